Context: an optimization exercise on an open-source flow, tuned for a short achievable clock period and few clock cycles. The choices shown serve that exercise and are no tape-out recipe. RTL that was checked went through simulation tests only; none was proved equivalent to the original. Runs are listed by start time; runs that overlapped did not see each other's results, and the first one shown may already differ from the original design. Some runs may be left out. An edit can pass the tests and still lose a function that they never use. Function not checked in runs 3 and 5 to 8: the RTL went through the layout flow alone. No activity file was given, so power comes from the tool's default toggle rates.

--- design.v ---
module ALU (
    VAL1,
    VAL2,
    EXE_cmd,
    c_in,
    ALU_res,
    status_bits
);
    input[31:0] VAL1;
    input[31:0] VAL2;
    input[3:0] EXE_cmd;
    input c_in;
    output[31:0] ALU_res;
    output[3:0] status_bits;
    wire N, Z, C, V;
    assign status_bits = {N, Z, C, V};
    assign {C, ALU_res}=(EXE_cmd == 4'b0001) ? VAL2:
                        (EXE_cmd == 4'b1001) ? ~VAL2:
                        (EXE_cmd == 4'b0010) ? VAL1 + VAL2:
                        (EXE_cmd == 4'b0011) ? VAL1 + VAL2 + c_in:
                        (EXE_cmd == 4'b0100) ? VAL1 - VAL2:
                        (EXE_cmd == 4'b0101) ? VAL1 - VAL2 - {31'b0, ~c_in}:
                        (EXE_cmd == 4'b0110) ? VAL1 & VAL2:
                        (EXE_cmd == 4'b0111) ? VAL1 | VAL2:
                        (EXE_cmd == 4'b1000) ? VAL1 ^ VAL2:
                        33'b0;
    assign Z = ~(|ALU_res);
    assign N = ALU_res[31];
    assign V =  (EXE_cmd == 4'b0010 || EXE_cmd == 4'b0011) ? 
                ((ALU_res[31] & ~VAL1[31] & ~VAL2[31]) || (~ALU_res[31] & VAL1[31] & VAL2[31])):
                (EXE_cmd == 4'b0100 || EXE_cmd == 4'b0101) ?
                ((ALU_res[31] & ~VAL1[31] & VAL2[31]) || (~ALU_res[31] & VAL1[31] & ~VAL2[31])):
                1'b0;                      
endmodule
module Condition_Check (
    cond, Status_Reg, 
    cond_check
);
    input [3:0] cond, Status_Reg;
    output reg cond_check;
    wire Z_SR, C, N, V;
    assign N = Status_Reg[3];
    assign Z_SR = Status_Reg[2];
    assign C = Status_Reg[1];
    assign V = Status_Reg[0];
    always @(cond, Status_Reg) begin
        cond_check = 0;
        case (cond)
            4'd0:
                cond_check = Z_SR;
            4'd1:
                cond_check = ~Z_SR;
            4'd2:
                cond_check = C;
            4'd3:
                cond_check = ~C;
            4'd4:
                cond_check = N;
            4'd5:
                cond_check = ~N;
            4'd6:
                cond_check = V;
            4'd7:
                cond_check = ~V;
            4'd8:
                cond_check = C & ~Z_SR;
            4'd9:
                cond_check = ~C & Z_SR;
            4'd10:
                cond_check = N == V;
            4'd11:
                cond_check = N != V;
            4'd12:
                cond_check = Z_SR == 0 & N == V;
            4'd13:
                cond_check = Z_SR == 1 | N != V;
            4'd14:
                cond_check = 1;
            default:
                cond_check = 1;
        endcase
    end
endmodule
module ControlUnit(
    mode,
    opcode, 
    S,
	Instruction,
    mem_read,
    mem_write,
    B,
    EXE_CMD, 
	WB_enable, 
    up_status
);
    input [1:0] mode;
    input [3:0] opcode;
    input S;
	input [31:0] Instruction;
    output reg mem_write, mem_read;
    output reg WB_enable, B;
    output reg [3:0] EXE_CMD;
    output reg up_status;
    always @(*) begin
        {up_status, B, EXE_CMD, mem_write, mem_read, WB_enable} = 0;
        if (mode == 2'b00) begin
            up_status = S;
            case (opcode)
                4'b1101: begin
                    WB_enable = 1'b1;
                    EXE_CMD = 4'b0001;
                end
                4'b1111: begin
                    WB_enable = 1'b1;
                    EXE_CMD = 4'b1001;
                end
                4'b0100: begin
                    WB_enable = 1'b1;
                    EXE_CMD = 4'b0010;
                end
                4'b0101: begin
                    WB_enable = 1'b1;
                    EXE_CMD = 4'b0011;
                end
                4'b0010: begin
                    WB_enable = 1'b1;
                    EXE_CMD = 4'b0100;
                end
                4'b0110: begin
                    WB_enable = 1'b1;
                    EXE_CMD = 4'b0101;
                end
                4'b0000: begin
                    WB_enable = (Instruction == {4'b1110, 28'b0}) ? 1'b0 : 1'b1;
                    EXE_CMD = 4'b0110;
                end
                4'b1100: begin
                    WB_enable = 1'b1;
                    EXE_CMD = 4'b0111;
                end
                4'b0001: begin
                    WB_enable = 1'b1;
                    EXE_CMD = 4'b1000;
                end
                4'b1010: begin  
                    WB_enable = 1'b0;
                    EXE_CMD = 4'b0100;
                end
                4'b1000: begin  
                    WB_enable = 1'b0;
                    EXE_CMD = 4'b0110;
                end
            endcase
        end
        else if (mode == 2'b01) begin
            if (opcode == 4'b0100) begin
                if (S == 1'b1) begin
                    mem_read = 1'b1;
                    EXE_CMD = 4'b0010;
                    WB_enable = 1'b1;
                end
                else begin
                    mem_write = 1'b1;
                    EXE_CMD = 4'b0010;
                end
            end
        end
        else if (mode == 2'b10) begin
            if(Instruction[24] == 0)begin
                B = 1'b1;
            end
        end
        else begin
            {B, EXE_CMD, mem_write, mem_read, WB_enable} = 0;
        end
    end
endmodule
module DecodeReg (
    clk,
    rst,
    flush,
    PC_in,
    B_in,
    EXE_CMD_in,
    S_in,
    MEM_R_EN_in,
    MEM_W_EN_in,
    Status_Reg_in,
    WB_EN_in,
    Signed_imm_24_in,
    Dest_in,
    Val_Rn_in,
    Val_Rm_in,
    imm_in,
    Shift_operand_in,
    PC,
    B,
    EXE_CMD,
    S,
    MEM_R_EN,
    MEM_W_EN,
    WB_EN,
    Signed_imm_24,
    Dest,
    Val_Rn,
    Val_Rm,
    imm,
    Shift_operand,
    Status_Reg,
    src1_in,
    src2_in,
    src1,
    src2,
    freeze
);
    input wire clk;
    input wire rst;
    input wire flush;
    input wire [31:0] PC_in, Val_Rn_in, Val_Rm_in;
    input B_in, S_in, MEM_R_EN_in, MEM_W_EN_in, WB_EN_in, imm_in;
    input [23:0] Signed_imm_24_in;
    input [3:0] Dest_in, EXE_CMD_in, Status_Reg_in;
    input [11:0] Shift_operand_in;
    input [3:0] src1_in, src2_in;
    input freeze;
    output reg [31:0] PC;
    output reg [23:0] Signed_imm_24;
    output reg [3:0] Dest;
    output reg B, S, MEM_W_EN, MEM_R_EN, WB_EN, imm;
    output reg [3:0] EXE_CMD, Status_Reg;
    output reg [31:0] Val_Rm, Val_Rn;
    output reg [11:0] Shift_operand;
    output reg [3:0] src1, src2;
    always @(posedge clk, posedge rst) begin
        if(rst)begin
            {PC, Signed_imm_24, Dest, B, S, MEM_W_EN, MEM_R_EN, WB_EN, EXE_CMD, Val_Rm, Val_Rn, imm, Shift_operand, Status_Reg, src1, src2} <= 0;
        end
        else if(flush)begin
            {PC, Signed_imm_24, Dest, B, S, MEM_W_EN, MEM_R_EN, WB_EN, EXE_CMD, Val_Rm, Val_Rn, imm, Shift_operand, Status_Reg, src1, src2} <= 0;
        end
        else if (~freeze) begin
            {PC, Signed_imm_24, Dest, B, S, MEM_W_EN, MEM_R_EN, WB_EN, EXE_CMD, Val_Rm, Val_Rn, imm, Shift_operand, Status_Reg, src1, src2} <=
            {PC_in, Signed_imm_24_in, Dest_in, B_in, S_in, MEM_W_EN_in, MEM_R_EN_in, WB_EN_in, EXE_CMD_in, Val_Rm_in, Val_Rn_in, imm_in, Shift_operand_in, Status_Reg_in, src1_in, src2_in};
        end
    end
endmodule
module DecodeStage (
    clk,
    rst,
    WB_WB_EN,
    Instruction,
    Status_Reg,
    hazard,
    Dest_wb,
    Result_Wb,
    Signed_imm_24,
    Dest,
    S,
    B,
    MEM_W_EN,
    MEM_R_EN,
    WB_EN,
    EXE_CMD,
    Val_Rn,
    Val_Rm,
    imm,
    Shift_operand,
    src1,
    src2,
    Two_src
);
    input clk;
    input rst;
    input [31:0] Instruction, Result_Wb;
    input [3:0] Status_Reg;
    input [3:0] Dest_wb;
    input hazard, WB_WB_EN;
    output [23:0] Signed_imm_24;
    output [3:0] Dest;
    output wire B, S, MEM_W_EN, MEM_R_EN, WB_EN;
    output wire [3:0] EXE_CMD;
    output wire [31:0] Val_Rn, Val_Rm;
	output imm;
	output[11:0] Shift_operand;
    output [3:0] src1, src2;
    output Two_src;
    assign imm = Instruction[25];
    assign Shift_operand = Instruction[11:0];
    wire [3:0] Rm, Rn, Rd;
    assign Rm = Instruction[3:0];
    assign Rd = Instruction[15:12];
    assign Rn = Instruction[19:16];
    wire [3:0] opcode;
    assign opcode = Instruction[24:21];
    wire S_in;
    assign S_in = Instruction[20];
    wire [1:0] mode;
    assign mode = Instruction[27:26];
    wire [3:0] cond;
    assign cond = Instruction[31:28];
    assign Dest = Rd;
    wire [3:0] in1_Addr, in2_Addr;
    wire cond_check;
    wire CU_B, CU_MEM_W_EN, CU_MEM_R_EN, CU_WB_EN, CU_up_status;
    wire [3:0] CU_EXE_CMD;
    assign in1_Addr = Rn;
    assign in2_Addr = CU_MEM_W_EN ? Rd : Rm;
    RegisterFile RF (
        .clk(clk),
        .rst(rst),
        .src1(in1_Addr), 
        .src2(in2_Addr), 
        .Dest_wb(Dest_wb),
        .Result_wb(Result_Wb),
        .writeBackEn(WB_WB_EN),
        .reg1(Val_Rn), 
		.reg2(Val_Rm)
    );
    ControlUnit CU (
        .mode(mode), 
        .opcode(opcode),
        .S(S_in),
		.Instruction(Instruction),
        .mem_read(CU_MEM_R_EN), 
        .mem_write(CU_MEM_W_EN),
        .B(CU_B),
        .EXE_CMD(CU_EXE_CMD),
		.WB_enable(CU_WB_EN), 
        .up_status(CU_up_status)
    );
    Condition_Check CC (
        .cond(cond), 
		.Status_Reg(Status_Reg),
        .cond_check(cond_check)
    );
    assign Signed_imm_24 = {{16{Instruction[7]}}, Instruction[7:0]};
    assign {S, B, MEM_W_EN, MEM_R_EN, WB_EN, EXE_CMD} = (~cond_check | hazard) ? 0 :
           {S_in, CU_B, CU_MEM_W_EN, CU_MEM_R_EN, CU_WB_EN, CU_EXE_CMD};
    assign Two_src = ~imm | CU_MEM_W_EN;
    assign src1 = in1_Addr;
    assign src2 = in2_Addr;
endmodule
module ExecuteReg (
    clk,
    rst,
    WB_en_in,
    MEM_R_EN_in,
    MEM_W_EN_in,
    ALU_result_in,
    ST_val_in,
    Dest_in,
    WB_en,
    MEM_R_EN,
    MEM_W_EN,
    ALU_result,
    ST_val,
    Dest,
    freeze
);
    input clk;
    input rst;
    input WB_en_in;
    input MEM_R_EN_in;
    input MEM_W_EN_in;
    input [31:0] ALU_result_in;
    input [31:0] ST_val_in;
    input [3:0] Dest_in;
    input freeze;
    output reg WB_en;
    output reg MEM_R_EN;
    output reg MEM_W_EN;
    output reg [31:0] ALU_result;
    output reg [31:0] ST_val;
    output reg [3:0] Dest;
	always @(posedge clk, posedge rst) begin
		if (rst == 1) begin
			WB_en	        <= 0;
			MEM_W_EN 	    <= 0;
			MEM_R_EN	    <= 0;
			ALU_result	    <= 32'b0;
			ST_val		    <= 32'b0;
			Dest			<= 4'b0;
		end
		else if(freeze != 1'b1) begin
			WB_en           <= WB_en_in;
			MEM_W_EN        <= MEM_W_EN_in;
			MEM_R_EN        <= MEM_R_EN_in;
			ALU_result      <= ALU_result_in;
		    ST_val          <= ST_val_in;
		    Dest            <= Dest_in;
		end		
	end
endmodule
module ExecuteStage(
    clk,
    EXE_CMD,
    MEM_R_EN,
    MEM_W_EN,
    PC,
    Val_Rn,
    Val_Rm,
    imm,
    Shift_operand,
    Signed_imm_24,
    Status_Reg_in,
    ALU_result,
    Br_addr,
    Status_Reg,
    sel_src1,
    sel_src2,
    ALU_result_ER,
    WB_Value,
    MEM_ADDR
);
    input clk;
    input MEM_R_EN;
    input MEM_W_EN;
    input imm;
    input [31:0] PC;
    input [31:0] Val_Rn;
    input [31:0] Val_Rm;
    input [3:0] EXE_CMD;
    input [3:0] Status_Reg_in;
    input [11:0] Shift_operand;
    input [23:0] Signed_imm_24;
    input [1:0] sel_src1, sel_src2;
    input [31:0] ALU_result_ER, WB_Value;
    output [31:0] ALU_result;
    output [31:0] Br_addr;
    output [3:0] Status_Reg;
    output [31:0] MEM_ADDR;
    wire [31:0] VAL2GEN;
    wire [31:0] Val1, Val2;
    assign Val1 =   (sel_src1 == 2'b00) ? Val_Rn : 
                    (sel_src1 == 2'b01) ? ALU_result_ER :
                    (sel_src1 == 2'b10) ? WB_Value : 32'b0;
    assign Val2 =   (sel_src2 == 2'b00) ? Val_Rm : 
                    (sel_src2 == 2'b01) ? ALU_result_ER :
                    (sel_src2 == 2'b10) ? WB_Value : 32'b0;
    assign MEM_ADDR = Val2;
    ALU ALU1(
        .VAL1(Val1),
        .VAL2(VAL2GEN),
        .EXE_cmd(EXE_CMD),
        .c_in(Status_Reg_in[1]),
        .ALU_res(ALU_result),
        .status_bits(Status_Reg)
    );
    adder_addr ADDEER_ADDR(
        .PC(PC),
        .sign_24_imm(Signed_imm_24),
        .br_addr(Br_addr)
    );
    Val2_Gen VAL2GENERATOR(
        .imm(imm),
        .MEM_RW_EN(MEM_W_EN | MEM_R_EN),
        .shift_operand(Shift_operand),
        .Val_Rm(Val2),
        .Val2(VAL2GEN)
    );
endmodule
module FetchReg (
    clk,
    rst,
    freeze,
    flush,
    PC_in,
    Instruction_in,
    PC,
    Instruction
);
    input wire clk;
    input wire rst;
    input wire freeze;
    input wire flush;
    input [31:0] PC_in;
    input [31:0] Instruction_in;
    output reg [31:0] PC;
    output reg [31:0] Instruction;
    always @(posedge clk, posedge rst) begin
        if(rst)begin
            Instruction <= 0;
            PC <= 0;
        end
        else if (flush)begin
            Instruction <= {4'b1110, 28'b0};
            PC <= 0;
        end        
        else if(~freeze)begin
            PC <= PC_in;
            Instruction <= Instruction_in;
        end
    end
endmodule
module FetchStage (
    clk,
    rst,
    freeze,
    Branch_taken,
    BranchAddr,
    Inst_addr,
    Inst_data,
    PC,
    Instruction
);
    input wire clk;
    input wire rst;
    input wire freeze;
    input wire Branch_taken;
    input [31:0] BranchAddr;
    input [31:0] Inst_data;
    output [31:0] Inst_addr;
    output [31:0] PC;
    output [31:0] Instruction;
    reg [31:0] PC_Reg;
    wire [31:0] PC_In;
    assign Inst_addr = PC_Reg;
    assign Instruction = Inst_data;
    always @(posedge clk, posedge rst) begin
        if(rst)
            PC_Reg <= 0;
        else if(~freeze)
            PC_Reg <= PC_In;
    end
    assign PC_In = Branch_taken ? BranchAddr : PC;
    assign PC = PC_Reg + 4;
endmodule
module ForwardingUnit (
    src1, 
    src2,
    Dest_ER,
    Dest_MR, 
    WB_EN_MR,
    WB_EN_ER,
    sel_src1,
    sel_src2
);
    input [3:0] src1; 
    input [3:0] src2;
    input [3:0] Dest_ER, Dest_MR;
    input WB_EN_ER, WB_EN_MR;
    output [1:0] sel_src1;
    output [1:0] sel_src2;
    assign sel_src1 =   ((src1 == Dest_ER) && (WB_EN_ER == 1'b1)) ? 2'b01 :
                        ((src1 == Dest_MR) && (WB_EN_MR == 1'b1)) ? 2'b10 : 2'b00;
    assign sel_src2 =   ((src2 == Dest_ER) && (WB_EN_ER == 1'b1)) ? 2'b01 :
                        ((src2 == Dest_MR) && (WB_EN_MR == 1'b1)) ? 2'b10 : 2'b00;
endmodule
module HazardDetectionUnit (
    EXE_MEM_R_EN,
    F_or_nH,
    opcode,
    src1,
    src2,
    two_src,
    Exe_Dest,
    Exe_WB_EN,
    Mem_Dest,
    Mem_WB_EN,
    hazard_detect
);
    input[3:0] src1, src2, Mem_Dest, Exe_Dest, opcode;
    input Exe_WB_EN, Mem_WB_EN, two_src;
    input EXE_MEM_R_EN, F_or_nH;
    output hazard_detect;
    assign hazard_detect =  (EXE_MEM_R_EN == 1'b1 && F_or_nH && (Exe_Dest == src1 || (Exe_Dest == src2 && two_src == 1'b1))) ? 1'b1 :
                            F_or_nH ? 1'b0 : ~(opcode == 4'b1101 || opcode == 4'b1111) ?
                            ((src1 == Exe_Dest)&&(Exe_WB_EN == 1'b1)) ? 1'b1 :
                            ((src1 == Mem_Dest)&&(Mem_WB_EN == 1'b1)) ? 1'b1 :
                            ((src2 == Exe_Dest)&&(Exe_WB_EN == 1'b1)&&(two_src == 1'b1)) ? 1'b1 :
                            ((src2 == Mem_Dest)&&(Mem_WB_EN == 1'b1)&&(two_src == 1'b1)) : 1'b0;
    endmodule
module MemAccessReg(
    clk,
    rst,
    WB_EN_in,
    MEM_R_EN_in,
	Dest_in,
	ALU_Res,
	Data_mem_res_in,
	ALU_Result,
	WB_EN,MEM_R_EN,
	Dest,
	Data_mem_res,
	freeze
);
	input clk, rst, WB_EN_in, MEM_R_EN_in;
	input [3:0] Dest_in;
	input [31:0] ALU_Res;
	input [31:0] Data_mem_res_in;
    input freeze;
	output reg [31:0] ALU_Result;
	output reg WB_EN, MEM_R_EN;
	output reg [3:0] Dest;
	output reg [31:0] Data_mem_res;
	always @(posedge clk, posedge rst) begin
		if (rst == 1) begin
			ALU_Result      <= 32'b0;
			WB_EN           <= 0;
			MEM_R_EN        <= 0;
			Dest            <= 4'b0;
			Data_mem_res    <= 32'b0;
		end
		else if (~freeze) begin
			ALU_Result      <= ALU_Res;
			WB_EN           <= WB_EN_in;
			MEM_R_EN        <= MEM_R_EN_in;
			Dest            <= Dest_in;
			Data_mem_res    <= Data_mem_res_in;
		end
	end
endmodule
module RegisterFile (
    clk,
    rst,
    src1,
    src2, 
    Dest_wb,
    Result_wb,
    writeBackEn,
    reg1,
    reg2
);
    input wire clk, rst;
    input wire [3:0] src1, src2, Dest_wb;
    input wire [31:0] Result_wb; 
    input wire writeBackEn;
    output wire [31:0] reg1, reg2;
    reg [31:0] Reg_File [14:0];
    integer i;
    always @(negedge clk, posedge rst) begin
        if (rst) begin
            for (i = 0; i < 15; i = i + 1) begin
                Reg_File[i] <= i;
            end
        end
        else if(writeBackEn) begin
            Reg_File[Dest_wb] <= Result_wb;
        end
    end
    assign reg1 = Reg_File[src1];
    assign reg2 = Reg_File[src2];
endmodule
module SRAM_Controller (
    input clk,
    input rst,
    input MEM_W_EN,
    input MEM_R_EN,
    input [31:0] Data_address,  
    input [31:0] Data_in,  
    output [31:0] Data_out,  
    output freeze_signal,
    input [15:0] SRAM_DQ_in,  
    output [15:0] SRAM_DQ_out,  
    output [17:0] SRAM_ADDR,  
    output SRAM_WE_N  
);
    reg [3:0] counter;
    always@(posedge clk, posedge rst)begin
        if(rst == 1'b1)begin
            counter <= 3'b0;
        end
        else if((MEM_W_EN == 1'b1) || (MEM_R_EN == 1'b1)) begin
            if(counter != 3'b101)
                counter <= counter + 3'b001;
            else
                counter <= 3'b0;
        end
        else 
            counter <= 3'b0;
    end
    assign SRAM_WE_N = ((MEM_W_EN == 1'b1) && (counter < 3'b010)) ? 1'b0 : 1'b1;
    assign freeze_signal = (MEM_W_EN || MEM_R_EN) & (counter != 3'b101);
    wire [31:0] Decoded_Address;
    assign Decoded_Address = (Data_address - 32'd1024);
    wire [31:0] Memory_address;
    assign Memory_address = {1'b0 , Decoded_Address[31:1]};
    assign SRAM_ADDR =  ((MEM_W_EN == 1'b1) && counter == 3'b000) ? (Memory_address [17:0]) :  
                        ((MEM_W_EN == 1'b1) && counter == 3'b001) ? (Memory_address [17:0] + 1'b1) :
                        ((MEM_R_EN == 1'b1) && counter == 3'b000) ? (Memory_address [17:0]) :
                        ((MEM_R_EN == 1'b1) && counter == 3'b001) ? (Memory_address [17:0] + 1'b1) : 18'b0;
    assign SRAM_DQ_out = ((MEM_W_EN == 1'b1) && counter == 3'b000) ? Data_in [15:0] :
                         ((MEM_W_EN == 1'b1) && counter == 3'b001) ? Data_in [31:16] : 16'b0;
    reg [31:0] Data_out_reg;
    always @(posedge clk, posedge rst) begin
        if (rst) begin
            Data_out_reg <= 0;
        end
        else if ((MEM_R_EN == 1'b1) && counter == 3'b000) begin
            Data_out_reg[15:0] <= SRAM_DQ_in;
        end
        else if ((MEM_R_EN == 1'b1) && counter == 3'b001) begin
            Data_out_reg[31:16] <= SRAM_DQ_in;
        end
    end
    assign Data_out = Data_out_reg;
endmodule
module Val2_Gen (
	imm,
	MEM_RW_EN,
	shift_operand,
	Val_Rm,
	Val2
);
	input imm;
	input MEM_RW_EN;
	input[11:0] shift_operand;
	input[31:0] Val_Rm;
	output reg[31:0] Val2;
	always @(imm, MEM_RW_EN, shift_operand, Val_Rm) 
	begin
		Val2 = Val_Rm;
		if (MEM_RW_EN == 1)
		begin
			Val2 = {{20{shift_operand[11]}}, shift_operand[11:0]};
		end
		else if (imm == 1) begin
			Val2 = {shift_operand[7:0], 24'b0, shift_operand[7:0]} >> {shift_operand[11:8], 1'b0};
		end
		else if(shift_operand[4] == 1'b0)
		begin
			case(shift_operand[6:5])
				2'b00:  Val2 = Val_Rm 		   << 	shift_operand[11:7];
		        2'b01:	Val2 = Val_Rm 		   >> 	shift_operand[11:7];
		        2'b10:	Val2 = Val_Rm 		   >>> 	shift_operand[11:7];
		        2'b11:	Val2 = {Val_Rm,Val_Rm} >>   shift_operand[11:7];
			endcase
		end
	end
endmodule
module WriteBackStage(
    ALU_result,
    MEM_result,
    MEM_R_en,
    out
);
	input  [31:0]ALU_result;
	input  [31:0]MEM_result;
	input  MEM_R_en;
	output [31:0]out;
	reg	   [31:0]out;
	always @(MEM_R_en, ALU_result, MEM_result) 
		case (MEM_R_en)
			1'b0  : out = ALU_result;
			1'b1  : out = MEM_result;			
		endcase
endmodule
module adder_addr(
    PC,
    sign_24_imm,
    br_addr
);
    input[31:0] PC;
    input[23:0] sign_24_imm;
    output[31:0] br_addr;
    wire[31:0] branch;
    assign branch = ({{8{sign_24_imm[23]}}, sign_24_imm}) << 2'b10;
    assign br_addr = PC + branch;
endmodule
module status_reg(
	clk,
	rst,
	S,
	status_bit,
	SR
);
	input clk, rst, S;
	input[3:0] status_bit;
	output reg [3:0] SR;
	always@(negedge clk, posedge rst)
	begin
		if(rst)
			SR <= 4'b0;
		else if(S)
			SR <= status_bit;
	end
endmodule
module ARM
	(
		CLK,							 
		RST,							 
		INST_ADDR,						 
		INST_DATA,						 
		SRAM_ADDR,						 
		SRAM_WE_N,						 
		SRAM_DQ_OUT,					 
		SRAM_DQ_IN						 
	);
input			CLK;
input			RST;
output	[31:0]	INST_ADDR;
input	[31:0]	INST_DATA;
output	[17:0]	SRAM_ADDR;
output			SRAM_WE_N;
output	[15:0]	SRAM_DQ_OUT;
input	[15:0]	SRAM_DQ_IN;
	wire [31:0] PC, PC_FR, PC_DR;
	wire [31:0] Instruction, Instruction_FR;
	wire flush, rst;
	wire hazard, freeze;
	wire F_or_nH;
	assign rst = RST;
	assign F_or_nH = 1'b1;  
	wire B_DR;
	wire [31:0] BranchAddr;
	wire CLOCK_25;
	assign CLOCK_25 = CLK;
	FetchStage FS (
		.clk(CLOCK_25),
		.rst(rst),
		.freeze(hazard | freeze),
		.Branch_taken(B_DR),
		.BranchAddr(BranchAddr),
		.Inst_addr(INST_ADDR),
		.Inst_data(INST_DATA),
		.PC(PC),
		.Instruction(Instruction)
	);
	FetchReg FR (
		.clk(CLOCK_25),
		.rst(rst),
		.freeze(hazard | freeze),
		.flush(flush),
		.PC_in(PC),
		.Instruction_in(Instruction),
		.PC(PC_FR),
		.Instruction(Instruction_FR)
	);
	wire [23:0] Signed_imm_24, Signed_imm_24_DR;
	wire S, B, MEM_R_EN, MEM_W_EN, WB_EN;
	wire S_DR, MEM_R_EN_DR, MEM_W_EN_DR, WB_EN_DR;
	wire MEM_R_EN_ER, MEM_W_EN_ER, WB_EN_ER, WB_EN_MR, MEM_R_EN_MR;
	wire [3:0] Dest, Dest_DR, Dest_ER, Dest_MR;
	wire [3:0] EXE_CMD, EXE_CMD_DR;
	wire [31:0] Val_Rn, Val_Rm, Val_Rn_DR, Val_Rm_DR, Val_Rm_ER;
	wire [31:0] WB_Value;
	wire imm, imm_DR;
	wire [11:0] Shift_operand, Shift_operand_DR;
	wire [3:0] Status_Reg, Status_Reg_DR, Status_Reg_ER;
	wire [3:0] Rn, src2, src1_DR, src2_DR;
	wire Two_src;
	wire [1:0] sel_src1, sel_src2, sel_src1_FU, sel_src2_FU;
	DecodeStage DS (
		.clk(CLOCK_25), 
		.rst(rst),
		.WB_WB_EN(WB_EN_MR),
		.Instruction(Instruction_FR),
		.Status_Reg(Status_Reg_ER),
		.hazard(hazard),
		.Dest_wb(Dest_MR),
		.Result_Wb(WB_Value),
		.Signed_imm_24(Signed_imm_24),
		.Dest(Dest),
		.S(S),
		.B(B),
		.MEM_W_EN(MEM_W_EN),
		.MEM_R_EN(MEM_R_EN),
		.WB_EN(WB_EN),
		.EXE_CMD(EXE_CMD),
    	.Val_Rn(Val_Rn),
    	.Val_Rm(Val_Rm),
		.imm(imm),
		.Shift_operand(Shift_operand),
		.src1(Rn),
		.src2(src2),
		.Two_src(Two_src)
	);
	assign flush = B_DR & ~freeze;
	DecodeReg DR (
		.clk(CLOCK_25),
		.rst(rst),
		.flush(flush),
		.imm_in(imm),
		.Shift_operand_in(Shift_operand),
		.PC_in(PC_FR),
		.PC(PC_DR),
		.B_in(B),
		.EXE_CMD_in(EXE_CMD),
		.S_in(S), 
		.MEM_R_EN_in(MEM_R_EN),
		.MEM_W_EN_in(MEM_W_EN),
    	.Status_Reg_in(Status_Reg_ER),
		.WB_EN_in(WB_EN),
		.Signed_imm_24_in(Signed_imm_24),
		.Dest_in(Dest),
		.B(B_DR),
		.EXE_CMD(EXE_CMD_DR),
		.S(S_DR),
		.MEM_R_EN(MEM_R_EN_DR),
		.MEM_W_EN(MEM_W_EN_DR),
		.WB_EN(WB_EN_DR),
		.Signed_imm_24(Signed_imm_24_DR),
		.Dest(Dest_DR),
		.Val_Rn_in(Val_Rn),
		.Val_Rm_in(Val_Rm),
		.Val_Rn(Val_Rn_DR),
		.Val_Rm(Val_Rm_DR),
		.imm(imm_DR),
		.Shift_operand(Shift_operand_DR),
		.Status_Reg(Status_Reg_DR),
    	.src1_in(Rn),
    	.src2_in(src2),
    	.src1(src1_DR),
    	.src2(src2_DR),
		.freeze(freeze)
	);
	status_reg sr(
		.clk(CLOCK_25),
		.rst(rst),
		.S(S_DR),
		.status_bit(Status_Reg),
		.SR(Status_Reg_ER)
	);
	wire [31:0] ALU_result, ALU_result_ER, ALU_result_MR, MEM_ADDR;
	ExecuteStage ES(
		.clk(CLOCK_25),
		.EXE_CMD(EXE_CMD_DR),
		.MEM_R_EN(MEM_R_EN_DR),
		.MEM_W_EN(MEM_W_EN_DR),
		.PC(PC_DR),
		.Val_Rn(Val_Rn_DR),
		.Val_Rm(Val_Rm_DR),
		.imm(imm_DR),
		.Shift_operand(Shift_operand_DR),
		.Signed_imm_24(Signed_imm_24_DR),
		.Status_Reg_in(Status_Reg_DR),
		.ALU_result(ALU_result),
		.Br_addr(BranchAddr),
		.Status_Reg(Status_Reg),
		.sel_src1(sel_src1),
		.sel_src2(sel_src2),
		.ALU_result_ER(ALU_result_ER),
		.WB_Value(WB_Value),
		.MEM_ADDR(MEM_ADDR)
	);
	ExecuteReg ER (
		.clk(CLOCK_25),
		.rst(rst),
		.WB_en_in(WB_EN_DR),
		.MEM_R_EN_in(MEM_R_EN_DR),
		.MEM_W_EN_in(MEM_W_EN_DR),
		.ALU_result_in(ALU_result),
		.ST_val_in(MEM_ADDR),
		.Dest_in(Dest_DR),
		.WB_en(WB_EN_ER),
		.MEM_R_EN(MEM_R_EN_ER),
		.MEM_W_EN(MEM_W_EN_ER),
		.ALU_result(ALU_result_ER),
		.ST_val(Val_Rm_ER),
		.Dest(Dest_ER),
		.freeze(freeze)
	);
	wire [31:0] Data_mem_res, Data_mem_res_MR;
	MemAccessReg MAR(
		.clk(CLOCK_25),
		.rst(rst),
		.WB_EN_in(WB_EN_ER),
		.MEM_R_EN_in(MEM_R_EN_ER),
		.Dest_in(Dest_ER),
		.ALU_Res(ALU_result_ER),
		.Data_mem_res_in(Data_mem_res),
		.ALU_Result(ALU_result_MR),
		.WB_EN(WB_EN_MR),
		.MEM_R_EN(MEM_R_EN_MR),
		.Dest(Dest_MR),
		.Data_mem_res(Data_mem_res_MR),
		.freeze(freeze)
	);
	WriteBackStage WBS(
		.ALU_result(ALU_result_MR),
		.MEM_result(Data_mem_res_MR),
		.MEM_R_en(MEM_R_EN_MR),
		.out(WB_Value)
	);
	HazardDetectionUnit HDU(
		.EXE_MEM_R_EN(MEM_R_EN_DR),
		.F_or_nH(F_or_nH),
		.opcode(Instruction_FR[24:21]),
		.src1(Rn),
		.src2(src2),
		.two_src(Two_src),
		.Exe_Dest(Dest_DR),
		.Exe_WB_EN(WB_EN_DR),
		.Mem_Dest(Dest_ER),
		.Mem_WB_EN(WB_EN_ER),
		.hazard_detect(hazard)
	);
	ForwardingUnit FU(
    	.src1(src1_DR),
		.src2(src2_DR),
		.Dest_ER(Dest_ER),
		.Dest_MR(Dest_MR),
		.WB_EN_MR(WB_EN_MR),
		.WB_EN_ER(WB_EN_ER),
		.sel_src1(sel_src1_FU),
		.sel_src2(sel_src2_FU)
	);
	assign sel_src1 = F_or_nH ? sel_src1_FU : 2'b0;
	assign sel_src2 = F_or_nH ? sel_src2_FU : 2'b0;
	SRAM_Controller SC(
		.clk(CLOCK_25),
		.rst(rst),
		.MEM_W_EN(MEM_W_EN_ER),
		.MEM_R_EN(MEM_R_EN_ER),
		.Data_address(ALU_result_ER),
		.Data_in(Val_Rm_ER),
		.freeze_signal(freeze),
		.Data_out(Data_mem_res),
		.SRAM_DQ_in(SRAM_DQ_IN),
		.SRAM_DQ_out(SRAM_DQ_OUT),
		.SRAM_ADDR(SRAM_ADDR),
		.SRAM_WE_N(SRAM_WE_N)
	);
endmodule
--- run.sh ---
#!/bin/bash
# synth_recipe.tcl (not shown) runs the flow's synth.tcl, then flattens the netlist and writes it again
# the make line also repeats each setting of config.mk as NAME=value (left out here)
make -C /OpenROAD-flow-scripts/flow DESIGN_CONFIG=/design/flow/config.mk WORK_HOME=/design/flow/orfs CLKGATE_MAP_FILE= SYNTH_SCRIPT=/design/flow/synth_recipe.tcl finish
--- constraint.sdc ---
create_clock -name core_clock -period 20.0 [get_ports {CLK}]
set_input_delay 4.0000 -clock core_clock [delete_from_list [all_inputs] [get_ports {CLK}]]
set_output_delay 4.0000 -clock core_clock [all_outputs]
set_load 0.01 [all_outputs]
--- config.mk ---
export PLATFORM = sky130hd
export DESIGN_NAME = ARM
export DESIGN_NICKNAME = ARM
export VERILOG_FILES = /design/flow/design.v
export SDC_FILE = /design/flow/constraint.sdc
export NUM_CORES = 4
export LEC_CHECK = 0
export ABC_CLOCK_PERIOD_IN_PS = 10000
export CAP_MARGIN = 20
export CORE_MARGIN = 2
export CORE_UTILIZATION = 40
export SETUP_SLACK_MARGIN = 3
export SLEW_MARGIN = 20
==> metrics.yaml, run 1 <==
outcome:
  status: "complete, no violations"
synthesis:
  yosys_warnings: 13
  synth_area_per_cell_um2: 8.29
  yosysSeqAreaShare: 0.379
  netlist_instances: 7086
  syn-cell-area_um2: 58700
  ys.flop_type: "dfrtn_1"
  ys_ff_latch: 888
  async_flop_share: 1.00
  synth_edf_count: 0
  synth_cell_types: 111
setup_path:
  required_ns: 10.47
  critPathMostFrequentCell: "buf_4"
  reg2reg_depth: 32
  cp_slowest_cell: "mux4_2"
  cp.depth: 32
  worstSetupEndpointType: "flip-flop"
  critPathMaxFanout: 29
  critPathMaxStageDelay_ns: 0.59
  path_class: "reg2reg"
  cp_top_family: "compound AO/OA/AOI/OAI gates"
  arrival_ns: 8.52
  crit_path_start_kind: "flip-flop"
  path_buf_inv: 9
finish:
  final_common_cell: "nand2_1"
  mostFrequentLayoutCells: "nand2_1, nor2_1, a21oi_1"
  largest_register_ffs: 480
  nNetsFinal: 7453
  top_register: "DS.RF.Reg_File"
  area_growth_pct: 19.6
  drive_above_1_share: 0.173
global_routing:
  grt_pass1_wl_mm: 419
  grt.total_usage: 0.377
  grt_max_degree: 210
  first_global_vias: 58000
  grt_overflow_total: 0
  antenna_found_initial: 13
floorplan:
  dieArea_um2: 150000
  core_area_um2: 146000
  ios: 117
  die_h_um: 387
  start_util: 0.403
  die_width_um: 387
  rows: 140
cts:
  numCtsBuffers: 91
  insertion_delay_ns: 0.71
  cts.sinks: 888
  clk_pin_slew_ns: 0.06
  htreeDepth: 3
  cts_buffer_depth: 3
  holdBufCountCts: 0
  cts_root_buf: "clkbuf_16"
  cts_tree: "done"
sta:
  skew_ns: 0.0771
  report.final.setup_viol: 0
  slew_headroom: 0.205
  setup_ws_ns: 1.96
  setup_tns_ns: 0
  finalHoldViolCount: 0
  finalMaxSlewViolations: 0
  worstMarginPinSlew_ns: 1.19
  grt_setup_unrepaired: "yes"
route:
  drtPass1Iterations: 9
  drtIter0Drc: 8179
  wl_per_cell_um: 31.6
  drc: 0
  vias: 61400
  finalWirelength_mm: 293
  avgViaCountPerCell: 6.62
  final_antenna_net_count: 0
power_and_ir_drop:
  switching_share: 0.533
  internal-power_mw: 7.36
  clkPwrFrac: 0.112
  share_comb_of_total_power: 0.678
  p_seq_frac: 0.209
  p_leak_nw: 29.1
  p_sw_mw: 8.41
  p_per_area_nw_per_um2: 225
  ir_drop_mv: 0.0989
place:
  gp_congestion: 1.07
  hpwl_mm: 199
  dp_slack_ns: 0.482
  portBuffers: 116
min_path:
  holdPathStages: 2
  min_path_type: "reg2reg"
flow_run:
  maxCapViolCount: 0
## through the flow
step / util / power (mW) / cells / cell area (um^2) / hold WS (ns)
final: 0.482 / 15.8 / 9268 / 70300 / 0.447
after global placement: 0.436 / 12.6 / 8908 / 63600 / 0.442
after detailed placement: 0.436 / 12.6 / 8909 / 63600 / 0.451
after floorplan: - / 8.73 / 7086 / 59000 / 0.427
after global routing: 0.482 / 16.4 / 9263 / 70300 / 0.473
after CTS: 0.476 / 15.1 / 9220 / 69400 / 0.451
## Yosys cell counts (68+ instances only)
cell      count  area, um^2
nand2_1     903        3390
nor2_1      817        3070
a21oi_1     675        3380
o21ai_0     547        2740
clkbuf_1    486        1820
dfrtn_1     456       11400
dfrtp_1     404       10100
a22oi_1     334        2510
nand3_1     154         771
inv_1       150         563
ha_1        133        1660
nand4_1     133         832
nor3_1      117         586
mux2i_1     112        1120
xnor2_1     108         946
o31ai_1      88         661
a22o_1       68         596
## worst paths after layout
| check | startpoint | to | slack (ns) |
|---|---|---|---|
| max in group asynchronous | RST | DS.RF.Reg_File[0][7] | 4.64 |
| max | DR.src2[0] | sr.SR[2] | 1.96 |
| min in group asynchronous | RST | DR.PC[31] | 4.35 |
| min | DS.RF.Reg_File[0][23] | DS.RF.Reg_File[0][23] | 0.45 |
| max reg2reg | DR.src2[0] | sr.SR[2] | 1.96 |
| min reg2reg | DS.RF.Reg_File[0][23] | DS.RF.Reg_File[0][23] | 0.45 |
## power groups by stage
stage | Sequential, mW | Clock [mW] | Combinational [mW]
final | 3.30 | 1.77 | 10.7
after floorplan | 2.97 | 0.00886 | 5.76
after global placement | 3.28 | 0.00886 | 9.30
after CTS | 3.28 | 1.79 | 10.0
after global routing | 3.38 | 1.87 | 11.2
after detailed placement | 3.29 | 0.00886 | 9.26
## routing by layer
layer	wire, um	part of all wire	global-route usage
met1	114000	0.39	0.491
met2	123000	0.42	0.547
met3	32600	0.11	0.0985
met4	23200	0.079	0.258
met5	37	0.00013	0
## tightest hold or removal path, stage by stage, from the launching register on
cell and delay [ns]:
dfrtn_1 0.42, nand2_1 0.05, o21ai_0 0.06
## layout make-up
type	count	area, um^2
timing repair buffer	634	5600
fill	14100	75500
inverter	157	598
antenna	8	20.0
sequential	888	22300
tap	1917	2400
clock buffer	132	2630
clock inverter	65	473
multi-input combinational	5467	36300
## repair_timing
item,in CTS,in global routing
endpoints found under the setup margin,4,4
setup buffers,106,38
cloned,9,2
resized for setup,310,94
pin swaps,83,67
## kinds of logic after synthesis
group | Yosys count | share of synthesized area
compound gates | 2481 | 0.279
buf+inv | 735 | 0.0495
fa+ha+maj | 136 | 0.0293
flops | 888 | 0.379
simple gates | 2437 | 0.184
xor+xnor | 176 | 0.0264
mux | 233 | 0.0537
Testbench counts, summed over its fixed seeds: cycles 84,912.
==> run 2, diff against run 1 <==
==> design.v (replaced) <==
module ARM
	(
		CLK,
		RST,
		INST_ADDR,
		INST_DATA,
		SRAM_ADDR,
		SRAM_WE_N,
		SRAM_DQ_OUT,
		SRAM_DQ_IN
	);
input			CLK;
input			RST;
output	[31:0]	INST_ADDR;
input	[31:0]	INST_DATA;
output	[17:0]	SRAM_ADDR;
output			SRAM_WE_N;
output	[15:0]	SRAM_DQ_OUT;
input	[15:0]	SRAM_DQ_IN;
	function cond_ok;
		input [3:0] c;
		input [3:0] f;	 
		begin
			case (c)
				4'd0:  cond_ok = f[2];
				4'd1:  cond_ok = ~f[2];
				4'd2:  cond_ok = f[1];
				4'd3:  cond_ok = ~f[1];
				4'd4:  cond_ok = f[3];
				4'd5:  cond_ok = ~f[3];
				4'd6:  cond_ok = f[0];
				4'd7:  cond_ok = ~f[0];
				4'd8:  cond_ok = f[1] & ~f[2];
				4'd9:  cond_ok = ~f[1] & f[2];
				4'd10: cond_ok = f[3] == f[0];
				4'd11: cond_ok = f[3] != f[0];
				4'd12: cond_ok = ~f[2] & (f[3] == f[0]);
				4'd13: cond_ok = f[2] | (f[3] != f[0]);
				default: cond_ok = 1'b1;
			endcase
		end
	endfunction
	reg [31:0] pc;
	reg        id_valid;
	reg [31:0] id_ir, id_pc;
	reg [31:0] rf [0:14];
	reg [3:0]  flags;			 
	reg [14:0] pending;			 
	reg        ex_valid;
	reg [3:0]  ex_cond;
	reg        ex_wb, ex_setf, ex_ld, ex_st, ex_br, ex_pred;
	reg [3:0]  ex_dest;
	reg        ex_add, ex_sub, ex_usec, ex_and, ex_orr, ex_eor, ex_mov, ex_mvn;
	reg        ex_breg;
	reg [4:0]  ex_samt;
	reg [1:0]  ex_styp;
	reg [31:0] ex_imm;
	reg [18:0] ex_imm_adj;
	reg [31:0] ex_a, ex_m;
	reg        ex_fa_alu, ex_fa_ld, ex_fm_alu, ex_fm_ld;
	reg [31:0] ex_alt_pc;
	reg [31:0] alu_q;			 
	reg [31:0] ld_q;			 
	reg        act_v, act_ph, act_ld;
	reg [3:0]  act_dest;
	reg [15:0] act_hi, act_lo;
	reg [17:0] sram_addr_q;
	reg [15:0] sram_dq_q;
	reg        sram_we_n_q;
	reg [1:0]  q_cnt;
	reg        q0_ld, q1_ld;
	reg [17:0] q0_h, q1_h;
	reg [31:0] q0_d, q1_d;
	reg [3:0]  q0_dest, q1_dest;
	assign INST_ADDR   = pc;
	assign SRAM_ADDR   = sram_addr_q;
	assign SRAM_DQ_OUT = sram_dq_q;
	assign SRAM_WE_N   = sram_we_n_q;
	wire ex_pass = cond_ok(ex_cond, flags);
	wire [31:0] opa = ex_fa_alu ? alu_q : ex_fa_ld ? ld_q : ex_a;
	wire [31:0] opm = ex_fm_alu ? alu_q : ex_fm_ld ? ld_q : ex_m;
	reg [31:0] shifted;
	always @(*) begin
		case (ex_styp)
			2'b00: shifted = opm << ex_samt;
			2'b11: shifted = ({opm, opm} >> ex_samt);
			default: shifted = opm >> ex_samt;
		endcase
	end
	wire [31:0] opb = ex_breg ? shifted : ex_imm;
	wire [31:0] bx  = ex_sub ? ~opb : opb;
	wire        cin = ex_usec ? flags[1] : ex_sub;
	wire [32:0] sum = {1'b0, opa} + {1'b0, bx} + {32'b0, cin};
	wire        arith = ex_add | ex_sub;
	wire [31:0] logic_r = ({32{ex_and}} & (opa & opb)) |
	                      ({32{ex_orr}} & (opa | opb)) |
	                      ({32{ex_eor}} & (opa ^ opb)) |
	                      ({32{ex_mov}} & opb) |
	                      ({32{ex_mvn}} & ~opb);
	wire [31:0] result = arith ? sum[31:0] : logic_r;
	wire f_n = result[31];
	wire f_z = ~|result;
	wire f_c = arith ? (sum[32] ^ ex_sub) : ex_mvn;
	wire f_v = arith & ((result[31] ^ opa[31]) & ~(opa[31] ^ bx[31]));
	wire ex_do    = ex_valid & ex_pass;
	wire ex_wr    = ex_do & ex_wb & ~ex_ld;
	wire ex_redir = ex_valid & ex_br & (ex_pass != ex_pred);
	wire [18:0] maddr = opa[18:0] + ex_imm_adj;
	wire        iss_v  = ex_do & (ex_ld | ex_st);
	wire ld_done  = act_v & act_ph & act_ld;
	wire sram_free = ~act_v | act_ph;
	wire q_pop   = sram_free & (q_cnt != 2'd0);
	wire direct  = sram_free & (q_cnt == 2'd0) & iss_v;
	wire q_push  = iss_v & ~direct;
	wire [31:0] ld_word = {SRAM_DQ_IN, act_lo};
	wire [3:0] opc = id_ir[24:21];
	wire m00 = id_ir[27:26] == 2'b00;
	wire m01 = id_ir[27:26] == 2'b01;
	wire m10 = id_ir[27:26] == 2'b10;
	wire is_mem = m01 & (opc == 4'b0100);
	wire is_ld  = is_mem & id_ir[20];
	wire is_st  = is_mem & ~id_ir[20];
	wire is_br  = m10 & ~id_ir[24];
	wire o_mov = m00 & (opc == 4'b1101);
	wire o_mvn = m00 & (opc == 4'b1111);
	wire o_add = m00 & (opc == 4'b0100);
	wire o_adc = m00 & (opc == 4'b0101);
	wire o_sub = m00 & (opc == 4'b0010);
	wire o_sbc = m00 & (opc == 4'b0110);
	wire o_and = m00 & (opc == 4'b0000);
	wire o_orr = m00 & (opc == 4'b1100);
	wire o_eor = m00 & (opc == 4'b0001);
	wire o_cmp = m00 & (opc == 4'b1010);
	wire o_tst = m00 & (opc == 4'b1000);
	wire d_wb = o_mov | o_mvn | o_add | o_adc | o_sub | o_sbc | o_orr | o_eor |
	            (o_and & (id_ir != 32'hE000_0000)) | is_ld;
	wire [3:0] rn = id_ir[19:16];
	wire [3:0] rd = id_ir[15:12];
	wire [3:0] rm = id_ir[3:0];
	wire [3:0] r2 = is_st ? rd : rm;
	wire use_a = (m00 & ~o_mov & ~o_mvn) | is_mem;
	wire use_m = (m00 & ~id_ir[25]) | is_st;
	wire use_d = d_wb;
	wire [31:0] rd_a = (rn == 4'd15) ? 32'b0 : rf[rn];
	wire [31:0] rd_m = (r2 == 4'd15) ? 32'b0 : rf[r2];
	wire ex_ld_go = ex_do & ex_ld;
	function busy;
		input [3:0] r;
		input [14:0] pend;
		input ldd; input [3:0] ldr;
		input exl; input [3:0] exr;
		begin
			busy = (r != 4'd15 && pend[r] && !(ldd && ldr == r)) || (exl && exr == r);
		end
	endfunction
	wire haz = (use_a & busy(rn, pending, ld_done, act_dest, ex_ld_go, ex_dest)) |
	           (use_m & busy(r2, pending, ld_done, act_dest, ex_ld_go, ex_dest)) |
	           (use_d & busy(rd, pending, ld_done, act_dest, ex_ld_go, ex_dest));
	wire memfull = is_mem & ((q_cnt + {1'b0, ex_valid & (ex_ld | ex_st)}) >= 2'd2);
	wire id_stall = id_valid & (haz | memfull);
	wire flags_stable = ~(ex_valid & ex_setf & ex_pass);
	wire id_pass = cond_ok(id_ir[31:28], flags);
	wire pred = flags_stable ? id_pass : ((id_ir[31:28] >= 4'd14) | id_ir[7]);
	wire [31:0] id_pc4 = id_pc + 32'd4;
	wire [31:0] br_tgt = id_pc4 + {{22{id_ir[7]}}, id_ir[7:0], 2'b00};
	wire id_take = id_valid & is_br & pred;
	wire [63:0] rot_src = {24'b0, id_ir[7:0], 24'b0, id_ir[7:0]};
	wire [63:0] rot_sh = rot_src >> {id_ir[11:8], 1'b0};
	wire [31:0] imm12 = {{20{id_ir[11]}}, id_ir[11:0]};
	wire [31:0] imm_adj = imm12 - 32'd1024;
	wire ld_fin = act_v & act_ph & act_ld;
	integer i;
	always @(posedge CLK or posedge RST) begin
		if (RST) begin
			pc <= 32'b0;
			id_valid <= 1'b0;
			id_ir <= 32'b0;
			id_pc <= 32'b0;
			for (i = 0; i < 15; i = i + 1) rf[i] <= i;
			flags <= 4'b0;
			pending <= 15'b0;
			ex_valid <= 1'b0;
			ex_cond <= 4'b0; ex_wb <= 1'b0; ex_setf <= 1'b0; ex_ld <= 1'b0; ex_st <= 1'b0;
			ex_br <= 1'b0; ex_pred <= 1'b0; ex_dest <= 4'b0;
			ex_add <= 1'b0; ex_sub <= 1'b0; ex_usec <= 1'b0; ex_and <= 1'b0; ex_orr <= 1'b0;
			ex_eor <= 1'b0; ex_mov <= 1'b0; ex_mvn <= 1'b0;
			ex_breg <= 1'b0; ex_samt <= 5'b0; ex_styp <= 2'b0; ex_imm <= 32'b0; ex_imm_adj <= 19'b0;
			ex_a <= 32'b0; ex_m <= 32'b0;
			ex_fa_alu <= 1'b0; ex_fa_ld <= 1'b0; ex_fm_alu <= 1'b0; ex_fm_ld <= 1'b0;
			ex_alt_pc <= 32'b0;
			alu_q <= 32'b0; ld_q <= 32'b0;
			act_v <= 1'b0; act_ph <= 1'b0; act_ld <= 1'b0; act_dest <= 4'b0;
			act_hi <= 16'b0; act_lo <= 16'b0;
			sram_addr_q <= 18'b0; sram_dq_q <= 16'b0; sram_we_n_q <= 1'b1;
			q_cnt <= 2'b0;
			q0_ld <= 1'b0; q1_ld <= 1'b0; q0_h <= 18'b0; q1_h <= 18'b0;
			q0_d <= 32'b0; q1_d <= 32'b0; q0_dest <= 4'b0; q1_dest <= 4'b0;
		end else begin
			if (ex_redir) begin
				pc <= ex_alt_pc;
				id_valid <= 1'b0;
			end else if (!id_stall) begin
				if (id_take) begin
					pc <= br_tgt;
					id_valid <= 1'b0;
				end else begin
					pc <= pc + 32'd4;
					id_valid <= 1'b1;
					id_ir <= INST_DATA;
					id_pc <= pc;
				end
			end
			ex_valid <= id_valid & ~id_stall & ~ex_redir;
			ex_cond <= id_ir[31:28];
			ex_wb <= d_wb;
			ex_setf <= id_ir[20];
			ex_ld <= is_ld;
			ex_st <= is_st;
			ex_br <= is_br;
			ex_pred <= pred;
			ex_dest <= rd;
			ex_add <= o_add | o_adc | is_mem;
			ex_sub <= o_sub | o_sbc | o_cmp;
			ex_usec <= o_adc | o_sbc;
			ex_and <= o_and | o_tst;
			ex_orr <= o_orr;
			ex_eor <= o_eor;
			ex_mov <= o_mov;
			ex_mvn <= o_mvn;
			ex_breg <= m00 & ~id_ir[25];
			ex_samt <= id_ir[4] ? 5'd0 : id_ir[11:7];
			ex_styp <= id_ir[6:5];
			ex_imm <= is_mem ? imm12 : rot_sh[31:0];
			ex_imm_adj <= imm_adj[18:0];
			ex_a <= rd_a;
			ex_m <= rd_m;
			ex_fa_alu <= ex_wr & (ex_dest == rn);
			ex_fm_alu <= ex_wr & (ex_dest == r2);
			ex_fa_ld <= ld_fin & (act_dest == rn);
			ex_fm_ld <= ld_fin & (act_dest == r2);
			ex_alt_pc <= pred ? id_pc4 : br_tgt;
			alu_q <= result;
			if (ex_do & ex_setf)
				flags <= {f_n, f_z, f_c, f_v};
			if (ex_wr && ex_dest != 4'd15)
				rf[ex_dest] <= result;
			if (ld_done) begin
				ld_q <= ld_word;
				if (act_dest != 4'd15 && !(ex_wr && ex_dest == act_dest))
					rf[act_dest] <= ld_word;
			end
			for (i = 0; i < 15; i = i + 1) begin
				if (ex_ld_go && ex_dest == i)
					pending[i] <= 1'b1;
				else if (ld_done && act_dest == i)
					pending[i] <= 1'b0;
			end
			if (sram_free) begin
				if (q_cnt != 2'd0) begin
					act_v <= 1'b1; act_ph <= 1'b0; act_ld <= q0_ld; act_dest <= q0_dest;
					sram_addr_q <= q0_h; sram_dq_q <= q0_d[15:0]; act_hi <= q0_d[31:16];
					sram_we_n_q <= q0_ld;
				end else if (iss_v) begin
					act_v <= 1'b1; act_ph <= 1'b0; act_ld <= ex_ld; act_dest <= ex_dest;
					sram_addr_q <= maddr[18:1]; sram_dq_q <= opm[15:0]; act_hi <= opm[31:16];
					sram_we_n_q <= ex_ld;
				end else begin
					act_v <= 1'b0; act_ph <= 1'b0;
					sram_we_n_q <= 1'b1;
				end
			end else begin
				act_ph <= 1'b1;
				sram_addr_q <= sram_addr_q + 18'd1;
				sram_dq_q <= act_hi;
				act_lo <= SRAM_DQ_IN;
			end
			if (q_pop) begin
				q0_ld <= q1_ld; q0_h <= q1_h; q0_d <= q1_d; q0_dest <= q1_dest;
			end
			if (q_push) begin
				if ((q_cnt - {1'b0, q_pop}) == 2'd0) begin
					q0_ld <= ex_ld; q0_h <= maddr[18:1]; q0_d <= opm; q0_dest <= ex_dest;
				end else begin
					q1_ld <= ex_ld; q1_h <= maddr[18:1]; q1_d <= opm; q1_dest <= ex_dest;
				end
			end
			q_cnt <= q_cnt - {1'b0, q_pop} + {1'b0, q_push};
		end
	end
endmodule
--- a/config.mk
+++ b/config.mk
@@ -6,8 +6,8 @@
 export NUM_CORES = 4
 export LEC_CHECK = 0
-export ABC_CLOCK_PERIOD_IN_PS = 10000
+export ABC_CLOCK_PERIOD_IN_PS = 4000
 export CAP_MARGIN = 20
 export CORE_MARGIN = 2
 export CORE_UTILIZATION = 40
-export SETUP_SLACK_MARGIN = 3
+export SETUP_SLACK_MARGIN = 5
 export SLEW_MARGIN = 20
==> metrics.yaml, run 2 <==
outcome:
  status: "complete, no violations"
sta:
  slew_headroom: 0.176
  finalCritPeriodShare: 0.445
  report.final.setup_viol: 0
  grt_setup_unrepaired: "no"
  fin_hold_ws_ns: 0.397
  skew_ns: 0.0748
  worstMarginPinSlew_ns: 1.24
  max_freq_mhz: 112
  finalHoldViolCount: 0
  finalMaxSlewViolations: 0
  min_period_ns: 8.91
  setup_tns_ns: 0
cts:
  holdBufCountCts: 0
  insertion_delay_ns: 0.81
  cts_root_buf: "clkbuf_16"
  htreeDepth: 3
  postCtsSetupBuffers: 0
  cts_tree: "done"
  cts.sinks: 1020
  clk_pin_slew_ns: 0.08
  cts_buffer_depth: 3
  ctsResizeCount: 0
  numCtsBuffers: 112
min_path:
  holdPathStages: 0
  min_path_type: "reg2reg"
synthesis:
  synth_edf_count: 0
  synth_cell_types: 95
  synth_top_area_cell: "dfrtp_1"
  ys.flop_type: "dfrtp_1"
  synth_common_cells: "dfrtp_1, nand2_1, nor2_1, clkbuf_1, o21ai_0"
  syn-cell-area_um2: 63800
  async_flop_share: 1.00
  ys_ff_latch: 1020
  yosysSeqAreaShare: 0.401
  synth.most_common_cell: "dfrtp_1"
  yosys_warnings: 2
  synth_top_area_frac: 0.389
  netlist_instances: 7154
  ys_top_cells_by_area: "dfrtp_1, mux2i_1, nand2_1, o21ai_0, nor2_1"
  synth_area_per_cell_um2: 8.92
finish:
  largest_register_ffs: 480
  drive_above_1_share: 0.119
  final_common_cell: "dfrtp_1"
  mostFrequentLayoutCells: "dfrtp_1, nand2_1, nor2_1"
  area_growth_pct: 11.3
  utilization: 0.448
  multi_input_area_um2: 35800
  seqCellArea_um2: 25600
  top_register: "rf"
  fillers: 15100
  nNetsFinal: 7140
floorplan:
  start_util: 0.403
  rows: 146
  ios: 117
  core_area_um2: 158000
  die_h_um: 403
  die_width_um: 403
  dieArea_um2: 163000
setup_path:
  cp_cell_sequence: "inv_2, buf_4, mux4_2, a2111oi_0, a21o_1, nor2_1, o311ai_0, nand2_1, a21oi_1, xnor2_1, ha_1, o2111ai_1, a31o_2, o211ai_1, a2111oi_0, buf_4, o311a_1, xnor2_1, o22ai_1, inv_1, or4_1, a211oi_1, nand4b_1, o41ai_2"
  critPathMaxStageDelay_ns: 0.91
  cp_slowest_cell: "o311ai_0"
  worstSetupEndpointType: "flip-flop"
  reg2reg_depth: 24
  required_ns: 20.69
  cp_top_family: "compound AO/OA/AOI/OAI gates"
  cp.depth: 24
  path_class: "reg2reg"
  crit_path_start_kind: "flip-flop"
  arrival_ns: 9.59
  path_buf_inv: 4
  critPathMaxFanout: 26
route:
  route.layer.met1.wl_mm: 109
  wl_per_cell_um: 31.0
  finalWirelength_mm: 283
  final_antenna_net_count: 0
  drc: 0
  drtIter0Drc: 9098
  top_layer: "met5"
  avgViaCountPerCell: 6.63
  drtPass1Iterations: 11
  wl_met2_mm: 122
  met3WireLength_mm: 32.4
  vias: 60400
place:
  portBuffers: 116
  hpwl_mm: 178
  gp_congestion: 1.02
power_and_ir_drop:
  p_leak_nw: 30.2
  ir_drop_mv: 0.131
  p_per_area_nw_per_um2: 202
global_routing:
  grt.total_usage: 0.339
  first_global_vias: 56900
  grt_overflow_total: 0
  grt_max_degree: 87
  antenna_found_initial: 18
  grt_pass1_wl_mm: 408
flow_run:
  maxCapViolCount: 0
==> run 2: cell count changes in the layout (fill, tap and decap cells not counted), sizes merged, moves of 120 or more <==
cell,before,now
a21oi,677,474
a31oi,51,194
buf,512,169
dfrtn,456,0
dfrtp,404,991
mux2,62,182
mux2i,112,391
nor2,818,669
==> run 2: path summary, 6_finish.rpt <==
kind                       slack, ns        from      endpoint
setup / recovery               11.09  ex_samt[0]      flags[2]
hold / removal                  0.40    id_pc[1]  ex_alt_pc[1]
setup reg to reg               11.09  ex_samt[0]      flags[2]
hold reg to reg                 0.40    id_pc[1]  ex_alt_pc[1]
max in group asynchronous      12.87         RST     rf[1][26]
min in group asynchronous       3.54         RST       ex_a[0]
==> run 2: cell families after synthesis <==
family / count (synthesis) / share of synthesized area
mux: 662 / 0.126
fa+ha+maj: 154 / 0.0307
buf+inv: 780 / 0.0467
simple gates: 2194 / 0.149
flops: 1020 / 0.401
compound gates: 2148 / 0.220
xor+xnor: 196 / 0.0269
==> run 2: report_power, final <==
| part | internal (mW) | switching, mW |
|---|---|---|
| Clock | 1.33 | 0.951 |
| Sequential | 2.99 | 1.11 |
| Combinational | 2.83 | 5.11 |
==> run 2: final cells by class <==
type                    count  area share
diodes                      5    0.000176
repair buffers            285      0.0346
inverters                 163     0.00867
flip-flops and latches   1020       0.360
clock inverters            51      0.0107
clock buffers             160      0.0457
well taps                2072      0.0365
multi-input cells        5354       0.504
==> run 2: per-stage QoR <==
step                cell area, um^2  power (mW)  setup slack [ns]  instances
floorplan                     63800        8.70              1.97       7154
global placement              66900        11.6             10.70       8893
detailed placement            67000        11.7             11.31       8894
CTS                           71000        14.0             11.24       9105
global route                  71000        14.9             10.64       9106
finish                        71000        14.3             11.09       9110
==> run 2: worst register-to-register path, stage by stage, from the launching register on <==
cell	delay, ns
dfrtp_2	0.53
inv_2	0.32
buf_4	0.51
mux4_2	0.64
a2111oi_0	0.78
a21o_1	0.34
nor2_1	0.09
o311ai_0	0.91
nand2_1	0.11
a21oi_1	0.39
xnor2_1	0.12
ha_1	0.37
o2111ai_1	0.17
a31o_2	0.31
o211ai_1	0.31
a2111oi_0	0.18
buf_4	0.18
o311a_1	0.38
xnor2_1	0.15
o22ai_1	0.41
inv_1	0.38
or4_1	0.60
a211oi_1	0.23
nand4b_1	0.18
o41ai_2	0.22
==> run 2: metal layers <==
layer	GRT usage	up-vias
met5	0	-
met4	0.192	8
met3	0.0935	1077
met2	0.511	4078
met1	0.439	29600
li1	-	25600
Testbench counts for the RTL of run 2, summed over its fixed seeds: cycles 45,838.
==> run 3, diff against run 2 <==
==> design.v (replaced) <==
module ARM
	(
		CLK,
		RST,
		INST_ADDR,
		INST_DATA,
		SRAM_ADDR,
		SRAM_WE_N,
		SRAM_DQ_OUT,
		SRAM_DQ_IN
	);
input			CLK;
input			RST;
output	[31:0]	INST_ADDR;
input	[31:0]	INST_DATA;
output	[17:0]	SRAM_ADDR;
output			SRAM_WE_N;
output	[15:0]	SRAM_DQ_OUT;
input	[15:0]	SRAM_DQ_IN;
	function cond_ok;
		input [3:0] c;
		input [3:0] f;	 
		begin
			case (c)
				4'd0:  cond_ok = f[2];
				4'd1:  cond_ok = ~f[2];
				4'd2:  cond_ok = f[1];
				4'd3:  cond_ok = ~f[1];
				4'd4:  cond_ok = f[3];
				4'd5:  cond_ok = ~f[3];
				4'd6:  cond_ok = f[0];
				4'd7:  cond_ok = ~f[0];
				4'd8:  cond_ok = f[1] & ~f[2];
				4'd9:  cond_ok = ~f[1] & f[2];
				4'd10: cond_ok = f[3] == f[0];
				4'd11: cond_ok = f[3] != f[0];
				4'd12: cond_ok = ~f[2] & (f[3] == f[0]);
				4'd13: cond_ok = f[2] | (f[3] != f[0]);
				default: cond_ok = 1'b1;
			endcase
		end
	endfunction
	function [32:0] ks_add;
		input [31:0] a;
		input [31:0] b;
		input        ci;
		reg [31:0] g, p, gg, pp, gn, pn;
		integer i, l;
		begin
			g = a & b;
			p = a ^ b;
			gg = g;
			pp = p;
			gg[0] = g[0] | (p[0] & ci);
			for (l = 0; l < 5; l = l + 1) begin
				for (i = 0; i < 32; i = i + 1) begin
					if (i >= (1 << l)) begin
						gn[i] = gg[i] | (pp[i] & gg[i - (1 << l)]);
						pn[i] = pp[i] & pp[i - (1 << l)];
					end else begin
						gn[i] = gg[i];
						pn[i] = pp[i];
					end
				end
				gg = gn;
				pp = pn;
			end
			ks_add[0] = p[0] ^ ci;
			for (i = 1; i < 32; i = i + 1)
				ks_add[i] = p[i] ^ gg[i - 1];
			ks_add[32] = gg[31];
		end
	endfunction
	function [8:0] ks_add8;
		input [7:0] a;
		input [7:0] b;
		reg [7:0] g, p, gg, pp, gn, pn;
		integer i, l;
		begin
			g = a & b;
			p = a ^ b;
			gg = g | p;
			gg[7:1] = g[7:1];
			pp = p;
			for (l = 0; l < 3; l = l + 1) begin
				for (i = 0; i < 8; i = i + 1) begin
					if (i >= (1 << l)) begin
						gn[i] = gg[i] | (pp[i] & gg[i - (1 << l)]);
						pn[i] = pp[i] & pp[i - (1 << l)];
					end else begin
						gn[i] = gg[i];
						pn[i] = pp[i];
					end
				end
				gg = gn;
				pp = pn;
			end
			ks_add8[0] = ~p[0];
			for (i = 1; i < 8; i = i + 1)
				ks_add8[i] = p[i] ^ gg[i - 1];
			ks_add8[8] = gg[7];
		end
	endfunction
	reg [31:0] pc;
	reg        id_valid;
	reg        ex_valid;
	reg [31:0] rf [0:14];
	reg [3:0]  flags;			 
	reg [14:0] pending;			 
	reg        wb_alu_v, wb_ld_v;	 
	reg        act_v;
	reg        sram_we_n_q;
	localparam QD = 4;
	localparam QW = 3;
	reg [QW-1:0] q_cnt;
	reg [31:0] id_ir, id_pc, id_pc4;
	reg        id_pred;
	reg [3:0]  ex_cond;
	reg        ex_wb, ex_setf, ex_ld, ex_st, ex_br, ex_pred;
	reg [3:0]  ex_dest;
	reg        ex_add, ex_sub, ex_usec, ex_and, ex_orr, ex_eor, ex_mov, ex_mvn;
	reg [31:0] ex_b;
	reg [18:0] ex_imm_adj;
	reg [31:0] ex_a, ex_m;
	reg        ex_fa_alu, ex_fa_ld, ex_fm_alu, ex_fm_ld, ex_fb_alu, ex_fb_ld;
	reg [31:0] ex_alt_pc;
	reg [31:0] alu_q;			 
	reg [31:0] ld_q;			 
	reg [3:0]  wb_alu_d, wb_ld_d;
	reg        act_ph, act_ld;
	reg [3:0]  act_dest;
	reg [15:0] act_hi, act_lo;
	reg [17:0] sram_addr_q;
	reg [15:0] sram_dq_q;
	reg        q_ld [0:QD-1];
	reg [17:0] q_h [0:QD-1];
	reg [31:0] q_d [0:QD-1];
	reg [3:0]  q_dest [0:QD-1];
	wire [31:0] id_tgt = id_pc4 + {{22{id_ir[7]}}, id_ir[7:0], 2'b00};
	assign INST_ADDR   = pc;
	assign SRAM_ADDR   = sram_addr_q;
	assign SRAM_DQ_OUT = sram_dq_q;
	assign SRAM_WE_N   = sram_we_n_q;
	wire ex_pass = cond_ok(ex_cond, flags);
	wire [31:0] opa = ex_fa_alu ? alu_q : ex_fa_ld ? ld_q : ex_a;
	wire [31:0] opm = ex_fm_alu ? alu_q : ex_fm_ld ? ld_q : ex_m;
	wire [31:0] opb = ex_fb_alu ? alu_q : ex_fb_ld ? ld_q : ex_b;
	wire [31:0] bx  = ex_sub ? ~opb : opb;
	wire        cin = ex_usec ? flags[1] : ex_sub;
	wire [32:0] sum = ks_add(opa, bx, cin);
	wire        arith = ex_add | ex_sub;
	wire [31:0] logic_r = ({32{ex_and}} & (opa & opb)) |
	                      ({32{ex_orr}} & (opa | opb)) |
	                      ({32{ex_eor}} & (opa ^ opb)) |
	                      ({32{ex_mov}} & opb) |
	                      ({32{ex_mvn}} & ~opb);
	wire [31:0] result = arith ? sum[31:0] : logic_r;
	wire [31:0] zt = {opa[30:0] | bx[30:0], cin};
	wire z_arith = &(~(opa ^ bx ^ zt));
	wire z_logic = ~|logic_r;
	wire f_n = result[31];
	wire f_z = arith ? z_arith : z_logic;
	wire f_c = arith ? (sum[32] ^ ex_sub) : ex_mvn;
	wire f_v = arith & ((result[31] ^ opa[31]) & ~(opa[31] ^ bx[31]));
	wire ex_do    = ex_valid & ex_pass;
	wire ex_wr    = ex_do & ex_wb & ~ex_ld;
	wire ex_redir = ex_valid & ex_br & (ex_pass != ex_pred);
	wire [18:0] maddr = opa[18:0] + ex_imm_adj;
	wire        iss_v = ex_do & (ex_ld | ex_st);
	wire ld_done   = act_v & act_ph & act_ld;
	wire sram_free = ~act_v | act_ph;
	wire q_pop     = sram_free & (q_cnt != 0);
	wire direct    = sram_free & (q_cnt == 0) & iss_v;
	wire q_push    = iss_v & ~direct;
	wire [QW-1:0] q_cnt_p = q_cnt - q_pop;
	wire [31:0] ld_word = {SRAM_DQ_IN, act_lo};
	wire [3:0] opc = id_ir[24:21];
	wire m00 = id_ir[27:26] == 2'b00;
	wire m01 = id_ir[27:26] == 2'b01;
	wire m10 = id_ir[27:26] == 2'b10;
	wire is_mem = m01 & (opc == 4'b0100);
	wire is_ld  = is_mem & id_ir[20];
	wire is_st  = is_mem & ~id_ir[20];
	wire is_br  = m10 & ~id_ir[24];
	wire o_mov = m00 & (opc == 4'b1101);
	wire o_mvn = m00 & (opc == 4'b1111);
	wire o_add = m00 & (opc == 4'b0100);
	wire o_adc = m00 & (opc == 4'b0101);
	wire o_sub = m00 & (opc == 4'b0010);
	wire o_sbc = m00 & (opc == 4'b0110);
	wire o_and = m00 & (opc == 4'b0000);
	wire o_orr = m00 & (opc == 4'b1100);
	wire o_eor = m00 & (opc == 4'b0001);
	wire o_cmp = m00 & (opc == 4'b1010);
	wire o_tst = m00 & (opc == 4'b1000);
	wire d_wb = o_mov | o_mvn | o_add | o_adc | o_sub | o_sbc | o_orr | o_eor |
	            (o_and & (id_ir != 32'hE000_0000)) | is_ld;
	wire [3:0] rn = id_ir[19:16];
	wire [3:0] rd = id_ir[15:12];
	wire [3:0] rm = id_ir[3:0];
	wire [3:0] r2 = is_st ? rd : rm;
	wire use_a = (m00 & ~o_mov & ~o_mvn) | is_mem;
	wire use_m = (m00 & ~id_ir[25]) | is_st;
	wire use_d = d_wb;
	wire breg = m00 & ~id_ir[25];					 
	wire [4:0] samt = id_ir[4] ? 5'd0 : id_ir[11:7];
	wire bshift = breg & (samt != 5'd0);			 
	wire [31:0] rd_a = (wb_alu_v && wb_alu_d == rn) ? alu_q :
	                   (wb_ld_v && wb_ld_d == rn) ? ld_q :
	                   (rn == 4'd15) ? 32'b0 : rf[rn];
	wire [31:0] rd_m = (wb_alu_v && wb_alu_d == r2) ? alu_q :
	                   (wb_ld_v && wb_ld_d == r2) ? ld_q :
	                   (r2 == 4'd15) ? 32'b0 : rf[r2];
	wire ex_ld_go = ex_do & ex_ld;
	function busy;
		input [3:0] r;
		input [14:0] pend;
		input ldd; input [3:0] ldr;
		input exl; input [3:0] exr;
		begin
			busy = (r != 4'd15 && pend[r] && !(ldd && ldr == r)) || (exl && exr == r);
		end
	endfunction
	wire haz = (use_a & busy(rn, pending, ld_done, act_dest, ex_ld_go, ex_dest)) |
	           (use_m & busy(r2, pending, ld_done, act_dest, ex_ld_go, ex_dest)) |
	           (use_d & busy(rd, pending, ld_done, act_dest, ex_ld_go, ex_dest));
	wire memfull = is_mem & ((q_cnt + (ex_valid & (ex_ld | ex_st))) >= QD);
	wire shdep = bshift & ((ex_wr & (ex_dest == rm)) | (ld_done & (act_dest == rm)));
	wire id_stall = id_valid & (haz | memfull | shdep);
	reg [31:0] shifted;
	always @(*) begin
		case (id_ir[6:5])
			2'b00: shifted = rd_m << samt;
			2'b11: shifted = ({rd_m, rd_m} >> samt);
			default: shifted = rd_m >> samt;
		endcase
	end
	wire [63:0] rot_src = {24'b0, id_ir[7:0], 24'b0, id_ir[7:0]};
	wire [63:0] rot_sh = rot_src >> {id_ir[11:8], 1'b0};
	wire [31:0] imm12 = {{20{id_ir[11]}}, id_ir[11:0]};
	wire [31:0] imm_adj = imm12 - 32'd1024;
	wire [31:0] pc4 = pc + 32'd4;
	wire [8:0]  f_lo = ks_add8(pc[9:2], INST_DATA[7:0]);
	wire        f_near = (f_lo[8] == INST_DATA[7]) & ~(&pc[9:2]);
	wire f_isbr = (INST_DATA[27:26] == 2'b10) & ~INST_DATA[24];
	wire f_stable = ~(id_valid & id_ir[20]) & ~(ex_valid & ex_setf & ex_pass);
	wire f_pred = f_stable ? cond_ok(INST_DATA[31:28], flags) :
	              ((INST_DATA[31:28] >= 4'd14) | INST_DATA[7]);
	wire f_take = f_isbr & f_pred & f_near;
	integer i;
	always @(posedge CLK or posedge RST) begin
		if (RST) begin
			pc <= 32'b0;
			id_valid <= 1'b0;
			ex_valid <= 1'b0;
			for (i = 0; i < 15; i = i + 1) rf[i] <= i;
			flags <= 4'b0;
			pending <= 15'b0;
			wb_alu_v <= 1'b0;
			wb_ld_v <= 1'b0;
			act_v <= 1'b0;
			sram_we_n_q <= 1'b1;
			q_cnt <= 0;
		end else begin
			if (ex_redir) begin
				pc <= ex_alt_pc;
				id_valid <= 1'b0;
			end else if (!id_stall) begin
				pc <= {pc4[31:10], f_take ? f_lo[7:0] : pc4[9:2], pc4[1:0]};
				id_valid <= 1'b1;
			end
			ex_valid <= id_valid & ~id_stall & ~ex_redir;
			if (ex_do & ex_setf)
				flags <= {f_n, f_z, f_c, f_v};
			wb_alu_v <= ex_wr;
			wb_ld_v <= ld_done;
			if (wb_alu_v && wb_alu_d != 4'd15)
				rf[wb_alu_d] <= alu_q;
			if (wb_ld_v && wb_ld_d != 4'd15 && !(wb_alu_v && wb_alu_d == wb_ld_d))
				rf[wb_ld_d] <= ld_q;
			for (i = 0; i < 15; i = i + 1) begin
				if (ex_ld_go && ex_dest == i)
					pending[i] <= 1'b1;
				else if (ld_done && act_dest == i)
					pending[i] <= 1'b0;
			end
			if (sram_free) begin
				if (q_cnt != 0) begin
					act_v <= 1'b1;
					sram_we_n_q <= q_ld[0];
				end else if (iss_v) begin
					act_v <= 1'b1;
					sram_we_n_q <= ex_ld;
				end else begin
					act_v <= 1'b0;
					sram_we_n_q <= 1'b1;
				end
			end
			q_cnt <= q_cnt_p + q_push;
		end
	end
	always @(posedge CLK) begin
		if (!ex_redir && !id_stall) begin
			id_ir <= INST_DATA;
			id_pc <= pc;
			id_pred <= f_take;
			id_pc4 <= pc4;
		end
		ex_cond <= id_ir[31:28];
		ex_wb <= d_wb;
		ex_setf <= id_ir[20];
		ex_ld <= is_ld;
		ex_st <= is_st;
		ex_br <= is_br;
		ex_pred <= id_pred;
		ex_dest <= rd;
		ex_add <= o_add | o_adc | is_mem;
		ex_sub <= o_sub | o_sbc | o_cmp;
		ex_usec <= o_adc | o_sbc;
		ex_and <= o_and | o_tst;
		ex_orr <= o_orr;
		ex_eor <= o_eor;
		ex_mov <= o_mov;
		ex_mvn <= o_mvn;
		ex_b <= breg ? shifted : is_mem ? imm12 : rot_sh[31:0];
		ex_imm_adj <= imm_adj[18:0];
		ex_a <= rd_a;
		ex_m <= rd_m;
		ex_fa_alu <= ex_wr & (ex_dest == rn);
		ex_fm_alu <= ex_wr & (ex_dest == r2);
		ex_fa_ld <= ld_done & (act_dest == rn);
		ex_fm_ld <= ld_done & (act_dest == r2);
		ex_fb_alu <= breg & ~bshift & ex_wr & (ex_dest == rm);
		ex_fb_ld <= breg & ~bshift & ld_done & (act_dest == rm);
		ex_alt_pc <= id_pred ? id_pc4 : id_tgt;
		alu_q <= result;
		wb_alu_d <= ex_dest;
		wb_ld_d <= act_dest;
		if (ld_done)
			ld_q <= ld_word;
		if (sram_free) begin
			act_ph <= 1'b0;
			if (q_cnt != 0) begin
				act_ld <= q_ld[0]; act_dest <= q_dest[0];
				sram_addr_q <= q_h[0]; sram_dq_q <= q_d[0][15:0]; act_hi <= q_d[0][31:16];
			end else begin
				act_ld <= ex_ld; act_dest <= ex_dest;
				sram_addr_q <= maddr[18:1]; sram_dq_q <= opm[15:0]; act_hi <= opm[31:16];
			end
		end else begin
			act_ph <= 1'b1;
			sram_addr_q <= sram_addr_q + 18'd1;
			sram_dq_q <= act_hi;
			act_lo <= SRAM_DQ_IN;
		end
		for (i = 0; i < QD; i = i + 1) begin
			if (q_push && q_cnt_p == i) begin
				q_ld[i] <= ex_ld; q_h[i] <= maddr[18:1]; q_d[i] <= opm; q_dest[i] <= ex_dest;
			end else if (q_pop && i < QD - 1) begin
				q_ld[i] <= q_ld[i+1]; q_h[i] <= q_h[i+1]; q_d[i] <= q_d[i+1]; q_dest[i] <= q_dest[i+1];
			end
		end
	end
endmodule
==> flow/run.sh (new file) <==
#!/bin/bash
# Layout flow: the standard synthesis unchanged, then the standard ORFS
# layout steps with timing repair aimed well below the clock constraint
# (a larger setup margin and full TNS repair), so the achieved period is
# pushed down. Each step's full output goes to a log file here; ORFS also
# keeps its per-stage logs under orfs/logs.
set -euo pipefail
MARGIN=${FLOW_SETUP_MARGIN:-14.5}
bash standard.sh synth > flow_synth.log 2>&1
bash standard.sh SETUP_SLACK_MARGIN=$MARGIN TNS_END_PERCENT=100 finish > flow_layout.log 2>&1
==> standard.sh (new file) <==
#!/bin/bash
# synth_recipe.tcl (not shown) runs the flow's synth.tcl, then flattens the netlist and writes it again
# the make line also repeats each setting of config.mk as NAME=value (left out here)
make -C /OpenROAD-flow-scripts/flow DESIGN_CONFIG=/design/flow/config.mk WORK_HOME=/design/flow/orfs CLKGATE_MAP_FILE= SYNTH_SCRIPT=/design/flow/synth_recipe.tcl "${@:-finish}"
--- a/config.mk
+++ b/config.mk
@@ -6,8 +6,8 @@
 export NUM_CORES = 4
 export LEC_CHECK = 0
-export ABC_CLOCK_PERIOD_IN_PS = 4000
+export ABC_CLOCK_PERIOD_IN_PS = 10000
 export CAP_MARGIN = 20
 export CORE_MARGIN = 2
 export CORE_UTILIZATION = 40
-export SETUP_SLACK_MARGIN = 5
+export SETUP_SLACK_MARGIN = 3
 export SLEW_MARGIN = 20
removed: run.sh
==> metrics.yaml, run 3 <==
synthesis:
  synth_area_per_cell_um2: 8.94
  ys_top_cells_by_area: "dfrtp_1, edfxtp_1, mux2i_1, dfxtp_1, o21ai_0"
  synth_top_area_frac: 0.175
  async_flop_share: 0.475
  synth_top_area_cell: "dfrtp_1"
  synth_edf_count: 354
  syn-cell-area_um2: 73100
  synth.most_common_cell: "nand2_1"
  yosys_warnings: 6
  synth_common_cells: "nand2_1, o21ai_0, mux2i_1, clkbuf_1, nor2_1"
  yosysSeqAreaShare: 0.397
  ys_ff_latch: 1138
  ys.flop_type: "dfrtp_1"
  netlist_instances: 8178
  synth_cell_types: 120
power_and_ir_drop:
  internal-power_mw: 7.40
  total_power_mw: 14.6
  clkPwrFrac: 0.182
  p_seq_frac: 0.309
  p_sw_mw: 7.20
  p_leak_nw: 33.4
  switching_share: 0.493
  ir_drop_mv: 0.0833
  p_per_area_nw_per_um2: 175
  share_comb_of_total_power: 0.510
route:
  drtIter0Drc: 12000
  drc: 0
  avgViaCountPerCell: 6.82
  finalWirelength_mm: 381
  drtPass1Iterations: 14
  vias: 71700
  wl_per_cell_um: 36.3
  final_antenna_net_count: 0
setup_path:
  arrival_ns: 6.54
  cp_top_family: "compound AO/OA/AOI/OAI gates"
  crit_path_start_kind: "primary input"
  path_buf_inv: 3
  path_class: "in2reg"
  reg2reg_depth: 15
  required_ns: 20.79
  critPathMaxFanout: 6
  worstSetupEndpointType: "flip-flop"
  critPathMostFrequentCell: "a21oi_2"
  cp_cell_sequence: "buf_12, inv_12, ha_4, inv_2, fa_2, a21o_1, a21oi_2, o21bai_1, a21oi_2, o21bai_1, a21oi_2, xnor2_2, or3_4, o31a_1, a211oi_2, a21o_1"
  critPathMaxStageDelay_ns: 0.41
  cp.depth: 16
  cp_slowest_cell: "or3_4"
finish:
  stdcell_count: 10500
  stdcell_area_um2: 83200
  nNetsFinal: 8256
  mostFrequentLayoutCells: "nand2_1, o21ai_0, mux2i_1"
  final_common_cell: "nand2_1"
  drive_above_1_share: 0.135
  utilization: 0.459
  top_register: "rf"
  largest_register_ffs: 480
  largestRegisters: "rf (480), q_d (128), q_h (72)"
  area_growth_pct: 13.7
global_routing:
  grt_overflow_total: 0
  antenna_found_initial: 23
  grt_pass1_wl_mm: 529
  grt_max_degree: 93
  grt.total_usage: 0.398
  first_global_vias: 66500
floorplan:
  rows: 156
  start_util: 0.404
  die_h_um: 432
  dieArea_um2: 186000
  core_area_um2: 181000
  ios: 117
  die_width_um: 432
cts:
  cts_root_buf: "clkbuf_16"
  cts_tree: "done"
  holdBufCountCts: 0
  cts.sinks: 1138
  numCtsBuffers: 137
  clk_pin_slew_ns: 0.06
  htreeDepth: 4
  insertion_delay_ns: 0.86
  cts_buffer_depth: 3
sta:
  min_period_ns: 5.75
  slew_headroom: 0.192
  setup_tns_ns: 0
  max_freq_mhz: 174
  finalHoldViolCount: 0
  finalMaxSlewViolations: 0
  finalCritPeriodShare: 0.288
  report.final.setup_viol: 0
  grt_setup_unrepaired: "yes"
  worstMarginPinSlew_ns: 1.20
  skew_ns: 0.0526
flow_run:
  maxCapViolCount: 0
place:
  gp_congestion: 1.09
  portBuffers: 116
  dpl.cell_count: 10200
  hpwl_mm: 255
  post_dp_cell_area_um2: 77000
min_path:
  min_path_type: "reg2reg"
  holdPathStages: 0
outcome:
  status: "complete, no violations"
## run 3: cell types whose count changed in the layout (fill, tap and decap cells not counted), sizes merged, moves of 54 or more
cell,previous run,this run
edfxtp,0,354
a31oi,194,87
clkdlybuf4s50,116,44
dfxtp,0,244
nand2,954,1008
buf,169,356
nand3,110,184
inv,168,248
dfrtp,991,511
mux2,182,91
mux2i,391,709
o21ai,508,854
mux4,89,24
nor2,669,536
## run 3: worst reg2reg max path: cells and delay by family (launching register included)
family | cells | cell delay [ns]
muxes | 1 | 0.56
AOI/OAI and AO/OA | 6 | 1.75
and+or+nand+nor | 5 | 1.99
buffers and inverters | 3 | 0.82
DFF | 1 | 0.47
## run 3: per-layer routing
layer  vias up  track usage  wire, um
li1      29800            -         -
met1     35000        0.515    148000
met2      5416        0.543    149000
met3      1502        0.167     53100
met4        16        0.248     30700
met5         -       0.0104       292
## run 3: cells by family after synthesis
| logic type | count (synthesis) | share of synthesized area |
|---|---|---|
| AO/OA/AOI/OAI | 2471 | 0.221 |
| buffers and inverters | 995 | 0.0544 |
| XOR/XNOR | 259 | 0.0310 |
| multiplexers | 824 | 0.119 |
| adder cells (fa/ha/maj) | 193 | 0.0335 |
| flip-flops | 1138 | 0.397 |
| AND/OR/NAND/NOR | 2298 | 0.144 |
## run 3: stage by stage
step	setup slack (ns)	hold WS, ns
2_1_floorplan	8.68	0.323
3_3_place_gp	12.16	0.329
3_5_place_dp	12.14	0.332
4_1_cts	14.18	0.348
5_1_grt	14.10	0.351
6_report	14.25	0.344
## run 3: final timing paths
path / from / slack [ns] / end
max: INST_DATA[0] / 14.25 / pc[5]
min in group asynchronous: RST / 3.71 / rf[2][18]
max reg2reg: id_ir[20] / 14.33 / ex_b[24]
min reg2reg: id_pc4[1] / 0.34 / ex_alt_pc[1]
max in group asynchronous: RST / 14.69 / sram_we_n_q
min: id_pc4[1] / 0.34 / ex_alt_pc[1]
## run 3: what timing repair did
item | in CTS | in global routing
gates resized for setup | 364 | 93
setup buffers | 45 | 7
pin swaps | 18 | 15
setup endpoints to repair | 530 | 301
cloned | 2 | 1
## run 3: power by group through the flow
stage	logic, mW	registers [mW]	clock network (mW)
after CTS	7.02	4.43	2.67
after global routing	7.74	4.55	2.76
after floorplan	4.18	4.03	0
final	7.44	4.50	2.65
after global placement	6.73	4.48	0
after detailed placement	6.79	4.49	0
## run 3: final cells by class
| class | count | area (um^2) |
|---|---|---|
| Antenna cell | 22 | 55.1 |
| Timing Repair Buffer | 445 | 3790 |
| Clock buffer | 179 | 3750 |
| Timing Repair inverter | 2 | 10.0 |
| Clock inverter | 73 | 993 |
| Sequential cell | 1138 | 29100 |
| Fill cell | 17300 | 97900 |
| Inverter | 243 | 941 |
| Multi-Input combinational cell | 6046 | 41600 |
| Tap cell | 2370 | 2970 |
==> run 4, diff against run 3 <==
==> design.v (replaced) <==
module ALU (
    input  [31:0] alu_q,	 
    input  [31:0] ld_q,		 
    input  [31:0] ex_a,		 
    input  [31:0] ex_b,		 
    input         fa_alu, fa_ld, fb_alu, fb_ld,	 
    input         add, sub, usec, op_and, orr, eor, mov, mvn,
    input         c_in,		 
    output [31:0] opa,
    output [31:0] result,
    output [3:0]  nzcv
);
    assign opa = fa_alu ? alu_q : fa_ld ? ld_q : ex_a;
    wire [31:0] opb = fb_alu ? alu_q : fb_ld ? ld_q : ex_b;
    wire [31:0] bx  = sub ? ~opb : opb;
    wire        cin = usec ? c_in : sub;
    reg [31:0] g, p, gg, pp, gn, pn;
    reg [32:0] sum;
    integer i, l;
    always @(*) begin
        g = opa & bx;
        p = opa ^ bx;
        gg = g;
        pp = p;
        gg[0] = g[0] | (p[0] & cin);
        for (l = 0; l < 5; l = l + 1) begin
            for (i = 0; i < 32; i = i + 1) begin
                if (i >= (1 << l)) begin
                    gn[i] = gg[i] | (pp[i] & gg[i - (1 << l)]);
                    pn[i] = pp[i] & pp[i - (1 << l)];
                end else begin
                    gn[i] = gg[i];
                    pn[i] = pp[i];
                end
            end
            gg = gn;
            pp = pn;
        end
        sum[0] = p[0] ^ cin;
        for (i = 1; i < 32; i = i + 1)
            sum[i] = p[i] ^ gg[i - 1];
        sum[32] = gg[31];
    end
    wire        arith = add | sub;
    wire [31:0] logic_r = ({32{op_and}} & (opa & opb)) |
                          ({32{orr}} & (opa | opb)) |
                          ({32{eor}} & (opa ^ opb)) |
                          ({32{mov}} & opb) |
                          ({32{mvn}} & ~opb);
    assign result = arith ? sum[31:0] : logic_r;
    wire [31:0] zt = {opa[30:0] | bx[30:0], cin};
    wire z_arith = &(~(opa ^ bx ^ zt));
    wire z_logic = ~|logic_r;
    assign nzcv[3] = result[31];
    assign nzcv[2] = arith ? z_arith : z_logic;
    assign nzcv[1] = arith ? (sum[32] ^ sub) : mvn;
    assign nzcv[0] = arith & ((result[31] ^ opa[31]) & ~(opa[31] ^ bx[31]));
endmodule
module FetchStage (
    input  [31:0] inst,		 
    input  [7:0]  pcw,		 
    input         pc_last,	 
    input  [3:0]  flags,	 
    input         stable,	 
    input  [7:0]  early_w,	 
    input         allow,	 
    output        take,		 
    output        near,
    output [7:0]  nxt_w		 
);
    function cond_ok;
        input [3:0] c;
        input [3:0] f;
        begin
            case (c)
                4'd0:  cond_ok = f[2];
                4'd1:  cond_ok = ~f[2];
                4'd2:  cond_ok = f[1];
                4'd3:  cond_ok = ~f[1];
                4'd4:  cond_ok = f[3];
                4'd5:  cond_ok = ~f[3];
                4'd6:  cond_ok = f[0];
                4'd7:  cond_ok = ~f[0];
                4'd8:  cond_ok = f[1] & ~f[2];
                4'd9:  cond_ok = ~f[1] & f[2];
                4'd10: cond_ok = f[3] == f[0];
                4'd11: cond_ok = f[3] != f[0];
                4'd12: cond_ok = ~f[2] & (f[3] == f[0]);
                4'd13: cond_ok = f[2] | (f[3] != f[0]);
                default: cond_ok = 1'b1;
            endcase
        end
    endfunction
    reg [7:0] g, p, gg, pp, gn, pn;
    reg [8:0] sum;
    integer i, l;
    always @(*) begin
        g = pcw & inst[7:0];
        p = pcw ^ inst[7:0];
        gg = g;
        gg[0] = g[0] | p[0];
        pp = p;
        for (l = 0; l < 3; l = l + 1) begin
            for (i = 0; i < 8; i = i + 1) begin
                if (i >= (1 << l)) begin
                    gn[i] = gg[i] | (pp[i] & gg[i - (1 << l)]);
                    pn[i] = pp[i] & pp[i - (1 << l)];
                end else begin
                    gn[i] = gg[i];
                    pn[i] = pp[i];
                end
            end
            gg = gn;
            pp = pn;
        end
        sum[0] = ~p[0];
        for (i = 1; i < 8; i = i + 1)
            sum[i] = p[i] ^ gg[i - 1];
        sum[8] = gg[7];
    end
    assign near = (sum[8] == inst[7]) & ~pc_last;
    wire isbr = (inst[27:26] == 2'b10) & ~inst[24];
    wire pred = stable ? cond_ok(inst[31:28], flags) :
                ((inst[31:28] >= 4'd14) | inst[7]);
    assign take = isbr & pred;
    assign nxt_w = (take & allow) ? sum[7:0] : early_w;
endmodule
module HazardDetectionUnit (
    input  [31:0] ir,
    input         valid,
    input  [14:0] pending,
    input         ld_done,
    input  [3:0]  ld_dest,
    input         ex_ld_go,
    input         ex_wr,
    input  [3:0]  ex_dest,
    input         q_full,	 
    input         q_near,	 
    input         ex_mem,
    output        stall
);
    wire [3:0] opc = ir[24:21];
    wire m00 = ir[27:26] == 2'b00;
    wire m01 = ir[27:26] == 2'b01;
    wire is_mem = m01 & (opc == 4'b0100);
    wire is_ld  = is_mem & ir[20];
    wire is_st  = is_mem & ~ir[20];
    wire o_mov = m00 & (opc == 4'b1101);
    wire o_mvn = m00 & (opc == 4'b1111);
    wire d_wb = (m00 & (opc == 4'b1101 || opc == 4'b1111 || opc == 4'b0100 ||
                        opc == 4'b0101 || opc == 4'b0010 || opc == 4'b0110 ||
                        opc == 4'b1100 || opc == 4'b0001 ||
                        (opc == 4'b0000 && ir != 32'hE000_0000))) | is_ld;
    wire [3:0] rn = ir[19:16];
    wire [3:0] rd = ir[15:12];
    wire [3:0] rm = ir[3:0];
    wire [3:0] r2 = is_st ? rd : rm;
    wire use_a = (m00 & ~o_mov & ~o_mvn) | is_mem;
    wire use_m = (m00 & ~ir[25]) | is_st;
    wire breg = m00 & ~ir[25];
    wire bshift = breg & ~ir[4] & (ir[11:7] != 5'd0);
    function busy;
        input [3:0] r;
        input [14:0] pend;
        input ldd; input [3:0] ldr;
        input exl; input [3:0] exr;
        begin
            busy = (r != 4'd15 && pend[r] && !(ldd && ldr == r)) || (exl && exr == r);
        end
    endfunction
    wire haz = (use_a & busy(rn, pending, ld_done, ld_dest, ex_ld_go, ex_dest)) |
               (use_m & busy(r2, pending, ld_done, ld_dest, ex_ld_go, ex_dest)) |
               (d_wb  & busy(rd, pending, ld_done, ld_dest, ex_ld_go, ex_dest));
    wire memfull = is_mem & (q_full | (q_near & ex_mem));
    wire shdep = bshift & ((ex_wr & (ex_dest == rm)) | (ld_done & (ld_dest == rm)));
    assign stall = valid & (haz | memfull | shdep);
endmodule
module ARM
	(
		CLK,
		RST,
		INST_ADDR,
		INST_DATA,
		SRAM_ADDR,
		SRAM_WE_N,
		SRAM_DQ_OUT,
		SRAM_DQ_IN
	);
input			CLK;
input			RST;
output	[31:0]	INST_ADDR;
input	[31:0]	INST_DATA;
output	[17:0]	SRAM_ADDR;
output			SRAM_WE_N;
output	[15:0]	SRAM_DQ_OUT;
input	[15:0]	SRAM_DQ_IN;
	function cond_ok;
		input [3:0] c;
		input [3:0] f;	 
		begin
			case (c)
				4'd0:  cond_ok = f[2];
				4'd1:  cond_ok = ~f[2];
				4'd2:  cond_ok = f[1];
				4'd3:  cond_ok = ~f[1];
				4'd4:  cond_ok = f[3];
				4'd5:  cond_ok = ~f[3];
				4'd6:  cond_ok = f[0];
				4'd7:  cond_ok = ~f[0];
				4'd8:  cond_ok = f[1] & ~f[2];
				4'd9:  cond_ok = ~f[1] & f[2];
				4'd10: cond_ok = f[3] == f[0];
				4'd11: cond_ok = f[3] != f[0];
				4'd12: cond_ok = ~f[2] & (f[3] == f[0]);
				4'd13: cond_ok = f[2] | (f[3] != f[0]);
				default: cond_ok = 1'b1;
			endcase
		end
	endfunction
	reg [31:0] pc;
	reg        id_valid;
	reg        ex_valid;
	reg [14:0] rf_set;			 
	reg [3:0]  flags;			 
	reg [14:0] pending;			 
	reg        wb_alu_v, wb_ld_v;	 
	reg        act_v;
	reg        sram_we_n_q;
	localparam QD = 4;
	localparam QW = 3;
	reg [QW-1:0] q_cnt;
	reg [31:0] rf [0:14];
	reg [31:0] id_ir, id_pc, id_pc4;
	reg        id_pred, id_near;
	reg [3:0]  ex_cond;
	reg        ex_wb, ex_setf, ex_ld, ex_st, ex_br, ex_pred;
	reg [3:0]  ex_dest;
	reg        ex_add, ex_sub, ex_usec, ex_and, ex_orr, ex_eor, ex_mov, ex_mvn;
	reg [31:0] ex_b;
	reg [18:0] ex_imm_adj;
	reg        ex_early;		 
	reg [31:0] ex_a, ex_m;
	reg        ex_fa_alu, ex_fa_ld, ex_fm_alu, ex_fm_ld, ex_fb_alu, ex_fb_ld;
	reg [31:0] ex_alt_pc;
	reg [31:0] alu_q;			 
	reg [31:0] ld_q;			 
	reg [3:0]  wb_alu_d, wb_ld_d;
	reg        act_ph, act_ld;
	reg [3:0]  act_dest;
	reg [15:0] act_hi, act_lo;
	reg [17:0] sram_addr_q;
	reg [15:0] sram_dq_q;
	reg        q_ld [0:QD-1];
	reg [17:0] q_h [0:QD-1];
	reg [31:0] q_d [0:QD-1];
	reg [3:0]  q_dest [0:QD-1];
	wire [31:0] id_tgt = id_pc4 + {{22{id_ir[7]}}, id_ir[7:0], 2'b00};
	assign INST_ADDR   = pc;
	assign SRAM_ADDR   = sram_addr_q;
	assign SRAM_DQ_OUT = sram_dq_q;
	assign SRAM_WE_N   = sram_we_n_q;
	wire ex_pass = cond_ok(ex_cond, flags);
	wire [31:0] opa, result;
	wire [3:0]  nzcv;
	ALU alu (
		.alu_q(alu_q), .ld_q(ld_q), .ex_a(ex_a), .ex_b(ex_b),
		.fa_alu(ex_fa_alu), .fa_ld(ex_fa_ld), .fb_alu(ex_fb_alu), .fb_ld(ex_fb_ld),
		.add(ex_add), .sub(ex_sub), .usec(ex_usec), .op_and(ex_and), .orr(ex_orr),
		.eor(ex_eor), .mov(ex_mov), .mvn(ex_mvn), .c_in(flags[1]),
		.opa(opa), .result(result), .nzcv(nzcv)
	);
	wire [31:0] opm = ex_fm_alu ? alu_q : ex_fm_ld ? ld_q : ex_m;
	wire ex_do    = ex_valid & ex_pass;
	wire ex_wr    = ex_do & ex_wb & ~ex_ld;
	wire ex_redir = ex_valid & ex_br & (ex_pass != ex_pred);
	wire z_next = (ex_valid & ex_pass & ex_setf) ? nzcv[2] : flags[2];
	wire id_zbr = id_valid & is_br & (id_ir[31:29] == 3'b000);
	wire id_ztk = id_ir[28] ^ z_next;
	wire id_br_pred = id_zbr ? id_ztk : id_pred;	 
	wire id_redir = id_valid & is_br & ~ex_redir &
	                ((id_br_pred != id_pred) | (id_pred & ~id_near));
	wire [31:0] id_redir_pc = id_br_pred ? id_tgt : id_pc4;
	wire [18:0] maddr = opa[18:0] + ex_imm_adj;
	wire        iss_v = ex_do & (ex_st | (ex_ld & ~ex_early));
	wire early_abort = ex_valid & ex_ld & ex_early & ~ex_pass;
	wire ld_done   = act_v & act_ph & act_ld;
	wire sram_free = ~act_v | act_ph;
	wire q_pop     = sram_free & (q_cnt != 0);
	wire direct    = sram_free & (q_cnt == 0) & iss_v;
	wire q_push    = iss_v & ~direct;
	wire [QW-1:0] q_cnt_p = q_cnt - q_pop;
	wire [31:0] ld_word = {SRAM_DQ_IN, act_lo};
	wire [3:0] opc = id_ir[24:21];
	wire m00 = id_ir[27:26] == 2'b00;
	wire m01 = id_ir[27:26] == 2'b01;
	wire m10 = id_ir[27:26] == 2'b10;
	wire is_mem = m01 & (opc == 4'b0100);
	wire is_ld  = is_mem & id_ir[20];
	wire is_st  = is_mem & ~id_ir[20];
	wire is_br  = m10 & ~id_ir[24];
	wire o_mov = m00 & (opc == 4'b1101);
	wire o_mvn = m00 & (opc == 4'b1111);
	wire o_add = m00 & (opc == 4'b0100);
	wire o_adc = m00 & (opc == 4'b0101);
	wire o_sub = m00 & (opc == 4'b0010);
	wire o_sbc = m00 & (opc == 4'b0110);
	wire o_and = m00 & (opc == 4'b0000);
	wire o_orr = m00 & (opc == 4'b1100);
	wire o_eor = m00 & (opc == 4'b0001);
	wire o_cmp = m00 & (opc == 4'b1010);
	wire o_tst = m00 & (opc == 4'b1000);
	wire d_wb = o_mov | o_mvn | o_add | o_adc | o_sub | o_sbc | o_orr | o_eor |
	            (o_and & (id_ir != 32'hE000_0000)) | is_ld;
	wire [3:0] rn = id_ir[19:16];
	wire [3:0] rd = id_ir[15:12];
	wire [3:0] rm = id_ir[3:0];
	wire [3:0] r2 = is_st ? rd : rm;
	wire breg = m00 & ~id_ir[25];					 
	wire [4:0] samt = id_ir[4] ? 5'd0 : id_ir[11:7];
	wire bshift = breg & (samt != 5'd0);			 
	wire [31:0] rd_a = (wb_alu_v && wb_alu_d == rn) ? alu_q :
	                   (wb_ld_v && wb_ld_d == rn) ? ld_q :
	                   (rn == 4'd15) ? 32'b0 : rf_set[rn] ? rf[rn] : {28'b0, rn};
	wire [31:0] rd_m = (wb_alu_v && wb_alu_d == r2) ? alu_q :
	                   (wb_ld_v && wb_ld_d == r2) ? ld_q :
	                   (r2 == 4'd15) ? 32'b0 : rf_set[r2] ? rf[r2] : {28'b0, r2};
	wire ex_ld_go = ex_do & ex_ld;
	wire id_stall;
	HazardDetectionUnit hdu (
		.ir(id_ir), .valid(id_valid), .pending(pending),
		.ld_done(ld_done), .ld_dest(act_dest), .ex_ld_go(ex_ld_go),
		.ex_wr(ex_wr), .ex_dest(ex_dest),
		.q_full(q_cnt >= QD), .q_near(q_cnt == QD - 1),
		.ex_mem(ex_valid & (ex_ld | ex_st)), .stall(id_stall)
	);
	reg [31:0] shifted;
	always @(*) begin
		case (id_ir[6:5])
			2'b00: shifted = rd_m << samt;
			2'b11: shifted = ({rd_m, rd_m} >> samt);
			default: shifted = rd_m >> samt;
		endcase
	end
	wire [63:0] rot_src = {24'b0, id_ir[7:0], 24'b0, id_ir[7:0]};
	wire [63:0] rot_sh = rot_src >> {id_ir[11:8], 1'b0};
	wire [31:0] imm12 = {{20{id_ir[11]}}, id_ir[11:0]};
	wire [31:0] imm_adj = imm12 - 32'd1024;
	wire early = id_valid & is_ld & ~id_stall & ~ex_redir & sram_free & (q_cnt == 0) &
	             ~(ex_valid & (ex_ld | ex_st)) &
	             ~(ex_wr & (ex_dest == rn)) & ~(ld_done & (act_dest == rn));
	wire [18:0] early_addr = rd_a[18:0] + imm_adj[18:0];
	wire [31:0] pc4 = pc + 32'd4;
	wire f_stable = ~(id_valid & id_ir[20]) & ~(ex_valid & ex_setf & ex_pass);
	wire [31:0] pc_early = ex_redir ? ex_alt_pc : id_redir ? id_redir_pc :
	                       id_stall ? pc : pc4;
	wire f_allow = ~ex_redir & ~id_redir & ~id_stall;
	wire f_take, f_near;
	wire [7:0] f_nxt;
	FetchStage fs (
		.inst(INST_DATA), .pcw(pc[9:2]), .pc_last(&pc[9:2]),
		.flags(flags), .stable(f_stable), .early_w(pc_early[9:2]), .allow(f_allow),
		.take(f_take), .near(f_near), .nxt_w(f_nxt)
	);
	integer i;
	always @(posedge CLK or posedge RST) begin
		if (RST) begin
			pc <= 32'b0;
			id_valid <= 1'b0;
			ex_valid <= 1'b0;
			rf_set <= 15'b0;
			flags <= 4'b0;
			pending <= 15'b0;
			wb_alu_v <= 1'b0;
			wb_ld_v <= 1'b0;
			act_v <= 1'b0;
			sram_we_n_q <= 1'b1;
			q_cnt <= 0;
		end else begin
			pc <= {pc_early[31:10], f_nxt, pc_early[1:0]};
			if (ex_redir | id_redir)
				id_valid <= 1'b0;
			else if (!id_stall)
				id_valid <= 1'b1;
			ex_valid <= id_valid & ~id_stall & ~ex_redir;
			if (ex_do & ex_setf)
				flags <= nzcv;
			wb_alu_v <= ex_wr;
			wb_ld_v <= ld_done;
			for (i = 0; i < 15; i = i + 1)
				if ((wb_alu_v && wb_alu_d == i) || (wb_ld_v && wb_ld_d == i))
					rf_set[i] <= 1'b1;
			for (i = 0; i < 15; i = i + 1) begin
				if (ex_ld_go && ex_dest == i)
					pending[i] <= 1'b1;
				else if (ld_done && act_dest == i)
					pending[i] <= 1'b0;
			end
			if (early_abort) begin
				act_v <= 1'b0;
				sram_we_n_q <= 1'b1;
			end else if (sram_free) begin
				if (q_cnt != 0) begin
					act_v <= 1'b1;
					sram_we_n_q <= q_ld[0];
				end else if (iss_v) begin
					act_v <= 1'b1;
					sram_we_n_q <= ex_ld;
				end else if (early) begin
					act_v <= 1'b1;
					sram_we_n_q <= 1'b1;
				end else begin
					act_v <= 1'b0;
					sram_we_n_q <= 1'b1;
				end
			end
			q_cnt <= q_cnt_p + q_push;
		end
	end
	always @(posedge CLK) begin
		if (!id_stall) begin
			id_ir <= INST_DATA;
			id_pc <= pc;
			id_pred <= f_take;
			id_near <= f_near;
			id_pc4 <= pc4;
		end
		ex_cond <= id_ir[31:28];
		ex_wb <= d_wb;
		ex_setf <= id_ir[20];
		ex_ld <= is_ld;
		ex_st <= is_st;
		ex_br <= is_br;
		ex_pred <= id_br_pred;
		ex_dest <= rd;
		ex_add <= o_add | o_adc | is_mem;
		ex_sub <= o_sub | o_sbc | o_cmp;
		ex_usec <= o_adc | o_sbc;
		ex_and <= o_and | o_tst;
		ex_orr <= o_orr;
		ex_eor <= o_eor;
		ex_mov <= o_mov;
		ex_mvn <= o_mvn;
		ex_b <= breg ? shifted : is_mem ? imm12 : rot_sh[31:0];
		ex_imm_adj <= imm_adj[18:0];
		ex_early <= early;
		ex_a <= rd_a;
		ex_m <= rd_m;
		ex_fa_alu <= ex_wr & (ex_dest == rn);
		ex_fm_alu <= ex_wr & (ex_dest == r2);
		ex_fa_ld <= ld_done & (act_dest == rn);
		ex_fm_ld <= ld_done & (act_dest == r2);
		ex_fb_alu <= breg & ~bshift & ex_wr & (ex_dest == rm);
		ex_fb_ld <= breg & ~bshift & ld_done & (act_dest == rm);
		ex_alt_pc <= id_br_pred ? id_pc4 : id_tgt;
		alu_q <= result;
		if (wb_alu_v && wb_alu_d != 4'd15)
			rf[wb_alu_d] <= alu_q;
		if (wb_ld_v && wb_ld_d != 4'd15 && !(wb_alu_v && wb_alu_d == wb_ld_d))
			rf[wb_ld_d] <= ld_q;
		wb_alu_d <= ex_dest;
		wb_ld_d <= act_dest;
		if (ld_done)
			ld_q <= ld_word;
		if (sram_free) begin
			act_ph <= 1'b0;
			if (q_cnt != 0) begin
				act_ld <= q_ld[0]; act_dest <= q_dest[0];
				sram_addr_q <= q_h[0]; sram_dq_q <= q_d[0][15:0]; act_hi <= q_d[0][31:16];
			end else if (iss_v) begin
				act_ld <= ex_ld; act_dest <= ex_dest;
				sram_addr_q <= maddr[18:1]; sram_dq_q <= opm[15:0]; act_hi <= opm[31:16];
			end else begin
				act_ld <= 1'b1; act_dest <= rd;
				sram_addr_q <= early_addr[18:1];
			end
		end else begin
			act_ph <= 1'b1;
			sram_addr_q <= sram_addr_q + 18'd1;
			sram_dq_q <= act_hi;
			act_lo <= SRAM_DQ_IN;
		end
		for (i = 0; i < QD; i = i + 1) begin
			if (q_push && q_cnt_p == i) begin
				q_ld[i] <= ex_ld; q_h[i] <= maddr[18:1]; q_d[i] <= opm; q_dest[i] <= ex_dest;
			end else if (q_pop && i < QD - 1) begin
				q_ld[i] <= q_ld[i+1]; q_h[i] <= q_h[i+1]; q_d[i] <= q_d[i+1]; q_dest[i] <= q_dest[i+1];
			end
		end
	end
endmodule
--- a/config.mk
+++ b/config.mk
@@ -12,2 +12,3 @@
 export SETUP_SLACK_MARGIN = 3
 export SLEW_MARGIN = 20
+export SYNTH_HIERARCHICAL = 1
==> metrics.yaml, run 4 <==
finish:
  seqCellArea_um2: 32200
  area_growth_pct: 16.4
  drive_above_1_share: 0.235
  largestRegisters: "rf (480), q_d (128), q_h (72)"
  fillers: 17000
  top_register: "rf"
  stdcell_count: 9965
  final_common_cell: "edfxtp_1"
  stdcell_area_um2: 87100
  mostFrequentLayoutCells: "edfxtp_1, nand2_1, mux2_2"
  utilization: 0.469
  nNetsFinal: 7620
  multi_input_area_um2: 40800
  largest_register_ffs: 480
global_routing:
  grt_max_degree: 93
  grt_pass1_wl_mm: 474
  grt_overflow_total: 0
  antenna_found_initial: 35
  grt.total_usage: 0.344
  first_global_vias: 62900
floorplan:
  start_util: 0.403
  core_area_um2: 186000
  rows: 158
  ios: 117
  die_width_um: 436
  dieArea_um2: 190000
  die_h_um: 436
sta:
  finalHoldViolCount: 0
  max_freq_mhz: 180
  grt_setup_unrepaired: "yes"
  finalMaxSlewViolations: 0
  finalCritPeriodShare: 0.278
  skew_ns: 0.0787
  setup_tns_ns: 0
  setup_ws_ns: 14.45
  report.final.setup_viol: 0
  min_period_ns: 5.55
  worstMarginPinSlew_ns: 1.27
  slew_headroom: 0.142
synthesis:
  synth_cell_types: 120
  yosysSeqAreaShare: 0.429
  ys_top_cells_by_area: "edfxtp_1, mux2_2, dfxtp_1, mux2i_1, nand2_1"
  synth_common_cells: "edfxtp_1, nand2_1, mux2_2, o21ai_0, clkbuf_1"
  synth_edf_count: 851
  ys_ff_latch: 1159
  synth_area_per_cell_um2: 10.2
  ys.flop_type: "edfxtp_1"
  syn-cell-area_um2: 74800
  yosys_warnings: 14
  synth_top_area_frac: 0.342
  synth.most_common_cell: "edfxtp_1"
  async_flop_share: 0.0647
  netlist_instances: 7313
  synth_top_area_cell: "edfxtp_1"
power_and_ir_drop:
  ir_drop_mv: 0.197
  p_leak_nw: 33.8
  p_per_area_nw_per_um2: 138
setup_path:
  r2r_slack_ns: 14.45
  r2r-start: "id_ir[22]"
  required_ns: 20.69
  cp_cell_sequence: "buf_4, nor4b_4, buf_4, buf_12, buf_16, a21oi_1, nor2_2, buf_8, nand2_2, o221ai_2, a221oi_1, buf_4, o21bai_1, o21ai_1, a22oi_1, mux2i_1, a22oi_1, a21oi_1, a211o_1"
  critPathMaxStageDelay_ns: 0.46
  critPathMaxFanout: 32
  path_class: "reg2reg"
  critPathMostFrequentCell: "buf_4"
  cp_slowest_cell: "o221ai_2"
  crit_path_start_kind: "flip-flop"
  worstSetupEndpointType: "flip-flop"
  arrival_ns: 6.24
  timing.rr.end: "ex_b[28]"
  path_buf_inv: 6
  reg2reg_depth: 19
  cp_top_family: "compound AO/OA/AOI/OAI gates"
min_path:
  worst_hold_path.endpoint: "ex_alt_pc[0]"
  holdPathStages: 0
  min_path_type: "reg2reg"
  worstHoldStart: "id_pc4[0]"
cts:
  holdBufCountCts: 0
  numCtsBuffers: 135
  cts_root_buf: "clkbuf_16"
  cts.sinks: 1159
  insertion_delay_ns: 0.85
  clk_pin_slew_ns: 0.06
  cts_tree: "done"
  htreeDepth: 4
  cts_buffer_depth: 3
route:
  vias: 66700
  final_antenna_net_count: 0
  drtIter0Drc: 11000
  finalWirelength_mm: 341
  drtPass1Iterations: 9
  drc: 0
  avgViaCountPerCell: 6.70
  wl_per_cell_um: 34.3
place:
  hpwl_mm: 221
  gp_congestion: 1.07
  portBuffers: 116
  dp_slack_ns: 12.65
  dpl.cell_count: 9515
  post_dp_cell_area_um2: 78900
outcome:
  status: "complete, no violations"
flow_run:
  maxCapViolCount: 0
run 4: changes by cell type in the layout (fill, tap and decap cells not counted), sizes merged, moves of 79 or more:
| cell | change |
|---|---|
| a21oi | -116 |
| o21ai | -365 |
| mux4 | +112 |
| mux2 | +499 |
| edfxtp | +497 |
| buf | +79 |
| a22oi | -221 |
| dfrtp | -437 |
| nor2 | -186 |
| mux2i | -386 |
| a211oi | +87 |
| nand2 | -163 |
run 4: where the power goes:
part	switching [mW]	internal, mW
sequential	0.449	3.40
combinational	3.60	1.96
clock	1.12	1.50
total	5.17	6.86
run 4: worst reg2reg max path, delay by kind of cell (launching register included):
family / cells / cell delay (ns)
AOI/OAI and AO/OA: 9 / 2.58
buffers and inverters: 6 / 1.40
and+or+nand+nor: 3 / 0.91
DFF: 1 / 0.36
muxes: 1 / 0.16
run 4: area by class of cell:
class                   count  area share
diodes                     14    0.000402
clock buffers             179      0.0425
clock inverters            70      0.0105
inverters                 275      0.0121
multi-input cells        5242       0.468
flip-flops and latches   1159       0.370
well taps                2480      0.0356
repair buffers            546      0.0609
run 4: repair_timing:
action                     in CTS  in global routing
gates resized for setup       437                177
cloned                         12                  6
buffers inserted               99                 70
setup endpoints to repair     184                 89
pin swaps                      23                 54
run 4: Yosys stat by module, one instance, submodules excluded:
module,cells,flops+latches
ALU,1013,0
ARM,6057,1159
FetchStage,83,0
HazardDetectionUnit,160,0
run 4: cells by family (layout without fill, tap and decap cells):
logic type	Yosys count	count (layout)	synth area share
buffers and inverters	916	1070	0.0489
flip-flops	1159	1159	0.429
AO/OA/AOI/OAI	1800	1800	0.162
adder cells (fa/ha/maj)	211	211	0.0359
AND/OR/NAND/NOR	1888	1892	0.117
XOR/XNOR	290	290	0.0343
other	0	14	0
multiplexers	1049	1049	0.173
run 4: stage by stage:
stage	hold slack, ns	power, mW
final	0.373	12.0
after floorplan	0.348	6.83
after CTS	0.376	11.7
after detailed placement	0.363	8.91
after global placement	0.355	8.85
after global routing	0.390	12.4
run 4: worst max path at each step:
stage                       from  depth (start not counted)             end  slack [ns]
floorplan           INST_DATA[0]                         10         id_near       14.36
global placement        ex_fb_ld                         21          pc[25]       12.74
finish                 id_ir[22]                         19        ex_b[28]       14.45
global route            ex_fb_ld                         22           pc[7]       14.32
CTS                 sram_dq_q[4]                          1  SRAM_DQ_OUT[4]       14.46
detailed placement      ex_fb_ld                         20          pc[13]       12.65
run 4: routing by layer:
layer  wire length (um)  part of all wire  GRT usage  vias to the layer above
met2             142000              0.42      0.498                     5101
met1             126000              0.37      0.433                    32800
met3              46300              0.14      0.125                     1343
li1                   -                 -          -                    27500
met4              26400             0.077      0.216                       22
met5                182           0.00053          0                        -
Testbench counts for the RTL of run 4, summed over its fixed seeds: cycles 42,132.
==> run 5, diff against run 4 <==
--- a/design.v
+++ b/design.v
@@ -129,4 +129,5 @@
     input  [31:0] ir,
     input         valid,
+    input  [14:0] sa, s2, sd,	 
     input  [14:0] pending,
     input         ld_done,
@@ -160,16 +161,10 @@
     wire breg = m00 & ~ir[25];
     wire bshift = breg & ~ir[4] & (ir[11:7] != 5'd0);
-    function busy;
-        input [3:0] r;
-        input [14:0] pend;
-        input ldd; input [3:0] ldr;
-        input exl; input [3:0] exr;
-        begin
-            busy = (r != 4'd15 && pend[r] && !(ldd && ldr == r)) || (exl && exr == r);
-        end
-    endfunction
-    wire haz = (use_a & busy(rn, pending, ld_done, ld_dest, ex_ld_go, ex_dest)) |
-               (use_m & busy(r2, pending, ld_done, ld_dest, ex_ld_go, ex_dest)) |
-               (d_wb  & busy(rd, pending, ld_done, ld_dest, ex_ld_go, ex_dest));
+    reg [14:0] busy;
+    integer i;
+    always @(*)
+        for (i = 0; i < 15; i = i + 1)
+            busy[i] = (pending[i] & ~(ld_done & (ld_dest == i))) | (ex_ld_go & (ex_dest == i));
+    wire haz = (use_a & |(sa & busy)) | (use_m & |(s2 & busy)) | (d_wb & |(sd & busy));
     wire memfull = is_mem & (q_full | (q_near & ex_mem));
     wire shdep = bshift & ((ex_wr & (ex_dest == rm)) | (ld_done & (ld_dest == rm)));
@@ -218,4 +213,5 @@
 		end
 	endfunction
+	integer i;
 	reg [31:0] pc;
 	reg        id_valid;
@@ -232,4 +228,5 @@
 	reg [31:0] rf [0:14];
 	reg [31:0] id_ir, id_pc, id_pc4;
+	reg [14:0] id_sa, id_s2, id_sd;	 
 	reg        id_pred, id_near;
 	reg [3:0]  ex_cond;
@@ -319,14 +316,21 @@
 	wire [4:0] samt = id_ir[4] ? 5'd0 : id_ir[11:7];
 	wire bshift = breg & (samt != 5'd0);			 
+	reg [31:0] rf_a, rf_m;
+	always @(*) begin
+		rf_a = 32'b0;
+		rf_m = 32'b0;
+		for (i = 0; i < 15; i = i + 1) begin
+			rf_a = rf_a | ({32{id_sa[i]}} & (rf_set[i] ? rf[i] : i));
+			rf_m = rf_m | ({32{id_s2[i]}} & (rf_set[i] ? rf[i] : i));
+		end
+	end
 	wire [31:0] rd_a = (wb_alu_v && wb_alu_d == rn) ? alu_q :
-	                   (wb_ld_v && wb_ld_d == rn) ? ld_q :
-	                   (rn == 4'd15) ? 32'b0 : rf_set[rn] ? rf[rn] : {28'b0, rn};
+	                   (wb_ld_v && wb_ld_d == rn) ? ld_q : rf_a;
 	wire [31:0] rd_m = (wb_alu_v && wb_alu_d == r2) ? alu_q :
-	                   (wb_ld_v && wb_ld_d == r2) ? ld_q :
-	                   (r2 == 4'd15) ? 32'b0 : rf_set[r2] ? rf[r2] : {28'b0, r2};
+	                   (wb_ld_v && wb_ld_d == r2) ? ld_q : rf_m;
 	wire ex_ld_go = ex_do & ex_ld;
 	wire id_stall;
 	HazardDetectionUnit hdu (
-		.ir(id_ir), .valid(id_valid), .pending(pending),
+		.ir(id_ir), .valid(id_valid), .sa(id_sa), .s2(id_s2), .sd(id_sd), .pending(pending),
 		.ld_done(ld_done), .ld_dest(act_dest), .ex_ld_go(ex_ld_go),
 		.ex_wr(ex_wr), .ex_dest(ex_dest),
@@ -350,4 +354,12 @@
 	             ~(ex_wr & (ex_dest == rn)) & ~(ld_done & (act_dest == rn));
 	wire [18:0] early_addr = rd_a[18:0] + imm_adj[18:0];
+	function [14:0] onehot;
+		input [3:0] r;
+		onehot = 15'b1 << r;
+	endfunction
+	wire f_st = (INST_DATA[27:26] == 2'b01) & (INST_DATA[24:21] == 4'b0100) & ~INST_DATA[20];
+	wire [14:0] f_sa = onehot(INST_DATA[19:16]);
+	wire [14:0] f_sd = onehot(INST_DATA[15:12]);
+	wire [14:0] f_s2 = f_st ? f_sd : onehot(INST_DATA[3:0]);
 	wire [31:0] pc4 = pc + 32'd4;
 	wire f_stable = ~(id_valid & id_ir[20]) & ~(ex_valid & ex_setf & ex_pass);
@@ -362,5 +374,4 @@
 		.take(f_take), .near(f_near), .nxt_w(f_nxt)
 	);
-	integer i;
 	always @(posedge CLK or posedge RST) begin
 		if (RST) begin
@@ -424,4 +435,7 @@
 			id_near <= f_near;
 			id_pc4 <= pc4;
+			id_sa <= f_sa;
+			id_s2 <= f_s2;
+			id_sd <= f_sd;
 		end
 		ex_cond <= id_ir[31:28];
--- a/flow/run.sh
+++ b/flow/run.sh
@@ -6,5 +6,5 @@
 # keeps its per-stage logs under orfs/logs.
 set -euo pipefail
-MARGIN=${FLOW_SETUP_MARGIN:-14.5}
+MARGIN=${FLOW_SETUP_MARGIN:-14.8}
 bash standard.sh synth > flow_synth.log 2>&1
 bash standard.sh SETUP_SLACK_MARGIN=$MARGIN TNS_END_PERCENT=100 finish > flow_layout.log 2>&1
==> metrics.yaml, run 5 <==
place:
  gp_congestion: 1.02
  dpl.cell_count: 9161
  portBuffers: 116
  hpwl_mm: 206
  post_dp_cell_area_um2: 77000
synthesis:
  synth_common_cells: "edfxtp_1, nand2_1, mux2_2, clkbuf_1, o21ai_0"
  synth_compound_gate_area_share: 0.178
  synth_cell_types: 115
  netlist_instances: 7068
  yosysSeqAreaShare: 0.456
  synth_area_per_cell_um2: 10.4
  synth_top_family_by_area: "compound AO/OA/AOI/OAI gates"
  yosys_warnings: 14
  ys.flop_type: "edfxtp_1"
  synthAdderAreaFrac: 0.0367
  async_flop_share: 0.0625
  ys_top_cells_by_area: "edfxtp_1, mux2_2, dfxtp_1, nand2_1, ha_1"
  synth_top_area_frac: 0.367
  synth.most_common_cell: "edfxtp_1"
  ys_ff_latch: 1200
  syn-cell-area_um2: 73200
  synth_xor_area_frac: 0.0316
  muxShareOfSynthArea: 0.134
  synth_edf_count: 896
  synth_simple_gate_area_frac: 0.119
  synth_top_area_cell: "edfxtp_1"
sta:
  setup_tns_ns: 0
  min_period_ns: 5.71
  worstMarginPinSlew_ns: 1.26
  slew_headroom: 0.152
  finalCritPeriodShare: 0.286
  grt_setup_unrepaired: "yes"
  skew_ns: 0.0794
  report.final.setup_viol: 0
  finalHoldViolCount: 0
  finalMaxSlewViolations: 0
  max_freq_mhz: 175
finish:
  largestRegisters: "rf (480), q_d (128), q_h (72)"
  largest_register_ffs: 480
  stdcell_count: 9626
  area_growth_pct: 15.4
  final_common_cell: "edfxtp_1"
  stdcell_area_um2: 84500
  top_register: "rf"
  nNetsFinal: 7377
  mostFrequentLayoutCells: "edfxtp_1, nand2_1, mux2_2"
  drive_above_1_share: 0.222
  utilization: 0.463
setup_path:
  cp_cell_sequence: "buf_6"
  path_class: "reg2out"
  cp_slowest_cell: "dfstp_2"
  worstSetupEndpointType: "primary output"
  arrival_ns: 1.71
  path_buf_inv: 1
  critPathMaxStageDelay_ns: 0.72
  cp_top_family: "flip-flops"
  crit_path_start_kind: "flip-flop"
  required_ns: 16.00
  critPathMaxFanout: 2
floorplan:
  core_area_um2: 182000
  rows: 157
  dieArea_um2: 186000
  die_width_um: 432
  ios: 117
  start_util: 0.401
  die_h_um: 432
route:
  vias: 64400
  drtIter0Drc: 10700
  wl_per_cell_um: 33.8
  finalWirelength_mm: 325
  drtPass1Iterations: 10
  avgViaCountPerCell: 6.69
  drc: 0
  final_antenna_net_count: 0
cts:
  cts.sinks: 1200
  numCtsBuffers: 140
  cts_buffer_depth: 3
  cts_root_buf: "clkbuf_16"
  clk_pin_slew_ns: 0.06
  htreeDepth: 4
  insertion_delay_ns: 0.83
  holdBufCountCts: 0
  cts_tree: "done"
global_routing:
  grt_pass1_wl_mm: 455
  grt.total_usage: 0.337
  antenna_found_initial: 9
  first_global_vias: 61200
  grt_overflow_total: 0
  grt_max_degree: 87
power_and_ir_drop:
  ir_drop_mv: 0.0941
  total_power_mw: 11.6
  p_per_area_nw_per_um2: 137
  p_leak_nw: 32.3
outcome:
  status: "complete, no violations"
flow_run:
  maxCapViolCount: 0
min_path:
  min_path_type: "reg2reg"
run 5: cell types whose count changed in the layout (fill, tap and decap cells not counted), sizes merged, moves of 59 or more:
cell / delta
mux2i: -99
nand2: -159
mux4: -85
a22o: +59
a22oi: +243
nand4: +75
a211oi: -92
a222oi: +61
run 5: area by class of cell:
class / count / area (um^2)
diodes: 7 / 17.5
clock buffers: 177 / 3720
clock inverters: 83 / 837
fillers: 16800 / 98000
inverters: 240 / 922
multi-input cells: 5027 / 37800
flip-flops and latches: 1200 / 33500
well taps: 2385 / 2980
repair buffers: 507 / 4710
run 5: kinds of logic (layout without fill, tap and decap cells):
family                   count (synthesis)  after routing
AO/OA/AOI/OAI                         1897           1897
other                                    0              7
AND/OR/NAND/NOR                       1817           1819
buffers and inverters                  843           1007
XOR/XNOR                               261            261
multiplexers                           839            839
adder cells (fa/ha/maj)                211            211
flip-flops                            1200           1200
run 5: modules after synthesis, one instance, submodules excluded:
| module | cell area [um^2] | cells |
|---|---|---|
| ARM | 64100 | 5769 |
| ALU | 7150 | 1013 |
| HazardDetectionUnit | 1360 | 203 |
| FetchStage | 654 | 83 |
run 5: path summary, 6_finish.rpt:
kind                             start      endpoint  slack (ns)  cells past startpoint
hold reg to reg              id_pc4[0]  ex_alt_pc[0]        0.37                      0
hold / removal               id_pc4[0]  ex_alt_pc[0]        0.37                      0
min in group asynchronous          RST    pending[4]        3.70                      2
max in group asynchronous          RST        pc[11]       14.97                      3
setup reg to reg              ex_fb_ld         pc[9]       14.52                     20
setup / recovery           sram_we_n_q     SRAM_WE_N       14.29                      1
run 5: where the power goes:
part | internal [mW] | total (mW) | switching, mW | leakage, nW
clock network | 1.45 | 2.59 | 1.14 | 2.22
logic | 1.78 | 5.08 | 3.29 | 18.7
registers | 3.48 | 3.89 | 0.409 | 11.4
run 5: timing repair:
item                                   CTS  global route
setup endpoints to repair              195           170
buffers inserted                       137            45
cloned                                  12             4
resized for setup                      533           111
endpoints found under the hold margin    0             0
pin swaps                               23            41
run 5: metal layers:
metal | vias to the layer above | wire length [um] | GRT usage
li1 | 26900 | - | -
met1 | 31500 | 125000 | 0.444
met2 | 4755 | 138000 | 0.499
met3 | 1118 | 38800 | 0.0843
met4 | 4 | 24200 | 0.201
met5 | - | 23 | 0
run 5: through the flow:
step / setup WS (ns) / hold WS (ns)
after floorplan: 14.37 / 0.348
after global placement: 12.88 / 0.358
after detailed placement: 13.22 / 0.370
after CTS: 14.27 / 0.376
after global routing: 14.30 / 0.400
final: 14.29 / 0.375
==> run 6, diff against run 5 <==
--- a/design.v
+++ b/design.v
@@ -222,5 +222,5 @@
 	reg        wb_alu_v, wb_ld_v;	 
 	reg        act_v;
-	reg        sram_we_n_q;
+	reg        sram_we_q;			 
 	localparam QD = 4;
 	localparam QW = 3;
@@ -235,5 +235,5 @@
 	reg        ex_add, ex_sub, ex_usec, ex_and, ex_orr, ex_eor, ex_mov, ex_mvn;
 	reg [31:0] ex_b;
-	reg [18:0] ex_imm_adj;
+	reg [18:0] ex_imm_adj, ex_imm_adj2;
 	reg        ex_early;		 
 	reg [31:0] ex_a, ex_m;
@@ -246,5 +246,6 @@
 	reg [3:0]  act_dest;
 	reg [15:0] act_hi, act_lo;
-	reg [17:0] sram_addr_q;
+	reg [17:0] sram_addr_q;		 
+	reg [17:0] sram_addr_hi;		 
 	reg [15:0] sram_dq_q;
 	reg        q_ld [0:QD-1];
@@ -256,5 +257,5 @@
 	assign SRAM_ADDR   = sram_addr_q;
 	assign SRAM_DQ_OUT = sram_dq_q;
-	assign SRAM_WE_N   = sram_we_n_q;
+	assign SRAM_WE_N   = ~sram_we_q;
 	wire ex_pass = cond_ok(ex_cond, flags);
 	wire [31:0] opa, result;
@@ -279,4 +280,5 @@
 	wire [31:0] id_redir_pc = id_br_pred ? id_tgt : id_pc4;
 	wire [18:0] maddr = opa[18:0] + ex_imm_adj;
+	wire [18:0] maddr2 = opa[18:0] + ex_imm_adj2;	 
 	wire        iss_v = ex_do & (ex_st | (ex_ld & ~ex_early));
 	wire early_abort = ex_valid & ex_ld & ex_early & ~ex_pass;
@@ -354,4 +356,5 @@
 	             ~(ex_wr & (ex_dest == rn)) & ~(ld_done & (act_dest == rn));
 	wire [18:0] early_addr = rd_a[18:0] + imm_adj[18:0];
+	wire [18:0] early_addr2 = rd_a[18:0] + (imm_adj[18:0] + 19'd2);
 	function [14:0] onehot;
 		input [3:0] r;
@@ -385,5 +388,5 @@
 			wb_ld_v <= 1'b0;
 			act_v <= 1'b0;
-			sram_we_n_q <= 1'b1;
+			sram_we_q <= 1'b0;
 			q_cnt <= 0;
 		end else begin
@@ -409,18 +412,18 @@
 			if (early_abort) begin
 				act_v <= 1'b0;
-				sram_we_n_q <= 1'b1;
+				sram_we_q <= 1'b0;
 			end else if (sram_free) begin
 				if (q_cnt != 0) begin
 					act_v <= 1'b1;
-					sram_we_n_q <= q_ld[0];
+					sram_we_q <= ~q_ld[0];
 				end else if (iss_v) begin
 					act_v <= 1'b1;
-					sram_we_n_q <= ex_ld;
+					sram_we_q <= ~ex_ld;
 				end else if (early) begin
 					act_v <= 1'b1;
-					sram_we_n_q <= 1'b1;
+					sram_we_q <= 1'b0;
 				end else begin
 					act_v <= 1'b0;
-					sram_we_n_q <= 1'b1;
+					sram_we_q <= 1'b0;
 				end
 			end
@@ -457,4 +460,5 @@
 		ex_b <= breg ? shifted : is_mem ? imm12 : rot_sh[31:0];
 		ex_imm_adj <= imm_adj[18:0];
+		ex_imm_adj2 <= imm_adj[18:0] + 19'd2;
 		ex_early <= early;
 		ex_a <= rd_a;
@@ -480,15 +484,17 @@
 			if (q_cnt != 0) begin
 				act_ld <= q_ld[0]; act_dest <= q_dest[0];
-				sram_addr_q <= q_h[0]; sram_dq_q <= q_d[0][15:0]; act_hi <= q_d[0][31:16];
+				sram_addr_q <= q_h[0]; sram_addr_hi <= q_h[0] + 18'd1;
+				sram_dq_q <= q_d[0][15:0]; act_hi <= q_d[0][31:16];
 			end else if (iss_v) begin
 				act_ld <= ex_ld; act_dest <= ex_dest;
-				sram_addr_q <= maddr[18:1]; sram_dq_q <= opm[15:0]; act_hi <= opm[31:16];
+				sram_addr_q <= maddr[18:1]; sram_addr_hi <= maddr2[18:1];
+				sram_dq_q <= opm[15:0]; act_hi <= opm[31:16];
 			end else begin
 				act_ld <= 1'b1; act_dest <= rd;
-				sram_addr_q <= early_addr[18:1];
+				sram_addr_q <= early_addr[18:1]; sram_addr_hi <= early_addr2[18:1];
 			end
 		end else begin
 			act_ph <= 1'b1;
-			sram_addr_q <= sram_addr_q + 18'd1;
+			sram_addr_q <= sram_addr_hi;
 			sram_dq_q <= act_hi;
 			act_lo <= SRAM_DQ_IN;
==> flow/run.sh (replaced) <==
#!/bin/bash
# Layout flow: the standard synthesis unchanged, then the standard ORFS
# layout steps with timing repair aimed well below the clock constraint
# (a larger setup margin and full TNS repair), sizing not held to the cell
# footprint, and port buffers of a stronger cell, so the achieved period is
# pushed down. Each step's full output goes to a log file here; ORFS also
# keeps its per-stage logs under orfs/logs.
set -euo pipefail
MARGIN=${FLOW_SETUP_MARGIN:-14.8}
bash standard.sh synth > flow_synth.log 2>&1
bash standard.sh SETUP_SLACK_MARGIN=$MARGIN TNS_END_PERCENT=100 MATCH_CELL_FOOTPRINT=0 \
  "BUFFER_PORTS_ARGS=-buffer_cell sky130_fd_sc_hd__buf_4" finish > flow_layout.log 2>&1
==> metrics.yaml, run 6 <==
global_routing:
  first_global_vias: 63900
  grt_use_met3: 0.100
  top_usage_layer: "met2"
  grt.met1_usage: 0.446
  grt_overflow_total: 0
  grt_max_degree: 87
  antenna_found_initial: 21
  grtUsageMet2: 0.503
  grt.total_usage: 0.341
  grt_pass1_wl_mm: 478
cts:
  cts_root_buf: "clkbuf_16"
  numCtsBuffers: 138
  insertion_delay_ns: 0.84
  htreeDepth: 4
  holdBufCountCts: 0
  clk_pin_slew_ns: 0.06
  cts_tree: "done"
  cts_buffer_depth: 3
  cts.sinks: 1231
place:
  dpl.cell_count: 9777
  hpwl_mm: 219
  gp_congestion: 1.02
  portBuffers: 116
sta:
  finalMaxSlewViolations: 0
  fin_hold_ws_ns: 0.380
  finalHoldViolCount: 0
  report.final.setup_viol: 0
  finalCritPeriodShare: 0.280
  grt_setup_unrepaired: "yes"
  skew_ns: 0.0434
  slew_headroom: 0.175
  max_freq_mhz: 178
  setup_tns_ns: 0
  min_period_ns: 5.60
  worstMarginPinSlew_ns: 1.24
synthesis:
  yosys_warnings: 14
  synth_edf_count: 914
  synth_top_area_frac: 0.360
  synth.most_common_cell: "edfxtp_1"
  ys.flop_type: "edfxtp_1"
  yosysSeqAreaShare: 0.448
  synth_cell_types: 124
  synth_common_cells: "edfxtp_1, nand2_1, mux2_2, clkbuf_1, o21ai_0"
  synth_top_area_cell: "edfxtp_1"
  synth_area_per_cell_um2: 10.1
  ys_top_cells_by_area: "edfxtp_1, mux2_2, dfxtp_1, nand2_1, ha_1"
  ys_ff_latch: 1231
  syn-cell-area_um2: 76200
  netlist_instances: 7579
  async_flop_share: 0.0609
floorplan:
  ios: 117
  rows: 160
  die_width_um: 440
  dieArea_um2: 194000
  die_h_um: 440
  start_util: 0.401
  core_area_um2: 190000
setup_path:
  arrival_ns: 6.31
  path_class: "reg2reg"
  path_buf_inv: 7
  critPathMaxFanout: 13
  cp_slowest_cell: "a222oi_1"
  critPathMaxStageDelay_ns: 0.47
  required_ns: 20.71
  crit_path_start_kind: "flip-flop"
  cp_cell_sequence: "buf_12, buf_4, mux2i_1, o21a_1, inv_1, ha_1, a222oi_1, nand4_1, or3_4, or4_4, nor4_4, a21o_2, buf_12, nor3b_1, o211a_1, nor3_1, or4_4, buf_12, nand2_8, buf_4, nor2_4, buf_4, nand2_1, o31ai_1"
  cp_top_family: "simple AND/OR/NAND/NOR gates"
  worstSetupEndpointType: "flip-flop"
finish:
  area_growth_pct: 14.5
  mostFrequentLayoutCells: "edfxtp_1, nand2_1, mux2_2"
  nNetsFinal: 7873
  largestRegisters: "rf (480), q_d (128), q_h (72)"
  stdcell_count: 10200
  final_common_cell: "edfxtp_1"
  seqCellArea_um2: 34300
  largest_register_ffs: 480
  fillers: 17600
  drive_above_1_share: 0.211
  multi_input_area_um2: 39700
  top_register: "rf"
route:
  drtIter0Drc: 10800
  finalWirelength_mm: 342
  wl_per_cell_um: 33.5
  drtPass1Iterations: 14
  vias: 68100
  avgViaCountPerCell: 6.66
  drc: 0
  final_antenna_net_count: 0
outcome:
  status: "complete, no violations"
power_and_ir_drop:
  ir_drop_mv: 0.0995
  p_leak_nw: 33.5
  p_per_area_nw_per_um2: 141
min_path:
  min_path_type: "reg2reg"
flow_run:
  maxCapViolCount: 0
-- run 6: cell count changes after synthesis, sizes merged, moves of 21 or more --
| cell | before | now |
|---|---|---|
| mux4 | 51 | 5 |
| ha | 205 | 241 |
| nor2 | 324 | 357 |
| mux2i | 224 | 197 |
| o21a | 57 | 78 |
| buf | 92 | 144 |
| nor3 | 89 | 136 |
| xnor2 | 177 | 202 |
| nand2 | 686 | 860 |
| a22oi | 297 | 328 |
| a31oi | 46 | 85 |
-- run 6: path summary, 6_finish.rpt --
check	startpoint	depth (start not counted)	slack, ns	endpoint
min in group asynchronous	RST	2	3.18	pc[7]
min reg2reg	id_pc4[1]	0	0.38	ex_alt_pc[1]
max in group asynchronous	RST	3	15.85	pending[5]
max	ex_fa_ld	24	14.40	pc[26]
min	id_pc4[1]	0	0.38	ex_alt_pc[1]
max reg2reg	ex_fa_ld	24	14.40	pc[26]
-- run 6: cells by family after synthesis --
family | count (synthesis) | share of synthesized area
flip-flops | 1231 | 0.448
XOR/XNOR | 299 | 0.0348
AO/OA/AOI/OAI | 2045 | 0.186
AND/OR/NAND/NOR | 2098 | 0.131
multiplexers | 772 | 0.112
adder cells (fa/ha/maj) | 249 | 0.0417
buffers and inverters | 885 | 0.0463
-- run 6: power breakdown --
| part | switching (mW) | internal (mW) | total (mW) | leakage, nW |
|---|---|---|---|---|
| clock network | 1.15 | 1.51 | 2.66 | 2.27 |
| logic | 3.73 | 1.93 | 5.66 | 19.6 |
| registers | 0.432 | 3.59 | 4.02 | 11.7 |
-- run 6: timing repair --
action,4_1_cts,5_1_grt
pin swaps,41,25
gates resized for setup,289,75
gates cloned,10,2
endpoints found under the setup margin,309,225
buffers inserted,107,48
-- run 6: area by class of cell --
cell class	instances	share of cell area
antenna	9	0.000258
clock buffer	180	0.0440
clock inverter	77	0.00916
inverter	242	0.0110
multi-input combinational	5465	0.455
sequential	1231	0.392
tap	2511	0.0360
timing repair buffer	496	0.0516
-- run 6: metrics by stage --
| step | instance area [um^2] | setup WS [ns] | utilization | total power, mW |
|---|---|---|---|---|
| 3_5_place_dp | 79800 | 12.86 | 0.420 | 9.23 |
| 5_1_grt | 87300 | 14.22 | 0.460 | 12.8 |
| 3_3_place_gp | 79800 | 12.97 | 0.420 | 9.17 |
| 2_1_floorplan | 76300 | 14.37 | - | 7.09 |
| 4_1_cts | 86500 | 14.52 | 0.456 | 12.1 |
| 6_report | 87300 | 14.40 | 0.460 | 12.3 |
-- run 6: metal layers --
layer  wire length (um)  vias to the layer above
met2             145000                     5000
met1             132000                    33200
li1                   -                    28600
met5                286                        -
met3              41800                     1243
met4              22000                       26
-- run 6: modules after synthesis, one instance, submodules excluded --
module	cells inside	times used
FetchStage	83	1
ARM	6280	1
ALU	1013	1
HazardDetectionUnit	203	1
==> run 7, diff against run 6 <==
--- a/design.v
+++ b/design.v
@@ -57,4 +57,25 @@
     assign nzcv[0] = arith & ((result[31] ^ opa[31]) & ~(opa[31] ^ bx[31]));
 endmodule
+module ZeroFlag (
+    input  [31:0] alu_q, ld_q, ex_a, ex_b,
+    input         fa_alu, fa_ld, fb_alu, fb_ld,
+    input         add, sub, usec, op_and, orr, eor, mov, mvn,
+    input         c_in,
+    output        z
+);
+    wire [31:0] opa = fa_alu ? alu_q : fa_ld ? ld_q : ex_a;
+    wire [31:0] opb = fb_alu ? alu_q : fb_ld ? ld_q : ex_b;
+    wire [31:0] bx  = sub ? ~opb : opb;
+    wire        cin = usec ? c_in : sub;
+    wire [31:0] logic_r = ({32{op_and}} & (opa & opb)) |
+                          ({32{orr}} & (opa | opb)) |
+                          ({32{eor}} & (opa ^ opb)) |
+                          ({32{mov}} & opb) |
+                          ({32{mvn}} & ~opb);
+    wire [31:0] zt = {opa[30:0] | bx[30:0], cin};
+    wire z_arith = &(~(opa ^ bx ^ zt));
+    wire z_logic = ~|logic_r;
+    assign z = (add | sub) ? z_arith : z_logic;
+endmodule
 module FetchStage (
     input  [31:0] inst,		 
@@ -223,6 +244,6 @@
 	reg        act_v;
 	reg        sram_we_q;			 
-	localparam QD = 4;
-	localparam QW = 3;
+	localparam QD = 3;
+	localparam QW = 2;
 	reg [QW-1:0] q_cnt;
 	reg [31:0] rf [0:14];
@@ -272,5 +293,12 @@
 	wire ex_wr    = ex_do & ex_wb & ~ex_ld;
 	wire ex_redir = ex_valid & ex_br & (ex_pass != ex_pred);
-	wire z_next = (ex_valid & ex_pass & ex_setf) ? nzcv[2] : flags[2];
+	wire ex_z;
+	ZeroFlag zf (
+		.alu_q(alu_q), .ld_q(ld_q), .ex_a(ex_a), .ex_b(ex_b),
+		.fa_alu(ex_fa_alu), .fa_ld(ex_fa_ld), .fb_alu(ex_fb_alu), .fb_ld(ex_fb_ld),
+		.add(ex_add), .sub(ex_sub), .usec(ex_usec), .op_and(ex_and), .orr(ex_orr),
+		.eor(ex_eor), .mov(ex_mov), .mvn(ex_mvn), .c_in(flags[1]), .z(ex_z)
+	);
+	wire z_next = (ex_valid & ex_pass & ex_setf) ? ex_z : flags[2];
 	wire id_zbr = id_valid & is_br & (id_ir[31:29] == 3'b000);
 	wire id_ztk = id_ir[28] ^ z_next;
@@ -367,7 +395,6 @@
 	wire [31:0] pc4 = pc + 32'd4;
 	wire f_stable = ~(id_valid & id_ir[20]) & ~(ex_valid & ex_setf & ex_pass);
-	wire [31:0] pc_early = ex_redir ? ex_alt_pc : id_redir ? id_redir_pc :
-	                       id_stall ? pc : pc4;
-	wire f_allow = ~ex_redir & ~id_redir & ~id_stall;
+	wire [31:0] pc_early = ex_redir ? ex_alt_pc : id_stall ? pc : pc4;
+	wire f_allow = ~ex_redir & ~id_stall;
 	wire f_take, f_near;
 	wire [7:0] f_nxt;
@@ -391,5 +418,5 @@
 			q_cnt <= 0;
 		end else begin
-			pc <= {pc_early[31:10], f_nxt, pc_early[1:0]};
+			pc <= id_redir ? id_redir_pc : {pc_early[31:10], f_nxt, pc_early[1:0]};
 			if (ex_redir | id_redir)
 				id_valid <= 1'b0;
==> metrics.yaml, run 7 <==
sta:
  finalMaxSlewViolations: 0
  skew_ns: 0.0624
  setup_ws_ns: 14.39
  report.final.setup_viol: 0
  fin_hold_ws_ns: 0.375
  min_period_ns: 5.61
  setup_tns_ns: 0
  finalHoldViolCount: 0
  finalCritPeriodShare: 0.281
  slew_headroom: 0.114
  grt_setup_unrepaired: "yes"
  max_freq_mhz: 178
  worstMarginPinSlew_ns: 1.32
global_routing:
  antenna_found_initial: 33
  grt.total_usage: 0.367
  grt_pass1_wl_mm: 520
  grt_max_degree: 93
  grt_overflow_total: 0
  first_global_vias: 67300
floorplan:
  ios: 117
  core_area_um2: 195000
  rows: 162
  die_width_um: 446
  start_util: 0.402
  die_h_um: 446
  dieArea_um2: 199000
place:
  portBuffers: 116
  hpwl_mm: 250
  dp_slack_ns: 13.32
  gp_congestion: 1.02
  post_dp_cell_area_um2: 82000
  dpl.cell_count: 10400
synthesis:
  synth_top_area_frac: 0.330
  synth_common_cells: "nand2_1, edfxtp_1, o21ai_0, clkbuf_1, nor2_1"
  ys_ff_latch: 1175
  synth_edf_count: 859
  synth.most_common_cell: "nand2_1"
  yosysSeqAreaShare: 0.416
  ys.flop_type: "edfxtp_1"
  synth_area_per_cell_um2: 9.58
  netlist_instances: 8163
  syn-cell-area_um2: 78200
  synth_top_area_cell: "edfxtp_1"
  async_flop_share: 0.0630
  yosys_warnings: 14
  ys_top_cells_by_area: "edfxtp_1, dfxtp_1, ha_1, nand2_1, o21ai_0"
  synth_cell_types: 120
setup_path:
  required_ns: 16.00
  r2r-start: "id_s2[9]"
  arrival_ns: 1.61
  cp_top_family: "flip-flops"
  critPathMaxFanout: 2
  cp_slowest_cell: "dfrtp_4"
  crit_start: "sram_we_q"
  critPathMaxStageDelay_ns: 0.48
  path_buf_inv: 3
  cp_cell_sequence: "buf_12, clkinv_4, buf_6"
  crit_path_start_kind: "flip-flop"
  worstSetupEndpointType: "primary output"
  path_class: "reg2out"
finish:
  drive_above_1_share: 0.165
  top_register: "rf"
  fillers: 18500
  stdcell_area_um2: 88500
  area_growth_pct: 13.2
  mostFrequentLayoutCells: "nand2_1, edfxtp_1, o21ai_0"
  nNetsFinal: 8496
  stdcell_count: 10800
  multi_input_area_um2: 42800
  largestRegisters: "rf (480), q_d (96), q_h (54)"
  largest_register_ffs: 480
  seqCellArea_um2: 32600
  final_common_cell: "nand2_1"
cts:
  cts.sinks: 1175
  clk_pin_slew_ns: 0.06
  cts_tree: "done"
  htreeDepth: 4
  holdBufCountCts: 0
  cts_buffer_depth: 3
  numCtsBuffers: 139
  cts_root_buf: "clkbuf_16"
  insertion_delay_ns: 0.83
power_and_ir_drop:
  p_per_area_nw_per_um2: 140
  ir_drop_mv: 0.0998
  p_leak_nw: 33.6
route:
  avgViaCountPerCell: 6.69
  drtIter0Drc: 12100
  finalWirelength_mm: 378
  final_antenna_net_count: 0
  drc: 0
  drtPass1Iterations: 12
  wl_per_cell_um: 35.1
  vias: 72100
min_path:
  min_path_type: "reg2reg"
  worstHoldStart: "id_pc4[1]"
flow_run:
  maxCapViolCount: 0
outcome:
  status: "complete, no violations"
==> run 7: worst register-to-register path: stages, from the launching register on <==
cell and delay [ns]:
edfxtp_1 0.69, and2_1 0.33, buf_4 0.37, a22o_1 0.37, a221oi_1 0.21, nand4_1 0.66
mux4_2 0.71, o21ai_1 0.54, mux2i_1 0.22, o21ai_0 0.26, nor2_1 0.09, a21oi_1 0.47
a41oi_1 0.33
==> run 7: timing repair <==
item,in CTS,in global routing
pin swaps,4,23
gates resized for setup,205,113
endpoints found under the setup margin,265,222
hold endpoints to repair,0,0
gates cloned,2,3
buffers inserted,58,28
==> run 7: cell type report <==
cell class                 count  area share
multi-input combinational   5987       0.483
sequential                  1175       0.368
timing repair buffer         467      0.0462
clock buffer                 188      0.0430
tap                         2542      0.0359
inverter                     335      0.0146
clock inverter                67     0.00850
antenna                       14    0.000396
==> run 7: logic make-up (layout without fill, tap and decap cells) <==
| kind of cell | count (synthesis) | after routing | share of synthesized area |
|---|---|---|---|
| mux | 656 | 656 | 0.101 |
| compound gates | 2270 | 2271 | 0.194 |
| simple gates | 2354 | 2355 | 0.142 |
| buf+inv | 1003 | 1057 | 0.0510 |
| xor+xnor | 364 | 364 | 0.0411 |
| flops | 1175 | 1175 | 0.416 |
| other cells | 0 | 14 | 0 |
| fa+ha+maj | 341 | 341 | 0.0553 |
==> run 7: per-module statistics from Yosys, one instance, submodules excluded <==
module	copies in the design	cell area (um^2)	flip-flops and latches
ALU	1	7150	0
ARM	1	64600	1175
FetchStage	1	654	0
HazardDetectionUnit	1	1360	0
ZeroFlag	1	4410	0
==> run 7: path summary, 6_finish.rpt <==
path,cells after the start,endpoint,slack (ns)
worst max-delay path,3,SRAM_WE_N,14.39
worst min-delay path,0,ex_alt_pc[1],0.37
worst max register to register,12,ex_b[22],14.55
worst min register to register,0,ex_alt_pc[1],0.37
max in group asynchronous,3,flags[1],15.34
min in group asynchronous,2,rf_set[0],3.39
==> run 7: report_power, final <==
part | total, mW | switching, mW | internal, mW
Sequential | 3.81 | 0.443 | 3.36
Combinational | 6.00 | 4.00 | 2.01
Clock | 2.60 | 1.14 | 1.46
==> run 7: stage by stage <==
stage	total power, mW	util
6_report	12.4	0.455
5_1_grt	12.8	0.455
4_1_cts	12.1	0.451
3_5_place_dp	9.38	0.421
3_3_place_gp	9.32	0.421
2_1_floorplan	7.04	-
==> run 7: layer usage <==
| metal | track usage | vias up | wire length [um] |
|---|---|---|---|
| met1 | 0.457 | 34800 | 139000 |
| li1 | - | 30300 | - |
| met3 | 0.114 | 1414 | 48000 |
| met2 | 0.539 | 5546 | 157000 |
| met5 | 0 | - | 112 |
| met4 | 0.261 | 12 | 33800 |
==> run 8, diff against run 7 <==
--- a/design.v
+++ b/design.v
@@ -243,5 +243,4 @@
 	reg        wb_alu_v, wb_ld_v;	 
 	reg        act_v;
-	reg        sram_we_q;			 
 	localparam QD = 3;
 	localparam QW = 2;
@@ -250,4 +249,6 @@
 	reg [31:0] id_ir, id_pc, id_pc4;
 	reg [14:0] id_sa, id_s2, id_sd;	 
+	reg [3:0]  id_r2;				 
+	reg        id_ba_alu, id_ba_ld, id_b2_alu, id_b2_ld;	 
 	reg        id_pred, id_near;
 	reg [3:0]  ex_cond;
@@ -267,4 +268,6 @@
 	reg [3:0]  act_dest;
 	reg [15:0] act_hi, act_lo;
+	reg [31:0] pc_o;
+	reg        sram_we_n_o;
 	reg [17:0] sram_addr_q;		 
 	reg [17:0] sram_addr_hi;		 
@@ -275,8 +278,8 @@
 	reg [3:0]  q_dest [0:QD-1];
 	wire [31:0] id_tgt = id_pc4 + {{22{id_ir[7]}}, id_ir[7:0], 2'b00};
-	assign INST_ADDR   = pc;
+	assign INST_ADDR   = pc_o;
 	assign SRAM_ADDR   = sram_addr_q;
 	assign SRAM_DQ_OUT = sram_dq_q;
-	assign SRAM_WE_N   = ~sram_we_q;
+	assign SRAM_WE_N   = sram_we_n_o;
 	wire ex_pass = cond_ok(ex_cond, flags);
 	wire [31:0] opa, result;
@@ -342,5 +345,5 @@
 	wire [3:0] rd = id_ir[15:12];
 	wire [3:0] rm = id_ir[3:0];
-	wire [3:0] r2 = is_st ? rd : rm;
+	wire [3:0] r2 = id_r2;
 	wire breg = m00 & ~id_ir[25];					 
 	wire [4:0] samt = id_ir[4] ? 5'd0 : id_ir[11:7];
@@ -355,8 +358,6 @@
 		end
 	end
-	wire [31:0] rd_a = (wb_alu_v && wb_alu_d == rn) ? alu_q :
-	                   (wb_ld_v && wb_ld_d == rn) ? ld_q : rf_a;
-	wire [31:0] rd_m = (wb_alu_v && wb_alu_d == r2) ? alu_q :
-	                   (wb_ld_v && wb_ld_d == r2) ? ld_q : rf_m;
+	wire [31:0] rd_a = id_ba_alu ? alu_q : id_ba_ld ? ld_q : rf_a;
+	wire [31:0] rd_m = id_b2_alu ? alu_q : id_b2_ld ? ld_q : rf_m;
 	wire ex_ld_go = ex_do & ex_ld;
 	wire id_stall;
@@ -393,4 +394,7 @@
 	wire [14:0] f_sd = onehot(INST_DATA[15:12]);
 	wire [14:0] f_s2 = f_st ? f_sd : onehot(INST_DATA[3:0]);
+	wire [3:0]  f_r2 = f_st ? INST_DATA[15:12] : INST_DATA[3:0];
+	wire [3:0]  nx_rn = id_stall ? rn : INST_DATA[19:16];
+	wire [3:0]  nx_r2 = id_stall ? r2 : f_r2;
 	wire [31:0] pc4 = pc + 32'd4;
 	wire f_stable = ~(id_valid & id_ir[20]) & ~(ex_valid & ex_setf & ex_pass);
@@ -398,4 +402,5 @@
 	wire f_allow = ~ex_redir & ~id_stall;
 	wire f_take, f_near;
+	wire [31:0] pc_next;
 	wire [7:0] f_nxt;
 	FetchStage fs (
@@ -404,4 +409,5 @@
 		.take(f_take), .near(f_near), .nxt_w(f_nxt)
 	);
+	assign pc_next = id_redir ? id_redir_pc : {pc_early[31:10], f_nxt, pc_early[1:0]};
 	always @(posedge CLK or posedge RST) begin
 		if (RST) begin
@@ -415,8 +421,7 @@
 			wb_ld_v <= 1'b0;
 			act_v <= 1'b0;
-			sram_we_q <= 1'b0;
 			q_cnt <= 0;
 		end else begin
-			pc <= id_redir ? id_redir_pc : {pc_early[31:10], f_nxt, pc_early[1:0]};
+			pc <= pc_next;
 			if (ex_redir | id_redir)
 				id_valid <= 1'b0;
@@ -437,26 +442,17 @@
 					pending[i] <= 1'b0;
 			end
-			if (early_abort) begin
+			if (early_abort)
 				act_v <= 1'b0;
-				sram_we_q <= 1'b0;
-			end else if (sram_free) begin
-				if (q_cnt != 0) begin
-					act_v <= 1'b1;
-					sram_we_q <= ~q_ld[0];
-				end else if (iss_v) begin
-					act_v <= 1'b1;
-					sram_we_q <= ~ex_ld;
-				end else if (early) begin
-					act_v <= 1'b1;
-					sram_we_q <= 1'b0;
-				end else begin
-					act_v <= 1'b0;
-					sram_we_q <= 1'b0;
-				end
-			end
+			else if (sram_free)
+				act_v <= (q_cnt != 0) | iss_v | early;
 			q_cnt <= q_cnt_p + q_push;
 		end
 	end
+	wire we_n_next = early_abort ? 1'b1 :
+	                 sram_free ? ((q_cnt != 0) ? q_ld[0] : iss_v ? ex_ld : 1'b1) :
+	                 act_ld;
 	always @(posedge CLK) begin
+		pc_o <= RST ? 32'b0 : pc_next;
+		sram_we_n_o <= RST | we_n_next;
 		if (!id_stall) begin
 			id_ir <= INST_DATA;
@@ -468,4 +464,5 @@
 			id_s2 <= f_s2;
 			id_sd <= f_sd;
+			id_r2 <= f_r2;
 		end
 		ex_cond <= id_ir[31:28];
@@ -489,4 +486,8 @@
 		ex_imm_adj2 <= imm_adj[18:0] + 19'd2;
 		ex_early <= early;
+		id_ba_alu <= ex_wr & (ex_dest == nx_rn);
+		id_ba_ld <= ld_done & (act_dest == nx_rn);
+		id_b2_alu <= ex_wr & (ex_dest == nx_r2);
+		id_b2_ld <= ld_done & (act_dest == nx_r2);
 		ex_a <= rd_a;
 		ex_m <= rd_m;
@@ -520,4 +521,5 @@
 				act_ld <= 1'b1; act_dest <= rd;
 				sram_addr_q <= early_addr[18:1]; sram_addr_hi <= early_addr2[18:1];
+				sram_dq_q <= opm[15:0];
 			end
 		end else begin
==> metrics.yaml, run 8 <==
finish:
  stdcell_count: 10700
  fillers: 18200
  area_growth_pct: 13.0
  largest_register_ffs: 480
  nNetsFinal: 8369
  final_common_cell: "edfxtp_1"
  top_register: "rf"
  largestRegisters: "rf (480), q_d (96), q_h (54)"
  mostFrequentLayoutCells: "edfxtp_1, nand2_1, nand3_1"
  drive_above_1_share: 0.178
  stdcell_area_um2: 89000
synthesis:
  ys_top_cells_by_area: "edfxtp_1, dfxtp_1, mux2_2, ha_1, mux2i_1"
  synth_common_cells: "edfxtp_1, nand2_1, nand3_1, clkbuf_1, mux2_2"
  ys.flop_type: "edfxtp_1"
  syn-cell-area_um2: 78800
  synth.most_common_cell: "edfxtp_1"
  synth_area_per_cell_um2: 9.75
  yosysSeqAreaShare: 0.421
  synth_top_area_cell: "edfxtp_1"
  yosys_warnings: 14
  synth_cell_types: 119
  netlist_instances: 8075
  ys_ff_latch: 1215
  synth_edf_count: 842
  async_flop_share: 0.0601
  synth_top_area_frac: 0.321
outcome:
  status: "complete, no violations"
power_and_ir_drop:
  switching_share: 0.446
  p_leak_nw: 34.2
  clkPwrFrac: 0.216
  p_seq_frac: 0.309
  p_per_area_nw_per_um2: 140
  p_sw_mw: 5.54
  share_comb_of_total_power: 0.475
  ir_drop_mv: 0.102
  internal-power_mw: 6.88
  total_power_mw: 12.4
sta:
  grt_setup_unrepaired: "yes"
  skew_ns: 0.0492
  fin_hold_ws_ns: 0.381
  worstMarginPinSlew_ns: 1.24
  finalHoldViolCount: 0
  report.final.setup_viol: 0
  finalMaxSlewViolations: 0
  finalCritPeriodShare: 0.268
  min_period_ns: 5.37
  setup_tns_ns: 0
  max_freq_mhz: 186
  slew_headroom: 0.166
floorplan:
  dieArea_um2: 200000
  start_util: 0.403
  core_area_um2: 195000
  rows: 162
  ios: 117
  die_width_um: 448
  die_h_um: 448
setup_path:
  path_buf_inv: 2
  critPathMaxFanout: 25
  worstSetupEndpointType: "flip-flop"
  r2r_slack_ns: 14.63
  r2r-start: "id_s2[4]"
  timing.rr.end: "ex_b[29]"
  required_ns: 20.64
  critPathMaxStageDelay_ns: 0.96
  cp_top_family: "compound AO/OA/AOI/OAI gates"
  crit_path_start_kind: "flip-flop"
  reg2reg_depth: 14
  cp_cell_sequence: "buf_4, nand3_1, nand4_1, nor4_2, nor2_1, a21boi_1, inv_1, mux2i_1, mux2_2, mux2i_1, a22oi_1, o21ai_1, a21oi_1, o32ai_1"
  path_class: "reg2reg"
  critPathMostFrequentCell: "mux2i_1"
  cp_slowest_cell: "edfxtp_1"
  arrival_ns: 6.01
route:
  finalWirelength_mm: 365
  avgViaCountPerCell: 6.65
  wl_per_cell_um: 34.1
  drtPass1Iterations: 12
  final_antenna_net_count: 0
  vias: 71300
  drtIter0Drc: 11300
  drc: 0
global_routing:
  grt_max_degree: 97
  first_global_vias: 67100
  grt_pass1_wl_mm: 508
  antenna_found_initial: 21
  grt.total_usage: 0.353
  grt_overflow_total: 0
place:
  post_dp_cell_area_um2: 82800
  gp_congestion: 1.03
  dpl.cell_count: 10400
  hpwl_mm: 236
  portBuffers: 116
min_path:
  holdPathStages: 0
  worst_hold_path.endpoint: "ex_alt_pc[0]"
  min_path_type: "reg2reg"
  worstHoldStart: "id_pc4[0]"
cts:
  htreeDepth: 4
  holdBufCountCts: 0
  cts.sinks: 1215
  clk_pin_slew_ns: 0.06
  cts_buffer_depth: 3
  cts_tree: "done"
  insertion_delay_ns: 0.86
  numCtsBuffers: 139
  cts_root_buf: "clkbuf_16"
flow_run:
  maxCapViolCount: 0
-- run 8: cell types whose count changed after synthesis, sizes merged, moves of 51 or more --
cell | previous run | this run
mux2 | 337 | 585
dfxtp | 242 | 300
a31oi | 48 | 108
nand3 | 212 | 534
nand4 | 145 | 196
a22oi | 293 | 211
nand2 | 994 | 741
o21ai | 692 | 456
a222oi | 78 | 20
-- run 8: stage by stage --
step           worst slack (ns)   util
2_1_floorplan             14.23      -
3_3_place_gp              13.61  0.424
3_5_place_dp              13.67  0.424
4_1_cts                   14.62  0.451
5_1_grt                   14.64  0.456
6_report                  14.63  0.456
-- run 8: routing by layer --
layer  wire [um]  vias to the layer above  global-route usage
met2      154000                     5092               0.523
met5         124                        -                   0
met3       43800                     1402               0.106
met1      140000                    34900               0.450
li1            -                    29900                   -
met4       27000                       16               0.213
-- run 8: final cells by class --
cell class	instances	area [um^2]	area share
multi-input combinational	5911	42900	0.482
antenna	15	37.5	0.000422
tap	2624	3280	0.0369
clock buffer	181	3720	0.0418
clock inverter	77	951	0.0107
timing repair buffer	422	3720	0.0418
inverter	289	1110	0.0124
sequential	1215	33300	0.374
-- run 8: cells by family after synthesis --
family	share of synthesized area
xor+xnor	0.0423
flops	0.421
buf+inv	0.0479
fa+ha+maj	0.0549
simple gates	0.152
compound gates	0.154
mux	0.129
-- run 8: per-module statistics from Yosys (local to each module, per instance) --
module               cell area (um^2)  flip-flops and latches  cells  times used
ARM                             65500                    1215   6298           1
ZeroFlag                         4100                       0    478           1
HazardDetectionUnit              1360                       0    203           1
ALU                              7150                       0   1013           1
FetchStage                        654                       0     83           1
-- run 8: how the worst max path moves through the flow --
stage,cells past startpoint,startpoint,slack [ns],to
after floorplan,9,INST_DATA[30],14.23,pc_o[4]
after global placement,8,INST_DATA[27],13.61,id_b2_ld
after detailed placement,8,INST_DATA[27],13.67,id_b2_ld
after CTS,1,pc_o[26],14.62,INST_ADDR[26]
after global routing,1,pc_o[26],14.64,INST_ADDR[26]
final,14,id_s2[4],14.63,ex_b[29]
-- run 8: power by group through the flow --
| stage | sequential (mW) | combinational (mW) | clock (mW) |
|---|---|---|---|
| after global placement | 3.84 | 5.48 | 0 |
| after detailed placement | 3.85 | 5.53 | 0 |
| after CTS | 3.83 | 5.61 | 2.70 |
| after floorplan | 3.72 | 3.33 | 0 |
| after global routing | 3.88 | 6.16 | 2.78 |
| final | 3.84 | 5.90 | 2.68 |
-- run 8: what timing repair did --
item / in CTS / in global routing
pin swaps: 3 / 21
gates resized for setup: 199 / 111
gates cloned: 0 / 4
setup buffers: 4 / 29
setup endpoints to repair: 274 / 149
==> run 9, diff against run 8 <==
--- a/design.v
+++ b/design.v
@@ -81,12 +81,13 @@
     input  [31:0] inst,		 
     input  [7:0]  pcw,		 
-    input         pc_last,	 
     input  [3:0]  flags,	 
     input         stable,	 
     input  [7:0]  early_w,	 
     input         allow,	 
+    input  [7:0]  early_w_o,	 
+    input         allow_o,
     output        take,		 
-    output        near,
-    output [7:0]  nxt_w		 
+    output [7:0]  nxt_w,	 
+    output [7:0]  nxt_w_o	 
 );
     function cond_ok;
@@ -140,5 +141,4 @@
         sum[8] = gg[7];
     end
-    assign near = (sum[8] == inst[7]) & ~pc_last;
     wire isbr = (inst[27:26] == 2'b10) & ~inst[24];
     wire pred = stable ? cond_ok(inst[31:28], flags) :
@@ -146,4 +146,5 @@
     assign take = isbr & pred;
     assign nxt_w = (take & allow) ? sum[7:0] : early_w;
+    assign nxt_w_o = (take & allow_o) ? sum[7:0] : early_w_o;
 endmodule
 module HazardDetectionUnit (
@@ -192,4 +193,15 @@
     assign stall = valid & (haz | memfull | shdep);
 endmodule
+module adder_addr (
+    input  [18:0] base,
+    input  [18:0] imm_adj,	 
+    output [17:0] h_lo,		 
+    output [17:0] h_hi		 
+);
+    wire [18:0] a0 = base + imm_adj;
+    wire [18:0] a2 = base + (imm_adj + 19'd2);
+    assign h_lo = a0[18:1];
+    assign h_hi = a2[18:1];
+endmodule
 module ARM
 	(
@@ -251,5 +263,5 @@
 	reg [3:0]  id_r2;				 
 	reg        id_ba_alu, id_ba_ld, id_b2_alu, id_b2_ld;	 
-	reg        id_pred, id_near;
+	reg        id_pred;
 	reg [3:0]  ex_cond;
 	reg        ex_wb, ex_setf, ex_ld, ex_st, ex_br, ex_pred;
@@ -277,5 +289,6 @@
 	reg [31:0] q_d [0:QD-1];
 	reg [3:0]  q_dest [0:QD-1];
-	wire [31:0] id_tgt = id_pc4 + {{22{id_ir[7]}}, id_ir[7:0], 2'b00};
+	wire [31:0] id_tgt;
+	assign id_tgt = id_pc4 + {{22{id_ir[7]}}, id_ir[7:0], 2'b00};
 	assign INST_ADDR   = pc_o;
 	assign SRAM_ADDR   = sram_addr_q;
@@ -307,4 +320,5 @@
 	wire id_ztk = id_ir[28] ^ z_next;
 	wire id_br_pred = id_zbr ? id_ztk : id_pred;	 
+	wire id_near = id_tgt[31:10] == id_pc4[31:10];
 	wire id_redir = id_valid & is_br & ~ex_redir &
 	                ((id_br_pred != id_pred) | (id_pred & ~id_near));
@@ -354,6 +368,6 @@
 		rf_m = 32'b0;
 		for (i = 0; i < 15; i = i + 1) begin
-			rf_a = rf_a | ({32{id_sa[i]}} & (rf_set[i] ? rf[i] : i));
-			rf_m = rf_m | ({32{id_s2[i]}} & (rf_set[i] ? rf[i] : i));
+			rf_a = rf_a | ({32{id_sa[i] & rf_set[i]}} & rf[i]) | ({32{id_sa[i] & ~rf_set[i]}} & i);
+			rf_m = rf_m | ({32{id_s2[i] & rf_set[i]}} & rf[i]) | ({32{id_s2[i] & ~rf_set[i]}} & i);
 		end
 	end
@@ -384,6 +398,6 @@
 	             ~(ex_valid & (ex_ld | ex_st)) &
 	             ~(ex_wr & (ex_dest == rn)) & ~(ld_done & (act_dest == rn));
-	wire [18:0] early_addr = rd_a[18:0] + imm_adj[18:0];
-	wire [18:0] early_addr2 = rd_a[18:0] + (imm_adj[18:0] + 19'd2);
+	wire [17:0] early_h, early_h2;
+	adder_addr ea (.base(rd_a[18:0]), .imm_adj(imm_adj[18:0]), .h_lo(early_h), .h_hi(early_h2));
 	function [14:0] onehot;
 		input [3:0] r;
@@ -400,14 +414,18 @@
 	wire f_stable = ~(id_valid & id_ir[20]) & ~(ex_valid & ex_setf & ex_pass);
 	wire [31:0] pc_early = ex_redir ? ex_alt_pc : id_stall ? pc : pc4;
-	wire f_allow = ~ex_redir & ~id_stall;
-	wire f_take, f_near;
+	wire f_allow = ~ex_redir & ~id_stall & ~id_redir;
+	wire [31:0] pc_early2 = id_redir ? id_redir_pc : pc_early;
+	wire [31:0] pc_early_o = pc_early2 & {32{~RST}};
+	wire f_allow_o = f_allow & ~RST;
+	wire f_take;
 	wire [31:0] pc_next;
-	wire [7:0] f_nxt;
+	wire [7:0] f_nxt, f_nxt_o;
 	FetchStage fs (
-		.inst(INST_DATA), .pcw(pc[9:2]), .pc_last(&pc[9:2]),
-		.flags(flags), .stable(f_stable), .early_w(pc_early[9:2]), .allow(f_allow),
-		.take(f_take), .near(f_near), .nxt_w(f_nxt)
+		.inst(INST_DATA), .pcw(pc[9:2]),
+		.flags(flags), .stable(f_stable), .early_w(pc_early2[9:2]), .allow(f_allow),
+		.early_w_o(pc_early_o[9:2]), .allow_o(f_allow_o),
+		.take(f_take), .nxt_w(f_nxt), .nxt_w_o(f_nxt_o)
 	);
-	assign pc_next = id_redir ? id_redir_pc : {pc_early[31:10], f_nxt, pc_early[1:0]};
+	assign pc_next = {pc_early2[31:10], f_nxt, pc_early2[1:0]};
 	always @(posedge CLK or posedge RST) begin
 		if (RST) begin
@@ -453,5 +471,5 @@
 	                 act_ld;
 	always @(posedge CLK) begin
-		pc_o <= RST ? 32'b0 : pc_next;
+		pc_o <= {pc_early_o[31:10], f_nxt_o, pc_early_o[1:0]};
 		sram_we_n_o <= RST | we_n_next;
 		if (!id_stall) begin
@@ -459,9 +477,5 @@
 			id_pc <= pc;
 			id_pred <= f_take;
-			id_near <= f_near;
 			id_pc4 <= pc4;
-			id_sa <= f_sa;
-			id_s2 <= f_s2;
-			id_sd <= f_sd;
 			id_r2 <= f_r2;
 		end
@@ -486,4 +500,7 @@
 		ex_imm_adj2 <= imm_adj[18:0] + 19'd2;
 		ex_early <= early;
+		id_sa <= id_stall ? onehot(rn) : f_sa;
+		id_s2 <= id_stall ? onehot(r2) : f_s2;
+		id_sd <= id_stall ? onehot(rd) : f_sd;
 		id_ba_alu <= ex_wr & (ex_dest == nx_rn);
 		id_ba_ld <= ld_done & (act_dest == nx_rn);
@@ -520,5 +537,5 @@
 			end else begin
 				act_ld <= 1'b1; act_dest <= rd;
-				sram_addr_q <= early_addr[18:1]; sram_addr_hi <= early_addr2[18:1];
+				sram_addr_q <= early_h; sram_addr_hi <= early_h2;
 				sram_dq_q <= opm[15:0];
 			end
@@ -526,4 +543,5 @@
 			act_ph <= 1'b1;
 			sram_addr_q <= sram_addr_hi;
+			sram_addr_hi <= early_h2;	 
 			sram_dq_q <= act_hi;
 			act_lo <= SRAM_DQ_IN;
==> metrics.yaml, run 9 <==
setup_path:
  critPathMaxFanout: 39
  crit_path_start_kind: "flip-flop"
  arrival_ns: 6.11
  required_ns: 20.61
  r2r_slack_ns: 14.50
  reg2reg_depth: 12
  path_class: "reg2reg"
  timing.rr.end: "ex_b[19]"
  worstSetupEndpointType: "flip-flop"
  r2r-start: "id_b2_ld"
synthesis:
  synth.most_common_cell: "edfxtp_1"
  synth_top_family_by_area: "simple AND/OR/NAND/NOR gates"
  syn-cell-area_um2: 79800
  synth_top_area_cell: "edfxtp_1"
  ys_ff_latch: 1214
  synth_xor_area_frac: 0.0455
  synth_compound_gate_area_share: 0.151
  yosysSeqAreaShare: 0.407
  ys_top_cells_by_area: "edfxtp_1, dfxtp_1, mux2_2, ha_1, nand3_1"
  synth_simple_gate_area_frac: 0.153
  synth_cell_types: 134
  yosys_warnings: 14
  synth_common_cells: "edfxtp_1, nand2_1, nand3_1, mux2_2, clkbuf_1"
  synthAdderAreaFrac: 0.0577
  netlist_instances: 8233
  async_flop_share: 0.0601
  muxShareOfSynthArea: 0.135
  synth_area_per_cell_um2: 9.69
  ys.flop_type: "edfxtp_1"
  synth_top_area_frac: 0.293
  synth_edf_count: 778
route:
  finalWirelength_mm: 355
  drtIter0Drc: 12100
  avgViaCountPerCell: 6.61
  drtPass1Iterations: 17
  vias: 72300
  final_antenna_net_count: 0
  wl_per_cell_um: 32.5
  drc: 0
sta:
  finalHoldViolCount: 0
  min_period_ns: 5.50
  finalCritPeriodShare: 0.275
  slew_headroom: 0.124
  grt_setup_unrepaired: "yes"
  setup_tns_ns: 0
  report.final.setup_viol: 0
  max_freq_mhz: 182
  worstMarginPinSlew_ns: 1.31
  skew_ns: 0.0476
  finalMaxSlewViolations: 0
cts:
  numCtsBuffers: 143
  insertion_delay_ns: 0.85
  cts.sinks: 1214
  clk_pin_slew_ns: 0.06
  htreeDepth: 4
  cts_buffer_depth: 3
  cts_root_buf: "clkbuf_16"
  cts_tree: "done"
finish:
  largestRegisters: "rf (480), q_d (96), q_h (54)"
  mostFrequentLayoutCells: "edfxtp_1, nand2_1, nand3_1"
  multi_input_area_um2: 44400
  fillers: 18700
  top_register: "rf"
  area_growth_pct: 13.5
  nNetsFinal: 8569
  seqCellArea_um2: 32600
  drive_above_1_share: 0.200
  final_common_cell: "edfxtp_1"
  largest_register_ffs: 480
place:
  hpwl_mm: 223
  portBuffers: 116
  gp_congestion: 1.01
floorplan:
  ios: 117
  die_width_um: 451
  die_h_um: 451
  start_util: 0.403
  dieArea_um2: 203000
  core_area_um2: 198000
  rows: 163
power_and_ir_drop:
  p_leak_nw: 35.3
  total_power_mw: 12.0
  p_per_area_nw_per_um2: 133
  ir_drop_mv: 0.108
global_routing:
  grt.total_usage: 0.334
  grt_pass1_wl_mm: 497
  first_global_vias: 68900
  grt_overflow_total: 0
  grt_max_degree: 90
  antenna_found_initial: 17
outcome:
  status: "complete, no violations"
min_path:
  worst_hold_path.endpoint: "ex_alt_pc[0]"
  worstHoldStart: "id_pc4[0]"
  min_path_type: "reg2reg"
  holdPathStages: 0
flow_run:
  maxCapViolCount: 0
[run 9: how the worst max path moves through the flow]
stage / endpoint / slack (ns) / cells after the start / start
after CTS: pc_o[4] / 14.65 / 25 / ex_fb_ld
after floorplan: pc[4] / 14.42 / 6 / INST_DATA[31]
after global routing: pc_o[6] / 14.47 / 25 / ex_fb_ld
after global placement: pc[4] / 13.02 / 21 / ex_fb_ld
final: ex_b[19] / 14.50 / 12 / id_b2_ld
after detailed placement: pc[8] / 12.93 / 20 / ex_fb_ld
[run 9: per-module statistics from Yosys, one instance, submodules excluded]
module	cells	area [um^2]	flops+latches	copies in the design
HazardDetectionUnit	203	1360	0	1
FetchStage	102	840	0	1
ALU	1013	7150	0	1
adder_addr	220	1830	0	1
ARM	6218	64200	1214	1
ZeroFlag	477	4410	0	1
[run 9: per-layer routing]
layer	part of all wire	GRT usage	vias up
li1	-	-	30300
met1	0.38	0.431	35000
met2	0.42	0.495	5408
met3	0.13	0.102	1488
met4	0.076	0.194	12
met5	0.00036	0	-
[run 9: repair_timing]
action / in CTS / in global routing
endpoints found under the setup margin: 277 / 153
pin swaps: 18 / 25
cloned: 8 / 2
buffers inserted: 74 / 27
resized for setup: 263 / 94
hold buffers: 0 / 0
[run 9: kinds of logic after synthesis]
| family | Yosys count |
|---|---|
| multiplexers | 935 |
| AO/OA/AOI/OAI | 1804 |
| buffers and inverters | 1030 |
| adder cells (fa/ha/maj) | 355 |
| AND/OR/NAND/NOR | 2493 |
| XOR/XNOR | 402 |
| flip-flops | 1214 |
[run 9: layout make-up]
class | count | area share
Clock buffer | 204 | 0.0444
Timing Repair inverter | 1 | 0.0000553
Clock inverter | 57 | 0.00621
Sequential cell | 1214 | 0.360
Tap cell | 2640 | 0.0365
Multi-Input combinational cell | 5989 | 0.490
Timing Repair Buffer | 453 | 0.0470
Antenna cell | 9 | 0.000249
Inverter | 362 | 0.0153
[run 9: critical path, cell delays in order (launching register included)]
cell and delay, ns:
dfxtp_2 0.32, buf_4 0.50, buf_4 0.65, a31oi_1 0.09, nand3_1 0.13, nor4_1 0.13
o31ai_2 1.08, mux2i_1 0.34, mux2i_1 0.59, o21ai_0 0.15, a21oi_1 0.31, a221oi_1 0.17
a31oi_1 0.75
[run 9: stage by stage]
stage / util / area, um^2 / setup slack (ns) / hold WS [ns] / cells
2_1_floorplan: - / 79900 / 14.42 / 0.341 / 8233
3_3_place_gp: 0.422 / 83600 / 13.02 / 0.369 / 10500
3_5_place_dp: 0.423 / 83600 / 12.93 / 0.357 / 10500
4_1_cts: 0.454 / 89900 / 14.65 / 0.371 / 10900
5_1_grt: 0.457 / 90500 / 14.47 / 0.390 / 10900
6_report: 0.458 / 90500 / 14.50 / 0.377 / 10900
[run 9: power breakdown]
part | switching (mW) | internal (mW)
clock | 1.12 | 1.48
sequential | 0.387 | 3.36
combinational | 3.75 | 1.93
total | 5.26 | 6.78
Testbench counts for the RTL of run 9, summed over its fixed seeds: cycles 42,135.
==> run 10, diff against run 9 <==
--- a/config.mk
+++ b/config.mk
@@ -10,4 +10,6 @@
 export CORE_MARGIN = 2
 export CORE_UTILIZATION = 40
+export CTS_CLUSTER_DIAMETER = 100
+export CTS_CLUSTER_SIZE = 20
 export SETUP_SLACK_MARGIN = 3
 export SLEW_MARGIN = 20
==> metrics.yaml, run 10 <==
route:
  wl_per_cell_um: 32.7
  vias: 71600
  avgViaCountPerCell: 6.62
  finalWirelength_mm: 353
  final_antenna_net_count: 0
  drc: 0
  drtIter0Drc: 11900
  drtPass1Iterations: 10
synthesis:
  async_flop_share: 0.0601
  synth_top_area_frac: 0.293
  ys.flop_type: "edfxtp_1"
  synth_top_area_cell: "edfxtp_1"
  ys_ff_latch: 1214
  synth_top_family_by_area: "simple AND/OR/NAND/NOR gates"
  synth_edf_count: 778
  syn-cell-area_um2: 79800
  synth_cell_types: 134
  synth_common_cells: "edfxtp_1, nand2_1, nand3_1, mux2_2, clkbuf_1"
  synth_area_per_cell_um2: 9.69
  muxShareOfSynthArea: 0.135
  synth_xor_area_frac: 0.0455
  yosysSeqAreaShare: 0.407
  ys_top_cells_by_area: "edfxtp_1, dfxtp_1, mux2_2, ha_1, nand3_1"
  netlist_instances: 8233
  synthAdderAreaFrac: 0.0577
  synth.most_common_cell: "edfxtp_1"
  yosys_warnings: 14
  synth_compound_gate_area_share: 0.151
  synth_simple_gate_area_frac: 0.153
place:
  dp_slack_ns: 12.93
  portBuffers: 116
  hpwl_mm: 223
  gp_congestion: 1.01
setup_path:
  crit_path_start_kind: "flip-flop"
  endpoint: "pc_o[6]"
  path_class: "reg2reg"
  crit_start: "ld_q[2]"
  r2r_slack_ns: 14.49
  required_ns: 20.65
  arrival_ns: 6.15
  worstSetupEndpointType: "flip-flop"
  reg2reg_depth: 24
  critPathMaxFanout: 7
  r2r-start: "ld_q[2]"
  timing.rr.end: "pc_o[6]"
global_routing:
  antenna_found_initial: 16
  first_global_vias: 68300
  grt_overflow_total: 0
  grt.total_usage: 0.333
  grt_pass1_wl_mm: 495
  grt_max_degree: 90
sta:
  finalCritPeriodShare: 0.275
  setup_tns_ns: 0
  max_freq_mhz: 182
  setup_ws_ns: 14.49
  finalMaxSlewViolations: 0
  finalHoldViolCount: 0
  worstMarginPinSlew_ns: 1.32
  min_period_ns: 5.51
  report.final.setup_viol: 0
  slew_headroom: 0.117
  skew_ns: 0.0549
  grt_setup_unrepaired: "yes"
finish:
  fillers: 18900
  area_growth_pct: 11.0
  drive_above_1_share: 0.192
  largest_register_ffs: 480
  mostFrequentLayoutCells: "edfxtp_1, nand2_1, nand3_1"
  largestRegisters: "rf (480), q_d (96), q_h (54)"
  final_common_cell: "edfxtp_1"
  nNetsFinal: 8513
  top_register: "rf"
cts:
  numCtsBuffers: 78
  insertion_delay_ns: 0.78
  cts_tree: "done"
  clk_pin_slew_ns: 0.09
  cts.sinks: 1214
  holdBufCountCts: 0
  htreeDepth: 3
  cts_root_buf: "clkbuf_16"
  cts_buffer_depth: 3
flow_run:
  maxCapViolCount: 0
floorplan:
  dieArea_um2: 203000
  ios: 117
  start_util: 0.403
  die_width_um: 451
  core_area_um2: 198000
  rows: 163
  die_h_um: 451
power_and_ir_drop:
  p_leak_nw: 34.3
  p_per_area_nw_per_um2: 126
  ir_drop_mv: 0.108
min_path:
  holdPathStages: 0
  min_path_type: "reg2reg"
outcome:
  status: "complete, no violations"
## run 10: cell counts after synthesis
Identical to the previous run, type by type.
## run 10: per-layer routing
metal	global-route usage	share of wire	vias up
met4	0.194	0.072	4
met5	0.000473	0.000096	-
li1	-	-	30100
met2	0.493	0.42	5315
met3	0.0967	0.13	1311
met1	0.430	0.38	34800
## run 10: power breakdown
group / switching [mW] / total (mW) / internal (mW) / leakage (nW)
Clock: 0.968 / 1.78 / 0.816 / 1.21
Combinational: 3.74 / 5.67 / 1.93 / 21.8
Sequential: 0.390 / 3.75 / 3.36 / 11.3
Total: 5.09 / 11.2 / 6.10 / 34.3
## run 10: worst min path at each step
stage	start	end	slack, ns
6_report	id_pc4[0]	ex_alt_pc[0]	0.38
5_1_grt	id_pc4[0]	ex_alt_pc[0]	0.40
4_1_cts	id_pc4[0]	ex_alt_pc[0]	0.38
3_5_place_dp	id_pc4[0]	ex_alt_pc[0]	0.36
3_3_place_gp	id_pc4[0]	ex_alt_pc[0]	0.37
2_1_floorplan	id_pc4[0]	ex_alt_pc[0]	0.34
## run 10: area by class of cell
cell class              instances  area, um^2  area share
repair buffers                462        4350      0.0491
inverters                     362        1380      0.0156
multi-input cells            5989       44400       0.501
repair inverters                1        5.00   0.0000565
well taps                    2640        3300      0.0373
clock inverters                23         284     0.00321
flip-flops and latches       1214       32600       0.368
clock buffers                 117        2210      0.0250
diodes                          5        12.5    0.000141
## run 10: metrics by stage
stage,cell area [um^2],hold WS [ns],power [mW],std cells,util
finish,88500,0.377,11.2,10800,0.448
global route,88500,0.401,11.6,10800,0.448
CTS,87800,0.378,10.9,10800,0.444
detailed placement,83600,0.357,8.99,10500,0.423
global placement,83600,0.369,8.93,10500,0.422
floorplan,79900,0.341,6.90,8233,-
## run 10: cells by family (layout without fill, tap and decap cells)
group / count (synthesis) / count (layout)
buf+inv: 1030 / 965
fa+ha+maj: 355 / 355
xor+xnor: 402 / 402
compound gates: 1804 / 1804
simple gates: 2493 / 2493
flops: 1214 / 1214
mux: 935 / 935
other cells: 0 / 5
## run 10: timing repair
item                       4_1_cts  5_1_grt
gates resized for setup        270       88
gates cloned                     7        3
setup endpoints to repair      277      134
pin swaps                       21       20
setup buffers                   76       32
## run 10: worst max-delay path, stage by stage, from the launching register on
cell      delay [ns]
edfxtp_1        0.68
mux2_4          0.39
mux2i_4         0.21
buf_4           0.15
xor2_1          0.15
ha_1            0.18
xor2_1          0.36
nand4_1         0.16
nor3_2          0.22
nand4_1         0.15
o21ai_4         0.12
buf_12          0.15
nand3b_1        0.09
a21o_1          0.20
nor3b_4         0.16
buf_6           0.14
a21oi_2         0.11
and4_1          0.22
and3_4          0.21
buf_12          0.11
nor2_4          0.05
nor4_4          0.21
nand3_2         0.17
o22ai_4         0.41
mux2_4          0.34
## run 10: per-module statistics from Yosys, one instance, submodules excluded
module	area, um^2	copies in the design	cells inside
FetchStage	840	1	102
ZeroFlag	4410	1	477
adder_addr	1830	1	220
HazardDetectionUnit	1360	1	203
ARM	64200	1	6218
ALU	7150	1	1013
==> run 11, diff against run 10 <==
--- a/design.v
+++ b/design.v
@@ -261,4 +261,5 @@
 	reg [31:0] id_ir, id_pc, id_pc4;
 	reg [14:0] id_sa, id_s2, id_sd;	 
+	reg [14:0] id_sa_h, id_s2_h;		 
 	reg [3:0]  id_r2;				 
 	reg        id_ba_alu, id_ba_ld, id_b2_alu, id_b2_ld;	 
@@ -368,6 +369,8 @@
 		rf_m = 32'b0;
 		for (i = 0; i < 15; i = i + 1) begin
-			rf_a = rf_a | ({32{id_sa[i] & rf_set[i]}} & rf[i]) | ({32{id_sa[i] & ~rf_set[i]}} & i);
-			rf_m = rf_m | ({32{id_s2[i] & rf_set[i]}} & rf[i]) | ({32{id_s2[i] & ~rf_set[i]}} & i);
+			rf_a[15:0] = rf_a[15:0] | ({16{id_sa[i] & rf_set[i]}} & rf[i][15:0]) | ({16{id_sa[i] & ~rf_set[i]}} & i);
+			rf_m[15:0] = rf_m[15:0] | ({16{id_s2[i] & rf_set[i]}} & rf[i][15:0]) | ({16{id_s2[i] & ~rf_set[i]}} & i);
+			rf_a[31:16] = rf_a[31:16] | ({16{id_sa_h[i] & rf_set[i]}} & rf[i][31:16]);
+			rf_m[31:16] = rf_m[31:16] | ({16{id_s2_h[i] & rf_set[i]}} & rf[i][31:16]);
 		end
 	end
@@ -414,7 +417,6 @@
 	wire f_stable = ~(id_valid & id_ir[20]) & ~(ex_valid & ex_setf & ex_pass);
 	wire [31:0] pc_early = ex_redir ? ex_alt_pc : id_stall ? pc : pc4;
-	wire f_allow = ~ex_redir & ~id_stall & ~id_redir;
-	wire [31:0] pc_early2 = id_redir ? id_redir_pc : pc_early;
-	wire [31:0] pc_early_o = pc_early2 & {32{~RST}};
+	wire f_allow = ~ex_redir & ~id_stall;
+	wire [31:0] pc_early_o = pc_early & {32{~RST}};
 	wire f_allow_o = f_allow & ~RST;
 	wire f_take;
@@ -423,9 +425,9 @@
 	FetchStage fs (
 		.inst(INST_DATA), .pcw(pc[9:2]),
-		.flags(flags), .stable(f_stable), .early_w(pc_early2[9:2]), .allow(f_allow),
+		.flags(flags), .stable(f_stable), .early_w(pc_early[9:2]), .allow(f_allow),
 		.early_w_o(pc_early_o[9:2]), .allow_o(f_allow_o),
 		.take(f_take), .nxt_w(f_nxt), .nxt_w_o(f_nxt_o)
 	);
-	assign pc_next = {pc_early2[31:10], f_nxt, pc_early2[1:0]};
+	assign pc_next = id_redir ? id_redir_pc : {pc_early[31:10], f_nxt, pc_early[1:0]};
 	always @(posedge CLK or posedge RST) begin
 		if (RST) begin
@@ -471,5 +473,5 @@
 	                 act_ld;
 	always @(posedge CLK) begin
-		pc_o <= {pc_early_o[31:10], f_nxt_o, pc_early_o[1:0]};
+		pc_o <= (id_redir & ~RST) ? id_redir_pc : {pc_early_o[31:10], f_nxt_o, pc_early_o[1:0]};
 		sram_we_n_o <= RST | we_n_next;
 		if (!id_stall) begin
@@ -502,4 +504,6 @@
 		id_sa <= id_stall ? onehot(rn) : f_sa;
 		id_s2 <= id_stall ? onehot(r2) : f_s2;
+		id_sa_h <= id_stall ? onehot(rn) : f_sa;
+		id_s2_h <= id_stall ? onehot(r2) : f_s2;
 		id_sd <= id_stall ? onehot(rd) : f_sd;
 		id_ba_alu <= ex_wr & (ex_dest == nx_rn);
--- a/config.mk
+++ b/config.mk
@@ -10,6 +10,4 @@
 export CORE_MARGIN = 2
 export CORE_UTILIZATION = 40
-export CTS_CLUSTER_DIAMETER = 100
-export CTS_CLUSTER_SIZE = 20
 export SETUP_SLACK_MARGIN = 3
 export SLEW_MARGIN = 20
==> metrics.yaml, run 11 <==
setup_path:
  arrival_ns: 6.01
  critPathMaxFanout: 47
  required_ns: 20.62
  reg2reg_depth: 13
  worstSetupEndpointType: "flip-flop"
  crit_path_start_kind: "flip-flop"
  r2r-start: "id_b2_ld"
  r2r_slack_ns: 14.61
  timing.rr.end: "ex_b[25]"
  path_class: "reg2reg"
synthesis:
  synth_edf_count: 778
  syn-cell-area_um2: 79500
  ys_top_cells_by_area: "edfxtp_1, dfxtp_1, mux2_2, ha_1, mux2i_1"
  synth_top_area_cell: "edfxtp_1"
  yosys_warnings: 14
  synth_area_per_cell_um2: 9.75
  synth.most_common_cell: "edfxtp_1"
  netlist_instances: 8150
  yosysSeqAreaShare: 0.408
  synth_common_cells: "edfxtp_1, nand2_1, nand3_1, mux2_2, clkbuf_1"
  synth_cell_types: 126
  async_flop_share: 0.0601
  ys_ff_latch: 1214
  synth_top_area_frac: 0.294
  ys.flop_type: "edfxtp_1"
power_and_ir_drop:
  p_leak_nw: 34.7
  ir_drop_mv: 0.0805
  p_per_area_nw_per_um2: 133
place:
  gp_congestion: 1.02
  hpwl_mm: 219
  post_dp_cell_area_um2: 83300
  portBuffers: 116
cts:
  htreeDepth: 4
  numCtsBuffers: 141
  cts.sinks: 1214
  holdBufCountCts: 0
  clk_pin_slew_ns: 0.06
  cts_tree: "done"
  cts_buffer_depth: 3
  cts_root_buf: "clkbuf_16"
  insertion_delay_ns: 0.84
floorplan:
  dieArea_um2: 202000
  start_util: 0.403
  ios: 117
  rows: 163
  core_area_um2: 197000
  die_width_um: 450
  die_h_um: 450
finish:
  final_common_cell: "edfxtp_1"
  stdcell_area_um2: 89900
  largestRegisters: "rf (480), q_d (96), q_h (54)"
  mostFrequentLayoutCells: "edfxtp_1, nand2_1, nand3_1"
  drive_above_1_share: 0.195
  nNetsFinal: 8457
  top_register: "rf"
  area_growth_pct: 13.1
  largest_register_ffs: 480
sta:
  finalMaxSlewViolations: 0
  setup_tns_ns: 0
  skew_ns: 0.0773
  worstMarginPinSlew_ns: 1.24
  min_period_ns: 5.39
  slew_headroom: 0.175
  finalHoldViolCount: 0
  finalCritPeriodShare: 0.269
  report.final.setup_viol: 0
  grt_setup_unrepaired: "yes"
  max_freq_mhz: 186
global_routing:
  grt_overflow_total: 0
  first_global_vias: 68000
  antenna_found_initial: 18
  grt_max_degree: 88
  grt_pass1_wl_mm: 491
  grt.total_usage: 0.331
route:
  vias: 71900
  finalWirelength_mm: 352
  route.layer.met1.wl_mm: 133
  drtIter0Drc: 12200
  wl_per_cell_um: 32.5
  drtPass1Iterations: 10
  drc: 0
  avgViaCountPerCell: 6.65
  wl_met2_mm: 147
  top_layer: "met5"
  met3WireLength_mm: 46.9
  final_antenna_net_count: 0
min_path:
  holdPathStages: 0
  worstHoldStart: "id_pc4[0]"
  worst_hold_path.endpoint: "ex_alt_pc[0]"
  min_path_type: "reg2reg"
flow_run:
  maxCapViolCount: 0
outcome:
  status: "complete, no violations"
## run 11: cell count changes after synthesis, moves of 17 or more
cell     change
nand3_1     -25
mux2i_4     -24
a22oi_1     +26
nor2_1      +35
a21o_1      -17
mux2_2      +17
nor3_1      +18
nand2_1     -88
inv_1       -29
## run 11: critical path, cell delays in order, from the launching register on
cell and delay (ns):
dfxtp_2 0.31, buf_4 0.64, buf_4 0.48, a31oi_1 0.07, nand3_1 0.13, nor4_1 0.06, o31ai_2 0.95, mux2i_1 0.30
mux2_2 0.37, mux2i_1 0.55, nand2_1 0.17, nor3_1 0.17, nor3_1 0.09, o221ai_1 0.78
## run 11: modules after synthesis, one instance, submodules excluded
module | cells | cell area, um^2 | copies in the design
ZeroFlag | 478 | 4100 | 1
ARM | 6123 | 64100 | 1
HazardDetectionUnit | 203 | 1360 | 1
ALU | 1013 | 7150 | 1
adder_addr | 231 | 1870 | 1
FetchStage | 102 | 840 | 1
## run 11: per-layer routing
| layer | up-vias | GRT usage |
|---|---|---|
| met5 | - | 0.00900 |
| met1 | 34800 | 0.431 |
| li1 | 30000 | - |
| met4 | 16 | 0.182 |
| met3 | 1396 | 0.102 |
| met2 | 5638 | 0.489 |
## run 11: worst max path at each step
stage	startpoint	endpoint	slack (ns)	depth (start not counted)
3_3_place_gp	ex_fb_alu	pc[2]	12.78	17
6_report	id_b2_ld	ex_b[25]	14.61	13
3_5_place_dp	ex_fb_ld	pc[2]	12.77	17
4_1_cts	sram_dq_q[15]	SRAM_DQ_OUT[15]	14.68	1
2_1_floorplan	INST_DATA[31]	pc[5]	14.17	7
5_1_grt	rf_set[5]	sram_addr_hi[17]	14.65	19
## run 11: area by class of cell
cell class,instances,area [um^2]
Antenna cell,16,40.0
Clock buffer,189,3890
Clock inverter,65,678
Fill cell,18700,108000
Inverter,334,1290
Multi-Input combinational cell,5947,44200
Sequential cell,1214,32600
Tap cell,2640,3300
Timing Repair Buffer,414,3880
## run 11: where the power goes
group,internal [mW],total [mW],switching [mW]
logic,1.93,5.63,3.70
clock network,1.46,2.60,1.14
registers,3.37,3.75,0.386
total,6.76,12.0,5.23
## run 11: metrics by stage
| step | setup slack, ns | hold slack, ns | cells | utilization | total power [mW] |
|---|---|---|---|---|---|
| after floorplan | 14.17 | 0.350 | 8150 | - | 6.95 |
| after global placement | 12.78 | 0.375 | 10500 | 0.422 | 8.97 |
| after detailed placement | 12.77 | 0.370 | 10500 | 0.422 | 9.02 |
| after CTS | 14.68 | 0.402 | 10800 | 0.452 | 11.8 |
| after global routing | 14.65 | 0.407 | 10800 | 0.455 | 12.4 |
| final | 14.61 | 0.394 | 10800 | 0.455 | 12.0 |
## run 11: cells by family after synthesis
group / synth area share
AND/OR/NAND/NOR: 0.154
multiplexers: 0.137
adder cells (fa/ha/maj): 0.0580
AO/OA/AOI/OAI: 0.148
buffers and inverters: 0.0492
flip-flops: 0.408
XOR/XNOR: 0.0456
## run 11: timing repair
action	in CTS	in global routing
cloned	4	3
endpoints found under the setup margin	308	156
pin swaps	13	2
resized for setup	244	67
buffers inserted	46	21
Testbench counts for the RTL of run 11, summed over its fixed seeds: cycles 42,135.
==> run 12, diff against run 11 <==
--- a/config.mk
+++ b/config.mk
@@ -9,5 +9,5 @@
 export CAP_MARGIN = 20
 export CORE_MARGIN = 2
-export CORE_UTILIZATION = 40
+export CORE_UTILIZATION = 50
 export SETUP_SLACK_MARGIN = 3
 export SLEW_MARGIN = 20
==> metrics.yaml, run 12 <==
setup_path:
  cp_cell_sequence: "buf_4, nand3_1, nand4_1, nor4_1, o31ai_2, mux2i_1, a22oi_1, o21ai_0, nor2_1, nor3_1, o221ai_1"
  crit_start: "id_s2_h[5]"
  arrival_ns: 6.04
  r2r_slack_ns: 14.54
  crit_path_start_kind: "flip-flop"
  path_class: "reg2reg"
  r2r-start: "id_s2_h[5]"
  critPathMaxStageDelay_ns: 1.08
  worstSetupEndpointType: "flip-flop"
  timing.rr.end: "ex_b[25]"
  reg2reg_depth: 11
  cp_slowest_cell: "dfxtp_2"
  required_ns: 20.59
  endpoint: "ex_b[25]"
  critPathMaxFanout: 18
sta:
  setup_ws_ns: 14.54
  setup_tns_ns: 0
  finalHoldViolCount: 0
  min_period_ns: 5.46
  max_freq_mhz: 183
  finalCritPeriodShare: 0.273
  worstMarginPinSlew_ns: 1.37
  slew_headroom: 0.0792
  grt_setup_unrepaired: "yes"
  skew_ns: 0.0636
  report.final.setup_viol: 0
  finalMaxSlewViolations: 0
finish:
  largestRegisters: "rf (480), q_d (96), q_h (54)"
  largest_register_ffs: 480
  fillers: 13800
  stdcell_area_um2: 89300
  utilization: 0.565
  nNetsFinal: 8465
  final_common_cell: "edfxtp_1"
  mostFrequentLayoutCells: "edfxtp_1, nand2_1, nand3_1"
  drive_above_1_share: 0.198
  area_growth_pct: 12.4
  top_register: "rf"
floorplan:
  ios: 117
  die_h_um: 403
  dieArea_um2: 162000
  die_width_um: 403
  rows: 146
  start_util: 0.503
  core_area_um2: 158000
synthesis:
  synth.most_common_cell: "edfxtp_1"
  synth_top_area_cell: "edfxtp_1"
  synth_top_area_frac: 0.294
  async_flop_share: 0.0601
  syn-cell-area_um2: 79500
  ys_ff_latch: 1214
  synth_cell_types: 126
  yosys_warnings: 14
  synth_edf_count: 778
  ys_top_cells_by_area: "edfxtp_1, dfxtp_1, mux2_2, ha_1, mux2i_1"
  netlist_instances: 8150
  ys.flop_type: "edfxtp_1"
  yosysSeqAreaShare: 0.408
  synth_area_per_cell_um2: 9.75
  synth_common_cells: "edfxtp_1, nand2_1, nand3_1, mux2_2, clkbuf_1"
route:
  final_antenna_net_count: 0
  wl_per_cell_um: 34.0
  vias: 72000
  avgViaCountPerCell: 7.02
  drtPass1Iterations: 12
  drc: 0
  finalWirelength_mm: 349
  drtIter0Drc: 12100
power_and_ir_drop:
  total_power_mw: 12.1
  ir_drop_mv: 0.112
  p_leak_nw: 34.8
  p_per_area_nw_per_um2: 135
place:
  gp_congestion: 1.03
  post_dp_cell_area_um2: 82600
  hpwl_mm: 222
  portBuffers: 116
  dp_slack_ns: 13.13
min_path:
  min_path_type: "reg2reg"
cts:
  cts.sinks: 1214
  cts_root_buf: "clkbuf_16"
  clk_pin_slew_ns: 0.06
  insertion_delay_ns: 0.83
  holdBufCountCts: 0
  cts_buffer_depth: 3
  numCtsBuffers: 140
  cts_tree: "done"
  htreeDepth: 4
global_routing:
  grt_use_met3: 0.139
  grt.total_usage: 0.413
  grt_pass1_wl_mm: 487
  grtUsageMet2: 0.598
  grt.met1_usage: 0.543
  grt_overflow_total: 0
  grt_max_degree: 88
  top_usage_layer: "met2"
  antenna_found_initial: 26
  first_global_vias: 67300
flow_run:
  maxCapViolCount: 0
outcome:
  status: "complete, no violations"
[run 12: kinds of logic (layout without fill, tap and decap cells)]
group	Yosys count	in the layout	share of synthesized area
AO/OA/AOI/OAI	1760	1760	0.148
XOR/XNOR	400	400	0.0456
adder cells (fa/ha/maj)	355	355	0.0580
buffers and inverters	990	1018	0.0492
flip-flops	1214	1214	0.408
multiplexers	959	959	0.137
other	0	11	0
AND/OR/NAND/NOR	2472	2472	0.154
[run 12: cell type report]
| class | count | area [um^2] | share of cell area |
|---|---|---|---|
| multi-input cells | 5946 | 44200 | 0.494 |
| flip-flops and latches | 1214 | 32600 | 0.365 |
| clock buffers | 198 | 3930 | 0.0440 |
| repair buffers | 424 | 3880 | 0.0435 |
| well taps | 2072 | 2590 | 0.0290 |
| inverters | 334 | 1290 | 0.0144 |
| clock inverters | 62 | 836 | 0.00936 |
| diodes | 11 | 27.5 | 0.000308 |
[run 12: repair_timing]
item	4_1_cts	5_1_grt
cloned	2	2
pin swaps	11	8
endpoints found under the hold margin	0	0
setup endpoints to repair	295	153
setup buffers	42	40
gates resized for setup	235	79
[run 12: routing by layer]
metal  wire, um  part of all wire
met1     132000              0.38
met5        365            0.0010
met2     143000              0.41
met4      25200             0.072
met3      48400              0.14
[run 12: per-stage QoR]
stage | std cells | hold WS (ns)
floorplan | 8150 | 0.350
global placement | 9902 | 0.373
detailed placement | 9902 | 0.371
CTS | 10200 | 0.401
global route | 10300 | 0.409
finish | 10300 | 0.395
[run 12: power by group]
part | internal, mW | leakage [nW] | switching [mW]
logic | 1.94 | 21.3 | 3.63
clock network | 1.58 | 2.30 | 1.13
registers | 3.37 | 11.3 | 0.456
total | 6.88 | 34.8 | 5.22
[run 12: worst min-delay path by stage]
stage | cells after the start | start | slack [ns] | end
after floorplan | 0 | id_pc4[0] | 0.35 | ex_alt_pc[0]
after detailed placement | 0 | id_pc4[0] | 0.37 | ex_alt_pc[0]
after global placement | 0 | id_pc4[1] | 0.37 | ex_alt_pc[1]
after global routing | 0 | id_pc4[0] | 0.41 | ex_alt_pc[0]
after CTS | 0 | id_pc4[0] | 0.40 | ex_alt_pc[0]
final | 0 | act_lo[4] | 0.39 | ld_q[4]
[run 12: worst max-delay path: cells and delay by family (launching register included)]
kind                   cells  cell delay (ns)
AO/OA/AOI/OAI              4             2.57
buffers and inverters      1             0.62
flip-flops                 1             1.08
multiplexers               1             0.27
AND/OR/NAND/NOR            5             0.71
[run 12: modules after synthesis, one instance, submodules excluded]
module	cells inside	cell area [um^2]	copies in the design
ALU	1013	7150	1
ZeroFlag	478	4100	1
ARM	6123	64100	1
FetchStage	102	840	1
HazardDetectionUnit	203	1360	1
adder_addr	231	1870	1
==> run 13, diff against run 12 <==
--- a/design.v
+++ b/design.v
@@ -261,5 +261,5 @@
 	reg [31:0] id_ir, id_pc, id_pc4;
 	reg [14:0] id_sa, id_s2, id_sd;	 
-	reg [14:0] id_sa_h, id_s2_h;		 
+	reg [14:0] id_sae, id_sae_h, id_sac, id_s2e, id_s2e_h, id_s2c;
 	reg [3:0]  id_r2;				 
 	reg        id_ba_alu, id_ba_ld, id_b2_alu, id_b2_ld;	 
@@ -365,12 +365,16 @@
 	wire bshift = breg & (samt != 5'd0);			 
 	reg [31:0] rf_a, rf_m;
+	reg [14:0] rf_set_nx;			 
+	always @(*)
+		for (i = 0; i < 15; i = i + 1)
+			rf_set_nx[i] = rf_set[i] | (wb_alu_v && wb_alu_d == i) | (wb_ld_v && wb_ld_d == i);
 	always @(*) begin
 		rf_a = 32'b0;
 		rf_m = 32'b0;
 		for (i = 0; i < 15; i = i + 1) begin
-			rf_a[15:0] = rf_a[15:0] | ({16{id_sa[i] & rf_set[i]}} & rf[i][15:0]) | ({16{id_sa[i] & ~rf_set[i]}} & i);
-			rf_m[15:0] = rf_m[15:0] | ({16{id_s2[i] & rf_set[i]}} & rf[i][15:0]) | ({16{id_s2[i] & ~rf_set[i]}} & i);
-			rf_a[31:16] = rf_a[31:16] | ({16{id_sa_h[i] & rf_set[i]}} & rf[i][31:16]);
-			rf_m[31:16] = rf_m[31:16] | ({16{id_s2_h[i] & rf_set[i]}} & rf[i][31:16]);
+			rf_a[15:0] = rf_a[15:0] | ({16{id_sae[i]}} & rf[i][15:0]) | ({16{id_sac[i]}} & i);
+			rf_m[15:0] = rf_m[15:0] | ({16{id_s2e[i]}} & rf[i][15:0]) | ({16{id_s2c[i]}} & i);
+			rf_a[31:16] = rf_a[31:16] | ({16{id_sae_h[i]}} & rf[i][31:16]);
+			rf_m[31:16] = rf_m[31:16] | ({16{id_s2e_h[i]}} & rf[i][31:16]);
 		end
 	end
@@ -414,4 +418,6 @@
 	wire [3:0]  nx_rn = id_stall ? rn : INST_DATA[19:16];
 	wire [3:0]  nx_r2 = id_stall ? r2 : f_r2;
+	wire [14:0] nx_sa = id_stall ? onehot(rn) : f_sa;
+	wire [14:0] nx_s2 = id_stall ? onehot(r2) : f_s2;
 	wire [31:0] pc4 = pc + 32'd4;
 	wire f_stable = ~(id_valid & id_ir[20]) & ~(ex_valid & ex_setf & ex_pass);
@@ -453,7 +459,5 @@
 			wb_alu_v <= ex_wr;
 			wb_ld_v <= ld_done;
-			for (i = 0; i < 15; i = i + 1)
-				if ((wb_alu_v && wb_alu_d == i) || (wb_ld_v && wb_ld_d == i))
-					rf_set[i] <= 1'b1;
+			rf_set <= rf_set_nx;
 			for (i = 0; i < 15; i = i + 1) begin
 				if (ex_ld_go && ex_dest == i)
@@ -502,8 +506,12 @@
 		ex_imm_adj2 <= imm_adj[18:0] + 19'd2;
 		ex_early <= early;
-		id_sa <= id_stall ? onehot(rn) : f_sa;
-		id_s2 <= id_stall ? onehot(r2) : f_s2;
-		id_sa_h <= id_stall ? onehot(rn) : f_sa;
-		id_s2_h <= id_stall ? onehot(r2) : f_s2;
+		id_sa <= nx_sa;
+		id_s2 <= nx_s2;
+		id_sae <= nx_sa & rf_set_nx;
+		id_sae_h <= nx_sa & rf_set_nx;
+		id_sac <= nx_sa & ~rf_set_nx;
+		id_s2e <= nx_s2 & rf_set_nx;
+		id_s2e_h <= nx_s2 & rf_set_nx;
+		id_s2c <= nx_s2 & ~rf_set_nx;
 		id_sd <= id_stall ? onehot(rd) : f_sd;
 		id_ba_alu <= ex_wr & (ex_dest == nx_rn);
--- a/config.mk
+++ b/config.mk
@@ -9,5 +9,5 @@
 export CAP_MARGIN = 20
 export CORE_MARGIN = 2
-export CORE_UTILIZATION = 50
+export CORE_UTILIZATION = 40
 export SETUP_SLACK_MARGIN = 3
 export SLEW_MARGIN = 20
==> metrics.yaml, run 13 <==
floorplan:
  die_width_um: 451
  start_util: 0.401
  rows: 164
  core_area_um2: 199000
  die_h_um: 451
  dieArea_um2: 203000
  ios: 117
finish:
  mostFrequentLayoutCells: "nand2_1, edfxtp_1, mux2_2"
  area_growth_pct: 14.2
  final_common_cell: "nand2_1"
  nNetsFinal: 8417
  top_register: "rf"
  largest_register_ffs: 480
  stdcell_area_um2: 91200
  fillers: 18700
  largestRegisters: "rf (480), q_d (96), q_h (54)"
  drive_above_1_share: 0.206
setup_path:
  critPathMaxFanout: 28
  arrival_ns: 6.00
  critPathMaxStageDelay_ns: 0.99
  timing.rr.end: "ex_b[15]"
  path_class: "reg2reg"
  required_ns: 20.61
  crit_path_start_kind: "flip-flop"
  reg2reg_depth: 11
  cp_slowest_cell: "o21ai_1"
  r2r_slack_ns: 14.62
  cp_cell_sequence: "buf_4, inv_2, o32ai_1, o21ai_1, mux2i_1, mux2i_1, nand2_1, o21ai_0, o211ai_1, a21boi_0, o21ai_0"
  worstSetupEndpointType: "flip-flop"
  r2r-start: "id_b2_ld"
cts:
  cts_root_buf: "clkbuf_16"
  cts.sinks: 1272
  insertion_delay_ns: 0.86
  htreeDepth: 4
  holdBufCountCts: 0
  clk_pin_slew_ns: 0.07
  cts_buffer_depth: 3
  cts_tree: "done"
  numCtsBuffers: 145
synthesis:
  synth_cell_types: 134
  synth_edf_count: 778
  synth_compound_gate_area_share: 0.173
  ys_ff_latch: 1272
  async_flop_share: 0.0574
  synth_simple_gate_area_frac: 0.125
  synth_top_area_cell: "edfxtp_1"
  synth_top_family_by_area: "compound AO/OA/AOI/OAI gates"
  synthAdderAreaFrac: 0.0577
  ys_top_cells_by_area: "edfxtp_1, dfxtp_1, mux2_2, ha_1, a22oi_1"
  synth_xor_area_frac: 0.0442
  netlist_instances: 8059
  syn-cell-area_um2: 79900
  muxShareOfSynthArea: 0.131
  yosysSeqAreaShare: 0.421
  ys.flop_type: "edfxtp_1"
  synth_common_cells: "nand2_1, edfxtp_1, mux2_2, clkbuf_1, nor2_1"
  yosys_warnings: 14
  synth_top_area_frac: 0.292
  synth.most_common_cell: "nand2_1"
  synth_area_per_cell_um2: 9.91
sta:
  min_period_ns: 5.38
  setup_tns_ns: 0
  report.final.setup_viol: 0
  setup_ws_ns: 14.62
  finalCritPeriodShare: 0.269
  finalMaxSlewViolations: 0
  grt_setup_unrepaired: "yes"
  skew_ns: 0.0685
  slew_headroom: 0.0868
  finalHoldViolCount: 0
  max_freq_mhz: 186
  worstMarginPinSlew_ns: 1.36
route:
  wl_per_cell_um: 31.4
  finalWirelength_mm: 339
  drtIter0Drc: 11000
  avgViaCountPerCell: 6.49
  vias: 70100
  drtPass1Iterations: 8
  drc: 0
  final_antenna_net_count: 0
min_path:
  min_path_type: "reg2reg"
  worstHoldStart: "id_pc4[0]"
  worst_hold_path.endpoint: "ex_alt_pc[0]"
  holdPathStages: 0
global_routing:
  first_global_vias: 66500
  antenna_found_initial: 11
  grt_pass1_wl_mm: 477
  grt_max_degree: 79
  grt.total_usage: 0.319
  grt_overflow_total: 0
place:
  post_dp_cell_area_um2: 83700
  dp_slack_ns: 12.62
  gp_congestion: 0.999
  portBuffers: 116
  hpwl_mm: 215
power_and_ir_drop:
  p_leak_nw: 35.2
  p_per_area_nw_per_um2: 133
  ir_drop_mv: 0.112
  total_power_mw: 12.1
flow_run:
  maxCapViolCount: 0
outcome:
  status: "complete, no violations"
-- run 13: changes by cell type after synthesis, sizes merged, moves of 32 or more --
| cell | change |
|---|---|
| dfxtp | +58 |
| nor2b | -39 |
| nor4 | -36 |
| a22oi | +230 |
| mux2i | -68 |
| clkbuf | -35 |
| nor2 | +48 |
| nand3 | -462 |
| nand4 | -32 |
| nand2 | +208 |
| a21oi | +54 |
-- run 13: critical path, delay by kind of cell (launching register included) --
| family | cells | cell delay (ns) |
|---|---|---|
| flops | 1 | 0.31 |
| mux | 2 | 0.65 |
| buf+inv | 2 | 1.23 |
| compound gates | 6 | 2.83 |
| simple gates | 1 | 0.09 |
-- run 13: cell type report --
class                           instances  area [um^2]  share of cell area
Antenna cell                            6         15.0            0.000165
Tap cell                             2656         3320              0.0364
Inverter                              346         1320              0.0145
Clock inverter                         95         1150              0.0126
Sequential cell                      1272        33800               0.371
Multi-Input combinational cell       5834        43800               0.480
Clock buffer                          174         3870              0.0424
Timing Repair Buffer                  413         3930              0.0431
-- run 13: worst max-delay path by stage --
| stage | from | to | depth (start not counted) | slack, ns |
|---|---|---|---|---|
| after floorplan | INST_DATA[31] | pc[7] | 7 | 14.16 |
| after global placement | ex_fb_alu | pc_o[16] | 20 | 12.72 |
| after detailed placement | ex_fb_alu | pc_o[16] | 20 | 12.62 |
| after CTS | pc_o[10] | INST_ADDR[10] | 1 | 14.63 |
| after global routing | ex_fb_ld | pc_o[3] | 24 | 14.60 |
| final | id_b2_ld | ex_b[15] | 11 | 14.62 |
-- run 13: kinds of logic after synthesis --
family	count (synthesis)
AO/OA/AOI/OAI	2053
flip-flops	1272
XOR/XNOR	398
AND/OR/NAND/NOR	2127
multiplexers	897
adder cells (fa/ha/maj)	355
buffers and inverters	957
-- run 13: metal layers --
metal  wire length [um]  GRT usage  vias to the layer above
met1             133000      0.426                    34400
met4              20400      0.161                       10
met2             146000      0.477                     4828
met3              40000     0.0784                     1090
met5                 67          0                        -
li1                   -          -                    29800
-- run 13: where the power goes --
| part | internal [mW] | switching [mW] |
|---|---|---|
| combinational | 1.91 | 3.44 |
| clock | 1.61 | 1.22 |
| sequential | 3.49 | 0.441 |
-- run 13: modules after synthesis (local to each module, per instance) --
| module | area (um^2) | cells inside |
|---|---|---|
| HazardDetectionUnit | 1360 | 203 |
| ALU | 7150 | 1013 |
| FetchStage | 840 | 102 |
| adder_addr | 1870 | 231 |
| ZeroFlag | 4400 | 480 |
| ARM | 64300 | 6030 |
-- run 13: stage by stage --
stage	std cells	utilization	hold slack [ns]
6_report	10800	0.458	0.403
3_3_place_gp	10400	0.420	0.361
4_1_cts	10700	0.453	0.383
5_1_grt	10800	0.458	0.416
3_5_place_dp	10400	0.420	0.367
2_1_floorplan	8059	-	0.348
-- run 13: repair_timing --
action | in CTS | in global routing
setup buffers | 63 | 37
gates cloned | 7 | 5
resized for setup | 248 | 96
endpoints found under the setup margin | 354 | 145
pin swaps | 25 | 26
Testbench counts for the RTL of run 13, summed over its fixed seeds: cycles 42,135.
==> run 14, diff against run 13 <==
--- a/config.mk
+++ b/config.mk
@@ -10,4 +10,6 @@
 export CORE_MARGIN = 2
 export CORE_UTILIZATION = 40
+export CTS_CLUSTER_DIAMETER = 100
+export CTS_CLUSTER_SIZE = 20
 export SETUP_SLACK_MARGIN = 3
 export SLEW_MARGIN = 20
==> metrics.yaml, run 14 <==
outcome:
  status: "complete, no violations"
setup_path:
  crit_path_start_kind: "flip-flop"
  critPathMaxStageDelay_ns: 1.11
  path_class: "reg2reg"
  cp_slowest_cell: "o21ai_1"
  r2r-start: "id_b2_ld"
  worstSetupEndpointType: "flip-flop"
  arrival_ns: 6.07
  cp_cell_sequence: "buf_4, inv_2, o32ai_1, o21ai_1, mux2i_1, mux2i_1, nand2_1, o21ai_0, o211ai_1, a21boi_0, o21ai_0"
  crit_start: "id_b2_ld"
  critPathMaxFanout: 28
  required_ns: 20.57
sta:
  max_freq_mhz: 182
  setup_tns_ns: 0
  grt_setup_unrepaired: "yes"
  skew_ns: 0.0864
  finalCritPeriodShare: 0.275
  slew_headroom: 0.0929
  finalHoldViolCount: 0
  report.final.setup_viol: 0
  worstMarginPinSlew_ns: 1.35
  min_period_ns: 5.49
  fin_hold_ws_ns: 0.431
  setup_ws_ns: 14.51
  finalMaxSlewViolations: 0
finish:
  stdcell_count: 10700
  mostFrequentLayoutCells: "nand2_1, edfxtp_1, mux2_2"
  largest_register_ffs: 480
  nNetsFinal: 8364
  utilization: 0.446
  top_register: "rf"
  final_common_cell: "nand2_1"
  drive_above_1_share: 0.197
  largestRegisters: "rf (480), q_d (96), q_h (54)"
  area_growth_pct: 11.2
global_routing:
  grt_max_degree: 79
  antenna_found_initial: 14
  grt.total_usage: 0.317
  grt_overflow_total: 0
  first_global_vias: 65800
  grt_pass1_wl_mm: 475
floorplan:
  ios: 117
  core_area_um2: 199000
  die_width_um: 451
  dieArea_um2: 203000
  rows: 164
  die_h_um: 451
  start_util: 0.401
route:
  vias: 69300
  wl_per_cell_um: 31.6
  drc: 0
  avgViaCountPerCell: 6.49
  drtIter0Drc: 11200
  final_antenna_net_count: 0
  drtPass1Iterations: 15
  finalWirelength_mm: 337
min_path:
  worstHoldStart: "act_lo[8]"
  min_path_type: "reg2reg"
place:
  dpl.cell_count: 10400
  hpwl_mm: 215
  dp_slack_ns: 12.62
  portBuffers: 116
  gp_congestion: 0.999
synthesis:
  ys.flop_type: "edfxtp_1"
  synth.most_common_cell: "nand2_1"
  synth_common_cells: "nand2_1, edfxtp_1, mux2_2, clkbuf_1, nor2_1"
  syn-cell-area_um2: 79900
  synth_compound_gate_area_share: 0.173
  synth_simple_gate_area_frac: 0.125
  yosysSeqAreaShare: 0.421
  synth_top_area_cell: "edfxtp_1"
  yosys_warnings: 14
  synth_cell_types: 134
  synth_edf_count: 778
  synth_area_per_cell_um2: 9.91
  synthAdderAreaFrac: 0.0577
  muxShareOfSynthArea: 0.131
  async_flop_share: 0.0574
  synth_xor_area_frac: 0.0442
  ys_top_cells_by_area: "edfxtp_1, dfxtp_1, mux2_2, ha_1, a22oi_1"
  synth_top_area_frac: 0.292
  ys_ff_latch: 1272
  synth_top_family_by_area: "compound AO/OA/AOI/OAI gates"
  netlist_instances: 8059
cts:
  numCtsBuffers: 78
  cts_tree: "done"
  cts_root_buf: "clkbuf_16"
  clk_pin_slew_ns: 0.09
  cts.sinks: 1272
  holdBufCountCts: 0
  insertion_delay_ns: 0.82
  htreeDepth: 3
  cts_buffer_depth: 3
flow_run:
  maxCapViolCount: 0
power_and_ir_drop:
  clkPwrFrac: 0.162
  internal-power_mw: 6.18
  ir_drop_mv: 0.0871
  p_seq_frac: 0.354
  p_leak_nw: 34.0
  p_per_area_nw_per_um2: 125
  switching_share: 0.442
  p_sw_mw: 4.90
  share_comb_of_total_power: 0.484
run 14: cell counts after synthesis:
Identical to the previous run, type by type.
run 14: final timing paths:
kind	cells after the start	end	slack, ns
worst max-delay path	11	ex_b[15]	14.51
worst min-delay path	0	ld_q[8]	0.43
worst max register to register	11	ex_b[15]	14.51
worst min register to register	0	ld_q[8]	0.43
max in group asynchronous	3	rf_set[14]	15.72
min in group asynchronous	2	q_cnt[0]	3.42
run 14: cell families (layout without fill, tap and decap cells):
| family | count (synthesis) | count (layout) |
|---|---|---|
| AND/OR/NAND/NOR | 2127 | 2132 |
| AO/OA/AOI/OAI | 2053 | 2053 |
| flip-flops | 1272 | 1272 |
| buffers and inverters | 957 | 918 |
| multiplexers | 897 | 897 |
| XOR/XNOR | 398 | 398 |
| adder cells (fa/ha/maj) | 355 | 355 |
| other | 0 | 5 |
run 14: layer usage:
layer | part of all wire | track usage | up-vias
li1 | - | - | 29600
met5 | 0.00024 | 0.000710 | -
met3 | 0.12 | 0.0757 | 1001
met1 | 0.39 | 0.426 | 34000
met2 | 0.43 | 0.474 | 4681
met4 | 0.060 | 0.158 | 12
run 14: layout make-up:
| type | count | area [um^2] |
|---|---|---|
| fill | 19000 | 110000 |
| multi-input combinational | 5835 | 43900 |
| sequential | 1272 | 33800 |
| timing repair buffer | 426 | 3930 |
| tap | 2656 | 3320 |
| clock buffer | 128 | 2170 |
| inverter | 346 | 1330 |
| clock inverter | 18 | 310 |
| antenna | 5 | 12.5 |
run 14: per-stage QoR:
step	power (mW)	area (um^2)
after floorplan	7.03	80100
after global placement	8.87	83700
after detailed placement	8.92	83700
after CTS	10.9	87700
after global routing	11.6	88800
final	11.1	88800
run 14: modules after synthesis, one instance, submodules excluded:
module	flip-flops and latches	times used	area, um^2
ZeroFlag	0	1	4400
adder_addr	0	1	1870
ARM	1272	1	64300
ALU	0	1	7150
HazardDetectionUnit	0	1	1360
FetchStage	0	1	840
run 14: power groups by stage:
stage	clock [mW]	sequential (mW)	combinational [mW]
3_3_place_gp	0	3.98	4.89
4_1_cts	1.80	3.92	5.13
6_report	1.79	3.93	5.36
5_1_grt	1.89	3.97	5.69
2_1_floorplan	0	3.79	3.24
3_5_place_dp	0	3.98	4.94
run 14: critical path: cells and delay by family (launching register included):
family	cells	cell delay, ns
flops	1	0.32
compound gates	6	2.90
mux	2	0.73
buf+inv	2	1.20
simple gates	1	0.09
run 14: what timing repair did:
action | CTS | global route
resized for setup | 215 | 155
setup endpoints to repair | 351 | 168
cloned | 5 | 6
buffers inserted | 80 | 36
pin swaps | 13 | 46
==> run 15, diff against run 14 <==
--- a/design.v
+++ b/design.v
@@ -81,6 +81,6 @@
     input  [31:0] inst,		 
     input  [7:0]  pcw,		 
-    input  [3:0]  flags,	 
-    input         stable,	 
+    input  [15:0] ptab,		 
+    input         unst,		 
     input  [7:0]  early_w,	 
     input         allow,	 
@@ -91,27 +91,4 @@
     output [7:0]  nxt_w_o	 
 );
-    function cond_ok;
-        input [3:0] c;
-        input [3:0] f;
-        begin
-            case (c)
-                4'd0:  cond_ok = f[2];
-                4'd1:  cond_ok = ~f[2];
-                4'd2:  cond_ok = f[1];
-                4'd3:  cond_ok = ~f[1];
-                4'd4:  cond_ok = f[3];
-                4'd5:  cond_ok = ~f[3];
-                4'd6:  cond_ok = f[0];
-                4'd7:  cond_ok = ~f[0];
-                4'd8:  cond_ok = f[1] & ~f[2];
-                4'd9:  cond_ok = ~f[1] & f[2];
-                4'd10: cond_ok = f[3] == f[0];
-                4'd11: cond_ok = f[3] != f[0];
-                4'd12: cond_ok = ~f[2] & (f[3] == f[0]);
-                4'd13: cond_ok = f[2] | (f[3] != f[0]);
-                default: cond_ok = 1'b1;
-            endcase
-        end
-    endfunction
     reg [7:0] g, p, gg, pp, gn, pn;
     reg [8:0] sum;
@@ -142,6 +119,5 @@
     end
     wire isbr = (inst[27:26] == 2'b10) & ~inst[24];
-    wire pred = stable ? cond_ok(inst[31:28], flags) :
-                ((inst[31:28] >= 4'd14) | inst[7]);
+    wire pred = ptab[inst[31:28]] | (unst & inst[7]);
     assign take = isbr & pred;
     assign nxt_w = (take & allow) ? sum[7:0] : early_w;
@@ -429,7 +405,11 @@
 	wire [31:0] pc_next;
 	wire [7:0] f_nxt, f_nxt_o;
+	reg [15:0] f_ptab;
+	always @(*)
+		for (i = 0; i < 16; i = i + 1)
+			f_ptab[i] = f_stable ? cond_ok(i, flags) : (i >= 14);
 	FetchStage fs (
 		.inst(INST_DATA), .pcw(pc[9:2]),
-		.flags(flags), .stable(f_stable), .early_w(pc_early[9:2]), .allow(f_allow),
+		.ptab(f_ptab), .unst(~f_stable), .early_w(pc_early[9:2]), .allow(f_allow),
 		.early_w_o(pc_early_o[9:2]), .allow_o(f_allow_o),
 		.take(f_take), .nxt_w(f_nxt), .nxt_w_o(f_nxt_o)
--- a/config.mk
+++ b/config.mk
@@ -10,6 +10,4 @@
 export CORE_MARGIN = 2
 export CORE_UTILIZATION = 40
-export CTS_CLUSTER_DIAMETER = 100
-export CTS_CLUSTER_SIZE = 20
 export SETUP_SLACK_MARGIN = 3
 export SLEW_MARGIN = 20
==> metrics.yaml, run 15 <==
outcome:
  status: "complete, no violations"
sta:
  worstMarginPinSlew_ns: 1.29
  finalCritPeriodShare: 0.272
  finalMaxSlewViolations: 0
  skew_ns: 0.0823
  min_period_ns: 5.44
  grt_setup_unrepaired: "yes"
  slew_headroom: 0.133
  report.final.setup_viol: 0
  setup_tns_ns: 0
  finalHoldViolCount: 0
  fin_hold_ws_ns: 0.397
  setup_ws_ns: 14.56
  max_freq_mhz: 184
finish:
  multi_input_area_um2: 43600
  mostFrequentLayoutCells: "edfxtp_1, nand2_1, mux2_2"
  nNetsFinal: 8322
  drive_above_1_share: 0.209
  stdcell_area_um2: 91200
  seqCellArea_um2: 33800
  area_growth_pct: 14.1
  fillers: 18600
  final_common_cell: "edfxtp_1"
  top_register: "rf"
  largest_register_ffs: 480
  utilization: 0.458
  largestRegisters: "rf (480), q_d (96), q_h (54)"
  stdcell_count: 10700
cts:
  cts_root_buf: "clkbuf_16"
  numCtsBuffers: 147
  cts_buffer_depth: 3
  htreeDepth: 4
  cts_tree: "done"
  cts.sinks: 1272
  clk_pin_slew_ns: 0.06
  insertion_delay_ns: 0.84
setup_path:
  critPathMaxStageDelay_ns: 1.04
  path_class: "reg2reg"
  crit_start: "id_b2_ld"
  cp_slowest_cell: "nor3_1"
  critPathMaxFanout: 23
  path_buf_inv: 3
  reg2reg_depth: 12
  r2r-start: "id_b2_ld"
  cp_cell_sequence: "buf_4, inv_1, buf_4, o32ai_1, o21ai_1, mux2i_1, mux4_2, nand2_1, o211ai_1, o21ai_0, nor3_1, nor3_1"
  timing.rr.end: "ex_b[18]"
  arrival_ns: 6.04
  worstSetupEndpointType: "flip-flop"
  r2r_slack_ns: 14.56
  crit_path_start_kind: "flip-flop"
  cp_top_family: "compound AO/OA/AOI/OAI gates"
  required_ns: 20.60
place:
  dpl.cell_count: 10300
  dp_slack_ns: 12.45
  gp_congestion: 0.953
  portBuffers: 116
  post_dp_cell_area_um2: 83700
  hpwl_mm: 215
global_routing:
  first_global_vias: 65400
  grt.total_usage: 0.313
  grt_pass1_wl_mm: 467
  grt_max_degree: 89
  grt_overflow_total: 0
  antenna_found_initial: 16
synthesis:
  synth_top_area_cell: "edfxtp_1"
  synth.most_common_cell: "edfxtp_1"
  syn-cell-area_um2: 79900
  yosysSeqAreaShare: 0.421
  synth_top_area_frac: 0.292
  ys.flop_type: "edfxtp_1"
  yosys_warnings: 14
  async_flop_share: 0.0574
  synth_cell_types: 123
  ys_ff_latch: 1272
  synth_common_cells: "edfxtp_1, nand2_1, mux2_2, nor2_1, clkbuf_1"
  netlist_instances: 7944
  synth_edf_count: 778
  synth_area_per_cell_um2: 10.1
  ys_top_cells_by_area: "edfxtp_1, dfxtp_1, mux2_2, ha_1, a22oi_1"
min_path:
  holdPathStages: 0
  min_path_type: "reg2reg"
  worstHoldStart: "id_pc4[1]"
  worst_hold_path.endpoint: "ex_alt_pc[1]"
floorplan:
  die_h_um: 451
  die_width_um: 451
  dieArea_um2: 203000
  start_util: 0.401
  rows: 164
  ios: 117
  core_area_um2: 199000
route:
  drtIter0Drc: 10200
  final_antenna_net_count: 0
  drc: 0
  drtPass1Iterations: 11
  avgViaCountPerCell: 6.44
  finalWirelength_mm: 333
  wl_per_cell_um: 31.1
  vias: 68900
power_and_ir_drop:
  p_leak_nw: 35.6
  total_power_mw: 12.1
  p_per_area_nw_per_um2: 132
  ir_drop_mv: 0.0990
flow_run:
  maxCapViolCount: 0
[run 15: cell count changes after synthesis, moves of 15 or more]
cell / delta
a21oi_1: -33
a31oi_1: -29
clkbuf_1: -21
inv_1: +30
mux2i_1: +31
mux4_2: +27
nand2_1: -135
nand3_1: +18
nand3b_1: -15
o21ai_0: +22
o31ai_1: +16
xnor2_1: -34
xor2_1: +35
[run 15: modules after synthesis (local to each module, per instance)]
module	flip-flops and latches	cells	times used
FetchStage	0	81	1
ARM	1272	5938	1
adder_addr	0	231	1
ALU	0	1013	1
HazardDetectionUnit	0	203	1
ZeroFlag	0	478	1
[run 15: worst max-delay path by stage]
stage | to | slack [ns] | cells after the start
floorplan | pc_o[8] | 14.21 | 6
global placement | pc[2] | 12.45 | 19
finish | ex_b[18] | 14.56 | 12
detailed placement | pc[3] | 12.45 | 19
CTS | INST_ADDR[15] | 14.65 | 1
global route | INST_ADDR[15] | 14.66 | 1
[run 15: kinds of logic (layout without fill, tap and decap cells)]
logic type,count (synthesis),in the layout,synth area share
AO/OA/AOI/OAI,1995,1996,0.168
XOR/XNOR,397,397,0.0437
adder cells (fa/ha/maj),356,356,0.0578
buffers and inverters,975,1066,0.0487
flip-flops,1272,1272,0.421
multiplexers,954,954,0.143
other,1,9,0.0000469
AND/OR/NAND/NOR,1994,1996,0.117
[run 15: cell type report]
| type | instances | share of cell area |
|---|---|---|
| well taps | 2656 | 0.0365 |
| repair buffers | 420 | 0.0431 |
| multi-input cells | 5701 | 0.478 |
| diodes | 7 | 0.000192 |
| clock inverters | 78 | 0.0120 |
| clock buffers | 194 | 0.0434 |
| inverters | 374 | 0.0156 |
| flip-flops and latches | 1272 | 0.371 |
[run 15: worst reg2reg max path, stage by stage (launching register included)]
cell and delay [ns]:
dfxtp_2 0.31, buf_4 0.26, inv_1 0.51, buf_4 0.61, o32ai_1 0.41, o21ai_1 0.74
mux2i_1 0.30, mux4_2 0.56, nand2_1 0.09, o211ai_1 0.11, o21ai_0 0.19, nor3_1 0.10
nor3_1 1.04
[run 15: per-layer routing]
metal,wire [um],GRT usage
met4,19800,0.163
met5,89,0.00118
met2,145000,0.471
met1,131000,0.413
met3,37300,0.0785
[run 15: timing repair]
action / CTS / global route
endpoints found under the setup margin: 324 / 181
hold buffers: 0 / 0
pin swaps: 13 / 35
gates resized for setup: 237 / 93
endpoints found under the hold margin: 0 / 0
buffers inserted: 49 / 44
cloned: 7 / 5
[run 15: power breakdown]
group          internal [mW]  switching [mW]  leakage, nW  total, mW
sequential              3.50           0.431         11.8       3.93
clock                   1.64            1.21         2.43       2.85
combinational           1.93            3.37         21.4       5.30
total                   7.07            5.01         35.6       12.1
Testbench counts for the RTL of run 15, summed over its fixed seeds: cycles 42,135.
==> run 16, diff against run 15 <==
--- a/design.v
+++ b/design.v
@@ -240,4 +240,5 @@
 	reg [3:0]  id_r2;				 
 	reg        id_ba_alu, id_ba_ld, id_b2_alu, id_b2_ld;	 
+	reg        id_ba_alu_h, id_ba_ld_h, id_b2_alu_h, id_b2_ld_h;	 
 	reg        id_pred;
 	reg [3:0]  ex_cond;
@@ -355,6 +356,8 @@
 		end
 	end
-	wire [31:0] rd_a = id_ba_alu ? alu_q : id_ba_ld ? ld_q : rf_a;
-	wire [31:0] rd_m = id_b2_alu ? alu_q : id_b2_ld ? ld_q : rf_m;
+	wire [31:0] rd_a = {id_ba_alu_h ? alu_q[31:16] : id_ba_ld_h ? ld_q[31:16] : rf_a[31:16],
+	                    id_ba_alu ? alu_q[15:0] : id_ba_ld ? ld_q[15:0] : rf_a[15:0]};
+	wire [31:0] rd_m = {id_b2_alu_h ? alu_q[31:16] : id_b2_ld_h ? ld_q[31:16] : rf_m[31:16],
+	                    id_b2_alu ? alu_q[15:0] : id_b2_ld ? ld_q[15:0] : rf_m[15:0]};
 	wire ex_ld_go = ex_do & ex_ld;
 	wire id_stall;
@@ -499,4 +502,8 @@
 		id_b2_alu <= ex_wr & (ex_dest == nx_r2);
 		id_b2_ld <= ld_done & (act_dest == nx_r2);
+		id_ba_alu_h <= ex_wr & (ex_dest == nx_rn);
+		id_ba_ld_h <= ld_done & (act_dest == nx_rn);
+		id_b2_alu_h <= ex_wr & (ex_dest == nx_r2);
+		id_b2_ld_h <= ld_done & (act_dest == nx_r2);
 		ex_a <= rd_a;
 		ex_m <= rd_m;
==> metrics.yaml, run 16 <==
synthesis:
  syn-cell-area_um2: 79300
  synth_top_area_cell: "edfxtp_1"
  synth_edf_count: 778
  yosysSeqAreaShare: 0.424
  synth_top_area_frac: 0.294
  synth_area_per_cell_um2: 9.51
  synth_cell_types: 121
  ys_ff_latch: 1272
  netlist_instances: 8341
  ys_top_cells_by_area: "edfxtp_1, dfxtp_1, ha_1, nand2_1, mux2_2"
  synth.most_common_cell: "nand2_1"
  ys.flop_type: "edfxtp_1"
  synth_common_cells: "nand2_1, edfxtp_1, o21ai_0, clkbuf_1, nor2_1"
  async_flop_share: 0.0574
  yosys_warnings: 14
global_routing:
  grt_max_degree: 92
  grt_overflow_total: 0
  antenna_found_initial: 17
  grt_pass1_wl_mm: 493
  grt.total_usage: 0.334
  first_global_vias: 67500
setup_path:
  path_class: "reg2reg"
  path_buf_inv: 6
  reg2reg_depth: 24
  cp_cell_sequence: "clkbuf_16, buf_12, mux2_4, mux2i_4, xor2_1, ha_1, xor2_2, nand4_1, nor4_2, nand4_1, o31ai_4, buf_12, nand3_2, o22a_1, a21oi_2, and3b_2, buf_12, nor4_2, nand4_1, buf_6, buf_4, or4_4, a21oi_1, or2_1"
  critPathMaxStageDelay_ns: 0.53
  cp_slowest_cell: "or4_4"
  cp_top_family: "simple AND/OR/NAND/NOR gates"
  arrival_ns: 6.16
  critPathMaxFanout: 7
  required_ns: 20.78
  worstSetupEndpointType: "flip-flop"
  crit_path_start_kind: "flip-flop"
  cp.depth: 24
sta:
  setup_ws_ns: 14.62
  skew_ns: 0.0643
  max_freq_mhz: 186
  report.final.setup_viol: 0
  worstMarginPinSlew_ns: 1.28
  min_period_ns: 5.38
  setup_tns_ns: 0
  finalMaxSlewViolations: 0
  slew_headroom: 0.142
  finalHoldViolCount: 0
  grt_setup_unrepaired: "yes"
  fin_hold_ws_ns: 0.381
  finalCritPeriodShare: 0.269
finish:
  fillers: 18400
  largestRegisters: "rf (480), q_d (96), q_h (54)"
  stdcell_area_um2: 90700
  area_growth_pct: 14.3
  utilization: 0.460
  mostFrequentLayoutCells: "nand2_1, edfxtp_1, o21ai_0"
  stdcell_count: 11100
  top_register: "rf"
  nNetsFinal: 8706
  final_common_cell: "nand2_1"
  drive_above_1_share: 0.170
  largest_register_ffs: 480
outcome:
  status: "complete, no violations"
route:
  final_antenna_net_count: 0
  wl_per_cell_um: 31.6
  drtPass1Iterations: 9
  drc: 0
  vias: 71300
  avgViaCountPerCell: 6.44
  finalWirelength_mm: 350
  drtIter0Drc: 11400
floorplan:
  rows: 163
  dieArea_um2: 202000
  die_width_um: 449
  start_util: 0.402
  ios: 117
  die_h_um: 449
  core_area_um2: 197000
min_path:
  min_path_type: "reg2reg"
  holdPathStages: 0
power_and_ir_drop:
  share_comb_of_total_power: 0.438
  switching_share: 0.425
  internal-power_mw: 6.97
  ir_drop_mv: 0.0973
  p_leak_nw: 35.2
  p_seq_frac: 0.323
  p_sw_mw: 5.14
  total_power_mw: 12.1
  clkPwrFrac: 0.239
  p_per_area_nw_per_um2: 134
cts:
  insertion_delay_ns: 0.85
  clk_pin_slew_ns: 0.06
  holdBufCountCts: 0
  htreeDepth: 4
  cts_root_buf: "clkbuf_16"
  cts_tree: "done"
  numCtsBuffers: 150
  cts.sinks: 1272
  cts_buffer_depth: 3
flow_run:
  maxCapViolCount: 0
place:
  hpwl_mm: 231
  post_dp_cell_area_um2: 83100
  gp_congestion: 1.00
  portBuffers: 116
  dpl.cell_count: 10700
  dp_slack_ns: 12.78
## run 16: worst paths after layout
check	start	end	slack, ns
max	ex_fb_ld	pc[13]	14.62
min	id_pc4[0]	ex_alt_pc[0]	0.38
max reg2reg	ex_fb_ld	pc[13]	14.62
min reg2reg	id_pc4[0]	ex_alt_pc[0]	0.38
max in group asynchronous	RST	wb_ld_v	15.81
min in group asynchronous	RST	pc[31]	3.34
## run 16: cell type report
class	count	area [um^2]	area share
clock buffer	205	4280	0.0472
sequential	1272	33800	0.373
timing repair buffer	430	4020	0.0443
inverter	379	1460	0.0161
clock inverter	74	916	0.0101
multi-input combinational	6067	42900	0.473
tap	2640	3300	0.0364
antenna	5	12.5	0.000138
## run 16: Yosys stat by module, one instance, submodules excluded
module | flops+latches | cell area (um^2) | copies in the design
HazardDetectionUnit | 0 | 1360 | 1
FetchStage | 0 | 707 | 1
adder_addr | 0 | 1870 | 1
ARM | 1272 | 63800 | 1
ALU | 0 | 7150 | 1
ZeroFlag | 0 | 4420 | 1
## run 16: power groups by stage
| stage | logic, mW | clock network (mW) | registers [mW] |
|---|---|---|---|
| after floorplan | 3.15 | 0 | 3.78 |
| after global placement | 4.89 | 0 | 3.94 |
| after detailed placement | 4.95 | 0 | 3.94 |
| after CTS | 5.13 | 2.92 | 3.90 |
| after global routing | 5.65 | 3.02 | 3.95 |
| final | 5.31 | 2.90 | 3.91 |
## run 16: repair_timing
action,in CTS,in global routing
gates resized for setup,256,93
buffers inserted,65,15
cloned,15,3
endpoints found under the setup margin,347,155
pin swaps,18,41
## run 16: worst register-to-register path: stages, from the launching register on
cell	delay (ns)
dfxtp_4	0.48
clkbuf_16	0.22
buf_12	0.11
mux2_4	0.30
mux2i_4	0.20
xor2_1	0.18
ha_1	0.22
xor2_2	0.23
nand4_1	0.23
nor4_2	0.37
nand4_1	0.21
o31ai_4	0.12
buf_12	0.16
nand3_2	0.08
o22a_1	0.26
a21oi_2	0.14
and3b_2	0.25
buf_12	0.13
nor4_2	0.12
nand4_1	0.13
buf_6	0.17
buf_4	0.13
or4_4	0.53
a21oi_1	0.23
or2_1	0.14
## run 16: routing by layer
metal,vias up,global-route usage,routed length [um]
met2,5144,0.491,148000
met1,34500,0.448,137000
met5,-,0.00260,97
met4,7,0.178,21600
met3,1106,0.0853,43700
li1,30500,-,-
## run 16: logic make-up (layout without fill, tap and decap cells)
| logic type | count (synthesis) | in the layout | synth area share |
|---|---|---|---|
| simple gates | 2342 | 2345 | 0.135 |
| compound gates | 2284 | 2284 | 0.186 |
| flops | 1272 | 1272 | 0.424 |
| buf+inv | 1006 | 1088 | 0.0502 |
| mux | 688 | 688 | 0.103 |
| xor+xnor | 392 | 392 | 0.0434 |
| fa+ha+maj | 356 | 356 | 0.0582 |
| other cells | 1 | 7 | 0.0000473 |
Testbench counts for the RTL of run 16, summed over its fixed seeds: cycles 42,135.
==> run 17, diff against run 16 <==
--- a/flow/run.sh
+++ b/flow/run.sh
@@ -7,5 +7,5 @@
 # keeps its per-stage logs under orfs/logs.
 set -euo pipefail
-MARGIN=${FLOW_SETUP_MARGIN:-14.8}
+MARGIN=${FLOW_SETUP_MARGIN:-15.0}
 bash standard.sh synth > flow_synth.log 2>&1
 bash standard.sh SETUP_SLACK_MARGIN=$MARGIN TNS_END_PERCENT=100 MATCH_CELL_FOOTPRINT=0 \
==> metrics.yaml, run 17 <==
outcome:
  status: "complete, no violations"
synthesis:
  ys.flop_type: "edfxtp_1"
  synth_top_area_cell: "edfxtp_1"
  synth_common_cells: "nand2_1, edfxtp_1, o21ai_0, clkbuf_1, nor2_1"
  ys_ff_latch: 1272
  synth_area_per_cell_um2: 9.51
  synth.most_common_cell: "nand2_1"
  yosys_warnings: 14
  syn-cell-area_um2: 79300
  synth_edf_count: 778
  ys_top_cells_by_area: "edfxtp_1, dfxtp_1, ha_1, nand2_1, mux2_2"
  synth_top_area_frac: 0.294
  netlist_instances: 8341
  async_flop_share: 0.0574
  yosysSeqAreaShare: 0.424
  synth_cell_types: 121
floorplan:
  rows: 163
  die_h_um: 449
  die_width_um: 449
  dieArea_um2: 202000
  core_area_um2: 197000
  ios: 117
  start_util: 0.402
setup_path:
  cp_top_family: "flip-flops"
  arrival_ns: 1.32
  crit_path_start_kind: "flip-flop"
  path_class: "reg2out"
  critPathMaxFanout: 1
  critPathMaxStageDelay_ns: 0.38
  path_buf_inv: 1
  cp_cell_sequence: "buf_6"
  worstSetupEndpointType: "primary output"
  cp_slowest_cell: "dfxtp_4"
  required_ns: 16.00
cts:
  htreeDepth: 4
  cts_buffer_depth: 3
  clk_pin_slew_ns: 0.06
  holdBufCountCts: 0
  cts_tree: "done"
  cts.sinks: 1272
  cts_root_buf: "clkbuf_16"
  insertion_delay_ns: 0.84
  numCtsBuffers: 147
finish:
  nNetsFinal: 8732
  seqCellArea_um2: 33800
  top_register: "rf"
  utilization: 0.462
  final_common_cell: "nand2_1"
  mostFrequentLayoutCells: "nand2_1, edfxtp_1, o21ai_0"
  drive_above_1_share: 0.176
  stdcell_area_um2: 91000
  largestRegisters: "rf (480), q_d (96), q_h (54)"
  largest_register_ffs: 480
  area_growth_pct: 14.8
  multi_input_area_um2: 43200
  fillers: 18500
place:
  gp_congestion: 0.973
  hpwl_mm: 224
  post_dp_cell_area_um2: 83100
  portBuffers: 116
route:
  wl_per_cell_um: 31.2
  vias: 71800
  drtPass1Iterations: 10
  drtIter0Drc: 11400
  finalWirelength_mm: 346
  drc: 0
  final_antenna_net_count: 0
  avgViaCountPerCell: 6.47
sta:
  setup_tns_ns: 0
  skew_ns: 0.0386
  slew_headroom: 0.143
  finalCritPeriodShare: 0.266
  report.final.setup_viol: 0
  grt_setup_unrepaired: "yes"
  worstMarginPinSlew_ns: 1.27
  max_freq_mhz: 188
  finalHoldViolCount: 0
  finalMaxSlewViolations: 0
  min_period_ns: 5.32
global_routing:
  grt_pass1_wl_mm: 486
  antenna_found_initial: 19
  first_global_vias: 67900
  grt_overflow_total: 0
  grt_max_degree: 89
  grt.total_usage: 0.328
power_and_ir_drop:
  total_power_mw: 12.1
  ir_drop_mv: 0.0994
  p_sw_mw: 5.14
  share_comb_of_total_power: 0.445
  switching_share: 0.426
  p_leak_nw: 35.4
  internal-power_mw: 6.94
  p_per_area_nw_per_um2: 133
  p_seq_frac: 0.323
  clkPwrFrac: 0.232
flow_run:
  maxCapViolCount: 0
min_path:
  min_path_type: "reg2reg"
[run 17: cell count changes in the layout (fill, tap and decap cells not counted), sizes merged]
cell / delta
buf: +32
clkbuf: -13
clkinv: +4
or4: -3
diode: -2
clkinvlp: -1
inv: +1
nand2: +1
[run 17: final cells by class]
class	count	share of cell area
tap	2640	0.0363
timing repair buffer	461	0.0480
clock inverter	78	0.00969
antenna	3	0.0000825
multi-input combinational	6065	0.474
sequential	1272	0.371
clock buffer	193	0.0445
inverter	379	0.0159
[run 17: per-module statistics from Yosys (local to each module, per instance)]
module / area, um^2 / times used / flops+latches / cells
ALU: 7150 / 1 / 0 / 1013
ARM: 63800 / 1 / 1272 / 6335
FetchStage: 707 / 1 / 0 / 81
HazardDetectionUnit: 1360 / 1 / 0 / 203
ZeroFlag: 4420 / 1 / 0 / 478
adder_addr: 1870 / 1 / 0 / 231
[run 17: final timing paths]
kind | from | endpoint | slack (ns) | cells after the start
worst max-delay path | pc_o[14] | INST_ADDR[14] | 14.68 | 1
worst min-delay path | id_pc4[1] | ex_alt_pc[1] | 0.38 | 0
worst max register to register | ex_fb_ld | pc[10] | 14.91 | 22
worst min register to register | id_pc4[1] | ex_alt_pc[1] | 0.38 | 0
max in group asynchronous | RST | rf_set[4] | 15.80 | 3
min in group asynchronous | RST | pc[1] | 3.33 | 2
[run 17: cell families after synthesis]
| family | count (synthesis) | share of synthesized area |
|---|---|---|
| DFF | 1272 | 0.424 |
| and+or+nand+nor | 2342 | 0.135 |
| buffers and inverters | 1006 | 0.0502 |
| AOI/OAI and AO/OA | 2284 | 0.186 |
| other | 1 | 0.0000473 |
| xor gates and xnor gates | 392 | 0.0434 |
| muxes | 688 | 0.103 |
| adders and majority gates | 356 | 0.0582 |
[run 17: power groups by stage]
stage	Sequential [mW]	Clock [mW]	Combinational (mW)
after CTS	3.89	2.81	5.15
after floorplan	3.78	0	3.15
after detailed placement	3.96	0	4.91
after global placement	3.96	0	4.85
after global routing	3.94	2.91	5.71
final	3.91	2.80	5.38
[run 17: routing by layer]
metal | track usage | wire length [um]
met1 | 0.432 | 133000
met2 | 0.479 | 144000
met3 | 0.0943 | 45100
met4 | 0.189 | 22800
met5 | 0 | 149
[run 17: per-stage QoR]
step	std cells	worst slack, ns	hold WS, ns
6_report	11100	14.68	0.377
5_1_grt	11100	14.66	0.394
4_1_cts	11100	14.63	0.379
3_5_place_dp	10700	13.29	0.363
3_3_place_gp	10700	13.32	0.355
2_1_floorplan	8342	14.20	0.350
[run 17: repair_timing]
| item | 4_1_cts | 5_1_grt |
|---|---|---|
| pin swaps | 70 | 43 |
| setup endpoints to repair | 304 | 168 |
| gates cloned | 7 | 4 |
| resized for setup | 297 | 113 |
| buffers inserted | 101 | 22 |
| hold endpoints to repair | 0 | 0 |
==> run 18, diff against run 17 <==
--- a/flow/run.sh
+++ b/flow/run.sh
@@ -7,5 +7,5 @@
 # keeps its per-stage logs under orfs/logs.
 set -euo pipefail
-MARGIN=${FLOW_SETUP_MARGIN:-15.0}
+MARGIN=${FLOW_SETUP_MARGIN:-15.4}
 bash standard.sh synth > flow_synth.log 2>&1
 bash standard.sh SETUP_SLACK_MARGIN=$MARGIN TNS_END_PERCENT=100 MATCH_CELL_FOOTPRINT=0 \
==> metrics.yaml, run 18 <==
global_routing:
  grt.met1_usage: 0.441
  grt_use_met3: 0.0971
  grt.total_usage: 0.332
  grtUsageMet2: 0.489
  grt_overflow_total: 0
  first_global_vias: 67800
  top_usage_layer: "met2"
  grt_pass1_wl_mm: 491
  antenna_found_initial: 23
  grt_max_degree: 79
sta:
  grt_setup_unrepaired: "yes"
  min_period_ns: 5.32
  finalHoldViolCount: 0
  report.final.setup_viol: 0
  max_freq_mhz: 188
  setup_tns_ns: 0
  worstMarginPinSlew_ns: 1.11
  skew_ns: 0.0416
  fin_hold_ws_ns: 0.378
  slew_headroom: 0.259
  finalMaxSlewViolations: 0
  finalCritPeriodShare: 0.266
min_path:
  min_path_type: "reg2reg"
cts:
  cts.sinks: 1272
  cts_root_buf: "clkbuf_16"
  insertion_delay_ns: 0.85
  numCtsBuffers: 147
  clk_pin_slew_ns: 0.06
  htreeDepth: 4
  cts_buffer_depth: 3
  cts_tree: "done"
  holdBufCountCts: 0
synthesis:
  syn-cell-area_um2: 79300
  yosys_warnings: 14
  netlist_instances: 8341
  yosysSeqAreaShare: 0.424
  ys_ff_latch: 1272
  ys_top_cells_by_area: "edfxtp_1, dfxtp_1, ha_1, nand2_1, mux2_2"
  synth_top_area_cell: "edfxtp_1"
  synth.most_common_cell: "nand2_1"
  ys.flop_type: "edfxtp_1"
  synth_area_per_cell_um2: 9.51
  async_flop_share: 0.0574
  synth_cell_types: 121
  synth_top_area_frac: 0.294
  synth_common_cells: "nand2_1, edfxtp_1, o21ai_0, clkbuf_1, nor2_1"
  synth_edf_count: 778
finish:
  final_common_cell: "nand2_1"
  largestRegisters: "rf (480), q_d (96), q_h (54)"
  stdcell_area_um2: 92500
  utilization: 0.469
  fillers: 18400
  top_register: "rf"
  area_growth_pct: 16.6
  mostFrequentLayoutCells: "nand2_1, edfxtp_1, o21ai_0"
  drive_above_1_share: 0.199
  largest_register_ffs: 480
  nNetsFinal: 8786
setup_path:
  arrival_ns: 1.32
  path_buf_inv: 1
  crit_path_start_kind: "flip-flop"
  cp_slowest_cell: "dfxtp_2"
  critPathMaxFanout: 1
  worstSetupEndpointType: "primary output"
  critPathMaxStageDelay_ns: 0.36
  cp_top_family: "flip-flops"
  required_ns: 16.00
  path_class: "reg2out"
  cp_cell_sequence: "buf_6"
flow_run:
  maxCapViolCount: 0
outcome:
  status: "complete, no violations"
route:
  drtPass1Iterations: 9
  avgViaCountPerCell: 6.46
  wl_per_cell_um: 31.3
  vias: 72100
  final_antenna_net_count: 0
  drtIter0Drc: 11800
  drc: 0
  finalWirelength_mm: 349
floorplan:
  die_width_um: 449
  ios: 117
  start_util: 0.402
  core_area_um2: 197000
  rows: 163
  dieArea_um2: 202000
  die_h_um: 449
place:
  post_dp_cell_area_um2: 83400
  portBuffers: 116
  gp_congestion: 1.00
  hpwl_mm: 225
power_and_ir_drop:
  total_power_mw: 12.1
  ir_drop_mv: 0.104
  p_per_area_nw_per_um2: 131
  p_leak_nw: 35.7
==> run 18: cell types whose count changed in the layout (fill, tap and decap cells not counted), moves of 13 or more <==
cell	delta
nor2_1	-23
o21ai_0	-19
buf_12	+14
buf_4	+23
mux2i_1	-21
nand2_1	-15
nor2_4	+13
==> run 18: modules after synthesis, one instance, submodules excluded <==
module | flops+latches | times used
adder_addr | 0 | 1
ARM | 1272 | 1
FetchStage | 0 | 1
HazardDetectionUnit | 0 | 1
ZeroFlag | 0 | 1
ALU | 0 | 1
==> run 18: metal layers <==
layer,up-vias,routed length (um)
met5,-,107
met4,10,22100
met3,1192,44900
met2,5288,147000
met1,34900,135000
li1,30700,-
==> run 18: kinds of logic after synthesis <==
logic type / Yosys count / synth area share
simple gates: 2342 / 0.135
mux: 688 / 0.103
xor+xnor: 392 / 0.0434
buf+inv: 1006 / 0.0502
other cells: 1 / 0.0000473
flops: 1272 / 0.424
fa+ha+maj: 356 / 0.0582
compound gates: 2284 / 0.186
==> run 18: per-stage QoR <==
stage                     setup WS (ns)  cells
final                             14.68  11200
after global routing              14.55  11100
after CTS                         14.64  11100
after detailed placement          12.89  10700
after global placement            12.92  10700
after floorplan                   14.20   8342
==> run 18: final timing paths <==
path | start | endpoint | slack [ns] | depth (start not counted)
worst max-delay path | pc_o[23] | INST_ADDR[23] | 14.68 | 1
worst min-delay path | id_pc4[0] | ex_alt_pc[0] | 0.38 | 0
worst max register to register | ex_fb_ld | pc_o[18] | 14.75 | 24
worst min register to register | id_pc4[0] | ex_alt_pc[0] | 0.38 | 0
max in group asynchronous | RST | flags[1] | 16.37 | 2
min in group asynchronous | RST | q_cnt[0] | 3.23 | 2
==> run 18: cell type report <==
type                            instances  area, um^2  area share
Multi-Input combinational cell       6069       44200       0.477
Sequential cell                      1272       33800       0.365
Timing Repair Buffer                  510        4980      0.0538
Clock buffer                          208        4210      0.0455
Tap cell                             2640        3300      0.0357
Inverter                              379        1490      0.0160
Clock inverter                         61         539     0.00583
Antenna cell                           15        37.5    0.000406
Timing Repair inverter                  1        11.3    0.000122
==> run 18: power by group <==
part | switching [mW] | leakage (nW) | internal, mW
clock network | 1.19 | 2.33 | 1.54
registers | 0.428 | 11.8 | 3.49
logic | 3.55 | 21.6 | 1.89
==> run 18: what timing repair did <==
action,in CTS,in global routing
endpoints found under the hold margin,0,0
pin swaps,111,73
setup endpoints to repair,457,341
cloned,18,4
resized for setup,431,200
setup buffers,115,48
==> run 19, diff against run 18 <==
--- a/flow/run.sh
+++ b/flow/run.sh
@@ -7,5 +7,5 @@
 # keeps its per-stage logs under orfs/logs.
 set -euo pipefail
-MARGIN=${FLOW_SETUP_MARGIN:-15.4}
+MARGIN=${FLOW_SETUP_MARGIN:-15.2}
 bash standard.sh synth > flow_synth.log 2>&1
 bash standard.sh SETUP_SLACK_MARGIN=$MARGIN TNS_END_PERCENT=100 MATCH_CELL_FOOTPRINT=0 \
==> metrics.yaml, run 19 <==
outcome:
  status: "complete, no violations"
setup_path:
  path_buf_inv: 1
  reg2reg_depth: 25
  cp_top_family: "flip-flops"
  arrival_ns: 1.33
  required_ns: 16.00
  critPathMaxStageDelay_ns: 0.36
  crit_path_start_kind: "flip-flop"
  r2r-start: "ex_fb_ld"
  cp_slowest_cell: "dfxtp_2"
  cp_cell_sequence: "buf_6"
  critPathMaxFanout: 1
  worstSetupEndpointType: "primary output"
  r2r_slack_ns: 14.81
  path_class: "reg2out"
  timing.rr.end: "pc[4]"
route:
  drtIter0Drc: 11000
  avgViaCountPerCell: 6.47
  vias: 71900
  drtPass1Iterations: 9
  drc: 0
  finalWirelength_mm: 350
  wl_per_cell_um: 31.5
  final_antenna_net_count: 0
place:
  gp_congestion: 0.985
  hpwl_mm: 227
  portBuffers: 116
power_and_ir_drop:
  p_leak_nw: 35.6
  p_per_area_nw_per_um2: 133
  ir_drop_mv: 0.156
sta:
  report.final.setup_viol: 0
  skew_ns: 0.0740
  finalMaxSlewViolations: 0
  max_freq_mhz: 188
  grt_setup_unrepaired: "yes"
  worstMarginPinSlew_ns: 1.28
  finalCritPeriodShare: 0.267
  slew_headroom: 0.141
  finalHoldViolCount: 0
  setup_tns_ns: 0
  min_period_ns: 5.33
min_path:
  min_path_type: "reg2reg"
  worstHoldStart: "id_pc4[1]"
  holdPathStages: 0
  worst_hold_path.endpoint: "ex_alt_pc[1]"
floorplan:
  rows: 163
  start_util: 0.402
  dieArea_um2: 202000
  core_area_um2: 197000
  die_h_um: 449
  die_width_um: 449
  ios: 117
finish:
  area_growth_pct: 15.8
  largestRegisters: "rf (480), q_d (96), q_h (54)"
  top_register: "rf"
  fillers: 18500
  drive_above_1_share: 0.183
  mostFrequentLayoutCells: "nand2_1, edfxtp_1, o21ai_0"
  utilization: 0.466
  largest_register_ffs: 480
  final_common_cell: "nand2_1"
  nNetsFinal: 8748
global_routing:
  grt_overflow_total: 0
  grt_pass1_wl_mm: 488
  grt_max_degree: 83
  first_global_vias: 67600
  grt.total_usage: 0.330
  antenna_found_initial: 15
cts:
  clk_pin_slew_ns: 0.06
  cts.sinks: 1272
  cts_root_buf: "clkbuf_16"
  cts_tree: "done"
  numCtsBuffers: 146
  holdBufCountCts: 0
  cts_buffer_depth: 3
  insertion_delay_ns: 0.87
  htreeDepth: 4
synthesis:
  yosys_warnings: 14
  synth_cell_types: 121
  ys_ff_latch: 1272
  synth_edf_count: 778
  netlist_instances: 8341
  ys.flop_type: "edfxtp_1"
  syn-cell-area_um2: 79300
  synth_top_family_by_area: "compound AO/OA/AOI/OAI gates"
  async_flop_share: 0.0574
  synth_top_area_frac: 0.294
  synth.most_common_cell: "nand2_1"
  synth_top_area_cell: "edfxtp_1"
  muxShareOfSynthArea: 0.103
  yosysSeqAreaShare: 0.424
  synth_simple_gate_area_frac: 0.135
  synth_compound_gate_area_share: 0.186
  synth_area_per_cell_um2: 9.51
  synth_common_cells: "nand2_1, edfxtp_1, o21ai_0, clkbuf_1, nor2_1"
  ys_top_cells_by_area: "edfxtp_1, dfxtp_1, ha_1, nand2_1, mux2_2"
  synth_xor_area_frac: 0.0434
  synthAdderAreaFrac: 0.0582
flow_run:
  maxCapViolCount: 0
run 19: cell counts after synthesis:
No cell type changed its count.
run 19: report_power, final:
group / switching [mW] / internal (mW) / leakage (nW) / total, mW
Clock: 1.22 / 1.63 / 2.49 / 2.85
Sequential: 0.447 / 3.49 / 11.8 / 3.94
Combinational: 3.53 / 1.86 / 21.3 / 5.39
Total: 5.19 / 6.99 / 35.6 / 12.2
run 19: through the flow:
step                      hold WS (ns)  setup slack (ns)  power (mW)  cells  area (um^2)
after floorplan                  0.350             14.20        6.93   8342        79600
after global placement           0.354             13.28        8.82  10700        83100
after detailed placement         0.366             13.28        8.88  10700        83100
after CTS                        0.382             14.61        12.0  11100        90900
after global routing             0.400             14.57        12.7  11100        91900
final                            0.381             14.67        12.2  11100        91900
run 19: layer usage:
layer | wire, um | track usage
met4 | 22500 | 0.175
met1 | 135000 | 0.438
met5 | 53 | 0.00118
met3 | 45500 | 0.0945
met2 | 147000 | 0.486
run 19: cells by family (layout without fill, tap and decap cells):
logic type / count (synthesis) / in the layout
muxes: 688 / 688
xor gates and xnor gates: 392 / 392
DFF: 1272 / 1272
and+or+nand+nor: 2342 / 2346
buffers and inverters: 1006 / 1127
adders and majority gates: 356 / 356
other: 1 / 9
AOI/OAI and AO/OA: 2284 / 2284
run 19: repair_timing:
item | 4_1_cts | 5_1_grt
resized for setup | 355 | 143
pin swaps | 67 | 61
buffers inserted | 103 | 35
cloned | 14 | 3
setup endpoints to repair | 404 | 281
run 19: final cells by class:
type	instances	area, um^2	area share
diodes	7	17.5	0.000191
repair buffers	475	4690	0.0511
clock inverters	74	938	0.0102
clock buffers	199	4220	0.0459
multi-input cells	6068	43400	0.473
well taps	2640	3300	0.0360
flip-flops and latches	1272	33800	0.368
inverters	379	1480	0.0161
run 19: modules after synthesis, one instance, submodules excluded:
module               cells inside  cell area, um^2
ALU                          1013             7150
ARM                          6335            63800
FetchStage                     81              707
HazardDetectionUnit           203             1360
ZeroFlag                      478             4420
adder_addr                    231             1870
run 19: how the worst max path moves through the flow:
stage	start	end	slack (ns)	cells past startpoint
4_1_cts	pc_o[14]	INST_ADDR[14]	14.61	1
5_1_grt	ex_fb_ld	pc[4]	14.57	27
3_3_place_gp	ex_fb_alu	pc_o[24]	13.28	18
6_report	pc_o[22]	INST_ADDR[22]	14.67	1
3_5_place_dp	ex_fb_ld	pc_o[24]	13.28	19
2_1_floorplan	INST_DATA[28]	pc[8]	14.20	6

[port drivers added, routing unchanged]
The results above use ideal ports. As a check the final layouts listed here were re-extracted and re-timed, cells and wires unchanged. Step 1 assumes that a clkbuf_16 drives the clock port and a buf_2 every other input. Step 2, shift: input delay + t, output delay - t, t = (earliest + latest rising clock arrival at the registers) / 2. This alone moves slack from input paths to output paths. a / b / c = ideal ports / drivers / drivers and shift; a / b = the first two.
| run | shift t [ns] | setup slack, ns | latest minus earliest clock arrival (ns) | worst register clock-pin slew, ns |
|---|---|---|---|---|
| run 2 | 0.859 | 11.092 / 11.092 / 11.092 | 0.075 / 0.075 | 0.08 / 0.08 |
| run 3 | 0.916 | 14.247 / 14.282 / 13.365 | 0.054 / 0.055 | 0.07 / 0.07 |
| run 4 | 0.889 | 14.447 / 14.437 / 13.570 | 0.079 / 0.078 | 0.07 / 0.07 |
| run 5 | 0.875 | 14.287 / 14.201 / 13.789 | 0.080 / 0.079 | 0.07 / 0.07 |
| run 6 | 0.909 | 14.396 / 14.396 / 13.989 | 0.044 / 0.044 | 0.08 / 0.08 |
| run 7 | 0.903 | 14.389 / 14.290 / 13.969 | 0.063 / 0.063 | 0.07 / 0.07 |
| run 8 | 0.925 | 14.632 / 14.588 / 13.881 | 0.050 / 0.050 | 0.07 / 0.07 |
| run 9 | 0.911 | 14.500 / 14.500 / 13.977 | 0.049 / 0.049 | 0.07 / 0.07 |
| run 10 | 0.841 | 14.494 / 14.494 / 14.007 | 0.056 / 0.056 | 0.10 / 0.10 |
| run 11 | 0.889 | 14.612 / 14.612 / 13.796 | 0.077 / 0.078 | 0.07 / 0.07 |
| run 12 | 0.875 | 14.544 / 14.544 / 13.813 | 0.064 / 0.064 | 0.07 / 0.07 |
| run 13 | 0.914 | 14.616 / 14.578 / 13.875 | 0.071 / 0.072 | 0.07 / 0.07 |
| run 14 | 0.873 | 14.506 / 14.506 / 13.905 | 0.088 / 0.088 | 0.10 / 0.10 |
| run 15 | 0.904 | 14.562 / 14.562 / 13.893 | 0.090 / 0.090 | 0.08 / 0.08 |
| run 16 | 0.905 | 14.620 / 14.579 / 13.853 | 0.065 / 0.065 | 0.08 / 0.08 |
| run 17 | 0.909 | 14.677 / 14.584 / 13.908 | 0.039 / 0.039 | 0.07 / 0.07 |
| run 18 | 0.928 | 14.682 / 14.583 / 13.844 | 0.041 / 0.041 | 0.07 / 0.07 |
| run 19 | 0.927 | 14.668 / 14.572 / 13.899 | 0.074 / 0.074 | 0.07 / 0.07 |
After both steps every run listed still meets setup and hold. The setup slack of run 3, which loses most, moves by +0.035 ns with the drivers and by -0.882 ns with both steps.
